This design comes from an exercise in tuning for small area, a short achievable clock period and few clock cycles per item on the open sky130 flow, not from production work.
RTL that was checked went through simulation tests only; none was proved equivalent to the original.
The runs stand in the order in which they began. Some may have run side by side, so a run need not build on the results above it, and the first need not be the original design.
The series may have gaps, and a smaller design here may also do less where the tests do not look.
No functional check of the RTL was part of runs 2 to 4, 8 to 10, 12 and 16.
Power is estimated from default activity; no workload was simulated.

File: design.v
module processor(clk, reset, start_pc, max_pc, output_reg_addr,
                 instr_addr, instr, data_addr, data_in,
                 wb_en, wb_addr, wb_data, halted, OUTPUT_REG);
input clk;
input reset;
input [7:0] start_pc;           
input [7:0] max_pc;             
input [4:0] output_reg_addr;    
output [7:0] instr_addr;        
input [31:0] instr;             
output [4:0] data_addr;         
input [7:0] data_in;            
output reg wb_en;               
output reg [4:0] wb_addr;       
output reg [7:0] wb_data;       
output reg halted;              
output [7:0] OUTPUT_REG;        
reg [7:0] reg_file [0:31];  
integer index;
reg [2:0] fsm_state;  
reg [7:0] PC ;  
reg [4:0] source_1;  
reg [4:0] source_2;  
reg [7:0] srcval_1;  
reg [7:0] srcval_2; 
reg [4:0] designation;  
reg [7:0] desg_val;  
reg writes;  
reg [5:0] opcode;
reg [5:0] func_code;
reg [15:0] immediate;
reg [31:0] curr_instr;
reg [25:0] target;
reg [4:0] load_val;  
assign instr_addr = PC;
assign data_addr = load_val;
assign OUTPUT_REG = reg_file[output_reg_addr];
always @ ( posedge clk ) begin
  if (reset) begin
      for(index = 0; index < 32; index = index + 1)
        reg_file[index] <= 8'd0;
      PC <= start_pc;
      fsm_state <= 3'b000;
      halted <= 1'b0;
      wb_en <= 1'b0;
      writes <= 1'b0;
      load_val <= 5'd0;
  end else begin
    wb_en <= 1'b0;
    case(fsm_state)
      3'b000: begin
          curr_instr <= instr;
          fsm_state <= 3'b001;
      end
      3'b001: begin
          opcode <= curr_instr[31:26];
          if (curr_instr[31:26]== 6'b000000) begin
             source_1 <= curr_instr[25:21];  
             source_2 <= curr_instr[20:16];  
             designation <= curr_instr[15:11];  
             func_code <= curr_instr [5:0];
          end
          else if (curr_instr[31:26]== 6'b000011) begin
             target <= curr_instr[25:0];
          end
          else begin
             source_1 <= curr_instr[25:21];  
             source_2 <= curr_instr[20:16];  
             designation <= curr_instr[20:16];  
             immediate <= curr_instr [15:0];
          end
          fsm_state <= 3'b010;
      end
      3'b010: begin
          srcval_1 <= reg_file[source_1];
          srcval_2 <= reg_file[source_2];
          fsm_state <= 3'b011;
      end
      3'b011: begin
          writes <= 1'b0;
          if (opcode == 6'b000000) begin
              case (func_code)
                  6'b100001: begin
                      desg_val <= srcval_1 + srcval_2;
                      writes <= 1'b1;
                      PC <= PC + 8'd1;
                  end
                  6'b101010: begin
                      desg_val <= ($signed(srcval_1) < $signed(srcval_2)) ? 8'd1 : 8'd0;
                      writes <= 1'b1;
                      PC <= PC + 8'd1;
                  end
                  6'b001000: begin
                      PC <= srcval_1;
                  end
                  default: ;
              endcase
          end
          else if (opcode == 6'b001001) begin
              desg_val <= srcval_1 + immediate[7:0];
              writes <= 1'b1;
              PC <= PC + 8'd1;
          end
          else if (opcode == 6'b000100) begin
              PC <= (srcval_1 == srcval_2) ? PC + immediate[7:0] : PC + 8'd1;
          end
          else if (opcode == 6'b000101) begin
              PC <= (srcval_1 != srcval_2) ? PC + immediate[7:0] : PC + 8'd1;
          end
          else if (opcode == 6'b000011) begin
              PC <= target[7:0];
              reg_file[31] <= PC + 8'd1;
              wb_en <= 1'b1;
              wb_addr <= 5'd31;
              wb_data <= PC + 8'd1;
          end
          else if (opcode == 6'b100011) begin
              load_val <= srcval_1[4:0] + immediate[4:0];
              writes <= 1'b1;
              PC <= PC + 8'd1;
          end
          fsm_state <= 3'b100;
      end
      3'b100: begin
          if (opcode == 6'b100011)
              desg_val <= data_in;
          fsm_state <= 3'b101;
      end
      3'b101: begin
          if (writes && designation != 5'b00000) begin
              reg_file[designation] <= desg_val;
              wb_en <= 1'b1;
              wb_addr <= designation;
              wb_data <= desg_val;
          end
          if (PC < max_pc) fsm_state <= 3'b000;
          else begin
              fsm_state <= 3'b110;
              halted <= 1'b1;
          end
      end
      default: begin
          fsm_state <= 3'b110;
      end
    endcase
  end
end
endmodule
File: run.sh
#!/bin/bash
# synth_recipe.tcl (not shown) runs the flow's synth.tcl, then flattens the netlist and writes it again
# the make line also repeats each setting of config.mk as NAME=value (left out here)
make -C /OpenROAD-flow-scripts/flow DESIGN_CONFIG=/design/flow/config.mk WORK_HOME=/design/flow/orfs CLKGATE_MAP_FILE= SYNTH_SCRIPT=/design/flow/synth_recipe.tcl finish
File: config.mk
export PLATFORM = sky130hd
export DESIGN_NAME = processor
export DESIGN_NICKNAME = processor
export VERILOG_FILES = /design/flow/design.v
export SDC_FILE = /design/flow/constraint.sdc
export NUM_CORES = 4
export LEC_CHECK = 0
export CAP_MARGIN = 20
export CORE_MARGIN = 2
export CORE_UTILIZATION = 40
export SLEW_MARGIN = 20
File: constraint.sdc
create_clock -name core_clock -period 5.5 [get_ports {clk}]
set_input_delay 1.1000 -clock core_clock [delete_from_list [all_inputs] [get_ports {clk}]]
set_output_delay 1.1000 -clock core_clock [all_outputs]
set_load 0.01 [all_outputs]
==> impl_metrics.tcl, run 1 <==
set metrics [dict create \
    route.detailed.drc 0 \
    via_per_inst 6.04 \
    synth_top_cell_by_area "edfxtp_1" \
    grt_usage_pct 23.3 \
    critPathRequiredTime_ns 4.40 \
    synth_top_area_share_pct 50.3 \
    port_buffers 95 \
    worst_clock_skew_ns 0.0224 \
    coreArea_mm2 0.0551 \
    run_status "finished clean" \
    synth-async-reset-ratio_pct 0 \
    path_cells "buf_4, buf_4, mux4_2, mux4_2, mux2_2, clkdlybuf4s50_1" \
    cp_slowest_cell "mux4_2" \
    slew_headroom_pct 30.4 \
    pin_count 99 \
    netlist_area_mm2 0.0223 \
    max_freq_mhz 210 \
    yosysWarnings 1 \
    worst_pin_slew_ns 1.04 \
    synth_cell_type_count 66 \
    finalPower_w 0.00707 \
    drt_wl_total_um 66300 \
    ctsLongestPathBuffers 3 \
    syn_area_per_cell_um2 15.0 \
    fillers 4843 \
    cts_made_buffers 42 \
    multi_input_area_mm2 0.0103 \
    path_class "in -> out" \
    seq_area_mm2 0.0114 \
    place_inst 2267 \
    peakVddDrop_mv 0.158 \
    stdcell_count 2342 \
    drive_above_1_share_pct 26.0 \
    slew_violations 0 \
    rows 86 \
    cts_setup_buffers 0 \
    antenna_found_initial 2 \
    setup_viol 0 \
    drt_iter0_markers 1547 \
    yosysMostFrequentCell "edfxtp_1" \
    area_delta_synth_final_pct 13.8 \
    hold_buffers 0 \
    arrival_ns 3.65 \
    fin_nets 1666 \
    place_congestion 0.875 \
    setup_tns_ns 0 \
    start_util_pct 40.5 \
    synth_ff_type "edfxtp_1" \
    cts-root-buf "clkbuf_16" \
    hold_path_class "reg -> reg" \
    synth.area.top_cells "edfxtp_1, mux4_2, and2_1, ha_1, mux2_2" \
    dpl.hpwl_um 47300 \
    ant_nets 0 \
    power_density_mw_per_mm2 279 \
    wl_per_cell_um 28.3 \
    cts_sinks 384 \
    drtPass1Iterations 5 \
    finalCritPeriodShare_pct 86.4 \
    clk_pin_slew_worst_paths_ns 0.06 \
    start_kind "input port" \
    finalCriticalPeriod_ns 4.75 \
    critPathMaxStageDelay_ns 0.58 \
    syn-instance-count 1486 \
    grt_pass1_vias 13500 \
    insertion_delay_ns 0.59 \
    synth_edf_count 373 \
    die_h_um 240 \
    max_cap_viol_count 0 \
    synth_commonest_cells "edfxtp_1, and2_1, mux4_2, nor2_1, clkbuf_1" \
    grt_pass1_wl_um 95300 \
    dieArea_mm2 0.0576 \
    grt_max_degree 68 \
    diodes 0 \
    rsz0062_at_grt "no" \
    synth-seq-cells 384 \
    leakage_nw 8.79 \
    overflow 0 \
    cts_tree "yes" \
    fin_util_pct 46.0 \
    cts_resized 0 \
    yosysSeqAreaShare_pct 51.2 \
    die_width_um 240 \
    cp-end-kind "primary output" \
    h-tree-depth 2 \
    vias 14200 \
    path_max_fanout 12 \
    hold_violations 0 \
]
==> cell families after synthesis <==
| kind of cell | synth area share (%) |
|---|---|
| and+or+nand+nor | 12.2 |
| DFF | 51.2 |
| muxes | 26.3 |
| AOI/OAI and AO/OA | 4.27 |
| buffers and inverters | 2.75 |
| adders and majority gates | 2.35 |
| xor gates and xnor gates | 0.865 |
| other | 0.0168 |
==> power breakdown <==
part           internal (W)  switching (W)
combinational      0.000426       0.000422
clock               0.00156        0.00121
sequential          0.00333       0.000123
==> critical path: cells and delay by family <==
family | cells | cell delay, ns
buffers and inverters | 3 | 1.08
muxes | 3 | 1.44
==> sequential cells by signal, indices dropped and copies added, names as in the netlist, 3 cells and up <==
| register | count |
|---|---|
| designation | 5 |
| func_code | 6 |
| wb_data | 8 |
| target | 8 |
| srcval_1 | 8 |
| reg_file | 256 |
| immediate | 8 |
| PC | 8 |
| opcode | 6 |
| source_1 | 5 |
| load_val | 5 |
| curr_instr | 29 |
| source_2 | 5 |
| desg_val | 8 |
| srcval_2 | 8 |
| wb_addr | 5 |
| fsm_state | 3 |
==> final cells by class <==
type	instances	share of cell area, %
Clock buffer	50	4.26
Clock inverter	25	0.957
Inverter	35	0.518
Multi-Input combinational cell	973	40.6
Sequential cell	384	45.0
Tap cell	748	3.69
Timing Repair Buffer	127	4.94
==> worst paths after layout <==
| check | endpoint | slack (ns) | from | depth (start not counted) |
|---|---|---|---|---|
| min | source_1[1] | 0.42 | curr_instr[22] | 0 |
| max | OUTPUT_REG[5] | 0.75 | output_reg_addr[0] | 6 |
| max reg2reg | reg_file[31][6] | 1.56 | fsm_state[2] | 5 |
| min reg2reg | source_1[1] | 0.42 | curr_instr[22] | 0 |
==> layer usage <==
metal | share of wire, % | up-vias | routed length [µm] | global-route usage [%]
met5 | 0.014 | - | 9 | 0
met4 | 2.4 | 2 | 1560 | 6.40
met3 | 11 | 92 | 7500 | 5.87
met2 | 43 | 748 | 28700 | 33.5
met1 | 43 | 7298 | 28500 | 35.0
li1 | - | 6014 | - | -
==> layout by cell type, fill, tap and decap left out, types with 6 or more instances in the layout <==
cell type,count
clkdlybuf4s50_1,92
nand2b_1,7
mux4_2,240
nand2_1,29
o21ai_0,28
clkinv_1,12
a21o_1,7
mux2_2,35
edfxtp_1,373
buf_12,6
inv_1,35
a221oi_1,7
ha_1,37
clkbuf_16,42
a22o_1,8
or2_2,39
nor3_1,8
nand3b_1,7
xnor2_1,12
xor2_1,10
buf_4,27
a21oi_1,36
nor2_1,89
dfxtp_1,11
clkbuf_1,8
nor2b_1,8
o31ai_1,6
and2_1,244
conb_1,8
nand3_1,16
==> per-stage QoR <==
stage                     hold slack, ns  instance area (µm²)  setup WS (ns)
final                              0.416                25400          0.748
after global routing               0.425                25400          0.723
after CTS                          0.419                25400          0.757
after detailed placement           0.405                24000          0.758
after global placement             0.409                24000          0.762
after floorplan                    0.400                22300          0.548
Testbench counts, summed over its fixed seeds: cycles 49,152, instructions 8,192.
==> run 2, diff against run 1 <==
==> design.v (replaced) <==
module processor(clk, reset, start_pc, max_pc, output_reg_addr,
                 instr_addr, instr, data_addr, data_in,
                 wb_en, wb_addr, wb_data, halted, OUTPUT_REG);
input clk;
input reset;
input [7:0] start_pc;
input [7:0] max_pc;
input [4:0] output_reg_addr;
output [7:0] instr_addr;
input [31:0] instr;
output [4:0] data_addr;
input [7:0] data_in;
output wb_en;
output [4:0] wb_addr;
output [7:0] wb_data;
output reg halted;
output [7:0] OUTPUT_REG;
reg [7:0] rf [1:31];    
reg [7:0] PC;
reg       stop;         
reg       w_valid;      
reg       w_lw;         
reg [4:0] w_rd;
reg [7:0] w_val;
reg [4:0] daddr;        
integer i;
assign instr_addr = PC;
assign data_addr  = daddr;
wire [7:0] w_data = w_lw ? data_in : w_val;
assign wb_en   = w_valid;
assign wb_addr = w_rd;
assign wb_data = w_data;
wire [5:0] op  = instr[31:26];
wire [4:0] rs  = instr[25:21];
wire [4:0] rt  = instr[20:16];
wire [4:0] rd  = instr[15:11];
wire [5:0] fn  = instr[5:0];
wire [7:0] imm = instr[7:0];
wire [4:0] rb = halted ? output_reg_addr : rt;
reg  [7:0] ra_val;
reg  [7:0] rb_val;
always @(*) begin
  ra_val = 8'd0;
  rb_val = 8'd0;
  for (i = 1; i < 32; i = i + 1) begin
    ra_val = ra_val | ({8{rs == i}} & rf[i]);
    rb_val = rb_val | ({8{rb == i}} & rf[i]);
  end
end
assign OUTPUT_REG = rb_val;
wire [7:0] va = (w_valid && w_rd == rs) ? w_data : ra_val;
wire [7:0] vb = (w_valid && w_rd == rt) ? w_data : rb_val;
wire is_r     = (op == 6'h00);
wire is_addu  = is_r & (fn == 6'h21);
wire is_slt   = is_r & (fn == 6'h2a);
wire is_jr    = is_r & (fn == 6'h08);
wire is_addiu = (op == 6'h09);
wire is_beq   = (op == 6'h04);
wire is_bne   = (op == 6'h05);
wire is_jal   = (op == 6'h03);
wire is_lw    = (op == 6'h23);
wire [7:0] pc1   = PC + 8'd1;
wire [7:0] pcimm = PC + imm;
wire       eq    = (va == vb);
wire       taken = (is_beq & eq) | (is_bne & ~eq);
wire [7:0] next_pc = is_jal ? imm :
                     is_jr  ? va :
                     taken  ? pcimm : pc1;
wire ge_pc1 = (pc1 >= max_pc);
wire ge_imm = (imm >= max_pc);
wire ge_va  = (va >= max_pc);
wire ge_br  = (pcimm >= max_pc);
wire halt_next = is_jal ? ge_imm :
                 is_jr  ? ge_va :
                 taken  ? ge_br : ge_pc1;
wire [7:0] sum = va + (is_addiu ? imm : vb);
wire       lt  = $signed(va) < $signed(vb);
wire [7:0] res = is_jal ? pc1 :
                 is_slt ? {7'd0, lt} : sum;
wire [4:0] wa  = is_jal ? 5'd31 : is_r ? rd : rt;
wire       wr  = (is_addu | is_slt | is_addiu | is_lw | is_jal) & (wa != 5'd0);
wire [7:0] rf_d = w_data & {8{~reset}};
always @(posedge clk) begin
  for (i = 1; i < 32; i = i + 1)
    if (reset | (w_valid & (w_rd == i)))
      rf[i] <= rf_d;
end
always @(posedge clk) begin
  w_val <= res;
  w_rd  <= wa;
  w_lw  <= is_lw;
  daddr <= va[4:0] + imm[4:0];
  if (reset) begin
    PC <= start_pc;
    stop <= 1'b0;
    halted <= 1'b0;
    w_valid <= 1'b0;
  end else begin
    halted <= stop;
    w_valid <= ~stop & wr;
    if (!stop) begin
      PC <= next_pc;
      stop <= halt_next;
    end
  end
end
endmodule
==> impl_metrics.tcl, run 2 <==
set metrics [dict create \
    run_status "failed layout checks" \
    violatedChecks "negative setup slack" \
    grt_max_degree 50 \
    hold_path_class "reg -> reg" \
    path_max_fanout 7 \
    synth_top_cell_by_area "edfxtp_1" \
    pin_count 99 \
    hold_buffers 0 \
    netlist_area_mm2 0.0157 \
    path_class "in -> out" \
    top_regs "rf x248, PC x8, w_val x8" \
    grt_pass1_wl_um 101000 \
    power_density_mw_per_mm2 379 \
    critPathRequiredTime_ns 4.40 \
    overflow 0 \
    synth_commonest_cells "nand3_1, edfxtp_1, clkbuf_1, nand2_1, nand4_1" \
    route.detailed.drc 0 \
    wl_per_cell_um 31.9 \
    dieArea_mm2 0.0407 \
    yosysSeqAreaShare_pct 51.9 \
    critPathCapture "OUTPUT_REG[3]" \
    slew_headroom_pct 28.8 \
    arrival_ns 4.40 \
    hold_violations 0 \
    rrSetupSlack_ns 0.39 \
    yosysWarnings 2 \
    worst_slack_ns -0.00464 \
    drt_iter0_markers 2788 \
    max_freq_mhz 182 \
    hold_depth 1 \
    finalPower_w 0.00761 \
    mostFrequentLayoutCells "nand3_1, edfxtp_1, buf_4" \
    syn_area_per_cell_um2 10.8 \
    die_width_um 202 \
    synth_edf_count 256 \
    worst_clock_skew_ns 0.0188 \
    cts_tree "yes" \
    h-tree-depth 1 \
    finalCritPeriodShare_pct 100 \
    synth-async-reset-ratio_pct 0 \
    switching_share_pct 32.5 \
    slew_violations 0 \
    synth_top_family_by_area "simple AND/OR/NAND/NOR gates" \
    synth_ff_type "edfxtp_1" \
    setup_viol 1 \
    fin_util_pct 52.0 \
    via_per_inst 6.73 \
    holdWs_ns 0.476 \
    p_int_w 0.00513 \
    start_kind "input port" \
    synthAdderAreaFrac_pct 5.10 \
    synth_top_area_share_pct 49.1 \
    crit_path_start "output_reg_addr[3]" \
    coreArea_mm2 0.0386 \
    grt_pass1_vias 14300 \
    drtPass1Iterations 9 \
    pwr-share-seq_pct 41.9 \
    finalCriticalPeriod_ns 5.50 \
    antenna_found_initial 2 \
    peakVddDrop_mv 0.276 \
    synth_compound_area_share_pct 14.7 \
    p_clk_share_pct 29.7 \
    leakage_nw 7.68 \
    area_delta_synth_final_pct 28.4 \
    muxShareOfSynthArea_pct 1.80 \
    rows 72 \
    diodes 0 \
    final_common_cell "nand3_1" \
    synth-simple-area-share_pct 21.3 \
    synth.area.top_cells "edfxtp_1, nand3_1, ha_1, dfxtp_1, nand4_1" \
    die_h_um 202 \
    cp-end-kind "primary output" \
    reg2reg_depth 17 \
    yosysMostFrequentCell "nand3_1" \
    synth-seq-cells 278 \
    r2r-end "w_val[6]" \
    dpl.hpwl_um 49300 \
    max_cap_viol_count 0 \
    r2r-start "halted" \
    syn-instance-count 1448 \
    clk_pin_slew_worst_paths_ns 0.06 \
    largest-register "rf" \
    combPwrFrac_pct 28.4 \
    insertion_delay_ns 0.61 \
    drive_above_1_share_pct 20.0 \
    synth_cell_type_count 80 \
    rsz0062_at_grt "yes" \
    cts-root-buf "clkbuf_16" \
    switchingPower_w 0.00248 \
    ctsLongestPathBuffers 3 \
    synthXorXnorAreaFrac_pct 1.73 \
    largest_reg_flops 248 \
    cts_sinks 278 \
    place_congestion 1.03 \
    port_buffers 95 \
    cts_made_buffers 31 \
    ant_nets 0 \
    fin_nets 1812 \
    start_util_pct 40.5 \
    vias 15000 \
    worst_pin_slew_ns 1.07 \
    drt_wl_total_um 71000 \
    grt_usage_pct 34.1 \
]
run 2: stage by stage:
stage / instance area [µm²] / setup slack (ns) / setup TNS (ns) / cells
after CTS: 20000 / 0.00167 / 0 / 2227
after global routing: 20100 / -0.168 / -0.326 / 2229
final: 20100 / -0.00464 / -0.00464 / 2229
after detailed placement: 18800 / -0.559 / -6.80 / 2168
after floorplan: 15700 / 0.292 / 0 / 1448
after global placement: 18800 / -0.560 / -6.64 / 2168
run 2: area by class of cell:
type	count	area, µm²
multi-input cells	1044	7260
fillers	3379	18500
inverters	21	78.8
well taps	518	648
flip-flops and latches	278	8130
clock inverters	25	322
clock buffers	32	779
repair buffers	311	2890
run 2: cells by family after synthesis:
family | count (synthesis)
AO/OA/AOI/OAI | 310
XOR/XNOR | 31
adder cells (fa/ha/maj) | 62
buffers and inverters | 126
flip-flops | 278
multiplexers | 27
AND/OR/NAND/NOR | 614
run 2: routing by layer:
| metal | routed length, µm | track usage [%] | up-vias |
|---|---|---|---|
| met2 | 30400 | 51.4 | 1286 |
| li1 | - | - | 6254 |
| met3 | 9560 | 8.98 | 275 |
| met4 | 4580 | 17.5 | 0 |
| met1 | 26400 | 45.3 | 7177 |
| met5 | 0 | 0 | - |
run 2: timing repair:
action | 4_1_cts | 5_1_grt
buffers inserted | 2 | 1
pin swaps | 1 | 3
endpoints found under the setup margin | 7 | 14
gates resized for setup | 9 | 28
hold endpoints to repair | 0 | 0
run 2: how the worst min path moves through the flow:
stage | startpoint | endpoint | slack (ns)
2_1_floorplan | stop | w_valid | 0.39
3_3_place_gp | stop | w_valid | 0.48
3_5_place_dp | stop | w_valid | 0.48
4_1_cts | stop | w_valid | 0.49
5_1_grt | stop | w_valid | 0.48
6_report | stop | w_valid | 0.48
run 2: critical path, cell delays in order:
cell,delay [ns]
clkdlybuf4s50_1,0.53
and3b_2,0.27
or2_4,0.30
buf_4,0.21
a32oi_2,0.26
nand4_1,0.14
a2111oi_1,0.39
or4b_4,0.56
buf_4,0.17
clkdlybuf4s50_1,0.47
run 2: power groups by stage:
stage / sequential [W] / combinational (W) / clock [W]
2_1_floorplan: 0.00308 / 0.00106 / 0
6_report: 0.00319 / 0.00216 / 0.00226
5_1_grt: 0.00321 / 0.00230 / 0.00234
3_5_place_dp: 0.00320 / 0.00207 / 0
4_1_cts: 0.00317 / 0.00209 / 0.00226
3_3_place_gp: 0.00320 / 0.00205 / 0
==> run 3, diff against run 2 <==
--- a/config.mk
+++ b/config.mk
@@ -8,4 +8,5 @@
 export CAP_MARGIN = 20
 export CORE_MARGIN = 2
 export CORE_UTILIZATION = 40
+export SETUP_SLACK_MARGIN = 1.5
 export SLEW_MARGIN = 20
==> impl_metrics.tcl, run 3 <==
set metrics [dict create \
    hold_path_class "reg -> reg" \
    cts_sinks 278 \
    switching_share_pct 32.3 \
    mostFrequentLayoutCells "nand3_1, edfxtp_1, buf_4" \
    hold_violations 0 \
    path_max_fanout 5 \
    critical-path-top-delay-family "buffers and inverters" \
    run_status "finished clean" \
    insertion_delay_ns 0.63 \
    drive_above_1_share_pct 29.2 \
    hold_buffers 0 \
    diodes 0 \
    path_class "in -> out" \
    synth_commonest_cells "nand3_1, edfxtp_1, clkbuf_1, nand2_1, nand4_1" \
    cts_tree "yes" \
    path_cells "buf_8, and3b_2, a2bb2oi_2, buf_6, buf_8, buf_12, a222oi_1, buf_4, nand4_1, or4b_4, buf_4, buf_6, buf_6" \
    combPwrFrac_pct 31.1 \
    p_int_w 0.00534 \
    max_freq_mhz 210 \
    vias 15300 \
    netlist_area_mm2 0.0157 \
    grt_usage_pct 34.9 \
    switchingPower_w 0.00255 \
    peakVddDrop_mv 0.252 \
    area_delta_synth_final_pct 37.5 \
    grt_pass1_vias 14800 \
    syn-instance-count 1448 \
    drtPass1Iterations 6 \
    synth_edf_count 256 \
    place_congestion 0.979 \
    cp-end-kind "primary output" \
    power_density_mw_per_mm2 367 \
    seq_area_mm2 0.00813 \
    cts_made_buffers 30 \
    yosysWarnings 2 \
    top_regs "rf x248, PC x8, w_val x8" \
    antenna_found_initial 2 \
    cp_slowest_cell "or4b_4" \
    via_per_inst 6.63 \
    finalPower_w 0.00789 \
    cts-root-buf "clkbuf_16" \
    h-tree-depth 1 \
    drt_iter0_markers 2661 \
    arrival_ns 3.67 \
    slew_headroom_pct 23.3 \
    start_kind "input port" \
    drt_wl_total_um 72600 \
    path_common_cell "buf_6" \
    holdWs_ns 0.492 \
    rsz0062_at_grt "yes" \
    fillers 3253 \
    start_util_pct 40.5 \
    max_cap_viol_count 0 \
    synth-async-reset-ratio_pct 0 \
    pwr-share-seq_pct 40.5 \
    ant_nets 0 \
    critPathRequiredTime_ns 4.40 \
    worst_clock_skew_ns 0.0480 \
    fin_nets 1894 \
    finalCritPeriodShare_pct 86.7 \
    die_h_um 202 \
    yosysSeqAreaShare_pct 51.9 \
    slew_violations 0 \
    dpl.hpwl_um 50500 \
    largest-register "rf" \
    leakage_nw 8.29 \
    overflow 0 \
    multi_input_area_mm2 0.00785 \
    critPathMaxStageDelay_ns 0.56 \
    synth_top_cell_by_area "edfxtp_1" \
    ctsLongestPathBuffers 3 \
    die_width_um 202 \
    grt_max_degree 58 \
    synth_top_area_share_pct 49.1 \
    p_clk_share_pct 28.5 \
    port_buffers 95 \
    synth_ff_type "edfxtp_1" \
    pin_count 99 \
    final_common_cell "nand3_1" \
    syn_area_per_cell_um2 10.8 \
    worst_pin_slew_ns 1.15 \
    finalCriticalPeriod_ns 4.77 \
    synth-seq-cells 278 \
    path_buf_inv 8 \
    coreArea_mm2 0.0386 \
    setup_viol 0 \
    synth_cell_type_count 80 \
    rows 72 \
    clk_pin_slew_worst_paths_ns 0.06 \
    yosysMostFrequentCell "nand3_1" \
    wl_per_cell_um 31.4 \
    largest_reg_flops 248 \
    dieArea_mm2 0.0407 \
    route.detailed.drc 0 \
    synth.area.top_cells "edfxtp_1, nand3_1, ha_1, dfxtp_1, nand4_1" \
    grt_pass1_wl_um 103000 \
]
[run 3: timing repair]
item | in CTS | in global routing
buffers inserted | 34 | 26
gates cloned | 2 | 0
setup endpoints to repair | 26 | 26
pin swaps | 73 | 60
gates resized for setup | 214 | 87
[run 3: logic make-up after synthesis]
kind of cell | synth area share [%]
AND/OR/NAND/NOR | 21.3
AO/OA/AOI/OAI | 14.7
flip-flops | 51.9
buffers and inverters | 3.48
adder cells (fa/ha/maj) | 5.10
XOR/XNOR | 1.73
multiplexers | 1.80
[run 3: per-stage QoR]
step                cells  utilization (%)  cell area, µm²  TNS (ns)  setup slack [ns]
floorplan            1448                -           15800         0             0.588
global route         2310             55.7           21500         0             0.663
finish               2310             55.7           21500         0             0.734
detailed placement   2193             49.2           19000     -4.07            -0.421
global placement     2193             49.2           19000     -3.35            -0.394
CTS                  2284             54.1           20900         0             0.826
[run 3: power groups by stage]
stage	Clock, W	Combinational, W	Sequential [W]
after floorplan	0	0.00109	0.00308
after global placement	0	0.00210	0.00320
after detailed placement	0	0.00211	0.00320
after CTS	0.00226	0.00227	0.00317
after global routing	0.00234	0.00260	0.00322
final	0.00225	0.00245	0.00319
[run 3: layout make-up]
class	instances	area share, %
multi-input combinational	1044	36.5
tap	518	3.01
clock buffer	35	3.57
timing repair buffer	394	17.3
inverter	21	0.366
sequential	278	37.8
clock inverter	20	1.51
[run 3: layer usage]
metal  part of all wire (%)  GRT usage (%)
met1                     37           45.5
met2                     42           50.9
met3                     14           11.1
met4                    7.2           20.4
met5                  0.018           1.43
[run 3: path summary, 6_finish.rpt]
path / startpoint / endpoint / slack (ns) / cells after the start
setup / recovery: instr[19] / OUTPUT_REG[3] / 0.73 / 13
hold / removal: stop / w_valid / 0.49 / 1
setup reg to reg: halted / w_val[6] / 0.89 / 21
hold reg to reg: stop / w_valid / 0.49 / 1
==> run 4, diff against run 3 <==
--- a/config.mk
+++ b/config.mk
@@ -8,5 +8,5 @@
 export CAP_MARGIN = 20
 export CORE_MARGIN = 2
 export CORE_UTILIZATION = 40
-export SETUP_SLACK_MARGIN = 1.5
+export SETUP_SLACK_MARGIN = 3
 export SLEW_MARGIN = 20
==> impl_metrics.tcl, run 4 <==
set metrics [dict create \
    p_clk_share_pct 25.7 \
    max_freq_mhz 211 \
    syn-instance-count 1448 \
    synth_top_area_share_pct 49.1 \
    fin_nets 1951 \
    max_cap_viol_count 0 \
    clk_pin_slew_worst_paths_ns 0.06 \
    top_regs "rf x248, PC x8, w_val x8" \
    fin_util_pct 58.1 \
    crit_path_start "instr[18]" \
    die_width_um 202 \
    grt_pass1_wl_um 105000 \
    drt_wl_total_um 75000 \
    largest-register "rf" \
    switchingPower_w 0.00268 \
    yosysWarnings 2 \
    antenna_found_initial 1 \
    dpl.hpwl_um 49100 \
    largest_reg_flops 248 \
    peakVddDrop_mv 0.257 \
    synth_top_cell_by_area "edfxtp_1" \
    cts_sinks 278 \
    insertion_delay_ns 0.62 \
    critPathMaxStageDelay_ns 0.47 \
    grt_pass1_vias 15200 \
    arrival_ns 3.64 \
    netlist_area_mm2 0.0157 \
    switching_share_pct 33.2 \
    via_per_inst 6.78 \
    setup_viol 0 \
    path_buf_inv 6 \
    path_cells "buf_8, and3b_2, or2_1, buf_6, buf_12, buf_4, a32o_1, a221oi_1, nand4_1, or4_4, buf_4, dlygate4sd2_1" \
    path_class "in -> out" \
    critical-path-top-delay-family "simple AND/OR/NAND/NOR gates" \
    route.detailed.drc 0 \
    hold_path_class "reg -> reg" \
    pwr-share-seq_pct 39.4 \
    finalCritPeriodShare_pct 86.2 \
    synth_cell_type_count 80 \
    combPwrFrac_pct 35.0 \
    slew_headroom_pct 23.3 \
    fillers 3163 \
    cp_slowest_cell "or4_4" \
    cp-end-kind "primary output" \
    synth_ff_type "edfxtp_1" \
    run_status "finished clean" \
    synth_edf_count 256 \
    h-tree-depth 1 \
    rows 72 \
    drtPass1Iterations 8 \
    path_common_cell "buf_4" \
    die_h_um 202 \
    overflow 0 \
    syn_area_per_cell_um2 10.8 \
    port_buffers 95 \
    coreArea_mm2 0.0386 \
    dieArea_mm2 0.0407 \
    cts_made_buffers 31 \
    drt_iter0_markers 2907 \
    worst_slack_ns 0.759 \
    area_delta_synth_final_pct 43.4 \
    leakage_nw 8.85 \
    pin_count 99 \
    worst_pin_slew_ns 1.15 \
    yosysSeqAreaShare_pct 51.9 \
    mostFrequentLayoutCells "nand3_1, edfxtp_1, buf_4" \
    slew_violations 0 \
    ctsLongestPathBuffers 3 \
    final_common_cell "nand3_1" \
    rsz0062_at_grt "yes" \
    seq_area_mm2 0.00816 \
    place_congestion 1.01 \
    finalCriticalPeriod_ns 4.74 \
    critPathRequiredTime_ns 4.40 \
    place_ws_ns -0.331 \
    cts-root-buf "clkbuf_16" \
    hold_buffers 0 \
    worst_clock_skew_ns 0.0183 \
    start_util_pct 40.5 \
    synth-async-reset-ratio_pct 0 \
    cts_tree "yes" \
    grt_usage_pct 35.5 \
    grt_max_degree 43 \
    drive_above_1_share_pct 34.7 \
    ant_nets 0 \
    start_kind "input port" \
    synth.area.top_cells "edfxtp_1, nand3_1, ha_1, dfxtp_1, nand4_1" \
    p_int_w 0.00538 \
    multi_input_area_mm2 0.00814 \
    hold_violations 0 \
    hp-start "stop" \
    path_max_fanout 5 \
    power_density_mw_per_mm2 359 \
    vias 16100 \
    synth_commonest_cells "nand3_1, edfxtp_1, clkbuf_1, nand2_1, nand4_1" \
    yosysMostFrequentCell "nand3_1" \
    wl_per_cell_um 31.7 \
    synth-seq-cells 278 \
    rrSetupSlack_ns 0.87 \
    r2r-start "halted" \
]
## run 4: changes by cell type in the layout (fill, tap and decap cells not counted), moves of 8 or more
cell / delta
clkdlybuf4s50_1: -37
buf_6: +35
buf_4: +20
buf_12: +11
dlymetal6s2s_1: +11
clkinv_1: +8
## run 4: cell type report
class,instances,area share [%]
antenna,1,0.0111
inverter,21,0.351
clock inverter,24,0.937
clock buffer,32,3.47
multi-input combinational,1044,36.3
tap,518,2.89
sequential,278,36.3
timing repair buffer,450,19.7
## run 4: worst paths after layout
path,end,cells past startpoint
hold / removal,w_valid,1
hold reg to reg,w_valid,1
setup / recovery,OUTPUT_REG[6],12
setup reg to reg,PC[1],22
## run 4: cells by family (layout without fill, tap and decap cells)
logic type      count (synthesis)  count (layout)  share of synthesized area (%)
mux                            27              27                           1.80
flops                         278             278                           51.9
other cells                     0               1                              0
simple gates                  614             614                           21.3
fa+ha+maj                      62              62                           5.10
compound gates                310             310                           14.7
xor+xnor                       31              31                           1.73
buf+inv                       126             527                           3.48
## run 4: layer usage
| metal | up-vias | global-route usage (%) | wire [µm] |
|---|---|---|---|
| met5 | - | 0 | 0 |
| met2 | 1508 | 53.0 | 31500 |
| met4 | 0 | 18.6 | 5130 |
| li1 | 6556 | - | - |
| met3 | 367 | 12.2 | 11500 |
| met1 | 7634 | 45.7 | 26800 |
## run 4: repair_timing
action | in CTS | in global routing
gates cloned | 4 | 0
setup endpoints to repair | 443 | 479
gates resized for setup | 352 | 138
pin swaps | 78 | 77
buffers inserted | 95 | 45
## run 4: stage by stage
step                      std cells  total power (W)  instance area (µm²)  setup TNS (ns)  hold WS, ns
final                          2368          0.00806                22400               0        0.429
after floorplan                1448          0.00421                16100               0        0.392
after global placement         2167          0.00532                19000           -2.57        0.430
after detailed placement       2167          0.00535                19000           -3.22        0.435
after CTS                      2322          0.00778                21600               0        0.433
after global routing           2367          0.00831                22400               0        0.434
## run 4: worst reg2reg max path, stage by stage (launching register included)
cell and delay, ns:
dfxtp_4 0.40, buf_4 0.25, and3b_2 0.27, buf_4 0.16, nor2_4 0.14, nor2_1 0.10, buf_4 0.16, buf_4 0.16
a22oi_2 0.20, nand3_1 0.09, or4b_4 0.54, buf_6 0.14, mux2i_4 0.18, ha_4 0.16, nand4_1 0.20, o21a_1 0.24
o211ai_1 0.15, buf_4 0.21, mux2i_1 0.19, nand2_1 0.06, o211ai_1 0.15, nand3_1 0.11, o21a_1 0.13
## run 4: power groups by stage
stage          Combinational (W)  Sequential [W]  Clock [W]
2_1_floorplan            0.00112         0.00309          0
5_1_grt                  0.00296         0.00319    0.00216
4_1_cts                  0.00255         0.00316    0.00207
3_3_place_gp             0.00212         0.00320          0
6_report                 0.00282         0.00317    0.00207
3_5_place_dp             0.00214         0.00321          0
==> run 5, diff against run 4 <==
--- a/design.v
+++ b/design.v
@@ -16,20 +16,28 @@
 output reg halted;
 output [7:0] OUTPUT_REG;
 reg [7:0] rf [1:31];    
-reg [7:0] PC;
-reg       stop;         
+reg [7:0] pc_seq;       
+reg [7:0] pc_br;        
+reg       pc_sel;       
+reg       first;        
+reg       stopped;      
 reg       w_valid;      
 reg       w_lw;         
+reg       w_slt;        
 reg [4:0] w_rd;
-reg [7:0] w_val;
-reg [4:0] daddr;        
+reg [7:0] w_a;
+reg [7:0] w_b;
 integer i;
+wire [7:0] PC = pc_sel ? pc_br : pc_seq;
 assign instr_addr = PC;
-assign data_addr  = daddr;
-wire [7:0] w_data = w_lw ? data_in : w_val;
+wire [7:0] w_sum  = w_a + w_b;
+wire       w_lt   = $signed(w_a) < $signed(w_b);
+wire [7:0] w_data = w_lw ? data_in : w_slt ? {7'd0, w_lt} : w_sum;
+assign data_addr = w_sum[4:0];
 assign wb_en   = w_valid;
 assign wb_addr = w_rd;
 assign wb_data = w_data;
+wire squash = stopped | (~first & (PC >= max_pc));
 wire [5:0] op  = instr[31:26];
 wire [4:0] rs  = instr[25:21];
 wire [4:0] rt  = instr[20:16];
@@ -60,23 +68,8 @@
 wire is_jal   = (op == 6'h03);
 wire is_lw    = (op == 6'h23);
 wire [7:0] pc1   = PC + 8'd1;
-wire [7:0] pcimm = PC + imm;
 wire       eq    = (va == vb);
 wire       taken = (is_beq & eq) | (is_bne & ~eq);
-wire [7:0] next_pc = is_jal ? imm :
-                     is_jr  ? va :
-                     taken  ? pcimm : pc1;
-wire ge_pc1 = (pc1 >= max_pc);
-wire ge_imm = (imm >= max_pc);
-wire ge_va  = (va >= max_pc);
-wire ge_br  = (pcimm >= max_pc);
-wire halt_next = is_jal ? ge_imm :
-                 is_jr  ? ge_va :
-                 taken  ? ge_br : ge_pc1;
-wire [7:0] sum = va + (is_addiu ? imm : vb);
-wire       lt  = $signed(va) < $signed(vb);
-wire [7:0] res = is_jal ? pc1 :
-                 is_slt ? {7'd0, lt} : sum;
 wire [4:0] wa  = is_jal ? 5'd31 : is_r ? rd : rt;
 wire       wr  = (is_addu | is_slt | is_addiu | is_lw | is_jal) & (wa != 5'd0);
 wire [7:0] rf_d = w_data & {8{~reset}};
@@ -86,22 +79,26 @@
       rf[i] <= rf_d;
 end
 always @(posedge clk) begin
-  w_val <= res;
+  pc_br <= PC + imm;
+  w_a   <= is_jal ? pc1 : va;
+  w_b   <= is_jal ? 8'd0 : (is_addiu | is_lw) ? imm : vb;
   w_rd  <= wa;
   w_lw  <= is_lw;
-  daddr <= va[4:0] + imm[4:0];
+  w_slt <= is_slt;
   if (reset) begin
-    PC <= start_pc;
-    stop <= 1'b0;
-    halted <= 1'b0;
+    pc_seq  <= start_pc;
+    pc_sel  <= 1'b0;
+    first   <= 1'b1;
+    stopped <= 1'b0;
+    halted  <= 1'b0;
     w_valid <= 1'b0;
   end else begin
-    halted <= stop;
-    w_valid <= ~stop & wr;
-    if (!stop) begin
-      PC <= next_pc;
-      stop <= halt_next;
-    end
+    pc_seq  <= is_jal ? imm : is_jr ? va : pc1;
+    pc_sel  <= taken;
+    first   <= 1'b0;
+    stopped <= squash;
+    halted  <= squash;
+    w_valid <= ~squash & wr;
   end
 end
 endmodule
--- a/config.mk
+++ b/config.mk
@@ -5,8 +5,9 @@
 export SDC_FILE = /design/flow/constraint.sdc
 export NUM_CORES = 4
 export LEC_CHECK = 0
+export ABC_CLOCK_PERIOD_IN_PS = 1500
 export CAP_MARGIN = 20
 export CORE_MARGIN = 2
 export CORE_UTILIZATION = 40
-export SETUP_SLACK_MARGIN = 3
+export SETUP_SLACK_MARGIN = 1.5
 export SLEW_MARGIN = 20
==> impl_metrics.tcl, run 5 <==
set metrics [dict create \
    run_status "finished clean" \
    hold_buffers 0 \
    cts_made_buffers 31 \
    place_area_mm2 0.0183 \
    drt_wl_total_um 84200 \
    synth_top_area_share_pct 48.3 \
    synth_commonest_cells "edfxtp_1, a22oi_1, nor2_1, nand2_1, o21ai_0" \
    vias 15100 \
    fillers 3279 \
    final_area_mm2 0.0206 \
    slew_headroom_pct 27.3 \
    seq_area_mm2 0.00831 \
    mostFrequentLayoutCells "edfxtp_1, buf_4, a22oi_1" \
    cts_tree "yes" \
    yosysWarnings 2 \
    synth_cell_type_count 84 \
    arrival_ns 3.40 \
    syn-instance-count 1380 \
    power_density_mw_per_mm2 432 \
    die_h_um 200 \
    port_buffers 95 \
    insertion_delay_ns 0.61 \
    fin_nets 1788 \
    grt_usage_pct 40.9 \
    clk_pin_slew_worst_paths_ns 0.06 \
    route.detailed.drc 0 \
    max_cap_viol_count 0 \
    path_buf_inv 3 \
    dpl.hpwl_um 60900 \
    drive_above_1_share_pct 27.4 \
    largest-register "rf" \
    path_max_fanout 5 \
    netlist_area_mm2 0.0154 \
    area_delta_synth_final_pct 34.0 \
    place_congestion 1.12 \
    critical-path-top-delay-family "simple AND/OR/NAND/NOR gates" \
    overflow 0 \
    worst_pin_slew_ns 1.09 \
    rows 71 \
    leakage_nw 8.00 \
    synth_edf_count 248 \
    critPathMaxStageDelay_ns 0.52 \
    cts-root-buf "clkbuf_16" \
    cp_slowest_cell "or4b_4" \
    grt_max_degree 33 \
    multi_input_area_mm2 0.00711 \
    rsz0062_at_grt "yes" \
    synth-seq-cells 291 \
    antenna_found_initial 1 \
    dieArea_mm2 0.0401 \
    grt_pass1_wl_um 114000 \
    finalCritPeriodShare_pct 81.8 \
    setup_tns_ns 0 \
    hold_violations 0 \
    synth_ff_type "edfxtp_1" \
    start_util_pct 40.8 \
    peakVddDrop_mv 0.315 \
    drtPass1Iterations 9 \
    start_kind "input port" \
    syn_area_per_cell_um2 11.2 \
    max_freq_mhz 222 \
    final_common_cell "edfxtp_1" \
    h-tree-depth 1 \
    yosysSeqAreaShare_pct 53.9 \
    synth.area.top_cells "edfxtp_1, dfxtp_1, a22oi_1, o21ai_0, ha_1" \
    path_cells "buf_8, buf_6, and4b_1, or2_4, a222oi_1, a21oi_1, a2111o_1, or4b_4, buf_6" \
    hold_path_class "reg -> reg" \
    synth-async-reset-ratio_pct 0 \
    worst_clock_skew_ns 0.00952 \
    critPathRequiredTime_ns 4.40 \
    setup_viol 0 \
    cts_sinks 291 \
    pin_count 99 \
    largest_reg_flops 248 \
    wl_per_cell_um 37.8 \
    slew_violations 0 \
    finalCriticalPeriod_ns 4.50 \
    grt_pass1_vias 14400 \
    via_per_inst 6.76 \
    path_class "in -> out" \
    synth_top_cell_by_area "edfxtp_1" \
    path_common_cell "buf_6" \
    coreArea_mm2 0.0378 \
    ant_nets 0 \
    die_width_um 200 \
    drt_iter0_markers 2584 \
    cp-end-kind "primary output" \
    yosysMostFrequentCell "edfxtp_1" \
    ctsLongestPathBuffers 3 \
]
run 5: per-layer routing:
| metal | wire length, µm | vias to the layer above | track usage [%] |
|---|---|---|---|
| met4 | 6600 | 0 | 26.3 |
| met3 | 11400 | 331 | 13.7 |
| li1 | - | 6113 | - |
| met2 | 35700 | 1283 | 61.1 |
| met1 | 30500 | 7343 | 50.8 |
| met5 | 0 | - | 0 |
run 5: path summary, 6_finish.rpt:
kind | start | endpoint | slack, ns | cells after the start
min reg2reg | first | stopped | 0.57 | 2
max | output_reg_addr[3] | OUTPUT_REG[3] | 1.00 | 9
max reg2reg | stopped | pc_sel | 1.58 | 15
min | first | stopped | 0.57 | 2
run 5: kinds of logic after synthesis:
group / Yosys count / synth area share (%)
multiplexers: 36 / 2.48
flip-flops: 291 / 53.9
adder cells (fa/ha/maj): 33 / 2.78
buffers and inverters: 133 / 3.77
AND/OR/NAND/NOR: 412 / 14.5
AO/OA/AOI/OAI: 440 / 20.6
XOR/XNOR: 35 / 1.99
run 5: what timing repair did:
action                                  CTS  global route
resized for setup                       184            92
endpoints found under the setup margin   21            18
cloned                                    2             1
buffers inserted                         47            26
pin swaps                                41            43
endpoints found under the hold margin     0             0
run 5: report_power, final:
group / internal [W] / leakage [nW] / total [W] / switching (W)
Sequential: 0.00337 / 2.89 / 0.00395 / 0.000576
Combinational: 0.00109 / 4.56 / 0.00269 / 0.00160
Clock: 0.00136 / 0.546 / 0.00229 / 0.000933
Total: 0.00581 / 8.00 / 0.00892 / 0.00311
run 5: area by class of cell:
class | instances | area share, %
diodes | 1 | 0.0121
flip-flops and latches | 291 | 40.3
repair buffers | 361 | 15.9
inverters | 51 | 0.927
clock inverters | 21 | 1.24
clock buffers | 37 | 4.17
multi-input cells | 956 | 34.4
well taps | 511 | 3.10
run 5: metrics by stage:
step	utilization [%]	instances	setup slack, ns	power (W)	hold slack (ns)
6_report	54.7	2229	1.00	0.00892	0.572
5_1_grt	54.7	2228	0.964	0.00915	0.606
4_1_cts	53.3	2201	0.995	0.00869	0.580
3_5_place_dp	48.4	2094	-0.0119	0.00623	0.579
3_3_place_gp	48.4	2094	-0.0214	0.00623	0.572
2_1_floorplan	-	1380	1.36	0.00478	0.520
run 5: worst reg2reg max path, delay by kind of cell (launching register included):
| family | cells | cell delay (ns) |
|---|---|---|
| buffers and inverters | 5 | 0.80 |
| AOI/OAI and AO/OA | 4 | 1.15 |
| and+or+nand+nor | 4 | 0.90 |
| DFF | 1 | 0.38 |
| muxes | 1 | 0.35 |
| xor gates and xnor gates | 1 | 0.24 |
Testbench counts for the RTL of run 5, summed over its fixed seeds: cycles 8,384, instructions 8,192.
==> run 6, diff against run 5 <==
--- a/config.mk
+++ b/config.mk
@@ -5,7 +5,7 @@
 export SDC_FILE = /design/flow/constraint.sdc
 export NUM_CORES = 4
 export LEC_CHECK = 0
-export ABC_CLOCK_PERIOD_IN_PS = 1500
+export ABC_CLOCK_PERIOD_IN_PS = 2500
 export CAP_MARGIN = 20
 export CORE_MARGIN = 2
 export CORE_UTILIZATION = 40
==> impl_metrics.tcl, run 6 <==
set metrics [dict create \
    final_area_mm2 0.0206 \
    run_status "finished clean" \
    final_common_cell "edfxtp_1" \
    wl_per_cell_um 37.8 \
    switchingPower_w 0.00311 \
    vias 15100 \
    synth_top_cell_by_area "edfxtp_1" \
    dieArea_mm2 0.0401 \
    coreArea_mm2 0.0378 \
    crit_path_start "output_reg_addr[3]" \
    finalCriticalPeriod_ns 4.50 \
    syn-instance-count 1380 \
    finalCritPeriodShare_pct 81.8 \
    grt_pass1_vias 14400 \
    setup_tns_ns 0 \
    path_cells "buf_8, buf_6, and4b_1, or2_4, a222oi_1, a21oi_1, a2111o_1, or4b_4, buf_6" \
    synth_ff_type "edfxtp_1" \
    port_buffers 95 \
    pwr-share-seq_pct 44.2 \
    grt_pass1_wl_um 114000 \
    synth_top_area_share_pct 48.3 \
    fin_util_pct 54.7 \
    drt_wl_total_um 84200 \
    mostFrequentLayoutCells "edfxtp_1, buf_4, a22oi_1" \
    insertion_delay_ns 0.61 \
    clk_pin_slew_worst_paths_ns 0.06 \
    multi_input_area_mm2 0.00711 \
    start_util_pct 40.8 \
    cts-root-buf "clkbuf_16" \
    cts_sinks 291 \
    drt_iter0_markers 2584 \
    max_freq_mhz 222 \
    path_class "in -> out" \
    yosysMostFrequentCell "edfxtp_1" \
    yosysSeqAreaShare_pct 53.9 \
    die_h_um 200 \
    fin_nets 1788 \
    netlist_area_mm2 0.0154 \
    rows 71 \
    largest-register "rf" \
    synth_commonest_cells "edfxtp_1, a22oi_1, nor2_1, nand2_1, o21ai_0" \
    route.detailed.drc 0 \
    leakage_nw 8.00 \
    ant_nets 0 \
    drive_above_1_share_pct 27.4 \
    grt_max_degree 33 \
    grt_usage_pct 40.9 \
    cp_slowest_cell "or4b_4" \
    die_width_um 200 \
    yosysWarnings 2 \
    path_common_cell "buf_6" \
    ctsLongestPathBuffers 3 \
    start_kind "input port" \
    antenna_found_initial 1 \
    hold_violations 0 \
    worst_clock_skew_ns 0.00952 \
    slew_headroom_pct 27.3 \
    fillers 3279 \
    peakVddDrop_mv 0.315 \
    place_area_mm2 0.0183 \
    hold_path_class "reg -> reg" \
    path_max_fanout 5 \
    max_cap_viol_count 0 \
    p_int_w 0.00581 \
    overflow 0 \
    synth-seq-cells 291 \
    critPathMaxStageDelay_ns 0.52 \
    hp-start "first" \
    synth_edf_count 248 \
    switching_share_pct 34.8 \
    worst_pin_slew_ns 1.09 \
    seq_area_mm2 0.00831 \
    h-tree-depth 1 \
    p_clk_share_pct 25.7 \
    power_density_mw_per_mm2 432 \
    largest_reg_flops 248 \
    drtPass1Iterations 9 \
    cp-end-kind "primary output" \
    cts_tree "yes" \
    synth.area.top_cells "edfxtp_1, dfxtp_1, a22oi_1, o21ai_0, ha_1" \
    hold_buffers 0 \
    area_delta_synth_final_pct 34.0 \
    setup_viol 0 \
    cts_made_buffers 31 \
    arrival_ns 3.40 \
    place_congestion 1.12 \
    combPwrFrac_pct 30.1 \
    slew_violations 0 \
    via_per_inst 6.76 \
    syn_area_per_cell_um2 11.2 \
    rsz0062_at_grt "yes" \
    dpl.hpwl_um 60900 \
    r2r-start "stopped" \
    synth-async-reset-ratio_pct 0 \
    critPathRequiredTime_ns 4.40 \
    pin_count 99 \
    synth_cell_type_count 84 \
]
## run 6: cell counts in the layout (fill, tap and decap cells not counted)
Identical to the previous run, type by type.
## run 6: power by group through the flow
stage | clock network (W) | registers [W] | logic (W)
after CTS | 0.00230 | 0.00388 | 0.00251
after detailed placement | 0 | 0.00391 | 0.00232
final | 0.00229 | 0.00395 | 0.00269
after floorplan | 0 | 0.00361 | 0.00117
after global placement | 0 | 0.00393 | 0.00231
after global routing | 0.00240 | 0.00395 | 0.00280
## run 6: stage by stage
step | hold WS, ns | cells | worst slack (ns) | total power (W)
3_3_place_gp | 0.572 | 2094 | -0.0214 | 0.00623
3_5_place_dp | 0.579 | 2094 | -0.0119 | 0.00623
4_1_cts | 0.580 | 2201 | 0.995 | 0.00869
6_report | 0.572 | 2229 | 1.00 | 0.00892
2_1_floorplan | 0.520 | 1380 | 1.36 | 0.00478
5_1_grt | 0.606 | 2228 | 0.964 | 0.00915
## run 6: layer usage
layer	vias to the layer above	routed length, µm	part of all wire (%)	GRT usage [%]
met5	-	0	0	0
met4	0	6600	7.8	26.3
met3	331	11400	14	13.7
met2	1283	35700	42	61.1
met1	7343	30500	36	50.8
li1	6113	-	-	-
## run 6: worst paths after layout
kind | endpoint | slack [ns] | cells past startpoint
worst max-delay path | OUTPUT_REG[3] | 1.00 | 9
worst min-delay path | stopped | 0.57 | 2
worst max register to register | pc_sel | 1.58 | 15
worst min register to register | stopped | 0.57 | 2
## run 6: layout make-up
class | instances | share of cell area (%)
Timing Repair Buffer | 361 | 15.9
Multi-Input combinational cell | 956 | 34.4
Inverter | 51 | 0.927
Tap cell | 511 | 3.10
Antenna cell | 1 | 0.0121
Sequential cell | 291 | 40.3
Clock buffer | 37 | 4.17
Clock inverter | 21 | 1.24
## run 6: what timing repair did
action,in CTS,in global routing
pin swaps,41,43
setup endpoints to repair,21,18
gates cloned,2,1
resized for setup,184,92
setup buffers,47,26
## run 6: kinds of logic after synthesis
family / Yosys count / share of synthesized area (%)
AOI/OAI and AO/OA: 440 / 20.6
and+or+nand+nor: 412 / 14.5
DFF: 291 / 53.9
xor gates and xnor gates: 35 / 1.99
buffers and inverters: 133 / 3.77
muxes: 36 / 2.48
adders and majority gates: 33 / 2.78
## run 6: worst max-delay path, delay by kind of cell
kind,cells,cell delay (ns)
AOI/OAI and AO/OA,3,0.89
buffers and inverters,3,0.37
and+or+nand+nor,3,1.04
==> run 7, diff against run 6 <==
--- a/config.mk
+++ b/config.mk
@@ -5,7 +5,6 @@
 export SDC_FILE = /design/flow/constraint.sdc
 export NUM_CORES = 4
 export LEC_CHECK = 0
-export ABC_CLOCK_PERIOD_IN_PS = 2500
 export CAP_MARGIN = 20
 export CORE_MARGIN = 2
 export CORE_UTILIZATION = 40
==> impl_metrics.tcl, run 7 <==
set metrics [dict create \
    worst_pin_slew_ns 1.09 \
    grtUsageMet2_pct 61.1 \
    met3_usage_pct 13.7 \
    place_congestion 1.12 \
    synthAdderAreaFrac_pct 2.78 \
    setup_viol 0 \
    peakVddDrop_mv 0.315 \
    grt_pass1_wl_um 114000 \
    cts_made_buffers 31 \
    route.detailed.drc 0 \
    place_ws_ns -0.0119 \
    place_area_mm2 0.0183 \
    arrival_ns 3.40 \
    port_buffers 95 \
    met1_usage_pct 50.8 \
    dieArea_mm2 0.0401 \
    synth-async-reset-ratio_pct 0 \
    busiest_layer "met2" \
    dpl.hpwl_um 60900 \
    path_class "in -> out" \
    ant_nets 0 \
    cp_slowest_cell "or4b_4" \
    area_delta_synth_final_pct 34.0 \
    cts_tree "yes" \
    vias 15100 \
    mostFrequentLayoutCells "edfxtp_1, buf_4, a22oi_1" \
    synth-simple-area-share_pct 14.5 \
    start_kind "input port" \
    die_h_um 200 \
    power_density_mw_per_mm2 432 \
    insertion_delay_ns 0.61 \
    yosysWarnings 2 \
    drt_iter0_markers 2584 \
    synth-seq-cells 291 \
    syn_area_per_cell_um2 11.2 \
    coreArea_mm2 0.0378 \
    die_width_um 200 \
    wl_per_cell_um 37.8 \
    fin_nets 1788 \
    critPathRequiredTime_ns 4.40 \
    critical-path-top-delay-family "simple AND/OR/NAND/NOR gates" \
    grt_max_degree 33 \
    finalCritPeriodShare_pct 81.8 \
    h-tree-depth 1 \
    slew_headroom_pct 27.3 \
    synth_compound_area_share_pct 20.6 \
    rsz0062_at_grt "yes" \
    slew_violations 0 \
    ctsLongestPathBuffers 3 \
    overflow 0 \
    drive_above_1_share_pct 27.4 \
    start_util_pct 40.8 \
    synth_cell_type_count 84 \
    drt_wl_total_um 84200 \
    crit_path_start "output_reg_addr[3]" \
    max_cap_viol_count 0 \
    muxShareOfSynthArea_pct 2.48 \
    finalPower_w 0.00892 \
    cts_sinks 291 \
    pin_count 99 \
    hold_violations 0 \
    max_freq_mhz 222 \
    synth_commonest_cells "edfxtp_1, a22oi_1, nor2_1, nand2_1, o21ai_0" \
    critPathMaxStageDelay_ns 0.52 \
    final_area_mm2 0.0206 \
    worst_clock_skew_ns 0.00952 \
    final_common_cell "edfxtp_1" \
    path_buf_inv 3 \
    holdWs_ns 0.572 \
    cts-root-buf "clkbuf_16" \
    rows 71 \
    clk_pin_slew_worst_paths_ns 0.06 \
    yosysMostFrequentCell "edfxtp_1" \
    grt_usage_pct 40.9 \
    cp-end-kind "primary output" \
    netlist_area_mm2 0.0154 \
    synth_top_family_by_area "compound AO/OA/AOI/OAI gates" \
    leakage_nw 8.00 \
    path_common_cell "buf_6" \
    finalCriticalPeriod_ns 4.50 \
    largest_reg_flops 248 \
    yosysSeqAreaShare_pct 53.9 \
    worst_slack_ns 1.00 \
    synth_top_cell_by_area "edfxtp_1" \
    hold_buffers 0 \
    syn-instance-count 1380 \
    via_per_inst 6.76 \
    path_max_fanout 5 \
    synth_top_area_share_pct 48.3 \
    hold_path_class "reg -> reg" \
    synthXorXnorAreaFrac_pct 1.99 \
    synth_ff_type "edfxtp_1" \
    drtPass1Iterations 9 \
    r2r-start "stopped" \
    synth.area.top_cells "edfxtp_1, dfxtp_1, a22oi_1, o21ai_0, ha_1" \
    antenna_found_initial 1 \
    largest-register "rf" \
    synth_edf_count 248 \
    path_cells "buf_8, buf_6, and4b_1, or2_4, a222oi_1, a21oi_1, a2111o_1, or4b_4, buf_6" \
    run_status "finished clean" \
    hp-start "first" \
    grt_pass1_vias 14400 \
]
[run 7: cell counts after synthesis]
No cell type changed its count.
[run 7: path summary, 6_finish.rpt]
check / depth (start not counted) / endpoint / slack (ns)
setup / recovery: 9 / OUTPUT_REG[3] / 1.00
hold / removal: 2 / stopped / 0.57
setup reg to reg: 15 / pc_sel / 1.58
hold reg to reg: 2 / stopped / 0.57
[run 7: repair_timing]
item                                    in CTS  in global routing
gates cloned                                 2                  1
buffers inserted                            47                 26
endpoints found under the setup margin      21                 18
pin swaps                                   41                 43
resized for setup                          184                 92
[run 7: metrics by stage]
step	TNS [ns]	instances	util, %
after floorplan	0	1380	-
after global placement	-0.0214	2094	48.4
after detailed placement	-0.0119	2094	48.4
after CTS	0	2201	53.3
after global routing	0	2228	54.7
final	0	2229	54.7
[run 7: metal layers]
layer  vias to the layer above  part of all wire, %
met5                         -                    0
met4                         0                  7.8
met3                       331                   14
met2                      1283                   42
met1                      7343                   36
li1                       6113                    -
[run 7: cell families (layout without fill, tap and decap cells)]
family / after synthesis / after routing
muxes: 36 / 36
AOI/OAI and AO/OA: 440 / 440
xor gates and xnor gates: 35 / 35
adders and majority gates: 33 / 33
DFF: 291 / 291
buffers and inverters: 133 / 470
and+or+nand+nor: 412 / 412
other: 0 / 1
[run 7: area by class of cell]
| cell class | count | area [µm²] |
|---|---|---|
| well taps | 511 | 639 |
| flip-flops and latches | 291 | 8310 |
| multi-input cells | 956 | 7110 |
| diodes | 1 | 2.50 |
| inverters | 51 | 191 |
| clock buffers | 37 | 862 |
| clock inverters | 21 | 255 |
| fillers | 3279 | 17100 |
| repair buffers | 361 | 3280 |
[run 7: worst min-delay path, stage by stage (launching register included)]
cell and delay, ns:
dfxtp_1 0.30, o21bai_1 0.08, and2_1 0.15
[run 7: power by group]
group	switching, W	internal, W
Sequential	0.000576	0.00337
Clock	0.000933	0.00136
Combinational	0.00160	0.00109
Total	0.00311	0.00581
==> run 8, diff against run 7 <==
--- a/design.v
+++ b/design.v
@@ -46,15 +46,21 @@
 wire [7:0] imm = instr[7:0];
 wire [4:0] rb = halted ? output_reg_addr : rt;
 reg  [7:0] ra_val;
-reg  [7:0] rb_val;
+reg  [7:0] rb_lo;
+reg  [7:0] rb_hi;
 always @(*) begin
   ra_val = 8'd0;
-  rb_val = 8'd0;
-  for (i = 1; i < 32; i = i + 1) begin
+  rb_lo = 8'd0;
+  rb_hi = 8'd0;
+  for (i = 1; i < 32; i = i + 1)
     ra_val = ra_val | ({8{rs == i}} & rf[i]);
-    rb_val = rb_val | ({8{rb == i}} & rf[i]);
+  for (i = 1; i < 16; i = i + 1) begin
+    rb_lo = rb_lo | ({8{rb[3:0] == i}} & rf[i]);
+    rb_hi = rb_hi | ({8{rb[3:0] == i}} & rf[i+16]);
   end
+  rb_hi = rb_hi | ({8{rb[3:0] == 0}} & rf[16]);
 end
+wire [7:0] rb_val = rb[4] ? rb_hi : rb_lo;
 assign OUTPUT_REG = rb_val;
 wire [7:0] va = (w_valid && w_rd == rs) ? w_data : ra_val;
 wire [7:0] vb = (w_valid && w_rd == rt) ? w_data : rb_val;
==> impl_metrics.tcl, run 8 <==
set metrics [dict create \
    run_status "finished clean" \
    dpl.hpwl_um 59000 \
    critPathRequiredTime_ns 4.40 \
    synth-async-reset-ratio_pct 0 \
    peakVddDrop_mv 0.241 \
    synth_ff_type "edfxtp_1" \
    synth_commonest_cells "edfxtp_1, nand3_1, nand2_1, nor2_1, clkbuf_1" \
    drive_above_1_share_pct 27.2 \
    place_area_mm2 0.0187 \
    worst_clock_skew_ns 0.0291 \
    synth_top_area_share_pct 46.8 \
    finalPower_w 0.00887 \
    vias 16100 \
    cts_sinks 291 \
    coreArea_mm2 0.0395 \
    yosysSeqAreaShare_pct 52.2 \
    drt_iter0_markers 3064 \
    route.detailed.drc 0 \
    hold_path_class "reg -> reg" \
    die_width_um 203 \
    setup_viol 0 \
    synth_edf_count 248 \
    grt_max_degree 36 \
    overflow 0 \
    syn_area_per_cell_um2 10.6 \
    arrival_ns 3.10 \
    insertion_delay_ns 0.56 \
    grt_pass1_vias 15200 \
    start_kind "input port" \
    place_congestion 1.09 \
    final_common_cell "edfxtp_1" \
    grt_pass1_wl_um 114000 \
    antenna_found_initial 1 \
    reg2reg_depth 22 \
    synth.area.top_cells "edfxtp_1, dfxtp_1, nand3_1, ha_1, nand2_1" \
    max_cap_viol_count 0 \
    h-tree-depth 2 \
    synth-seq-cells 291 \
    multi_input_area_mm2 0.00788 \
    cts_made_buffers 34 \
    mostFrequentLayoutCells "edfxtp_1, buf_4, nand3_1" \
    worst_pin_slew_ns 1.10 \
    syn-instance-count 1500 \
    die_h_um 203 \
    largest-register "rf" \
    met1_usage_pct 51.5 \
    synth_top_cell_by_area "edfxtp_1" \
    met3_usage_pct 13.3 \
    rsz0062_at_grt "yes" \
    yosysWarnings 2 \
    wl_per_cell_um 35.2 \
    finalCriticalPeriod_ns 4.20 \
    finalCritPeriodShare_pct 76.3 \
    start_util_pct 40.3 \
    leakage_nw 8.59 \
    clk_pin_slew_worst_paths_ns 0.06 \
    area_delta_synth_final_pct 37.5 \
    fin_nets 1902 \
    pin_count 99 \
    netlist_area_mm2 0.0159 \
    grt_usage_pct 39.7 \
    via_per_inst 6.83 \
    path_class "in -> out" \
    ctsLongestPathBuffers 3 \
    hold_violations 0 \
    ant_nets 0 \
    max_freq_mhz 238 \
    grtUsageMet2_pct 58.8 \
    cp-end-kind "primary output" \
    rows 73 \
    largest_reg_flops 248 \
    slew_violations 0 \
    cts_tree "yes" \
    power_density_mw_per_mm2 405 \
    dieArea_mm2 0.0414 \
    seq_area_mm2 0.00831 \
    port_buffers 95 \
    final_area_mm2 0.0219 \
    hold_depth 2 \
    yosysMostFrequentCell "edfxtp_1" \
    busiest_layer "met2" \
    hold_buffers 0 \
    slew_headroom_pct 26.5 \
    drtPass1Iterations 9 \
    synth_cell_type_count 76 \
    path_max_fanout 7 \
    cts-root-buf "clkbuf_16" \
    fillers 3425 \
    holdWs_ns 0.573 \
    drt_wl_total_um 83000 \
]
## run 8: worst max-delay path, stage by stage
cell and delay, ns:
buf_8 0.11, buf_8 0.14, or3b_4 0.46, o22ai_1 0.17
buf_4 0.16, buf_6 0.16, nand2_1 0.07, o211ai_1 0.15
nor3_2 0.09, nor2_2 0.23, buf_4 0.16, buf_6 0.09
## run 8: where the power goes
group          total, W  switching, W  leakage (nW)  internal, W
Combinational   0.00255       0.00147          5.10      0.00108
Sequential      0.00381      0.000534          2.89      0.00327
Clock           0.00251      0.000989         0.598      0.00152
## run 8: worst paths after layout
kind,start,end,slack [ns]
worst max-delay path,output_reg_addr[3],OUTPUT_REG[6],1.30
worst min-delay path,first,w_valid,0.57
worst max register to register,stopped,pc_sel,1.58
worst min register to register,first,w_valid,0.57
## run 8: logic make-up after synthesis
group	count (synthesis)	synth area share (%)
xor gates and xnor gates	32	1.76
DFF	291	52.2
and+or+nand+nor	584	19.6
AOI/OAI and AO/OA	372	17.4
adders and majority gates	33	2.69
muxes	41	2.66
buffers and inverters	147	3.68
## run 8: cell type report
| type | count | area share [%] |
|---|---|---|
| clock inverter | 23 | 1.37 |
| clock buffer | 39 | 4.28 |
| sequential | 291 | 38.0 |
| inverter | 40 | 0.686 |
| tap | 525 | 3.00 |
| multi-input combinational | 1063 | 36.0 |
| antenna | 2 | 0.0229 |
| timing repair buffer | 376 | 16.6 |
## run 8: per-stage QoR
stage                     setup slack (ns)  cells  setup TNS (ns)  utilization (%)
after detailed placement            -0.202   2185          -0.202             47.3
final                                 1.30   2359               0             55.4
after global routing                  1.29   2357               0             55.4
after CTS                             1.35   2335               0             54.4
after global placement              -0.152   2185          -0.152             47.3
after floorplan                       1.55   1500               0                -
## run 8: timing repair
item	in CTS	in global routing
pin swaps	61	41
setup endpoints to repair	17	14
cloned	4	0
gates resized for setup	288	56
setup buffers	84	22
## run 8: routing by layer
metal	routed length, µm	part of all wire [%]	up-vias
met5	18	0.022	-
met4	5320	6.4	2
met3	12100	15	339
met2	35000	42	1374
met1	30600	37	7822
li1	-	-	6568
==> run 9, diff against run 8 <==
--- a/design.v
+++ b/design.v
@@ -44,24 +44,25 @@
 wire [4:0] rd  = instr[15:11];
 wire [5:0] fn  = instr[5:0];
 wire [7:0] imm = instr[7:0];
-wire [4:0] rb = halted ? output_reg_addr : rt;
 reg  [7:0] ra_val;
-reg  [7:0] rb_lo;
-reg  [7:0] rb_hi;
+reg  [7:0] rb_val;
+reg  [7:0] ro_lo;
+reg  [7:0] ro_hi;
 always @(*) begin
   ra_val = 8'd0;
-  rb_lo = 8'd0;
-  rb_hi = 8'd0;
-  for (i = 1; i < 32; i = i + 1)
+  rb_val = 8'd0;
+  ro_lo = 8'd0;
+  ro_hi = 8'd0;
+  for (i = 1; i < 32; i = i + 1) begin
     ra_val = ra_val | ({8{rs == i}} & rf[i]);
-  for (i = 1; i < 16; i = i + 1) begin
-    rb_lo = rb_lo | ({8{rb[3:0] == i}} & rf[i]);
-    rb_hi = rb_hi | ({8{rb[3:0] == i}} & rf[i+16]);
+    rb_val = rb_val | ({8{rt == i}} & rf[i]);
   end
-  rb_hi = rb_hi | ({8{rb[3:0] == 0}} & rf[16]);
+  for (i = 0; i < 16; i = i + 1) begin
+    if (i != 0) ro_lo = ro_lo | ({8{output_reg_addr[3:0] == i}} & rf[i]);
+    ro_hi = ro_hi | ({8{output_reg_addr[3:0] == i}} & rf[i+16]);
+  end
 end
-wire [7:0] rb_val = rb[4] ? rb_hi : rb_lo;
-assign OUTPUT_REG = rb_val;
+assign OUTPUT_REG = output_reg_addr[4] ? ro_hi : ro_lo;
 wire [7:0] va = (w_valid && w_rd == rs) ? w_data : ra_val;
 wire [7:0] vb = (w_valid && w_rd == rt) ? w_data : rb_val;
 wire is_r     = (op == 6'h00);
--- a/config.mk
+++ b/config.mk
@@ -5,8 +5,8 @@
 export SDC_FILE = /design/flow/constraint.sdc
 export NUM_CORES = 4
 export LEC_CHECK = 0
-export CAP_MARGIN = 20
+export CAP_MARGIN = 0
 export CORE_MARGIN = 2
 export CORE_UTILIZATION = 40
 export SETUP_SLACK_MARGIN = 1.5
-export SLEW_MARGIN = 20
+export SLEW_MARGIN = 0
==> impl_metrics.tcl, run 9 <==
set metrics [dict create \
    run_status "failed layout checks" \
    violatedChecks "max-capacitance violations, max-slew violations" \
    r2r-start "w_rd[2]" \
    ctsLongestPathBuffers 3 \
    max_cap_viol_count 2 \
    critPathMaxStageDelay_ns 0.59 \
    syn_area_per_cell_um2 10.9 \
    port_buffers 95 \
    wl_per_cell_um 41.2 \
    crit_path_start "instr[23]" \
    critical_path_depth 13 \
    area_delta_synth_final_pct 25.6 \
    route.detailed.drc 0 \
    synth_commonest_cells "edfxtp_1, a22oi_1, nand2_1, nor2_1, a21oi_1" \
    worst_clock_skew_ns 0.0335 \
    reg2reg_depth 10 \
    final_common_cell "edfxtp_1" \
    ant_nets 0 \
    rsz0062_at_grt "yes" \
    critPathRequiredTime_ns 5.97 \
    cp-end-kind "flip-flop" \
    power_density_mw_per_mm2 406 \
    rows 74 \
    drt_wl_total_um 94900 \
    hold_path_class "reg -> reg" \
    dieArea_mm2 0.0425 \
    switchingPower_w 0.00308 \
    via_per_inst 7.27 \
    mostFrequentLayoutCells "edfxtp_1, a22oi_1, buf_4" \
    finalPower_w 0.00833 \
    arrival_ns 4.65 \
    cts_made_buffers 31 \
    p_int_w 0.00525 \
    place_congestion 1.14 \
    cp_slowest_cell "nor2_2" \
    yosysMostFrequentCell "edfxtp_1" \
    start_util_pct 40.3 \
    slew_headroom_pct -4.43 \
    synth_top_area_share_pct 45.6 \
    fin_util_pct 50.6 \
    met1_length_um 32600 \
    fillers 3694 \
    synth_top_cell_by_area "edfxtp_1" \
    cts_tree "yes" \
    grt_max_degree 34 \
    path_max_fanout 19 \
    setup_tns_ns 0 \
    max_freq_mhz 239 \
    vias 16700 \
    h-tree-depth 1 \
    start_kind "input port" \
    place_ws_ns 0.511 \
    worst_pin_slew_ns 1.56 \
    path_cells "clkdlybuf4s50_1, buf_4, or3b_4, nor2_2, a22oi_1, nand2_1, nor3_1, a22oi_1, buf_4, xor2_1, nor4_1, nand2_1, mux2_4" \
    synth_cell_type_count 85 \
    coreArea_mm2 0.0406 \
    hold_depth 2 \
    holdWs_ns 0.584 \
    setup_viol 0 \
    grt_pass1_wl_um 127000 \
    clk_pin_slew_worst_paths_ns 0.06 \
    die_width_um 206 \
    hp-start "stopped" \
    rrSetupSlack_ns 2.02 \
    netlist_area_mm2 0.0163 \
    met2_length_um 37200 \
    pwr-share-seq_pct 49.3 \
    synth_ff_type "edfxtp_1" \
    top_layer "met4" \
    drive_above_1_share_pct 21.5 \
    synth.area.top_cells "edfxtp_1, a22oi_1, dfxtp_1, nand2_1, a22o_1" \
    largest_reg_flops 248 \
    largest-register "rf" \
    finalCriticalPeriod_ns 4.18 \
    r2r-end "pc_sel" \
    cts-root-buf "clkbuf_16" \
    die_h_um 206 \
    finalCritPeriodShare_pct 76.1 \
    switching_share_pct 37.0 \
    path_buf_inv 3 \
    drtPass1Iterations 10 \
    slew_violations 12 \
    worst_slack_ns 1.32 \
    yosysWarnings 2 \
    synth-seq-cells 291 \
    syn-instance-count 1497 \
    wl_met3_um 15200 \
    leakage_nw 7.77 \
    yosysSeqAreaShare_pct 50.9 \
    fin_nets 1840 \
    hold_buffers 0 \
    drt_iter0_markers 3563 \
    grt_pass1_vias 15700 \
    antenna_found_initial 2 \
    critPathCapture "pc_sel" \
    cts_sinks 291 \
    synth_edf_count 248 \
    pin_count 99 \
    hold_violations 0 \
    overflow 0 \
    path_class "in -> reg" \
    p_clk_share_pct 23.6 \
    peakVddDrop_mv 0.274 \
    synth-async-reset-ratio_pct 0 \
    grt_usage_pct 44.2 \
    insertion_delay_ns 0.61 \
    critical-path-top-delay-family "simple AND/OR/NAND/NOR gates" \
    combPwrFrac_pct 27.1 \
    dpl.hpwl_um 65300 \
]
==> run 9: per-stage QoR <==
step           instances  area [µm²]
2_1_floorplan       1497       16300
3_3_place_gp        2188       18800
3_5_place_dp        2188       18800
4_1_cts             2294       20400
5_1_grt             2301       20500
6_report            2303       20500
==> run 9: logic make-up after synthesis <==
group / count (synthesis) / share of synthesized area [%]
muxes: 43 / 2.81
xor gates and xnor gates: 36 / 1.93
DFF: 291 / 50.9
and+or+nand+nor: 493 / 15.9
AOI/OAI and AO/OA: 480 / 22.3
buffers and inverters: 121 / 3.53
adders and majority gates: 33 / 2.62
==> run 9: power groups by stage <==
| stage | Clock, W | Sequential (W) | Combinational, W |
|---|---|---|---|
| 6_report | 0.00197 | 0.00410 | 0.00226 |
| 5_1_grt | 0.00206 | 0.00409 | 0.00237 |
| 4_1_cts | 0.00197 | 0.00402 | 0.00214 |
| 3_5_place_dp | 0 | 0.00406 | 0.00206 |
| 3_3_place_gp | 0 | 0.00409 | 0.00204 |
| 2_1_floorplan | 0 | 0.00369 | 0.00109 |
==> run 9: routing by layer <==
layer,GRT usage (%),vias up
met5,0,-
met4,34.9,0
met3,19.5,563
met2,61.6,1728
met1,52.9,7975
li1,-,6473
==> run 9: final cells by class <==
type	instances	area, µm²	share of cell area, %
Multi-Input combinational cell	1085	7860	38.3
Clock buffer	41	835	4.07
Sequential cell	291	8310	40.5
Clock inverter	15	91.3	0.445
Tap cell	532	666	3.24
Timing Repair Buffer	290	2590	12.6
Inverter	45	169	0.823
Antenna cell	4	10.0	0.0488
==> run 9: how the worst min path moves through the flow <==
| stage | to | slack [ns] |
|---|---|---|
| 2_1_floorplan | w_valid | 0.52 |
| 3_3_place_gp | w_valid | 0.59 |
| 3_5_place_dp | w_valid | 0.60 |
| 4_1_cts | w_valid | 0.61 |
| 5_1_grt | w_valid | 0.63 |
| 6_report | w_valid | 0.58 |
==> run 9: timing repair <==
item	4_1_cts	5_1_grt
gates cloned	1	0
resized for setup	101	23
endpoints found under the setup margin	21	14
buffers inserted	49	5
pin swaps	4	7
==> run 9: tightest hold or removal path, cell delays in order, from the launching register on <==
cell and delay (ns):
dfxtp_1 0.32, o21bai_1 0.15, nor3_1 0.06
==> run 10, diff against run 9 <==
--- a/config.mk
+++ b/config.mk
@@ -5,8 +5,8 @@
 export SDC_FILE = /design/flow/constraint.sdc
 export NUM_CORES = 4
 export LEC_CHECK = 0
-export CAP_MARGIN = 0
+export CAP_MARGIN = 20
 export CORE_MARGIN = 2
 export CORE_UTILIZATION = 40
 export SETUP_SLACK_MARGIN = 1.5
-export SLEW_MARGIN = 0
+export SLEW_MARGIN = 20
==> impl_metrics.tcl, run 10 <==
set metrics [dict create \
    grt_pass1_vias 15500 \
    insertion_delay_ns 0.60 \
    wl_per_cell_um 41.4 \
    critPathRequiredTime_ns 5.99 \
    drive_above_1_share_pct 22.1 \
    power_density_mw_per_mm2 423 \
    muxShareOfSynthArea_pct 2.81 \
    synth_edf_count 248 \
    final_area_mm2 0.0208 \
    critPathCapture "pc_sel" \
    overflow 0 \
    synth_commonest_cells "edfxtp_1, a22oi_1, nand2_1, nor2_1, a21oi_1" \
    setup_viol 0 \
    rows 74 \
    synthAdderAreaFrac_pct 2.62 \
    largest_reg_flops 248 \
    synth_top_cell_by_area "edfxtp_1" \
    cp-end-kind "flip-flop" \
    synth-simple-area-share_pct 15.9 \
    slew_violations 0 \
    rsz0062_at_grt "yes" \
    dieArea_mm2 0.0425 \
    synth-async-reset-ratio_pct 0 \
    synth-seq-cells 291 \
    cts_tree "yes" \
    netlist_area_mm2 0.0163 \
    vias 16700 \
    synth_cell_type_count 85 \
    synth_top_family_by_area "compound AO/OA/AOI/OAI gates" \
    max_cap_viol_count 0 \
    grt_max_degree 34 \
    hold_buffers 0 \
    synth_top_area_share_pct 45.6 \
    ctsLongestPathBuffers 3 \
    finalCriticalPeriod_ns 4.09 \
    drtPass1Iterations 12 \
    slew_headroom_pct 9.58 \
    start_util_pct 40.3 \
    start_kind "input port" \
    hold_path_class "reg -> reg" \
    r2r-start "w_b[0]" \
    fin_nets 1831 \
    cts_sinks 291 \
    pin_count 99 \
    die_width_um 206 \
    h-tree-depth 2 \
    stdcell_count 2299 \
    arrival_ns 4.58 \
    yosysMostFrequentCell "edfxtp_1" \
    dpl.hpwl_um 66200 \
    area_delta_synth_final_pct 27.1 \
    synth_compound_area_share_pct 22.3 \
    worst_clock_skew_ns 0.0420 \
    cts-root-buf "clkbuf_16" \
    mostFrequentLayoutCells "edfxtp_1, a22oi_1, buf_4" \
    reg2reg_depth 14 \
    cts_made_buffers 35 \
    crit_path_start "instr[16]" \
    yosysWarnings 2 \
    path_max_fanout 33 \
    via_per_inst 7.27 \
    place_congestion 1.14 \
    syn-instance-count 1497 \
    place_inst 2193 \
    place_ws_ns 0.455 \
    drt_wl_total_um 95300 \
    die_h_um 206 \
    max_freq_mhz 244 \
    grt_usage_pct 44.5 \
    coreArea_mm2 0.0406 \
    leakage_nw 7.83 \
    fin_util_pct 51.2 \
    run_status "finished clean" \
    final_common_cell "edfxtp_1" \
    ant_nets 0 \
    syn_area_per_cell_um2 10.9 \
    r2r-end "pc_sel" \
    synth_ff_type "edfxtp_1" \
    largest-register "rf" \
    clk_pin_slew_worst_paths_ns 0.08 \
    antenna_found_initial 1 \
    worst_pin_slew_ns 1.34 \
    yosysSeqAreaShare_pct 50.9 \
    setup_tns_ns 0 \
    synth.area.top_cells "edfxtp_1, a22oi_1, dfxtp_1, nand2_1, a22o_1" \
    synthXorXnorAreaFrac_pct 1.93 \
    place_area_mm2 0.0189 \
    route.detailed.drc 0 \
    port_buffers 95 \
    grt_pass1_wl_um 126000 \
    peakVddDrop_mv 0.324 \
    worst_slack_ns 1.41 \
    drt_iter0_markers 3835 \
    hold_violations 0 \
    rrSetupSlack_ns 2.14 \
    path_class "in -> reg" \
    finalCritPeriodShare_pct 74.4 \
]
[run 10: cell count changes in the layout (fill, tap and decap cells not counted), moves of 4 or more]
cell and change:
buf_4 -14, nor2_2 -7, clkbuf_16 +4, clkbuf_1 -7, nor2_4 +9, buf_12 -4
[run 10: power by group]
part / total (W) / switching (W) / internal (W)
combinational: 0.00231 / 0.00145 / 0.000854
sequential: 0.00411 / 0.000764 / 0.00334
clock: 0.00237 / 0.00101 / 0.00136
total: 0.00878 / 0.00323 / 0.00555
[run 10: cell type report]
cell class                      count  area, µm²
Clock buffer                       38        908
Sequential cell                   291       8310
Timing Repair Buffer              277       2480
Tap cell                          532        666
Multi-Input combinational cell   1085       7970
Clock inverter                     26        249
Antenna cell                        5       12.5
Inverter                           45        169
Fill cell                        3634      19800
[run 10: how the worst min path moves through the flow]
stage	depth (start not counted)	slack, ns	startpoint	end
2_1_floorplan	2	0.52	first	w_valid
3_3_place_gp	2	0.59	stopped	w_valid
3_5_place_dp	2	0.60	stopped	w_valid
4_1_cts	2	0.61	stopped	w_valid
5_1_grt	2	0.64	stopped	w_valid
6_report	2	0.58	stopped	w_valid
[run 10: repair_timing]
item,in CTS,in global routing
pin swaps,3,10
endpoints found under the setup margin,19,15
gates resized for setup,90,47
buffers inserted,28,9
[run 10: cells by family (layout without fill, tap and decap cells)]
logic type                 Yosys count  in the layout
and+or+nand+nor                    493            493
AOI/OAI and AO/OA                  480            480
DFF                                291            291
buffers and inverters              121            386
muxes                               43             43
xor gates and xnor gates            36             36
adders and majority gates           33             33
other                                0              5
[run 10: through the flow]
| step | hold WS (ns) | total power, W |
|---|---|---|
| 5_1_grt | 0.635 | 0.00897 |
| 2_1_floorplan | 0.515 | 0.00478 |
| 4_1_cts | 0.614 | 0.00853 |
| 3_3_place_gp | 0.592 | 0.00613 |
| 6_report | 0.579 | 0.00878 |
| 3_5_place_dp | 0.600 | 0.00613 |
[run 10: critical path: stages]
cell and delay (ns):
clkdlybuf4s50_1 0.50, buf_12 0.24, nor2b_1 0.77, a22oi_1 0.24, o2bb2ai_1 0.17, a221o_1 0.14, nor3_1 0.06, a22oi_1 0.34
buf_4 0.20, xor2_1 0.07, nor4_2 0.27, nand2_1 0.14, mux2_4 0.31
[run 10: routing by layer]
| metal | part of all wire (%) | routed length (µm) | track usage (%) | vias up |
|---|---|---|---|---|
| met5 | 0 | 0 | 0 | - |
| met4 | 9.6 | 9100 | 32.4 | 0 |
| met3 | 16 | 15300 | 20.9 | 528 |
| met2 | 40 | 37900 | 62.7 | 1704 |
| met1 | 35 | 32900 | 52.8 | 8015 |
| li1 | - | - | - | 6471 |
==> run 11, diff against run 10 <==
--- a/design.v
+++ b/design.v
@@ -18,7 +18,8 @@
 reg [7:0] rf [1:31];    
 reg [7:0] pc_seq;       
 reg [7:0] pc_br;        
-reg       pc_sel;       
+reg       w_beq;        
+reg       w_bne;        
 reg       first;        
 reg       stopped;      
 reg       w_valid;      
@@ -28,7 +29,8 @@
 reg [7:0] w_a;
 reg [7:0] w_b;
 integer i;
-wire [7:0] PC = pc_sel ? pc_br : pc_seq;
+wire       taken = (w_beq & (w_a == w_b)) | (w_bne & (w_a != w_b));
+wire [7:0] PC = taken ? pc_br : pc_seq;
 assign instr_addr = PC;
 wire [7:0] w_sum  = w_a + w_b;
 wire       w_lt   = $signed(w_a) < $signed(w_b);
@@ -75,8 +77,6 @@
 wire is_jal   = (op == 6'h03);
 wire is_lw    = (op == 6'h23);
 wire [7:0] pc1   = PC + 8'd1;
-wire       eq    = (va == vb);
-wire       taken = (is_beq & eq) | (is_bne & ~eq);
 wire [4:0] wa  = is_jal ? 5'd31 : is_r ? rd : rt;
 wire       wr  = (is_addu | is_slt | is_addiu | is_lw | is_jal) & (wa != 5'd0);
 wire [7:0] rf_d = w_data & {8{~reset}};
@@ -94,14 +94,16 @@
   w_slt <= is_slt;
   if (reset) begin
     pc_seq  <= start_pc;
-    pc_sel  <= 1'b0;
+    w_beq   <= 1'b0;
+    w_bne   <= 1'b0;
     first   <= 1'b1;
     stopped <= 1'b0;
     halted  <= 1'b0;
     w_valid <= 1'b0;
   end else begin
     pc_seq  <= is_jal ? imm : is_jr ? va : pc1;
-    pc_sel  <= taken;
+    w_beq   <= is_beq;
+    w_bne   <= is_bne;
     first   <= 1'b0;
     stopped <= squash;
     halted  <= squash;
==> impl_metrics.tcl, run 11 <==
set metrics [dict create \
    synth-async-reset-ratio_pct 0 \
    grt_max_degree 32 \
    slew_headroom_pct 18.4 \
    antenna_found_initial 3 \
    synth_ff_type "edfxtp_1" \
    power_density_mw_per_mm2 422 \
    route.detailed.drc 0 \
    start_util_pct 40.6 \
    grt_usage_pct 46.2 \
    cts_made_buffers 31 \
    grtUsageMet2_pct 66.4 \
    port_buffers 95 \
    cts-root-buf "clkbuf_16" \
    max_cap_viol_count 0 \
    hold_violations 0 \
    path_class "in -> reg" \
    h-tree-depth 1 \
    ctsLongestPathBuffers 3 \
    place_congestion 1.17 \
    syn_area_per_cell_um2 10.9 \
    critPathMaxStageDelay_ns 0.99 \
    leakage_nw 7.56 \
    grt_pass1_vias 15600 \
    dpl.hpwl_um 68200 \
    critical-path-top-delay-family "simple AND/OR/NAND/NOR gates" \
    synth_commonest_cells "a22oi_1, edfxtp_1, nor2_1, nand2_1, nand4_1" \
    syn-instance-count 1445 \
    grt_pass1_wl_um 129000 \
    cp-end-kind "flip-flop" \
    synth_top_cell_by_area "edfxtp_1" \
    start_kind "input port" \
    path_buf_inv 4 \
    mostFrequentLayoutCells "a22oi_1, edfxtp_1, buf_4" \
    run_status "finished clean" \
    synth_cell_type_count 70 \
    wl_per_cell_um 42.9 \
    path_common_cell "buf_4" \
    drive_above_1_share_pct 22.7 \
    synth_top_area_share_pct 47.4 \
    yosysMostFrequentCell "a22oi_1" \
    busiest_layer "met2" \
    largest-register "rf" \
    peakVddDrop_mv 0.303 \
    place_area_mm2 0.0185 \
    ant_nets 0 \
    setup_viol 0 \
    cp_slowest_cell "nor2_2" \
    met3_usage_pct 19.5 \
    coreArea_mm2 0.0387 \
    vias 16700 \
    worst_pin_slew_ns 1.22 \
    max_freq_mhz 242 \
    cts_sinks 292 \
    drtPass1Iterations 11 \
    cts_tree "yes" \
    synth.area.top_cells "edfxtp_1, a22oi_1, dfxtp_1, nor2_1, nand2_1" \
    path_cells "clkdlybuf4s50_1, buf_4, nand3b_1, nor2_2, a22oi_1, nand4_1, nor3_1, buf_4, a221o_1, a21oi_1, buf_4" \
    drt_wl_total_um 96600 \
    path_max_fanout 10 \
    rows 72 \
    met1_usage_pct 54.5 \
    synth_edf_count 248 \
    arrival_ns 4.69 \
    worst_clock_skew_ns 0.0281 \
    area_delta_synth_final_pct 28.8 \
    rsz0062_at_grt "yes" \
    yosysSeqAreaShare_pct 53.0 \
    die_width_um 202 \
    finalCritPeriodShare_pct 75.3 \
    setup_tns_ns 0 \
    overflow 0 \
    largest_reg_flops 248 \
    pin_count 99 \
    slew_violations 0 \
    final_common_cell "a22oi_1" \
    die_h_um 202 \
    finalCriticalPeriod_ns 4.14 \
    netlist_area_mm2 0.0157 \
    insertion_delay_ns 0.61 \
    hold_path_class "reg -> reg" \
    fin_nets 1804 \
    critPathRequiredTime_ns 6.05 \
    final_area_mm2 0.0202 \
    synth-seq-cells 292 \
    drt_iter0_markers 3275 \
    dieArea_mm2 0.0409 \
    yosysWarnings 2 \
    via_per_inst 7.41 \
    clk_pin_slew_worst_paths_ns 0.07 \
]
-- run 11: changes by cell type after synthesis, sizes merged, moves of 10 or more --
cell | before | now
nor2b | 20 | 10
a22o | 48 | 36
a22oi | 205 | 257
nand3 | 42 | 31
a32oi | 17 | 6
a221oi | 38 | 23
and3 | 23 | 7
buf | 38 | 19
-- run 11: final timing paths --
kind	start	end	slack, ns	depth (start not counted)
setup / recovery	instr[17]	w_b[3]	1.36	11
hold / removal	stopped	w_valid	0.61	2
setup reg to reg	w_b[1]	pc_br[7]	1.89	17
hold reg to reg	stopped	w_valid	0.61	2
-- run 11: stage by stage --
stage,util [%],setup slack (ns),hold WS [ns],instances,power [W]
after global placement,47.7,0.394,0.605,2162,0.00601
after CTS,51.4,1.38,0.621,2233,0.00829
after floorplan,-,1.69,0.562,1445,0.00466
after detailed placement,47.7,0.445,0.622,2162,0.00599
final,52.3,1.36,0.612,2252,0.00855
after global routing,52.3,1.34,0.662,2252,0.00872
-- run 11: what timing repair did --
item                                    CTS  global route
resized for setup                       114            56
buffers inserted                         12            18
endpoints found under the setup margin   22            29
hold buffers                              0             0
gates cloned                              1             0
pin swaps                                11             9
-- run 11: power breakdown --
group          switching [W]  internal (W)  total [W]
sequential          0.000766       0.00333    0.00410
clock               0.000980       0.00120    0.00218
combinational        0.00142      0.000856    0.00227
total                0.00316       0.00539    0.00855
-- run 11: final cells by class --
class / instances / area [µm²]
inverters: 45 / 169
repair buffers: 292 / 2470
well taps: 518 / 648
clock inverters: 22 / 206
multi-input cells: 1046 / 7580
fillers: 3424 / 18500
diodes: 1 / 2.50
flip-flops and latches: 292 / 8330
clock buffers: 36 / 836
-- run 11: cell families after synthesis --
| logic type | Yosys count | synth area share (%) |
|---|---|---|
| AOI/OAI and AO/OA | 489 | 23.1 |
| and+or+nand+nor | 461 | 14.6 |
| DFF | 292 | 53.0 |
| buffers and inverters | 107 | 2.74 |
| muxes | 34 | 2.23 |
| adders and majority gates | 33 | 2.72 |
| xor gates and xnor gates | 29 | 1.62 |
-- run 11: worst reg2reg max path, stage by stage, from the launching register on --
cell and delay, ns:
dfxtp_2 0.36, inv_1 0.07, ha_4 0.28, nand4_1 0.14, nor2_4 0.21, mux2i_4 0.31
buf_12 0.15, buf_4 0.13, mux2i_4 0.23, inv_2 0.08, buf_4 0.13, ha_1 0.28
a21o_1 0.20, a21oi_1 0.23, o21bai_1 0.09, a21oi_1 0.24, o21ai_0 0.19, xnor2_1 0.16
-- run 11: metal layers --
layer / share of wire [%] / wire length, µm / vias up
met5: 0.082 / 79 / -
met4: 10 / 10100 / 2
met3: 15 / 14900 / 589
met2: 40 / 38800 / 1754
met1: 34 / 32700 / 7977
li1: - / - / 6364
Testbench counts for the RTL of run 11, summed over its fixed seeds: cycles 8,384, instructions 8,192.
==> run 12, diff against run 11 <==
--- a/design.v
+++ b/design.v
@@ -13,13 +13,16 @@
 output wb_en;
 output [4:0] wb_addr;
 output [7:0] wb_data;
-output reg halted;
+output halted;
 output [7:0] OUTPUT_REG;
 reg [7:0] rf [1:31];    
 reg [7:0] pc_seq;       
 reg [7:0] pc_br;        
 reg       w_beq;        
 reg       w_bne;        
+reg       ge_seq;       
+reg       ge_br;        
+reg       halted_q;     
 reg       first;        
 reg       stopped;      
 reg       w_valid;      
@@ -39,7 +42,8 @@
 assign wb_en   = w_valid;
 assign wb_addr = w_rd;
 assign wb_data = w_data;
-wire squash = stopped | (~first & (PC >= max_pc));
+wire squash = stopped | (~first & (taken ? ge_br : ge_seq));
+assign halted = halted_q | (squash & ~w_valid);
 wire [5:0] op  = instr[31:26];
 wire [4:0] rs  = instr[25:21];
 wire [4:0] rt  = instr[20:16];
@@ -79,6 +83,8 @@
 wire [7:0] pc1   = PC + 8'd1;
 wire [4:0] wa  = is_jal ? 5'd31 : is_r ? rd : rt;
 wire       wr  = (is_addu | is_slt | is_addiu | is_lw | is_jal) & (wa != 5'd0);
+wire [7:0] pc_br_d  = PC + imm;
+wire [7:0] pc_seq_d = is_jal ? imm : is_jr ? va : pc1;
 wire [7:0] rf_d = w_data & {8{~reset}};
 always @(posedge clk) begin
   for (i = 1; i < 32; i = i + 1)
@@ -86,7 +92,9 @@
       rf[i] <= rf_d;
 end
 always @(posedge clk) begin
-  pc_br <= PC + imm;
+  pc_br  <= pc_br_d;
+  ge_br  <= pc_br_d >= max_pc;
+  ge_seq <= pc_seq_d >= max_pc;
   w_a   <= is_jal ? pc1 : va;
   w_b   <= is_jal ? 8'd0 : (is_addiu | is_lw) ? imm : vb;
   w_rd  <= wa;
@@ -98,15 +106,15 @@
     w_bne   <= 1'b0;
     first   <= 1'b1;
     stopped <= 1'b0;
-    halted  <= 1'b0;
+    halted_q <= 1'b0;
     w_valid <= 1'b0;
   end else begin
-    pc_seq  <= is_jal ? imm : is_jr ? va : pc1;
+    pc_seq  <= pc_seq_d;
     w_beq   <= is_beq;
     w_bne   <= is_bne;
     first   <= 1'b0;
     stopped <= squash;
-    halted  <= squash;
+    halted_q <= squash;
     w_valid <= ~squash & wr;
   end
 end
==> impl_metrics.tcl, run 12 <==
set metrics [dict create \
    h-tree-depth 2 \
    cts-root-buf "clkbuf_16" \
    r2r-start "w_b[1]" \
    overflow 0 \
    place_ws_ns 0.443 \
    grt_max_degree 43 \
    grt_usage_pct 42.5 \
    die_h_um 208 \
    place_area_mm2 0.0194 \
    cts_tree "yes" \
    place_congestion 1.06 \
    synth-seq-cells 294 \
    path_class "in -> reg" \
    route.detailed.drc 0 \
    rsz0062_at_grt "yes" \
    fin_nets 1933 \
    port_buffers 95 \
    area_delta_synth_final_pct 27.6 \
    run_status "finished clean" \
    hold_path_class "reg -> reg" \
    hp-start "stopped" \
    fillers 3660 \
    power_density_mw_per_mm2 407 \
    path_max_fanout 14 \
    synth-async-reset-ratio_pct 0 \
    synth.area.top_cells "edfxtp_1, a22oi_1, dfxtp_1, nand3_1, ha_1" \
    start_kind "input port" \
    synth_commonest_cells "edfxtp_1, nand3_1, a22oi_1, nand2_1, nor2_1" \
    netlist_area_mm2 0.0167 \
    wl_per_cell_um 39.4 \
    via_per_inst 7.45 \
    synth_ff_type "edfxtp_1" \
    crit_path_start "instr[18]" \
    setup_viol 0 \
    leakage_nw 8.04 \
    largest_reg_flops 248 \
    drive_above_1_share_pct 19.8 \
    fin_util_pct 52.0 \
    pin_count 99 \
    drtPass1Iterations 9 \
    clk_pin_slew_worst_paths_ns 0.05 \
    mostFrequentLayoutCells "edfxtp_1, nand3_1, a22oi_1" \
    slew_headroom_pct 16.2 \
    yosysMostFrequentCell "edfxtp_1" \
    cts_made_buffers 35 \
    rows 74 \
    drt_iter0_markers 3938 \
    largest-register "rf" \
    synth_cell_type_count 70 \
    drt_wl_total_um 94200 \
    worst_slack_ns 1.43 \
    final_area_mm2 0.0213 \
    insertion_delay_ns 0.56 \
    antenna_found_initial 3 \
    synth_edf_count 248 \
    yosysWarnings 2 \
    grt_pass1_wl_um 129000 \
    max_freq_mhz 246 \
    die_width_um 208 \
    syn_area_per_cell_um2 10.3 \
    worst_pin_slew_ns 1.26 \
    vias 17800 \
    finalCritPeriodShare_pct 74.1 \
    arrival_ns 4.47 \
    synth_top_area_share_pct 44.5 \
    hold_buffers 0 \
    ant_nets 0 \
    cp-end-kind "flip-flop" \
    setup_tns_ns 0 \
    dieArea_mm2 0.0435 \
    finalPower_w 0.00868 \
    final_common_cell "edfxtp_1" \
    grt_pass1_vias 16600 \
    yosysSeqAreaShare_pct 50.0 \
    syn-instance-count 1629 \
    synth_top_cell_by_area "edfxtp_1" \
    max_cap_viol_count 0 \
    ctsLongestPathBuffers 3 \
    worst_clock_skew_ns 0.0205 \
    start_util_pct 40.8 \
    cts_sinks 294 \
    peakVddDrop_mv 0.245 \
    slew_violations 0 \
    dpl.hpwl_um 61000 \
    finalCriticalPeriod_ns 4.07 \
    coreArea_mm2 0.0410 \
    critPathRequiredTime_ns 5.89 \
    hold_violations 0 \
]
run 12: cell count changes after synthesis, moves of 9 or more:
cell,delta
clkbuf_1,+36
nor2_1,-30
a31oi_1,+14
mux2_2,+9
and2_1,+11
nand3_1,+150
a22oi_1,-95
nand4_1,+16
and3_1,+38
a32oi_1,+12
run 12: what timing repair did:
action,4_1_cts,5_1_grt
cloned,5,0
setup endpoints to repair,25,16
setup buffers,23,8
pin swaps,12,10
gates resized for setup,132,45
run 12: per-layer routing:
metal	vias to the layer above	track usage, %	part of all wire, %
met5	-	2.11	0.13
met4	4	30.7	9.5
met2	1786	59.2	40
li1	6908	-	-
met3	529	18.7	15
met1	8562	51.8	35
run 12: layout make-up:
| class | instances | area [µm²] | area share [%] |
|---|---|---|---|
| multi-input combinational | 1196 | 8400 | 39.4 |
| sequential | 294 | 8370 | 39.2 |
| timing repair buffer | 263 | 2560 | 12.0 |
| clock buffer | 46 | 1020 | 4.79 |
| tap | 532 | 666 | 3.12 |
| clock inverter | 16 | 170 | 0.798 |
| inverter | 39 | 146 | 0.686 |
| antenna | 2 | 5.00 | 0.0235 |
run 12: power by group:
| part | leakage (nW) | internal (W) | switching (W) | total, W |
|---|---|---|---|---|
| Sequential | 2.92 | 0.00328 | 0.000722 | 0.00400 |
| Combinational | 4.55 | 0.000880 | 0.00137 | 0.00225 |
| Clock | 0.578 | 0.00145 | 0.000974 | 0.00243 |
| Total | 8.04 | 0.00561 | 0.00307 | 0.00868 |
run 12: cell families after synthesis:
group	Yosys count	synth area share [%]
AOI/OAI and AO/OA	434	19.1
xor gates and xnor gates	29	1.61
adders and majority gates	41	3.16
buffers and inverters	139	3.25
DFF	294	50.0
muxes	36	2.28
and+or+nand+nor	656	20.6
run 12: worst max-delay path, cell delays in order:
cell	delay (ns)
clkdlybuf4s50_1	0.86
nor3_1	0.13
buf_4	0.27
and2_1	0.54
a22oi_1	0.27
and4_1	0.21
nand4_1	0.12
nor4_2	0.63
buf_4	0.22
a21oi_1	0.10
run 12: final timing paths:
kind              endpoint  slack (ns)  cells past startpoint
hold reg to reg    stopped        0.48                      2
setup reg to reg    ge_seq        1.60                     18
hold / removal     stopped        0.48                      2
setup / recovery    w_b[2]        1.43                     10
run 12: per-stage QoR:
step / hold slack [ns] / std cells
final: 0.479 / 2388
after global routing: 0.526 / 2386
after CTS: 0.488 / 2375
after detailed placement: 0.475 / 2285
after global placement: 0.467 / 2283
after floorplan: 0.447 / 1629
==> run 13, diff against run 12 <==
--- a/design.v
+++ b/design.v
@@ -13,16 +13,13 @@
 output wb_en;
 output [4:0] wb_addr;
 output [7:0] wb_data;
-output halted;
+output reg halted;
 output [7:0] OUTPUT_REG;
 reg [7:0] rf [1:31];    
 reg [7:0] pc_seq;       
 reg [7:0] pc_br;        
 reg       w_beq;        
 reg       w_bne;        
-reg       ge_seq;       
-reg       ge_br;        
-reg       halted_q;     
 reg       first;        
 reg       stopped;      
 reg       w_valid;      
@@ -42,8 +39,7 @@
 assign wb_en   = w_valid;
 assign wb_addr = w_rd;
 assign wb_data = w_data;
-wire squash = stopped | (~first & (taken ? ge_br : ge_seq));
-assign halted = halted_q | (squash & ~w_valid);
+wire squash = stopped | (~first & (PC >= max_pc));
 wire [5:0] op  = instr[31:26];
 wire [4:0] rs  = instr[25:21];
 wire [4:0] rt  = instr[20:16];
@@ -83,8 +79,6 @@
 wire [7:0] pc1   = PC + 8'd1;
 wire [4:0] wa  = is_jal ? 5'd31 : is_r ? rd : rt;
 wire       wr  = (is_addu | is_slt | is_addiu | is_lw | is_jal) & (wa != 5'd0);
-wire [7:0] pc_br_d  = PC + imm;
-wire [7:0] pc_seq_d = is_jal ? imm : is_jr ? va : pc1;
 wire [7:0] rf_d = w_data & {8{~reset}};
 always @(posedge clk) begin
   for (i = 1; i < 32; i = i + 1)
@@ -92,9 +86,7 @@
       rf[i] <= rf_d;
 end
 always @(posedge clk) begin
-  pc_br  <= pc_br_d;
-  ge_br  <= pc_br_d >= max_pc;
-  ge_seq <= pc_seq_d >= max_pc;
+  pc_br <= PC + imm;
   w_a   <= is_jal ? pc1 : va;
   w_b   <= is_jal ? 8'd0 : (is_addiu | is_lw) ? imm : vb;
   w_rd  <= wa;
@@ -106,15 +98,15 @@
     w_bne   <= 1'b0;
     first   <= 1'b1;
     stopped <= 1'b0;
-    halted_q <= 1'b0;
+    halted  <= 1'b0;
     w_valid <= 1'b0;
   end else begin
-    pc_seq  <= pc_seq_d;
+    pc_seq  <= is_jal ? imm : is_jr ? va : pc1;
     w_beq   <= is_beq;
     w_bne   <= is_bne;
     first   <= 1'b0;
     stopped <= squash;
-    halted_q <= squash;
+    halted  <= squash;
     w_valid <= ~squash & wr;
   end
 end
--- a/config.mk
+++ b/config.mk
@@ -8,5 +8,5 @@
 export CAP_MARGIN = 20
 export CORE_MARGIN = 2
 export CORE_UTILIZATION = 40
-export SETUP_SLACK_MARGIN = 1.5
+export SETUP_SLACK_MARGIN = 2.5
 export SLEW_MARGIN = 20
==> impl_metrics.tcl, run 13 <==
set metrics [dict create \
    run_status "finished clean" \
    overflow 0 \
    finalPower_w 0.00962 \
    critical-path-top-delay-family "buffers and inverters" \
    busiest_layer "met2" \
    synth.area.top_cells "edfxtp_1, a22oi_1, dfxtp_1, nor2_1, nand2_1" \
    synth_top_cell_by_area "edfxtp_1" \
    syn_area_per_cell_um2 10.9 \
    coreArea_mm2 0.0387 \
    switching_share_pct 35.9 \
    pwr-share-seq_pct 42.4 \
    cts_sinks 292 \
    synth_cell_type_count 70 \
    drt_iter0_markers 3797 \
    mostFrequentLayoutCells "a22oi_1, edfxtp_1, buf_4" \
    antenna_found_initial 5 \
    ant_nets 0 \
    finalCritPeriodShare_pct 70.3 \
    leakage_nw 8.61 \
    syn-instance-count 1445 \
    rows 72 \
    setup_viol 0 \
    p_int_w 0.00617 \
    start_kind "input port" \
    drive_above_1_share_pct 37.4 \
    cp_slowest_cell "or2_4" \
    slew_headroom_pct 31.1 \
    grt_pass1_vias 16400 \
    largest-register "rf" \
    grt_pass1_wl_um 135000 \
    route.detailed.drc 0 \
    drtPass1Iterations 10 \
    switchingPower_w 0.00345 \
    die_h_um 202 \
    arrival_ns 2.77 \
    yosysWarnings 2 \
    dpl.hpwl_um 67000 \
    hold_violations 0 \
    path_common_cell "buf_8" \
    synth_top_area_share_pct 47.4 \
    fin_nets 1935 \
    combPwrFrac_pct 31.8 \
    setup_tns_ns 0 \
    grt_max_degree 33 \
    path_max_fanout 6 \
    finalCriticalPeriod_ns 3.87 \
    hold_path_class "reg -> reg" \
    path_buf_inv 5 \
    final_common_cell "a22oi_1" \
    cts_made_buffers 35 \
    cp-end-kind "primary output" \
    die_width_um 202 \
    fillers 3153 \
    grt_usage_pct 48.5 \
    max_cap_viol_count 0 \
    synth_edf_count 248 \
    max_freq_mhz 259 \
    port_buffers 95 \
    wl_per_cell_um 43.0 \
    dieArea_mm2 0.0409 \
    hold_buffers 0 \
    ctsLongestPathBuffers 3 \
    place_congestion 1.12 \
    yosysMostFrequentCell "a22oi_1" \
    largest_reg_flops 248 \
    vias 17800 \
    via_per_inst 7.46 \
    worst_pin_slew_ns 1.03 \
    clk_pin_slew_worst_paths_ns 0.06 \
    insertion_delay_ns 0.56 \
    h-tree-depth 2 \
    start_util_pct 40.6 \
    met3_usage_pct 24.7 \
    cts-root-buf "clkbuf_16" \
    drt_wl_total_um 102000 \
    path_class "in -> out" \
    pin_count 99 \
    power_density_mw_per_mm2 423 \
    cts_tree "yes" \
    rsz0062_at_grt "yes" \
    slew_violations 0 \
    synth-async-reset-ratio_pct 0 \
    synth_ff_type "edfxtp_1" \
    critPathRequiredTime_ns 4.40 \
    yosysSeqAreaShare_pct 53.0 \
    synth_commonest_cells "a22oi_1, edfxtp_1, nor2_1, nand2_1, nand4_1" \
    grtUsageMet2_pct 68.6 \
    peakVddDrop_mv 0.296 \
    fin_util_pct 58.8 \
    area_delta_synth_final_pct 44.8 \
    met1_usage_pct 55.3 \
    path_cells "buf_8, buf_8, or2_4, nor2_4, buf_12, buf_8, a22oi_1, nand4_1, nor2_2, a31oi_2, buf_2" \
    worst_clock_skew_ns 0.0410 \
    synth-seq-cells 292 \
    critPathMaxStageDelay_ns 0.30 \
    netlist_area_mm2 0.0157 \
    p_clk_share_pct 25.8 \
]
run 13: cell count changes after synthesis, sizes merged, moves of 12 or more:
cell | previous run | this run
clkbuf | 78 | 43
a22oi | 162 | 257
nand3 | 181 | 31
and3 | 44 | 7
a31oi | 21 | 7
a32oi | 18 | 6
and2 | 16 | 4
nand4 | 64 | 48
nor2 | 97 | 127
run 13: worst reg2reg max path, cell delays in order, from the launching register on:
cell      delay [ns]
dfxtp_2         0.33
inv_2           0.04
ha_4            0.28
nand4_1         0.18
nor2_4          0.20
mux2i_4         0.27
buf_12          0.16
buf_6           0.11
buf_6           0.10
mux2i_4         0.26
buf_6           0.12
buf_6           0.10
ha_4            0.19
nand2b_4        0.13
a21o_1          0.17
a21oi_1         0.12
nor2b_1         0.06
o21ai_1         0.11
a21oi_1         0.08
o41a_1          0.34
and2_1          0.17
run 13: power by group through the flow:
stage | Sequential [W] | Clock, W | Combinational [W]
after detailed placement | 0.00401 | 0 | 0.00202
after CTS | 0.00399 | 0.00247 | 0.00253
after global routing | 0.00407 | 0.00255 | 0.00315
after global placement | 0.00405 | 0 | 0.00200
final | 0.00408 | 0.00248 | 0.00306
after floorplan | 0.00370 | 0 | 0.00106
run 13: final cells by class:
| type | count | area, µm² | share of cell area (%) |
|---|---|---|---|
| repair buffers | 419 | 3880 | 17.0 |
| diodes | 3 | 7.51 | 0.0330 |
| clock buffers | 39 | 901 | 3.96 |
| multi-input cells | 1046 | 8510 | 37.4 |
| flip-flops and latches | 292 | 8360 | 36.7 |
| inverters | 45 | 178 | 0.781 |
| well taps | 518 | 648 | 2.85 |
| clock inverters | 22 | 285 | 1.25 |
run 13: layer usage:
layer | part of all wire [%] | vias up
met5 | 0.068 | -
met3 | 17 | 717
met4 | 11 | 6
met1 | 32 | 8395
met2 | 40 | 2012
li1 | - | 6651
run 13: worst paths after layout:
check / cells after the start / from / slack (ns) / to
max: 11 / output_reg_addr[3] / 1.63 / OUTPUT_REG[4]
max reg2reg: 20 / w_b[3] / 1.85 / stopped
min reg2reg: 2 / stopped / 0.62 / w_valid
min: 2 / stopped / 0.62 / w_valid
run 13: stage by stage:
| step | area (µm²) | hold slack (ns) | instances | worst slack [ns] |
|---|---|---|---|---|
| floorplan | 16100 | 0.588 | 1445 | 2.17 |
| global placement | 18700 | 0.614 | 2141 | 0.483 |
| detailed placement | 18700 | 0.621 | 2141 | 0.495 |
| CTS | 21900 | 0.628 | 2336 | 1.72 |
| global route | 22800 | 0.661 | 2381 | 1.61 |
| finish | 22800 | 0.624 | 2384 | 1.63 |
run 13: logic make-up after synthesis:
kind of cell	count (synthesis)	share of synthesized area, %
muxes	34	2.23
buffers and inverters	107	2.74
adders and majority gates	33	2.72
xor gates and xnor gates	29	1.62
AOI/OAI and AO/OA	489	23.1
DFF	292	53.0
and+or+nand+nor	461	14.6
run 13: repair_timing:
| item | 4_1_cts | 5_1_grt |
|---|---|---|
| pin swaps | 96 | 76 |
| resized for setup | 427 | 121 |
| setup buffers | 133 | 44 |
| endpoints found under the setup margin | 263 | 118 |
| gates cloned | 1 | 0 |
Testbench counts for the RTL of run 13, summed over its fixed seeds: cycles 8,384, instructions 8,192.
==> run 14, diff against run 13 <==
--- a/config.mk
+++ b/config.mk
@@ -8,5 +8,5 @@
 export CAP_MARGIN = 20
 export CORE_MARGIN = 2
 export CORE_UTILIZATION = 40
-export SETUP_SLACK_MARGIN = 2.5
+export SETUP_SLACK_MARGIN = 1.0
 export SLEW_MARGIN = 20
==> impl_metrics.tcl, run 14 <==
set metrics [dict create \
    synth_top_area_share_pct 47.4 \
    path_cells "buf_2, nand2b_4, nor2_1, buf_4, a22o_1, a221oi_1, nand3_1, a21oi_1, a31oi_2, clkdlybuf4s50_1" \
    vias 16600 \
    drtPass1Iterations 9 \
    synthAdderAreaFrac_pct 2.72 \
    route.detailed.drc 0 \
    place_congestion 1.17 \
    synth_ff_type "edfxtp_1" \
    synth-simple-area-share_pct 14.6 \
    arrival_ns 3.30 \
    critical-path-top-delay-family "buffers and inverters" \
    cts-root-buf "clkbuf_16" \
    cts_sinks 292 \
    synthXorXnorAreaFrac_pct 1.62 \
    final_common_cell "a22oi_1" \
    run_status "finished clean" \
    rsz0062_at_grt "no" \
    power_density_mw_per_mm2 424 \
    worst_clock_skew_ns 0.0342 \
    path_buf_inv 3 \
    drt_iter0_markers 3451 \
    fillers 3470 \
    synth-async-reset-ratio_pct 0 \
    grt_pass1_wl_um 128000 \
    final_area_mm2 0.0196 \
    yosysWarnings 2 \
    drive_above_1_share_pct 17.9 \
    muxShareOfSynthArea_pct 2.23 \
    cts_made_buffers 31 \
    start_kind "input port" \
    max_cap_viol_count 0 \
    synth-seq-cells 292 \
    area_delta_synth_final_pct 25.0 \
    finalCriticalPeriod_ns 4.40 \
    port_buffers 95 \
    fin_nets 1773 \
    critPathRequiredTime_ns 4.40 \
    cp-end-kind "primary output" \
    yosysMostFrequentCell "a22oi_1" \
    yosysSeqAreaShare_pct 53.0 \
    cts_setup_buffers 0 \
    fin_util_pct 50.7 \
    die_h_um 202 \
    place_area_mm2 0.0185 \
    antenna_found_initial 3 \
    cts_tree "yes" \
    place_inst 2162 \
    slew_headroom_pct 15.3 \
    grt_pass1_vias 15400 \
    overflow 0 \
    largest-register "rf" \
    pin_count 99 \
    synth_compound_area_share_pct 23.1 \
    path_class "in -> out" \
    wl_per_cell_um 42.9 \
    hold_path_class "reg -> reg" \
    synth_edf_count 248 \
    syn_area_per_cell_um2 10.9 \
    critPathMaxStageDelay_ns 0.53 \
    stdcell_count 2224 \
    slew_violations 0 \
    synth_cell_type_count 70 \
    h-tree-depth 1 \
    leakage_nw 7.32 \
    grt_usage_pct 45.9 \
    setup_viol 0 \
    setup_tns_ns 0 \
    clk_pin_slew_worst_paths_ns 0.07 \
    max_freq_mhz 227 \
    insertion_delay_ns 0.62 \
    peakVddDrop_mv 0.304 \
    rows 72 \
    largest_reg_flops 248 \
    drt_wl_total_um 95400 \
    finalCritPeriodShare_pct 80.0 \
    path_max_fanout 8 \
    ant_nets 0 \
    cp_slowest_cell "clkdlybuf4s50_1" \
    ctsLongestPathBuffers 3 \
    netlist_area_mm2 0.0157 \
    via_per_inst 7.47 \
    synth_top_cell_by_area "edfxtp_1" \
    syn-instance-count 1445 \
    die_width_um 202 \
    mostFrequentLayoutCells "a22oi_1, edfxtp_1, buf_4" \
    synth.area.top_cells "edfxtp_1, a22oi_1, dfxtp_1, nor2_1, nand2_1" \
    worst_pin_slew_ns 1.27 \
    grt_max_degree 32 \
    dpl.hpwl_um 68200 \
    dieArea_mm2 0.0409 \
    hold_violations 0 \
    start_util_pct 40.6 \
    synth_top_family_by_area "compound AO/OA/AOI/OAI gates" \
    coreArea_mm2 0.0387 \
    synth_commonest_cells "a22oi_1, edfxtp_1, nor2_1, nand2_1, nand4_1" \
]
==> run 14: cell counts after synthesis <==
No cell type changed its count.
==> run 14: worst min-delay path, delay by kind of cell, from the launching register on <==
kind	cells	cell delay, ns
and+or+nand+nor	1	0.06
DFF	1	0.35
AOI/OAI and AO/OA	1	0.16
==> run 14: logic make-up after synthesis <==
| logic type | Yosys count |
|---|---|
| adder cells (fa/ha/maj) | 33 |
| AND/OR/NAND/NOR | 461 |
| flip-flops | 292 |
| buffers and inverters | 107 |
| XOR/XNOR | 29 |
| AO/OA/AOI/OAI | 489 |
| multiplexers | 34 |
==> run 14: cell type report <==
type / count / area, µm² / share of cell area (%)
Antenna cell: 4 / 10.0 / 0.0509
Clock buffer: 36 / 836 / 4.25
Clock inverter: 22 / 206 / 1.05
Inverter: 45 / 169 / 0.860
Multi-Input combinational cell: 1046 / 7260 / 36.9
Sequential cell: 292 / 8330 / 42.4
Tap cell: 518 / 648 / 3.30
Timing Repair Buffer: 261 / 2200 / 11.2
==> run 14: metrics by stage <==
step	hold WS, ns	setup WS (ns)	power [W]
2_1_floorplan	0.562	1.69	0.00466
3_3_place_gp	0.605	0.394	0.00601
3_5_place_dp	0.622	0.445	0.00599
4_1_cts	0.621	0.981	0.00815
5_1_grt	0.661	1.00	0.00850
6_report	0.614	1.10	0.00833
==> run 14: report_power, final <==
part	internal, W	switching (W)	total, W	leakage, nW
sequential	0.00333	0.000743	0.00407	2.90
combinational	0.000730	0.00135	0.00208	3.90
clock	0.00120	0.000978	0.00218	0.515
total	0.00526	0.00307	0.00833	7.32
==> run 14: final timing paths <==
kind	startpoint	to	slack, ns	cells past startpoint
max	output_reg_addr[2]	OUTPUT_REG[2]	1.10	10
max reg2reg	w_b[1]	pc_br[7]	1.77	15
min	stopped	w_valid	0.61	2
min reg2reg	stopped	w_valid	0.61	2
==> run 14: what timing repair did <==
item | 4_1_cts | 5_1_grt
setup endpoints to repair | 11 | 10
gates resized for setup | 27 | 19
hold buffers | 0 | 0
==> run 14: per-layer routing <==
layer / vias up / part of all wire (%) / track usage, % / routed length [µm]
met5: - / 0.092 / 1.31 / 88
met4: 4 / 10 / 35.9 / 10000
met2: 1775 / 40 / 65.7 / 38400
met1: 7938 / 34 / 54.4 / 32400
met3: 587 / 15 / 18.9 / 14500
li1: 6299 / - / - / -
==> run 15, diff against run 14 <==
--- a/config.mk
+++ b/config.mk
@@ -8,5 +8,6 @@
 export CAP_MARGIN = 20
 export CORE_MARGIN = 2
 export CORE_UTILIZATION = 40
-export SETUP_SLACK_MARGIN = 1.0
+export CTS_BUF_LIST = sky130_fd_sc_hd__clkbuf_4 sky130_fd_sc_hd__clkbuf_8
+export SETUP_SLACK_MARGIN = 1.5
 export SLEW_MARGIN = 20
==> impl_metrics.tcl, run 15 <==
set metrics [dict create \
    synth.area.top_cells "edfxtp_1, a22oi_1, dfxtp_1, nor2_1, nand2_1" \
    drt_wl_total_um 97200 \
    largest_reg_flops 248 \
    leakage_nw 7.55 \
    drive_above_1_share_pct 23.4 \
    final_common_cell "a22oi_1" \
    run_status "finished clean" \
    wl_per_cell_um 42.8 \
    grt_usage_pct 46.9 \
    netlist_area_mm2 0.0157 \
    area_delta_synth_final_pct 28.8 \
    synth-async-reset-ratio_pct 0 \
    synth-seq-cells 292 \
    dpl.hpwl_um 68200 \
    overflow 0 \
    synth_edf_count 248 \
    synth_ff_type "edfxtp_1" \
    finalCriticalPeriod_ns 4.01 \
    peakVddDrop_mv 0.213 \
    fin_util_pct 52.2 \
    via_per_inst 7.38 \
    stdcell_count 2271 \
    grt_pass1_vias 15700 \
    worst_clock_skew_ns 0.0432 \
    cts-root-buf "clkbuf_8" \
    arrival_ns 2.91 \
    syn-instance-count 1445 \
    start_util_pct 40.6 \
    grt_pass1_wl_um 130000 \
    path_class "in -> out" \
    largest-register "rf" \
    cp-end-kind "primary output" \
    place_congestion 1.17 \
    max_cap_viol_count 0 \
    dieArea_mm2 0.0409 \
    rsz0062_at_grt "yes" \
    synth_commonest_cells "a22oi_1, edfxtp_1, nor2_1, nand2_1, nand4_1" \
    power_density_mw_per_mm2 428 \
    finalCritPeriodShare_pct 72.9 \
    port_buffers 95 \
    insertion_delay_ns 0.67 \
    yosysWarnings 2 \
    drt_iter0_markers 3389 \
    path_max_fanout 12 \
    ant_nets 0 \
    hold_violations 0 \
    slew_headroom_pct 20.0 \
    antenna_found_initial 5 \
    slew_violations 0 \
    setup_tns_ns 0 \
    route.detailed.drc 0 \
    pin_count 99 \
    die_h_um 202 \
    grt_max_degree 32 \
    yosysSeqAreaShare_pct 53.0 \
    die_width_um 202 \
    coreArea_mm2 0.0387 \
    place_inst 2162 \
    yosysMostFrequentCell "a22oi_1" \
    syn_area_per_cell_um2 10.9 \
    cts_tree "yes" \
    setup_viol 0 \
    cts_sinks 292 \
    mostFrequentLayoutCells "a22oi_1, edfxtp_1, buf_4" \
    synth_cell_type_count 70 \
    critPathRequiredTime_ns 4.40 \
    rows 72 \
    start_kind "input port" \
    synth_top_cell_by_area "edfxtp_1" \
    clk_pin_slew_worst_paths_ns 0.06 \
    max_freq_mhz 249 \
    ctsLongestPathBuffers 3 \
    synth_top_area_share_pct 47.4 \
    worst_pin_slew_ns 1.19 \
    drtPass1Iterations 14 \
    fin_nets 1809 \
    hold_path_class "reg -> reg" \
    fillers 3431 \
    vias 16800 \
    h-tree-depth 2 \
    cts_made_buffers 49 \
]
-- run 15: cell counts after synthesis --
No cell type changed its count.
-- run 15: report_power, final --
part / internal (W) / switching, W / total (W)
Sequential: 0.00333 / 0.000770 / 0.00410
Combinational: 0.000828 / 0.00141 / 0.00224
Clock: 0.00132 / 0.000995 / 0.00232
-- run 15: worst paths after layout --
kind,start,end,slack (ns),cells after the start
worst min-delay path,stopped,w_valid,0.63,2
worst max-delay path,output_reg_addr[0],OUTPUT_REG[7],1.49,9
worst max register to register,w_b[1],w_valid,1.98,17
worst min register to register,stopped,w_valid,0.63,2
-- run 15: what timing repair did --
action / 4_1_cts / 5_1_grt
endpoints found under the setup margin: 23 / 25
cloned: 1 / 0
pin swaps: 14 / 13
resized for setup: 123 / 53
hold buffers: 0 / 0
buffers inserted: 13 / 4
-- run 15: cells by family after synthesis --
family | share of synthesized area, %
and+or+nand+nor | 14.6
AOI/OAI and AO/OA | 23.1
DFF | 53.0
adders and majority gates | 2.72
buffers and inverters | 2.74
muxes | 2.23
xor gates and xnor gates | 1.62
-- run 15: per-layer routing --
| metal | wire length [µm] | share of wire, % | GRT usage (%) | up-vias |
|---|---|---|---|---|
| li1 | - | - | - | 6383 |
| met1 | 33000 | 34 | 55.3 | 8039 |
| met2 | 39300 | 40 | 67.7 | 1731 |
| met3 | 15300 | 16 | 21.0 | 596 |
| met4 | 9450 | 9.7 | 33.2 | 10 |
| met5 | 152 | 0.16 | 1.67 | - |
-- run 15: worst max-delay path: stages --
cell and delay [ns]:
buf_8 0.14, buf_4 0.17, nor2_1 0.32, a32oi_1 0.21, o2111ai_1 0.24, nor2_1 0.07
a31oi_1 0.17, buf_4 0.20, dlygate4sd2_1 0.28
-- run 15: cell type report --
class,count,area [µm²],area share [%]
Sequential cell,292,8330,41.2
Tap cell,518,648,3.20
Multi-Input combinational cell,1046,7610,37.6
Inverter,45,169,0.835
Clock inverter,33,397,1.96
Clock buffer,57,734,3.63
Antenna cell,1,2.50,0.0124
Timing Repair Buffer,279,2350,11.6
-- run 15: stage by stage --
| stage | setup WS [ns] | power, W | hold slack [ns] | instance area (µm²) |
|---|---|---|---|---|
| after floorplan | 1.69 | 0.00466 | 0.562 | 15700 |
| after global placement | 0.394 | 0.00601 | 0.605 | 18500 |
| after detailed placement | 0.445 | 0.00599 | 0.622 | 18500 |
| after CTS | 1.41 | 0.00843 | 0.631 | 20000 |
| after global routing | 1.41 | 0.00884 | 0.683 | 20200 |
| final | 1.49 | 0.00866 | 0.626 | 20200 |
==> run 16, diff against run 15 <==
--- a/design.v
+++ b/design.v
@@ -13,13 +13,16 @@
 output wb_en;
 output [4:0] wb_addr;
 output [7:0] wb_data;
-output reg halted;
+output halted;
 output [7:0] OUTPUT_REG;
 reg [7:0] rf [1:31];    
 reg [7:0] pc_seq;       
 reg [7:0] pc_br;        
 reg       w_beq;        
 reg       w_bne;        
+reg       ge_seq;       
+reg       ge_br;        
+reg       halted_q;     
 reg       first;        
 reg       stopped;      
 reg       w_valid;      
@@ -39,7 +42,8 @@
 assign wb_en   = w_valid;
 assign wb_addr = w_rd;
 assign wb_data = w_data;
-wire squash = stopped | (~first & (PC >= max_pc));
+wire squash = stopped | (~first & (taken ? ge_br : ge_seq));
+assign halted = halted_q | (squash & ~w_valid);
 wire [5:0] op  = instr[31:26];
 wire [4:0] rs  = instr[25:21];
 wire [4:0] rt  = instr[20:16];
@@ -79,6 +83,8 @@
 wire [7:0] pc1   = PC + 8'd1;
 wire [4:0] wa  = is_jal ? 5'd31 : is_r ? rd : rt;
 wire       wr  = (is_addu | is_slt | is_addiu | is_lw | is_jal) & (wa != 5'd0);
+wire [7:0] pc_br_d  = PC + imm;
+wire [7:0] pc_seq_d = is_jal ? imm : is_jr ? va : pc1;
 wire [7:0] rf_d = w_data & {8{~reset}};
 always @(posedge clk) begin
   for (i = 1; i < 32; i = i + 1)
@@ -86,7 +92,9 @@
       rf[i] <= rf_d;
 end
 always @(posedge clk) begin
-  pc_br <= PC + imm;
+  pc_br  <= pc_br_d;
+  ge_br  <= pc_br_d >= max_pc;
+  ge_seq <= pc_seq_d >= max_pc;
   w_a   <= is_jal ? pc1 : va;
   w_b   <= is_jal ? 8'd0 : (is_addiu | is_lw) ? imm : vb;
   w_rd  <= wa;
@@ -98,15 +106,15 @@
     w_bne   <= 1'b0;
     first   <= 1'b1;
     stopped <= 1'b0;
-    halted  <= 1'b0;
+    halted_q <= 1'b0;
     w_valid <= 1'b0;
   end else begin
-    pc_seq  <= is_jal ? imm : is_jr ? va : pc1;
+    pc_seq  <= pc_seq_d;
     w_beq   <= is_beq;
     w_bne   <= is_bne;
     first   <= 1'b0;
     stopped <= squash;
-    halted  <= squash;
+    halted_q <= squash;
     w_valid <= ~squash & wr;
   end
 end
==> impl_metrics.tcl, run 16 <==
set metrics [dict create \
    drtPass1Iterations 10 \
    cp_slowest_cell "or4_4" \
    grt_pass1_vias 16700 \
    path_common_cell "a21o_1" \
    finalCriticalPeriod_ns 4.07 \
    ctsLongestPathBuffers 3 \
    hold_violations 0 \
    path_class "in -> reg" \
    r2r-start "w_b[2]" \
    critical_path_depth 17 \
    yosysMostFrequentCell "edfxtp_1" \
    dpl.hpwl_um 61000 \
    stdcell_count 2424 \
    port_buffers 95 \
    drive_above_1_share_pct 22.2 \
    largest-register "rf" \
    hold_path_class "reg -> reg" \
    slew_violations 0 \
    grt_pass1_wl_um 130000 \
    final_common_cell "edfxtp_1" \
    vias 17700 \
    route.detailed.drc 0 \
    dieArea_mm2 0.0435 \
    path_buf_inv 2 \
    rows 74 \
    pin_count 99 \
    syn_area_per_cell_um2 10.3 \
    busiest_layer "met2" \
    drt_iter0_markers 3621 \
    setup_tns_ns 0 \
    synth-simple-area-share_pct 20.6 \
    synth-async-reset-ratio_pct 0 \
    h-tree-depth 2 \
    hp-start "stopped" \
    insertion_delay_ns 0.66 \
    overflow 0 \
    met1_usage_pct 52.5 \
    synthXorXnorAreaFrac_pct 1.61 \
    synth.area.top_cells "edfxtp_1, a22oi_1, dfxtp_1, nand3_1, ha_1" \
    grtUsageMet2_pct 60.5 \
    cts_sinks 294 \
    via_per_inst 7.29 \
    worst_pin_slew_ns 1.28 \
    start_util_pct 40.8 \
    synthAdderAreaFrac_pct 3.16 \
    synth_top_family_by_area "simple AND/OR/NAND/NOR gates" \
    synth_compound_area_share_pct 19.1 \
    start_kind "input port" \
    grt_max_degree 43 \
    rrSetupSlack_ns 1.60 \
    hold_buffers 0 \
    coreArea_mm2 0.0410 \
    cp-end-kind "flip-flop" \
    drt_wl_total_um 94400 \
    hold_depth 2 \
    die_width_um 208 \
    arrival_ns 4.61 \
    ant_nets 0 \
    grt_usage_pct 42.8 \
    setup_viol 0 \
    critPathMaxStageDelay_ns 0.55 \
    run_status "finished clean" \
    synth-seq-cells 294 \
    seq_area_mm2 0.00838 \
    max_freq_mhz 246 \
    place_inst 2285 \
    synth_top_area_share_pct 44.5 \
    synth_edf_count 248 \
    wl_per_cell_um 38.9 \
    area_delta_synth_final_pct 27.6 \
    finalCritPeriodShare_pct 73.9 \
    critPathRequiredTime_ns 6.05 \
    muxShareOfSynthArea_pct 2.28 \
    met3_usage_pct 18.3 \
    rsz0062_at_grt "yes" \
    synth_top_cell_by_area "edfxtp_1" \
    largest_reg_flops 248 \
    fillers 3691 \
    multi_input_area_mm2 0.00842 \
    synth_commonest_cells "edfxtp_1, nand3_1, a22oi_1, nand2_1, nor2_1" \
    netlist_area_mm2 0.0167 \
    max_cap_viol_count 0 \
    synth_cell_type_count 70 \
    synth_ff_type "edfxtp_1" \
    slew_headroom_pct 14.8 \
    cts_tree "yes" \
    worst_clock_skew_ns 0.0321 \
    peakVddDrop_mv 0.209 \
    path_cells "clkdlybuf4s15_2, buf_12, nor3_2, and2_2, a222oi_1, nand4_1, or4_4, o31ai_1, a21bo_2, ha_1, nand2b_1, a21o_1, a21o_1, a21o_1, a21o_1, a21oi_1, o21ai_1" \
    antenna_found_initial 3 \
    critical-path-top-delay-family "compound AO/OA/AOI/OAI gates" \
    yosysSeqAreaShare_pct 50.0 \
    leakage_nw 8.07 \
    cts_made_buffers 50 \
    reg2reg_depth 19 \
    die_h_um 208 \
    clk_pin_slew_worst_paths_ns 0.06 \
    path_max_fanout 14 \
    place_congestion 1.06 \
    cts-root-buf "clkbuf_8" \
    min_to "stopped" \
    r2r-end "ge_seq" \
    power_density_mw_per_mm2 402 \
    syn-instance-count 1629 \
    yosysWarnings 2 \
    fin_nets 1950 \
    mostFrequentLayoutCells "edfxtp_1, nand3_1, a22oi_1" \
]
-- run 16: cell count changes after synthesis, moves of 12 or more --
cell      previous run  this run
nand3_1             31       181
a31oi_1              7        21
and3_1               6        44
clkbuf_1            42        78
nor2_1             126        96
a32oi_1              6        18
nand4_1             48        64
a22oi_1            257       162
-- run 16: timing repair --
action,in CTS,in global routing
hold endpoints to repair,0,0
resized for setup,153,51
pin swaps,15,20
gates cloned,6,0
setup endpoints to repair,27,17
setup buffers,22,9
-- run 16: cell type report --
type                            instances  share of cell area (%)
Antenna cell                            4                  0.0469
Clock buffer                           63                    3.71
Clock inverter                         31                    1.61
Inverter                               39                   0.686
Multi-Input combinational cell       1196                    39.5
Sequential cell                       294                    39.3
Tap cell                              532                    3.12
Timing Repair Buffer                  265                    12.1
-- run 16: power breakdown --
group | internal [W] | switching [W] | leakage (nW)
Sequential | 0.00328 | 0.000716 | 2.92
Clock | 0.00129 | 0.000992 | 0.589
Combinational | 0.000912 | 0.00139 | 4.57
Total | 0.00548 | 0.00310 | 8.07
-- run 16: kinds of logic after synthesis --
kind of cell,Yosys count
AO/OA/AOI/OAI,434
XOR/XNOR,29
adder cells (fa/ha/maj),41
buffers and inverters,139
flip-flops,294
multiplexers,36
AND/OR/NAND/NOR,656
-- run 16: worst max-delay path by stage --
stage	end	start	slack, ns
final	ge_seq	instr[23]	1.43
after global routing	ge_seq	instr[25]	1.42
after CTS	OUTPUT_REG[0]	output_reg_addr[0]	1.41
after detailed placement	ge_seq	instr[21]	0.44
after global placement	ge_seq	instr[21]	0.43
after floorplan	ge_seq	instr[31]	1.14
-- run 16: worst reg2reg max path: stages, from the launching register on --
cell,delay (ns)
dfxtp_2,0.33
inv_2,0.04
ha_4,0.30
nand4_1,0.13
nor2_2,0.19
mux2i_2,0.30
buf_4,0.16
buf_4,0.11
mux2_4,0.34
ha_2,0.23
and3_1,0.21
xnor2_1,0.16
mux2_2,0.21
nor2_1,0.06
a211oi_2,0.23
o21ai_0,0.12
ha_1,0.28
a21o_1,0.19
a21oi_1,0.14
o21ai_1,0.07
-- run 16: stage by stage --
step | cell area, µm² | setup slack [ns] | util (%) | hold slack [ns] | power [W]
2_1_floorplan | 16700 | 1.14 | - | 0.447 | 0.00466
3_3_place_gp | 19400 | 0.427 | 47.2 | 0.467 | 0.00593
3_5_place_dp | 19400 | 0.443 | 47.2 | 0.475 | 0.00593
4_1_cts | 21100 | 1.41 | 51.4 | 0.504 | 0.00835
5_1_grt | 21300 | 1.42 | 52.0 | 0.545 | 0.00880
6_report | 21300 | 1.43 | 52.0 | 0.500 | 0.00858
-- run 16: per-layer routing --
metal | part of all wire (%) | up-vias
met1 | 36 | 8497
met4 | 8.9 | 4
li1 | - | 6953
met2 | 40 | 1714
met3 | 15 | 504
met5 | 0.078 | -
==> run 17, diff against run 16 <==
--- a/design.v
+++ b/design.v
@@ -13,16 +13,13 @@
 output wb_en;
 output [4:0] wb_addr;
 output [7:0] wb_data;
-output halted;
+output reg halted;
 output [7:0] OUTPUT_REG;
 reg [7:0] rf [1:31];    
 reg [7:0] pc_seq;       
 reg [7:0] pc_br;        
 reg       w_beq;        
 reg       w_bne;        
-reg       ge_seq;       
-reg       ge_br;        
-reg       halted_q;     
 reg       first;        
 reg       stopped;      
 reg       w_valid;      
@@ -42,8 +39,7 @@
 assign wb_en   = w_valid;
 assign wb_addr = w_rd;
 assign wb_data = w_data;
-wire squash = stopped | (~first & (taken ? ge_br : ge_seq));
-assign halted = halted_q | (squash & ~w_valid);
+wire squash = stopped | (~first & (PC >= max_pc));
 wire [5:0] op  = instr[31:26];
 wire [4:0] rs  = instr[25:21];
 wire [4:0] rt  = instr[20:16];
@@ -83,8 +79,6 @@
 wire [7:0] pc1   = PC + 8'd1;
 wire [4:0] wa  = is_jal ? 5'd31 : is_r ? rd : rt;
 wire       wr  = (is_addu | is_slt | is_addiu | is_lw | is_jal) & (wa != 5'd0);
-wire [7:0] pc_br_d  = PC + imm;
-wire [7:0] pc_seq_d = is_jal ? imm : is_jr ? va : pc1;
 wire [7:0] rf_d = w_data & {8{~reset}};
 always @(posedge clk) begin
   for (i = 1; i < 32; i = i + 1)
@@ -92,9 +86,7 @@
       rf[i] <= rf_d;
 end
 always @(posedge clk) begin
-  pc_br  <= pc_br_d;
-  ge_br  <= pc_br_d >= max_pc;
-  ge_seq <= pc_seq_d >= max_pc;
+  pc_br <= PC + imm;
   w_a   <= is_jal ? pc1 : va;
   w_b   <= is_jal ? 8'd0 : (is_addiu | is_lw) ? imm : vb;
   w_rd  <= wa;
@@ -106,15 +98,15 @@
     w_bne   <= 1'b0;
     first   <= 1'b1;
     stopped <= 1'b0;
-    halted_q <= 1'b0;
+    halted  <= 1'b0;
     w_valid <= 1'b0;
   end else begin
-    pc_seq  <= pc_seq_d;
+    pc_seq  <= is_jal ? imm : is_jr ? va : pc1;
     w_beq   <= is_beq;
     w_bne   <= is_bne;
     first   <= 1'b0;
     stopped <= squash;
-    halted_q <= squash;
+    halted  <= squash;
     w_valid <= ~squash & wr;
   end
 end
==> flow/run.sh (new file) <==
#!/bin/bash
# The standard layout (standard.sh: the standard flow's own ORFS flow and synthesis),
# with two changes: the port buffers are inserted as buf_1 cells (resized
# later by the flow's repair steps where timing needs it), and clock tree
# synthesis uses clkbuf_4/clkbuf_8 and inserts no dummy load cells.
set -euo pipefail
export BUFFER_PORTS_ARGS="-buffer_cell sky130_fd_sc_hd__buf_1"
export CTS_ARGS="-sink_clustering_enable -repair_clock_nets -dont_use_dummy_load -buf_list {sky130_fd_sc_hd__clkbuf_4 sky130_fd_sc_hd__clkbuf_8}"
bash standard.sh > standard.log 2>&1
==> standard.sh (new file) <==
#!/bin/bash
# synth_recipe.tcl (not shown) runs the flow's synth.tcl, then flattens the netlist and writes it again
# the make line also repeats each setting of config.mk as NAME=value (left out here)
make -C /OpenROAD-flow-scripts/flow DESIGN_CONFIG=/design/flow/config.mk WORK_HOME=/design/flow/orfs CLKGATE_MAP_FILE= SYNTH_SCRIPT=/design/flow/synth_recipe.tcl "${@:-finish}"
--- a/config.mk
+++ b/config.mk
@@ -8,6 +8,5 @@
 export CAP_MARGIN = 20
 export CORE_MARGIN = 2
 export CORE_UTILIZATION = 40
-export CTS_BUF_LIST = sky130_fd_sc_hd__clkbuf_4 sky130_fd_sc_hd__clkbuf_8
 export SETUP_SLACK_MARGIN = 1.5
 export SLEW_MARGIN = 20
removed: run.sh
==> impl_metrics.tcl, run 17 <==
set metrics [dict create \
    run_status "finished clean" \
    drtPass1Iterations 14 \
    grt_usage_pct 47.7 \
    syn-instance-count 1445 \
    path_cells "clkdlybuf4s15_1, or3b_2, nor2_2, buf_4, a22oi_1, nand4_1, nor4_1, a22o_1, o21ai_0, buf_4" \
    clk_pin_slew_worst_paths_ns 0.06 \
    synth_cell_type_count 70 \
    vias 16800 \
    rows 72 \
    cp-end-kind "flip-flop" \
    crit_path_start "instr[23]" \
    antenna_found_initial 7 \
    grt_pass1_vias 15700 \
    syn_area_per_cell_um2 10.9 \
    synth_top_area_share_pct 47.4 \
    final_area_mm2 0.0190 \
    coreArea_mm2 0.0387 \
    h-tree-depth 2 \
    critical-path-top-delay-family "buffers and inverters" \
    drt_wl_total_um 99500 \
    critPathCapture "w_a[0]" \
    finalCritPeriodShare_pct 77.2 \
    setup_viol 0 \
    power_density_mw_per_mm2 414 \
    r2r-end "stopped" \
    hold_violations 0 \
    rrSetupSlack_ns 1.88 \
    hold_buffers 0 \
    path_class "in -> reg" \
    overflow 0 \
    peakVddDrop_mv 0.224 \
    die_width_um 202 \
    ant_nets 0 \
    mostFrequentLayoutCells "a22oi_1, edfxtp_1, buf_4" \
    cts-root-buf "clkbuf_8" \
    place_congestion 1.11 \
    synth_top_cell_by_area "edfxtp_1" \
    grt_max_degree 32 \
    die_h_um 202 \
    path_common_cell "buf_4" \
    cts_sinks 292 \
    final_common_cell "a22oi_1" \
    finalCriticalPeriod_ns 4.24 \
    r2r-start "w_b[4]" \
    yosysMostFrequentCell "a22oi_1" \
    yosysSeqAreaShare_pct 53.0 \
    dpl.hpwl_um 68100 \
    slew_headroom_pct 14.3 \
    synth-async-reset-ratio_pct 0 \
    netlist_area_mm2 0.0157 \
    critPathMaxStageDelay_ns 0.75 \
    hold_path_class "reg -> reg" \
    path_buf_inv 3 \
    synth_edf_count 248 \
    worst_clock_skew_ns 0.0427 \
    cts_made_buffers 51 \
    synth-seq-cells 292 \
    synth_commonest_cells "a22oi_1, edfxtp_1, nor2_1, nand2_1, nand4_1" \
    place_area_mm2 0.0177 \
    pin_count 99 \
    via_per_inst 7.59 \
    stdcell_count 2208 \
    largest-register "rf" \
    place_inst 2132 \
    rsz0062_at_grt "yes" \
    cp_slowest_cell "clkdlybuf4s15_1" \
    fin_util_pct 49.0 \
    drive_above_1_share_pct 19.6 \
    drt_iter0_markers 3773 \
    fin_nets 1784 \
    synth_ff_type "edfxtp_1" \
    reg2reg_depth 17 \
    leakage_nw 6.87 \
    synth.area.top_cells "edfxtp_1, a22oi_1, dfxtp_1, nor2_1, nand2_1" \
    path_max_fanout 17 \
    area_delta_synth_final_pct 20.7 \
    dieArea_mm2 0.0409 \
    cts_tree "yes" \
    setup_tns_ns 0 \
    grt_pass1_wl_um 131000 \
    start_kind "input port" \
    max_cap_viol_count 0 \
    largest_reg_flops 248 \
    fillers 3593 \
    slew_violations 0 \
    critPathRequiredTime_ns 6.11 \
    wl_per_cell_um 45.1 \
    insertion_delay_ns 0.70 \
    ctsLongestPathBuffers 3 \
    yosysWarnings 2 \
    holdWs_ns 0.615 \
    worst_pin_slew_ns 1.28 \
    max_freq_mhz 236 \
    port_buffers 95 \
    start_util_pct 40.6 \
    route.detailed.drc 0 \
    arrival_ns 4.86 \
    critical_path_depth 10 \
]
run 17: layer usage:
layer  wire [µm]  vias up  GRT usage, %
li1            -     6297             -
met5         134        -         0.595
met3       14900      679          22.9
met1       33300     8033          53.5
met2       39700     1740          67.9
met4       11500       12          40.6
run 17: area by class of cell:
class	instances	area (µm²)	area share, %
antenna	4	10.0	0.0528
clock buffer	51	702	3.70
inverter	45	173	0.910
multi-input combinational	1046	7480	39.4
sequential	292	8330	43.9
tap	518	648	3.42
timing repair buffer	252	1620	8.56
run 17: metrics by stage:
step | setup slack, ns | total power [W]
floorplan | 1.69 | 0.00466
global placement | 0.767 | 0.00581
detailed placement | 0.670 | 0.00580
CTS | 1.40 | 0.00753
global route | 1.39 | 0.00801
finish | 1.26 | 0.00784
run 17: report_power, final:
part	internal [W]	switching (W)	total, W
logic	0.000666	0.00140	0.00207
clock network	0.000812	0.000892	0.00170
registers	0.00333	0.000736	0.00407
total	0.00481	0.00303	0.00784
run 17: worst min-delay path by stage:
stage / start / end / slack, ns / cells past startpoint
after global placement: stopped / w_valid / 0.59 / 2
after CTS: stopped / w_valid / 0.62 / 2
final: stopped / w_valid / 0.62 / 2
after detailed placement: stopped / w_valid / 0.61 / 2
after floorplan: pc_br[0] / w_a[0] / 0.56 / 3
after global routing: stopped / w_valid / 0.64 / 2
run 17: kinds of logic after synthesis:
kind of cell             after synthesis  synth area share [%]
AO/OA/AOI/OAI                        489                  23.1
buffers and inverters                107                  2.74
flip-flops                           292                  53.0
XOR/XNOR                              29                  1.62
adder cells (fa/ha/maj)               33                  2.72
AND/OR/NAND/NOR                      461                  14.6
multiplexers                          34                  2.23
run 17: worst register-to-register path: cells and delay by family, from the launching register on:
kind | cells | cell delay (ns)
AO/OA/AOI/OAI | 5 | 0.87
adder cells (fa/ha/maj) | 2 | 0.51
buffers and inverters | 3 | 0.44
flip-flops | 1 | 0.32
multiplexers | 2 | 0.65
AND/OR/NAND/NOR | 5 | 0.70
run 17: timing repair:
| action | 4_1_cts | 5_1_grt |
|---|---|---|
| pin swaps | 4 | 12 |
| endpoints found under the setup margin | 17 | 19 |
| gates resized for setup | 39 | 53 |
| setup buffers | 4 | 16 |
| cloned | 0 | 1 |
Testbench counts for the RTL of run 17, summed over its fixed seeds: cycles 8,384, instructions 8,192.
==> run 18, diff against run 17 <==
--- a/config.mk
+++ b/config.mk
@@ -8,5 +8,5 @@
 export CAP_MARGIN = 20
 export CORE_MARGIN = 2
 export CORE_UTILIZATION = 40
-export SETUP_SLACK_MARGIN = 1.5
+export SETUP_SLACK_MARGIN = 2.0
 export SLEW_MARGIN = 20
==> impl_metrics.tcl, run 18 <==
set metrics [dict create \
    fin_util_pct 51.9 \
    start_kind "input port" \
    fin_nets 1845 \
    overflow 0 \
    slew_violations 0 \
    drt_wl_total_um 99800 \
    rows 72 \
    drt_iter0_markers 3489 \
    cts_tree "yes" \
    p_clk_share_pct 20.8 \
    grt_usage_pct 47.9 \
    final_common_cell "a22oi_1" \
    synth_top_area_share_pct 47.4 \
    cts-root-buf "clkbuf_8" \
    switching_share_pct 38.1 \
    reg2reg_depth 18 \
    yosysWarnings 2 \
    synth_top_cell_by_area "edfxtp_1" \
    yosysSeqAreaShare_pct 53.0 \
    port_buffers 95 \
    syn-instance-count 1445 \
    power_density_mw_per_mm2 404 \
    place_congestion 1.09 \
    start_util_pct 40.6 \
    setup_tns_ns 0 \
    wl_per_cell_um 44.0 \
    met3_usage_pct 23.7 \
    switchingPower_w 0.00310 \
    p_int_w 0.00504 \
    coreArea_mm2 0.0387 \
    netlist_area_mm2 0.0157 \
    h-tree-depth 2 \
    die_width_um 202 \
    slew_headroom_pct 21.4 \
    cts_sinks 292 \
    hold_depth 2 \
    worst_pin_slew_ns 1.18 \
    hold_path_class "reg -> reg" \
    combPwrFrac_pct 28.8 \
    finalCritPeriodShare_pct 70.3 \
    cp-end-kind "primary output" \
    hp-start "stopped" \
    cts_made_buffers 52 \
    pwr-share-seq_pct 50.4 \
    rsz0062_at_grt "yes" \
    synth-async-reset-ratio_pct 0 \
    hold_violations 0 \
    mostFrequentLayoutCells "a22oi_1, edfxtp_1, buf_4" \
    r2r-end "stopped" \
    synth_commonest_cells "a22oi_1, edfxtp_1, nor2_1, nand2_1, nand4_1" \
    synth.area.top_cells "edfxtp_1, a22oi_1, dfxtp_1, nor2_1, nand2_1" \
    synth_edf_count 248 \
    antenna_found_initial 6 \
    r2r-start "w_b[3]" \
    synth_cell_type_count 70 \
    clk_pin_slew_worst_paths_ns 0.04 \
    rrSetupSlack_ns 1.98 \
    peakVddDrop_mv 0.240 \
    grt_max_degree 32 \
    leakage_nw 7.42 \
    path_max_fanout 7 \
    vias 17200 \
    worst_clock_skew_ns 0.0431 \
    ctsLongestPathBuffers 3 \
    syn_area_per_cell_um2 10.9 \
    setup_viol 0 \
    largest-register "rf" \
    max_cap_viol_count 0 \
    pin_count 99 \
    min_to "w_valid" \
    arrival_ns 2.76 \
    hold_buffers 0 \
    met1_usage_pct 55.8 \
    critPathRequiredTime_ns 4.40 \
    die_h_um 202 \
    drtPass1Iterations 9 \
    grt_pass1_vias 15900 \
    max_freq_mhz 259 \
    insertion_delay_ns 0.68 \
    dpl.hpwl_um 67600 \
    path_class "in -> out" \
    fillers 3434 \
    ant_nets 0 \
    grt_pass1_wl_um 132000 \
    largest_reg_flops 248 \
    area_delta_synth_final_pct 28.0 \
    synth-seq-cells 292 \
    drive_above_1_share_pct 28.3 \
    synth_ff_type "edfxtp_1" \
    dieArea_mm2 0.0409 \
    run_status "finished clean" \
    grtUsageMet2_pct 68.4 \
    route.detailed.drc 0 \
    via_per_inst 7.56 \
    yosysMostFrequentCell "a22oi_1" \
    busiest_layer "met2" \
    finalCriticalPeriod_ns 3.86 \
]
==> run 18: power by group through the flow <==
| stage | Clock, W | Sequential [W] | Combinational, W |
|---|---|---|---|
| after floorplan | 0 | 0.00368 | 0.000990 |
| after global placement | 0 | 0.00406 | 0.00177 |
| after detailed placement | 0 | 0.00401 | 0.00178 |
| after CTS | 0.00170 | 0.00401 | 0.00209 |
| after global routing | 0.00179 | 0.00409 | 0.00242 |
| final | 0.00169 | 0.00410 | 0.00234 |
==> run 18: cell families after synthesis <==
group,after synthesis,share of synthesized area [%]
flops,292,53.0
mux,34,2.23
fa+ha+maj,33,2.72
buf+inv,107,2.74
simple gates,461,14.6
compound gates,489,23.1
xor+xnor,29,1.62
==> run 18: through the flow <==
stage | hold slack, ns | power (W) | setup WS [ns] | instances | cell area, µm²
final | 0.660 | 0.00813 | 1.64 | 2268 | 20100
after global routing | 0.665 | 0.00831 | 1.63 | 2265 | 20100
after CTS | 0.636 | 0.00781 | 1.66 | 2248 | 19700
after detailed placement | 0.622 | 0.00579 | 0.919 | 2142 | 17800
after global placement | 0.613 | 0.00583 | 0.891 | 2142 | 17800
after floorplan | 0.562 | 0.00467 | 2.00 | 1445 | 15800
==> run 18: critical path: stages <==
cell and delay, ns:
buf_12 0.12, nand2b_4 0.16, buf_4 0.15, nor2_1 0.16, buf_4 0.28, a22oi_1 0.13, o2111ai_2 0.13, nor2_4 0.07
a31oi_4 0.25, buf_2 0.19
==> run 18: layout make-up <==
class                      instances  area (µm²)  area share (%)
sequential                       292        8340            41.5
tap                              518         648            3.22
timing repair buffer             312        2390            11.9
multi-input combinational       1046        7830            38.9
inverter                          45         174           0.865
clock buffer                      52         716            3.56
antenna                            3        7.51          0.0373
==> run 18: timing repair <==
item / CTS / global route
pin swaps: 57 / 41
setup endpoints to repair: 71 / 47
hold endpoints to repair: 0 / 0
cloned: 2 / 0
buffers inserted: 52 / 17
gates resized for setup: 201 / 61
==> run 18: worst max path at each step <==
stage                  startpoint            end  slack [ns]  cells after the start
2_1_floorplan  output_reg_addr[2]  OUTPUT_REG[3]        2.00                      6
3_3_place_gp            instr[16]         w_b[6]        0.89                     10
3_5_place_dp   output_reg_addr[1]  OUTPUT_REG[7]        0.92                      9
4_1_cts                    w_b[0]     wb_data[6]        1.66                      8
5_1_grt                    w_b[3]  instr_addr[6]        1.63                     10
6_report       output_reg_addr[1]  OUTPUT_REG[7]        1.64                     10
==> run 18: metal layers <==
layer | wire length, µm | vias up | share of wire (%)
met1 | 34000 | 8233 | 34
met5 | 69 | - | 0.069
met4 | 9990 | 8 | 10
met3 | 15600 | 604 | 16
met2 | 40100 | 1880 | 40
li1 | - | 6429 | -
==> run 19, diff against run 18 <==
--- a/config.mk
+++ b/config.mk
@@ -7,6 +7,6 @@
 export LEC_CHECK = 0
 export CAP_MARGIN = 20
 export CORE_MARGIN = 2
-export CORE_UTILIZATION = 40
-export SETUP_SLACK_MARGIN = 2.0
+export CORE_UTILIZATION = 50
+export SETUP_SLACK_MARGIN = 1.5
 export SLEW_MARGIN = 20
==> impl_metrics.tcl, run 19 <==
set metrics [dict create \
    place_ws_ns 1.05 \
    largest-register "rf" \
    synth-seq-cells 292 \
    synth_top_area_share_pct 47.4 \
    rows 64 \
    synth-async-reset-ratio_pct 0 \
    mostFrequentLayoutCells "a22oi_1, edfxtp_1, buf_4" \
    grt_max_degree 33 \
    run_status "finished clean" \
    critical-path-top-delay-family "compound AO/OA/AOI/OAI gates" \
    cts-root-buf "clkbuf_8" \
    worst_clock_skew_ns 0.0526 \
    dieArea_mm2 0.0329 \
    largest_reg_flops 248 \
    overflow 0 \
    drive_above_1_share_pct 15.9 \
    area_delta_synth_final_pct 17.1 \
    drtPass1Iterations 14 \
    synth_top_cell_by_area "edfxtp_1" \
    ant_nets 0 \
    netlist_area_mm2 0.0157 \
    antenna_found_initial 1 \
    path_max_fanout 11 \
    pin_count 99 \
    place_congestion 1.25 \
    hold_violations 0 \
    cts_tree "yes" \
    start_util_pct 51.1 \
    slew_violations 0 \
    worst_slack_ns 1.38 \
    cts_sinks 292 \
    crit_path_start "output_reg_addr[0]" \
    via_per_inst 8.05 \
    fin_util_pct 59.9 \
    leakage_nw 6.74 \
    fin_nets 1762 \
    die_h_um 181 \
    yosysSeqAreaShare_pct 53.0 \
    vias 16600 \
    synth.area.top_cells "edfxtp_1, a22oi_1, dfxtp_1, nor2_1, nand2_1" \
    cp_slowest_cell "a222oi_1" \
    max_cap_viol_count 0 \
    power_density_mw_per_mm2 412 \
    setup_tns_ns 0 \
    die_width_um 181 \
    drt_iter0_markers 4030 \
    multi_input_area_mm2 0.00725 \
    yosysWarnings 2 \
    grt_pass1_wl_um 119000 \
    fillers 2552 \
    yosysMostFrequentCell "a22oi_1" \
    r2r-start "w_b[3]" \
    clk_pin_slew_worst_paths_ns 0.05 \
    synth_commonest_cells "a22oi_1, edfxtp_1, nor2_1, nand2_1, nand4_1" \
    critPathCapture "OUTPUT_REG[0]" \
    setup_viol 0 \
    arrival_ns 3.02 \
    synth_edf_count 248 \
    hold_depth 2 \
    port_buffers 95 \
    start_kind "input port" \
    final_common_cell "a22oi_1" \
    stdcell_count 2065 \
    place_inst 1996 \
    rrSetupSlack_ns 1.89 \
    critPathMaxStageDelay_ns 0.61 \
    drt_wl_total_um 87800 \
    finalCritPeriodShare_pct 74.9 \
    critical_path_depth 9 \
    grt_usage_pct 52.6 \
    r2r-end "stopped" \
    route.detailed.drc 0 \
    slew_headroom_pct 6.98 \
    path_cells "clkbuf_4, buf_12, and2_1, a22o_1, a222oi_1, nand3_1, nor2_1, a21oi_1, buf_2" \
    place_area_mm2 0.0173 \
    hold_path_class "reg -> reg" \
    path_class "in -> out" \
    worst_pin_slew_ns 1.39 \
    grt_pass1_vias 15500 \
    path_buf_inv 3 \
    synth_cell_type_count 70 \
    peakVddDrop_mv 0.393 \
    cts_made_buffers 47 \
    finalCriticalPeriod_ns 4.12 \
    synth_ff_type "edfxtp_1" \
    final_area_mm2 0.0184 \
    h-tree-depth 2 \
    reg2reg_depth 17 \
    syn-instance-count 1445 \
    insertion_delay_ns 0.60 \
    rsz0062_at_grt "yes" \
    wl_per_cell_um 42.5 \
    syn_area_per_cell_um2 10.9 \
    max_freq_mhz 243 \
    seq_area_mm2 0.00833 \
    cp-end-kind "primary output" \
    coreArea_mm2 0.0307 \
    ctsLongestPathBuffers 3 \
    dpl.hpwl_um 62200 \
    critPathRequiredTime_ns 4.40 \
]
==> run 19: cell counts after synthesis <==
Identical to the previous run, type by type.
==> run 19: per-stage QoR <==
| step | total power (W) | hold slack, ns |
|---|---|---|
| after detailed placement | 0.00577 | 0.617 |
| after floorplan | 0.00466 | 0.562 |
| after CTS | 0.00732 | 0.625 |
| after global placement | 0.00575 | 0.585 |
| after global routing | 0.00771 | 0.661 |
| final | 0.00758 | 0.626 |
==> run 19: area by class of cell <==
cell class,count,area share (%)
diodes,5,0.0680
clock buffers,47,3.51
inverters,45,0.938
multi-input cells,1046,39.4
flip-flops and latches,292,45.3
well taps,396,2.69
repair buffers,234,8.14
==> run 19: cells by family after synthesis <==
logic type / synth area share (%)
compound gates: 23.1
simple gates: 14.6
flops: 53.0
buf+inv: 2.74
mux: 2.23
fa+ha+maj: 2.72
xor+xnor: 1.62
==> run 19: worst reg2reg max path, cell delays in order, from the launching register on <==
cell and delay (ns):
dfxtp_2 0.37, inv_1 0.06, ha_1 0.35, nand4_1 0.15, nor2_2 0.22, mux2i_2 0.28, buf_6 0.22, mux2i_4 0.27
buf_4 0.15, ha_1 0.21, nand2b_1 0.14, a21o_1 0.17, a21oi_1 0.14, nor2b_1 0.06, o21ai_0 0.14, a21oi_1 0.09
o41a_1 0.33, and2_1 0.16
==> run 19: worst min path at each step <==
stage | slack [ns] | to | startpoint
after floorplan | 0.56 | w_a[0] | pc_br[0]
after global placement | 0.59 | w_valid | stopped
after detailed placement | 0.62 | w_valid | stopped
after CTS | 0.63 | w_valid | stopped
after global routing | 0.66 | w_valid | stopped
final | 0.63 | w_valid | stopped
==> run 19: routing by layer <==
layer / wire length, µm / share of wire (%) / global-route usage [%]
met1: 29000 / 33 / 60.9
met2: 33100 / 38 / 69.5
met3: 16400 / 19 / 32.3
met4: 8790 / 10 / 38.3
met5: 460 / 0.52 / 10.2
==> run 19: what timing repair did <==
item	in CTS	in global routing
hold buffers	0	0
gates resized for setup	23	39
setup buffers	3	11
pin swaps	2	8
cloned	0	2
endpoints found under the setup margin	12	15
==> run 19: where the power goes <==
| group | total, W | leakage [nW] | switching (W) | internal (W) |
|---|---|---|---|---|
| clock | 0.00154 | 0.338 | 0.000793 | 0.000751 |
| sequential | 0.00422 | 2.90 | 0.000884 | 0.00333 |
| combinational | 0.00182 | 3.50 | 0.00125 | 0.000572 |
| total | 0.00758 | 6.74 | 0.00292 | 0.00466 |
==> run 20, diff against run 19 <==
--- a/config.mk
+++ b/config.mk
@@ -7,6 +7,6 @@
 export LEC_CHECK = 0
 export CAP_MARGIN = 20
 export CORE_MARGIN = 2
-export CORE_UTILIZATION = 50
-export SETUP_SLACK_MARGIN = 1.5
+export CORE_UTILIZATION = 40
+export SETUP_SLACK_MARGIN = 2.25
 export SLEW_MARGIN = 20
==> impl_metrics.tcl, run 20 <==
set metrics [dict create \
    fillers 3360 \
    arrival_ns 2.84 \
    start_util_pct 40.6 \
    switchingPower_w 0.00326 \
    start_kind "flip-flop" \
    antenna_found_initial 5 \
    yosysMostFrequentCell "a22oi_1" \
    synth_top_cell_by_area "edfxtp_1" \
    grt_usage_pct 47.8 \
    via_per_inst 7.47 \
    synth_ff_type "edfxtp_1" \
    ctsLongestPathBuffers 3 \
    slew_headroom_pct 25.5 \
    switching_share_pct 38.1 \
    grt_max_degree 33 \
    syn_area_per_cell_um2 10.9 \
    ant_nets 0 \
    met1_length_um 33500 \
    cts-root-buf "clkbuf_8" \
    slew_violations 0 \
    synth-seq-cells 292 \
    drtPass1Iterations 11 \
    h-tree-depth 2 \
    final_area_mm2 0.0207 \
    run_status "finished clean" \
    finalCriticalPeriod_ns 3.94 \
    setup_viol 0 \
    dpl.hpwl_um 67200 \
    area_delta_synth_final_pct 31.9 \
    clk_pin_slew_worst_paths_ns 0.06 \
    overflow 0 \
    synth_cell_type_count 70 \
    route.detailed.drc 0 \
    path_max_fanout 5 \
    largest_reg_flops 248 \
    pin_count 99 \
    p_clk_share_pct 20.3 \
    finalPower_w 0.00857 \
    place_area_mm2 0.0179 \
    cts_tree "yes" \
    yosysSeqAreaShare_pct 53.0 \
    die_h_um 202 \
    synth_edf_count 248 \
    place_congestion 1.11 \
    drt_iter0_markers 3433 \
    finalCritPeriodShare_pct 71.6 \
    mostFrequentLayoutCells "a22oi_1, edfxtp_1, buf_4" \
    yosysWarnings 2 \
    cts_sinks 292 \
    drive_above_1_share_pct 31.9 \
    port_buffers 95 \
    top_layer "met5" \
    rsz0062_at_grt "yes" \
    max_freq_mhz 254 \
    drt_wl_total_um 100000 \
    cp-end-kind "primary output" \
    p_int_w 0.00531 \
    cts_made_buffers 52 \
    synth.area.top_cells "edfxtp_1, a22oi_1, dfxtp_1, nor2_1, nand2_1" \
    pwr-share-seq_pct 47.9 \
    met2_length_um 40500 \
    syn-instance-count 1445 \
    vias 17200 \
    path_cells "inv_2, ha_4, nand4_1, nor2_4, mux2i_4, buf_6, buf_12, mux2i_4, inv_2, buf_6" \
    worst_clock_skew_ns 0.0359 \
    cp_slowest_cell "dfxtp_2" \
    largest-register "rf" \
    rows 72 \
    place_inst 2143 \
    grt_pass1_wl_um 132000 \
    synth_commonest_cells "a22oi_1, edfxtp_1, nor2_1, nand2_1, nand4_1" \
    hold_violations 0 \
    stdcell_count 2306 \
    peakVddDrop_mv 0.244 \
    dieArea_mm2 0.0409 \
    wl_per_cell_um 43.6 \
    wl_met3_um 15900 \
    path_class "reg -> out" \
    combPwrFrac_pct 31.8 \
    critPathRequiredTime_ns 4.40 \
    grt_pass1_vias 16100 \
    synth-async-reset-ratio_pct 0 \
    final_common_cell "a22oi_1" \
    coreArea_mm2 0.0387 \
    hold_buffers 0 \
    worst_pin_slew_ns 1.12 \
    insertion_delay_ns 0.70 \
    fin_nets 1879 \
    netlist_area_mm2 0.0157 \
    holdWs_ns 0.599 \
    power_density_mw_per_mm2 413 \
    setup_tns_ns 0 \
    max_cap_viol_count 0 \
    synth_top_area_share_pct 47.4 \
    critPathMaxStageDelay_ns 0.34 \
    hold_path_class "reg -> reg" \
    die_width_um 202 \
    leakage_nw 7.67 \
]
==> run 20: changes by cell type in the layout (fill, tap and decap cells not counted), moves of 15 or more <==
cell	before	now
nor2_1	114	67
inv_1	43	26
buf_4	127	213
nor2_4	3	21
nor2_2	10	39
buf_6	10	42
ha_4	0	15
ha_1	31	16
buf_1	87	57
==> run 20: power groups by stage <==
| stage | Clock [W] | Combinational, W | Sequential, W |
|---|---|---|---|
| 3_3_place_gp | 0 | 0.00175 | 0.00406 |
| 5_1_grt | 0.00181 | 0.00282 | 0.00409 |
| 2_1_floorplan | 0 | 0.00101 | 0.00368 |
| 4_1_cts | 0.00173 | 0.00227 | 0.00401 |
| 3_5_place_dp | 0 | 0.00177 | 0.00401 |
| 6_report | 0.00174 | 0.00272 | 0.00410 |
==> run 20: final cells by class <==
type                            count  area, µm²  area share [%]
Tap cell                          518        648            3.13
Inverter                           45        179           0.863
Sequential cell                   292       8340            40.2
Multi-Input combinational cell   1046       8160            39.4
Antenna cell                        7       17.5          0.0845
Clock buffer                       52        716            3.45
Timing Repair Buffer              346       2670            12.9
==> run 20: path summary, 6_finish.rpt <==
kind	startpoint	endpoint	cells after the start	slack (ns)
max	w_b[6]	instr_addr[7]	10	1.56
min	stopped	w_valid	2	0.60
max reg2reg	w_b[6]	stopped	19	1.83
min reg2reg	stopped	w_valid	2	0.60
==> run 20: worst max-delay path: cells and delay by family, from the launching register on <==
family	cells	cell delay, ns
and+or+nand+nor	2	0.42
adders and majority gates	1	0.26
muxes	2	0.58
buffers and inverters	5	0.54
DFF	1	0.34
==> run 20: metrics by stage <==
| step | utilization, % | worst slack [ns] |
|---|---|---|
| 2_1_floorplan | - | 2.17 |
| 3_3_place_gp | 46.3 | 0.954 |
| 3_5_place_dp | 46.3 | 0.937 |
| 4_1_cts | 51.6 | 1.63 |
| 5_1_grt | 53.5 | 1.50 |
| 6_report | 53.5 | 1.56 |
==> run 20: what timing repair did <==
| action | CTS | global route |
|---|---|---|
| pin swaps | 55 | 65 |
| setup endpoints to repair | 54 | 50 |
| gates cloned | 2 | 0 |
| gates resized for setup | 192 | 104 |
| setup buffers | 70 | 31 |
==> run 20: kinds of logic (layout without fill, tap and decap cells) <==
family / Yosys count / in the layout / share of synthesized area (%)
flip-flops: 292 / 292 / 53.0
adder cells (fa/ha/maj): 33 / 33 / 2.72
buffers and inverters: 107 / 443 / 2.74
multiplexers: 34 / 34 / 2.23
XOR/XNOR: 29 / 29 / 1.62
other: 0 / 7 / 0
AND/OR/NAND/NOR: 461 / 461 / 14.6
AO/OA/AOI/OAI: 489 / 489 / 23.1
==> run 20: layer usage <==
metal	GRT usage (%)	vias to the layer above
met5	0	-
met4	37.5	4
met3	22.6	637
met2	67.7	1862
met1	55.5	8247
li1	-	6485
==> run 21, diff against run 20 <==
--- a/config.mk
+++ b/config.mk
@@ -7,6 +7,6 @@
 export LEC_CHECK = 0
 export CAP_MARGIN = 20
 export CORE_MARGIN = 2
-export CORE_UTILIZATION = 40
-export SETUP_SLACK_MARGIN = 2.25
+export CORE_UTILIZATION = 50
+export SETUP_SLACK_MARGIN = 2.0
 export SLEW_MARGIN = 20
==> impl_metrics.tcl, run 21 <==
set metrics [dict create \
    arrival_ns 2.73 \
    cts_made_buffers 49 \
    synth_top_cell_by_area "edfxtp_1" \
    pwr-share-seq_pct 49.9 \
    synth.area.top_cells "edfxtp_1, a22oi_1, dfxtp_1, nor2_1, nand2_1" \
    cts_tree "yes" \
    critPathRequiredTime_ns 4.40 \
    max_freq_mhz 261 \
    fillers 2334 \
    finalCriticalPeriod_ns 3.83 \
    synth-seq-cells 292 \
    die_h_um 181 \
    drt_iter0_markers 4201 \
    synth_compound_area_share_pct 23.1 \
    seq_area_mm2 0.00834 \
    clk_pin_slew_worst_paths_ns 0.06 \
    h-tree-depth 2 \
    via_per_inst 8.26 \
    hold_path_class "reg -> reg" \
    leakage_nw 7.50 \
    reg2reg_depth 18 \
    hold_depth 2 \
    yosysMostFrequentCell "a22oi_1" \
    setup_viol 0 \
    grt_max_degree 32 \
    start_util_pct 51.1 \
    grt_pass1_vias 16600 \
    dpl.hpwl_um 62800 \
    synth-simple-area-share_pct 14.6 \
    peakVddDrop_mv 0.277 \
    fin_nets 1853 \
    ant_nets 0 \
    coreArea_mm2 0.0307 \
    antenna_found_initial 10 \
    place_congestion 1.14 \
    p_clk_share_pct 19.9 \
    mostFrequentLayoutCells "a22oi_1, edfxtp_1, buf_4" \
    grt_usage_pct 56.2 \
    largest-register "rf" \
    synth_cell_type_count 70 \
    netlist_area_mm2 0.0157 \
    place_ws_ns 0.822 \
    start_kind "flip-flop" \
    path_max_fanout 7 \
    synth-async-reset-ratio_pct 0 \
    synth_edf_count 248 \
    dieArea_mm2 0.0329 \
    route.detailed.drc 0 \
    multi_input_area_mm2 0.00801 \
    worst_clock_skew_ns 0.0696 \
    switching_share_pct 38.5 \
    synth_top_family_by_area "compound AO/OA/AOI/OAI gates" \
    rows 64 \
    place_inst 2003 \
    slew_headroom_pct 16.0 \
    stdcell_count 2164 \
    worst_pin_slew_ns 1.26 \
    finalCritPeriodShare_pct 69.6 \
    synth_ff_type "edfxtp_1" \
    cts-root-buf "clkbuf_8" \
    worst_slack_ns 1.67 \
    largest_reg_flops 248 \
    overflow 0 \
    cts_sinks 292 \
    setup_tns_ns 0 \
    grt_pass1_wl_um 127000 \
    max_cap_viol_count 0 \
    holdWs_ns 0.572 \
    die_width_um 181 \
    run_status "finished clean" \
    yosysWarnings 2 \
    insertion_delay_ns 0.61 \
    wl_per_cell_um 44.2 \
    drive_above_1_share_pct 29.1 \
    yosysSeqAreaShare_pct 53.0 \
    switchingPower_w 0.00315 \
    power_density_mw_per_mm2 404 \
    drtPass1Iterations 14 \
    ctsLongestPathBuffers 3 \
    port_buffers 95 \
    path_class "reg -> out" \
    synthXorXnorAreaFrac_pct 1.62 \
    muxShareOfSynthArea_pct 2.23 \
    synth_top_area_share_pct 47.4 \
    fin_util_pct 65.8 \
    drt_wl_total_um 95600 \
    slew_violations 0 \
    area_delta_synth_final_pct 28.8 \
    combPwrFrac_pct 30.2 \
    synth_commonest_cells "a22oi_1, edfxtp_1, nor2_1, nand2_1, nand4_1" \
    rsz0062_at_grt "yes" \
    vias 17900 \
    syn-instance-count 1445 \
    p_int_w 0.00503 \
    hold_violations 0 \
    synthAdderAreaFrac_pct 2.72 \
    pin_count 99 \
    syn_area_per_cell_um2 10.9 \
    cp-end-kind "primary output" \
]
-- run 21: cells by family after synthesis --
group | after synthesis
adders and majority gates | 33
and+or+nand+nor | 461
buffers and inverters | 107
AOI/OAI and AO/OA | 489
DFF | 292
xor gates and xnor gates | 29
muxes | 34
-- run 21: through the flow --
step | power [W] | cell area (µm²)
finish | 0.00818 | 20200
global route | 0.00828 | 20200
CTS | 0.00760 | 19500
detailed placement | 0.00569 | 17500
global placement | 0.00567 | 17500
floorplan | 0.00467 | 15800
-- run 21: repair_timing --
action / CTS / global route
pin swaps: 56 / 63
gates cloned: 2 / 0
resized for setup: 214 / 99
buffers inserted: 59 / 37
endpoints found under the setup margin: 80 / 45
hold buffers: 0 / 0
-- run 21: routing by layer --
metal  part of all wire [%]  global-route usage [%]  vias up
li1                       -                       -     6453
met1                     30                    59.6     8245
met2                     39                    77.2     2289
met3                     18                    34.8      881
met4                     12                    49.3       12
met5                   0.37                    5.04        -
-- run 21: cell type report --
| type | count | area share [%] |
|---|---|---|
| flip-flops and latches | 292 | 41.2 |
| multi-input cells | 1046 | 39.6 |
| repair buffers | 323 | 12.4 |
| clock buffers | 49 | 3.33 |
| well taps | 396 | 2.45 |
| inverters | 45 | 0.847 |
| diodes | 13 | 0.161 |
-- run 21: worst paths after layout --
check,endpoint,startpoint,slack [ns]
max,instr_addr[5],w_b[2],1.67
min,w_valid,stopped,0.57
max reg2reg,stopped,w_b[2],1.82
min reg2reg,w_valid,stopped,0.57
-- run 21: power groups by stage --
stage          combinational (W)  sequential, W  clock, W
6_report                 0.00247        0.00408   0.00163
5_1_grt                  0.00251        0.00407   0.00170
4_1_cts                  0.00201        0.00398   0.00161
3_5_place_dp             0.00171        0.00398         0
3_3_place_gp             0.00167        0.00400         0
2_1_floorplan           0.000990        0.00368         0
-- run 21: worst max-delay path, cell delays in order (launching register included) --
cell     delay (ns)
dfxtp_2        0.34
inv_2          0.05
ha_4           0.28
nand4_1        0.20
nor2_2         0.23
mux2i_2        0.28
buf_6          0.24
mux2i_4        0.29
inv_2          0.09
buf_6          0.12

afterwards: timing with drivers on the ports:
The results above use ideal ports. As a check the final layouts listed here were re-extracted and re-timed, cells and wires unchanged. Step 1 (the two cells are an assumption about what drives the block):
set clk [get_ports {clk}]
set_driving_cell -lib_cell sky130_fd_sc_hd__clkbuf_16 $clk
set_driving_cell -lib_cell sky130_fd_sc_hd__buf_2 [delete_from_list [all_inputs] $clk]
Step 2, shift: input delay + t, output delay - t, t = (earliest + latest rising clock arrival at the registers) / 2. This alone moves slack from input paths to output paths. a / b / c = no drivers / after step 1 / after step 2; a / b = the first two.
run | t (ns) | setup slack, ns | worst register clock-pin slew, ns | worst data-port slew with drivers (ns)
run 1 | 0.632 | 0.748 / 0.721 / 0.721 | 0.06 / 0.06 | 0.05
run 2 | 0.655 | -0.005 / -0.057 / -0.565 | 0.07 / 0.07 | 0.05
run 3 | 0.655 | 0.734 / 0.680 / 0.173 | 0.07 / 0.07 | 0.07
run 4 | 0.663 | 0.759 / 0.701 / 0.109 | 0.07 / 0.07 | 0.07
run 5 | 0.657 | 1.000 / 0.961 / 0.834 | 0.07 / 0.07 | 0.08
run 6 | 0.657 | 1.000 / 0.961 / 0.834 | 0.07 / 0.07 | 0.08
run 7 | 0.657 | 1.000 / 0.961 / 0.834 | 0.07 / 0.07 | 0.08
run 8 | 0.601 | 1.302 / 1.238 / 0.910 | 0.07 / 0.07 | 0.10
run 9 | 0.646 | 1.316 / 1.332 / 0.686 | 0.07 / 0.07 | 0.06
run 10 | 0.637 | 1.409 / 1.444 / 0.807 | 0.08 / 0.08 | 0.05
run 11 | 0.658 | 1.360 / 1.360 / 0.702 | 0.08 / 0.08 | 0.07
run 12 | 0.605 | 1.427 / 1.457 / 0.852 | 0.07 / 0.07 | 0.04
run 13 | 0.600 | 1.633 / 1.592 / 1.592 | 0.07 / 0.07 | 0.08
run 14 | 0.653 | 1.102 / 1.078 / 0.622 | 0.08 / 0.08 | 0.07
run 15 | 0.712 | 1.490 / 1.447 / 0.778 | 0.07 / 0.07 | 0.07
run 16 | 0.703 | 1.434 / 1.465 / 0.763 | 0.08 / 0.08 | 0.05
run 17 | 0.732 | 1.256 / 1.289 / 0.556 | 0.07 / 0.07 | 0.08
run 18 | 0.712 | 1.636 / 1.590 / 1.194 | 0.07 / 0.07 | 0.06
run 19 | 0.617 | 1.378 / 1.356 / 0.775 | 0.07 / 0.07 | 0.10
run 20 | 0.737 | 1.564 / 1.509 / 1.418 | 0.06 / 0.06 | 0.07
run 21 | 0.626 | 1.673 / 1.603 / 1.228 | 0.07 / 0.07 | 0.14
The setup slack of run 15, which loses most, moves by -0.043 ns with the drivers and by -0.712 ns with both steps.
